Background: an optimization exercise with open tools, aiming at small area and a short achievable clock period. Do not read the settings as production practice. In this exercise RTL edits were held to simulation tests only and were not proved equivalent to the original. Order is by start time. A run may have started before the one above it ended, and the first run may already hold edits. Not every run is shown, and edits may drop behaviour that the tests do not exercise. Power figures rest on the tool's default switching activity, not on a simulated workload.

===== flow/run.sh =====
#!/bin/bash
# synth_recipe.tcl (not shown) runs the flow's synth.tcl, then flattens the netlist and writes it again
# the make line also repeats each setting of config.mk as NAME=value (left out here)
make -C /OpenROAD-flow-scripts/flow DESIGN_CONFIG=/design/flow/config.mk WORK_HOME=/design/flow/orfs CLKGATE_MAP_FILE= SYNTH_SCRIPT=/design/flow/synth_recipe.tcl finish

===== flow/config.mk =====
export PLATFORM = sky130hd
export DESIGN_NAME = Mesh
export DESIGN_NICKNAME = Mesh
export VERILOG_FILES = /design/flow/design.v
export SDC_FILE = /design/flow/constraint.sdc
export NUM_CORES = 8
export LEC_CHECK = 0
export ABC_AREA = 1
export CAP_MARGIN = 20
export CORE_MARGIN = 2
export CORE_UTILIZATION = 45
export SETUP_SLACK_MARGIN = 0.2
export SLEW_MARGIN = 20

===== flow/constraint.sdc =====
create_clock -name core_clock -period 8.5 [get_ports {clock}]
set_input_delay 1.7000 -clock core_clock [delete_from_list [all_inputs] [get_ports {clock}]]
set_output_delay 1.7000 -clock core_clock [all_outputs]
set_load 0.01 [all_outputs]

===== flow/design.v =====
module MacUnit(
  input  [7:0]  io_in_a,
  input  [7:0]  io_in_b,
  input  [19:0] io_in_c,
  output [19:0] io_out_d
);
  wire pp_0_0 = io_in_a[0] & io_in_b[0];
  wire pp_0_1 = io_in_a[0] & io_in_b[1];
  wire pp_0_2 = io_in_a[0] & io_in_b[2];
  wire pp_0_3 = io_in_a[0] & io_in_b[3];
  wire pp_0_4 = io_in_a[0] & io_in_b[4];
  wire pp_0_5 = io_in_a[0] & io_in_b[5];
  wire pp_0_6 = io_in_a[0] & io_in_b[6];
  wire pp_0_7 = ~(io_in_a[0] & io_in_b[7]);
  wire pp_1_0 = io_in_a[1] & io_in_b[0];
  wire pp_1_1 = io_in_a[1] & io_in_b[1];
  wire pp_1_2 = io_in_a[1] & io_in_b[2];
  wire pp_1_3 = io_in_a[1] & io_in_b[3];
  wire pp_1_4 = io_in_a[1] & io_in_b[4];
  wire pp_1_5 = io_in_a[1] & io_in_b[5];
  wire pp_1_6 = io_in_a[1] & io_in_b[6];
  wire pp_1_7 = ~(io_in_a[1] & io_in_b[7]);
  wire pp_2_0 = io_in_a[2] & io_in_b[0];
  wire pp_2_1 = io_in_a[2] & io_in_b[1];
  wire pp_2_2 = io_in_a[2] & io_in_b[2];
  wire pp_2_3 = io_in_a[2] & io_in_b[3];
  wire pp_2_4 = io_in_a[2] & io_in_b[4];
  wire pp_2_5 = io_in_a[2] & io_in_b[5];
  wire pp_2_6 = io_in_a[2] & io_in_b[6];
  wire pp_2_7 = ~(io_in_a[2] & io_in_b[7]);
  wire pp_3_0 = io_in_a[3] & io_in_b[0];
  wire pp_3_1 = io_in_a[3] & io_in_b[1];
  wire pp_3_2 = io_in_a[3] & io_in_b[2];
  wire pp_3_3 = io_in_a[3] & io_in_b[3];
  wire pp_3_4 = io_in_a[3] & io_in_b[4];
  wire pp_3_5 = io_in_a[3] & io_in_b[5];
  wire pp_3_6 = io_in_a[3] & io_in_b[6];
  wire pp_3_7 = ~(io_in_a[3] & io_in_b[7]);
  wire pp_4_0 = io_in_a[4] & io_in_b[0];
  wire pp_4_1 = io_in_a[4] & io_in_b[1];
  wire pp_4_2 = io_in_a[4] & io_in_b[2];
  wire pp_4_3 = io_in_a[4] & io_in_b[3];
  wire pp_4_4 = io_in_a[4] & io_in_b[4];
  wire pp_4_5 = io_in_a[4] & io_in_b[5];
  wire pp_4_6 = io_in_a[4] & io_in_b[6];
  wire pp_4_7 = ~(io_in_a[4] & io_in_b[7]);
  wire pp_5_0 = io_in_a[5] & io_in_b[0];
  wire pp_5_1 = io_in_a[5] & io_in_b[1];
  wire pp_5_2 = io_in_a[5] & io_in_b[2];
  wire pp_5_3 = io_in_a[5] & io_in_b[3];
  wire pp_5_4 = io_in_a[5] & io_in_b[4];
  wire pp_5_5 = io_in_a[5] & io_in_b[5];
  wire pp_5_6 = io_in_a[5] & io_in_b[6];
  wire pp_5_7 = ~(io_in_a[5] & io_in_b[7]);
  wire pp_6_0 = io_in_a[6] & io_in_b[0];
  wire pp_6_1 = io_in_a[6] & io_in_b[1];
  wire pp_6_2 = io_in_a[6] & io_in_b[2];
  wire pp_6_3 = io_in_a[6] & io_in_b[3];
  wire pp_6_4 = io_in_a[6] & io_in_b[4];
  wire pp_6_5 = io_in_a[6] & io_in_b[5];
  wire pp_6_6 = io_in_a[6] & io_in_b[6];
  wire pp_6_7 = ~(io_in_a[6] & io_in_b[7]);
  wire pp_7_0 = ~(io_in_a[7] & io_in_b[0]);
  wire pp_7_1 = ~(io_in_a[7] & io_in_b[1]);
  wire pp_7_2 = ~(io_in_a[7] & io_in_b[2]);
  wire pp_7_3 = ~(io_in_a[7] & io_in_b[3]);
  wire pp_7_4 = ~(io_in_a[7] & io_in_b[4]);
  wire pp_7_5 = ~(io_in_a[7] & io_in_b[5]);
  wire pp_7_6 = ~(io_in_a[7] & io_in_b[6]);
  wire pp_7_7 = io_in_a[7] & io_in_b[7];
  wire s0 = pp_0_5 ^ pp_1_4;
  wire c0 = pp_0_5 & pp_1_4;
  wire s1 = pp_0_6 ^ pp_1_5 ^ pp_2_4;
  wire c1 = (pp_0_6 & pp_1_5) | (pp_0_6 & pp_2_4) | (pp_1_5 & pp_2_4);
  wire s2 = pp_3_3 ^ pp_4_2;
  wire c2 = pp_3_3 & pp_4_2;
  wire s3 = pp_0_7 ^ pp_1_6 ^ pp_2_5;
  wire c3 = (pp_0_7 & pp_1_6) | (pp_0_7 & pp_2_5) | (pp_1_6 & pp_2_5);
  wire s4 = pp_3_4 ^ pp_4_3 ^ pp_5_2;
  wire c4 = (pp_3_4 & pp_4_3) | (pp_3_4 & pp_5_2) | (pp_4_3 & pp_5_2);
  wire s5 = pp_6_1 ^ pp_7_0;
  wire c5 = pp_6_1 & pp_7_0;
  wire s6 = pp_1_7 ^ pp_2_6 ^ pp_3_5;
  wire c6 = (pp_1_7 & pp_2_6) | (pp_1_7 & pp_3_5) | (pp_2_6 & pp_3_5);
  wire s7 = pp_4_4 ^ pp_5_3 ^ pp_6_2;
  wire c7 = (pp_4_4 & pp_5_3) | (pp_4_4 & pp_6_2) | (pp_5_3 & pp_6_2);
  wire s8 = pp_7_1 ^ io_in_c[8] ^ 1'b1;
  wire c8 = (pp_7_1 & io_in_c[8]) | (pp_7_1 & 1'b1) | (io_in_c[8] & 1'b1);
  wire s9 = pp_2_7 ^ pp_3_6 ^ pp_4_5;
  wire c9 = (pp_2_7 & pp_3_6) | (pp_2_7 & pp_4_5) | (pp_3_6 & pp_4_5);
  wire s10 = pp_5_4 ^ pp_6_3 ^ pp_7_2;
  wire c10 = (pp_5_4 & pp_6_3) | (pp_5_4 & pp_7_2) | (pp_6_3 & pp_7_2);
  wire s11 = pp_3_7 ^ pp_4_6 ^ pp_5_5;
  wire c11 = (pp_3_7 & pp_4_6) | (pp_3_7 & pp_5_5) | (pp_4_6 & pp_5_5);
  wire s12 = pp_0_3 ^ pp_1_2;
  wire c12 = pp_0_3 & pp_1_2;
  wire s13 = pp_0_4 ^ pp_1_3 ^ pp_2_2;
  wire c13 = (pp_0_4 & pp_1_3) | (pp_0_4 & pp_2_2) | (pp_1_3 & pp_2_2);
  wire s14 = pp_3_1 ^ pp_4_0;
  wire c14 = pp_3_1 & pp_4_0;
  wire s15 = pp_2_3 ^ pp_3_2 ^ pp_4_1;
  wire c15 = (pp_2_3 & pp_3_2) | (pp_2_3 & pp_4_1) | (pp_3_2 & pp_4_1);
  wire s16 = pp_5_0 ^ io_in_c[5] ^ s0;
  wire c16 = (pp_5_0 & io_in_c[5]) | (pp_5_0 & s0) | (io_in_c[5] & s0);
  wire s17 = pp_5_1 ^ pp_6_0 ^ io_in_c[6];
  wire c17 = (pp_5_1 & pp_6_0) | (pp_5_1 & io_in_c[6]) | (pp_6_0 & io_in_c[6]);
  wire s18 = c0 ^ s1 ^ s2;
  wire c18 = (c0 & s1) | (c0 & s2) | (s1 & s2);
  wire s19 = io_in_c[7] ^ c1 ^ c2;
  wire c19 = (io_in_c[7] & c1) | (io_in_c[7] & c2) | (c1 & c2);
  wire s20 = s3 ^ s4 ^ s5;
  wire c20 = (s3 & s4) | (s3 & s5) | (s4 & s5);
  wire s21 = c3 ^ c4 ^ c5;
  wire c21 = (c3 & c4) | (c3 & c5) | (c4 & c5);
  wire s22 = s6 ^ s7 ^ s8;
  wire c22 = (s6 & s7) | (s6 & s8) | (s7 & s8);
  wire s23 = io_in_c[9] ^ c6 ^ c7;
  wire c23 = (io_in_c[9] & c6) | (io_in_c[9] & c7) | (c6 & c7);
  wire s24 = c8 ^ s9 ^ s10;
  wire c24 = (c8 & s9) | (c8 & s10) | (s9 & s10);
  wire s25 = pp_6_4 ^ pp_7_3 ^ io_in_c[10];
  wire c25 = (pp_6_4 & pp_7_3) | (pp_6_4 & io_in_c[10]) | (pp_7_3 & io_in_c[10]);
  wire s26 = c9 ^ c10 ^ s11;
  wire c26 = (c9 & c10) | (c9 & s11) | (c10 & s11);
  wire s27 = pp_4_7 ^ pp_5_6 ^ pp_6_5;
  wire c27 = (pp_4_7 & pp_5_6) | (pp_4_7 & pp_6_5) | (pp_5_6 & pp_6_5);
  wire s28 = pp_7_4 ^ io_in_c[11] ^ c11;
  wire c28 = (pp_7_4 & io_in_c[11]) | (pp_7_4 & c11) | (io_in_c[11] & c11);
  wire s29 = pp_5_7 ^ pp_6_6 ^ pp_7_5;
  wire c29 = (pp_5_7 & pp_6_6) | (pp_5_7 & pp_7_5) | (pp_6_6 & pp_7_5);
  wire s30 = pp_0_2 ^ pp_1_1;
  wire c30 = pp_0_2 & pp_1_1;
  wire s31 = pp_2_1 ^ pp_3_0 ^ io_in_c[3];
  wire c31 = (pp_2_1 & pp_3_0) | (pp_2_1 & io_in_c[3]) | (pp_3_0 & io_in_c[3]);
  wire s32 = io_in_c[4] ^ c12 ^ s13;
  wire c32 = (io_in_c[4] & c12) | (io_in_c[4] & s13) | (c12 & s13);
  wire s33 = c13 ^ c14 ^ s15;
  wire c33 = (c13 & c14) | (c13 & s15) | (c14 & s15);
  wire s34 = c15 ^ c16 ^ s17;
  wire c34 = (c15 & c16) | (c15 & s17) | (c16 & s17);
  wire s35 = c17 ^ c18 ^ s19;
  wire c35 = (c17 & c18) | (c17 & s19) | (c18 & s19);
  wire s36 = c19 ^ c20 ^ s21;
  wire c36 = (c19 & c20) | (c19 & s21) | (c20 & s21);
  wire s37 = c21 ^ c22 ^ s23;
  wire c37 = (c21 & c22) | (c21 & s23) | (c22 & s23);
  wire s38 = c23 ^ c24 ^ s25;
  wire c38 = (c23 & c24) | (c23 & s25) | (c24 & s25);
  wire s39 = c25 ^ c26 ^ s27;
  wire c39 = (c25 & c26) | (c25 & s27) | (c26 & s27);
  wire s40 = io_in_c[12] ^ c27 ^ c28;
  wire c40 = (io_in_c[12] & c27) | (io_in_c[12] & c28) | (c27 & c28);
  wire s41 = pp_6_7 ^ pp_7_6 ^ io_in_c[13];
  wire c41 = (pp_6_7 & pp_7_6) | (pp_6_7 & io_in_c[13]) | (pp_7_6 & io_in_c[13]);
  wire s42 = pp_0_1 ^ pp_1_0;
  wire c42 = pp_0_1 & pp_1_0;
  wire s43 = pp_2_0 ^ io_in_c[2] ^ s30;
  wire c43 = (pp_2_0 & io_in_c[2]) | (pp_2_0 & s30) | (io_in_c[2] & s30);
  wire s44 = s12 ^ c30 ^ s31;
  wire c44 = (s12 & c30) | (s12 & s31) | (c30 & s31);
  wire s45 = s14 ^ c31 ^ s32;
  wire c45 = (s14 & c31) | (s14 & s32) | (c31 & s32);
  wire s46 = s16 ^ c32 ^ s33;
  wire c46 = (s16 & c32) | (s16 & s33) | (c32 & s33);
  wire s47 = s18 ^ c33 ^ s34;
  wire c47 = (s18 & c33) | (s18 & s34) | (c33 & s34);
  wire s48 = s20 ^ c34 ^ s35;
  wire c48 = (s20 & c34) | (s20 & s35) | (c34 & s35);
  wire s49 = s22 ^ c35 ^ s36;
  wire c49 = (s22 & c35) | (s22 & s36) | (c35 & s36);
  wire s50 = s24 ^ c36 ^ s37;
  wire c50 = (s24 & c36) | (s24 & s37) | (c36 & s37);
  wire s51 = s26 ^ c37 ^ s38;
  wire c51 = (s26 & c37) | (s26 & s38) | (c37 & s38);
  wire s52 = s28 ^ c38 ^ s39;
  wire c52 = (s28 & c38) | (s28 & s39) | (c38 & s39);
  wire s53 = s29 ^ c39 ^ s40;
  wire c53 = (s29 & c39) | (s29 & s40) | (c39 & s40);
  wire s54 = c29 ^ c40 ^ s41;
  wire c54 = (c29 & c40) | (c29 & s41) | (c40 & s41);
  wire s55 = pp_7_7 ^ io_in_c[14] ^ c41;
  wire c55 = (pp_7_7 & io_in_c[14]) | (pp_7_7 & c41) | (io_in_c[14] & c41);
  wire s56 = io_in_c[15] ^ 1'b1;
  wire c56 = io_in_c[15] & 1'b1;
  wire s57 = io_in_c[16] ^ 1'b1;
  wire c57 = io_in_c[16] & 1'b1;
  wire s58 = io_in_c[17] ^ 1'b1;
  wire c58 = io_in_c[17] & 1'b1;
  wire s59 = io_in_c[18] ^ 1'b1;
  wire c59 = io_in_c[18] & 1'b1;
  wire s60 = io_in_c[19] ^ 1'b1;
  wire c60 = io_in_c[19] & 1'b1;
  wire [19:0] sum_x = {c59, c58, c57, c56, c55, c54, c53, c52, c51, c50, c49, c48, c47, c46, c45, c44, c43, c42, io_in_c[1], pp_0_0};
  wire [19:0] sum_y = {s60, s59, s58, s57, s56, s55, s54, s53, s52, s51, s50, s49, s48, s47, s46, s45, s44, s43, s42, io_in_c[0]};
  assign io_out_d = sum_x + sum_y;
endmodule
module PE_256(
  input         clock,
  input  [7:0]  io_in_a,
  input  [19:0] io_in_b,
  input  [19:0] io_in_d,
  input         io_in_control_dataflow,
  input         io_in_control_propagate,
  input  [4:0]  io_in_control_shift,
  input         io_in_valid,
  input         io_next_propagate,
  output [19:0] io_out_b,
  output [19:0] io_out_c
);
  reg  [19:0] sel;
  reg  [19:0] oth;
  reg         last_s;
  wire        df   = io_in_control_dataflow;
  wire        prop = io_in_control_propagate;
  wire [19:0] mac;
  MacUnit mac_unit (
    .io_in_a (io_in_a),
    .io_in_b (df ? oth[7:0] : io_in_b[7:0]),
    .io_in_c (df ? io_in_b : oth),
    .io_out_d(mac)
  );
  wire [4:0]  s = (~df & (last_s ^ prop)) ? io_in_control_shift : 5'd0;
  wire signed [20:0] z = $signed({sel, 1'b0}) >>> s;    
  wire [18:0] below;                                   
  genvar j;
  generate
    for (j = 0; j < 19; j = j + 1) begin : m
      assign below[j] = sel[j] & (s >= j + 2);
    end
  endgenerate
  wire        rnd = z[0] & ((|below) | z[1]);
  assign io_out_c = z[20:1] + {19'd0, rnd};
  assign io_out_b = df ? mac : io_in_b;
  wire [19:0] sel_new = io_in_valid ? io_in_d : sel;
  wire [19:0] oth_new = (io_in_valid & ~df) ? mac : oth;
  wire        swap    = io_next_propagate ^ prop;
  always @(posedge clock) begin
    sel <= swap ? oth_new : sel_new;
    oth <= swap ? sel_new : oth_new;
    if (io_in_valid) last_s <= prop;
  end
endmodule
module Tile(
  input         clock,
  input  [7:0]  io_in_a,
  input  [19:0] io_in_b,
  input  [19:0] io_in_d,
  input         io_in_dataflow,
  input         io_in_propagate,
  input  [4:0]  io_in_shift,
  input         io_in_valid,
  output [7:0]  io_out_a,
  output [19:0] io_out_b,
  output [19:0] io_out_c,
  output        io_out_dataflow,
  output        io_out_propagate,
  output [4:0]  io_out_shift,
  output        io_out_valid
);
  reg [7:0]  in_a;
  reg [19:0] in_b;
  reg [19:0] in_d;
  reg        in_dataflow;
  reg        in_propagate;
  reg [4:0]  in_shift;
  reg        in_valid;
  always @(posedge clock) begin
    in_a         <= io_in_a;
    in_b         <= io_in_b;
    in_d         <= io_in_d;
    in_dataflow  <= io_in_dataflow;
    in_propagate <= io_in_propagate;
    in_shift     <= io_in_shift;
    in_valid     <= io_in_valid;
  end
  PE_256 pe (
    .clock                  (clock),
    .io_in_a                (in_a),
    .io_in_b                (in_b),
    .io_in_d                (in_d),
    .io_in_control_dataflow (in_dataflow),
    .io_in_control_propagate(in_propagate),
    .io_in_control_shift    (in_shift),
    .io_in_valid            (in_valid),
    .io_next_propagate      (io_in_propagate),
    .io_out_b               (io_out_b),
    .io_out_c               (io_out_c)
  );
  assign io_out_a         = in_a;
  assign io_out_dataflow  = in_dataflow;
  assign io_out_propagate = in_propagate;
  assign io_out_shift     = in_shift;
  assign io_out_valid     = in_valid;
endmodule
module Mesh(
  input         clock,
  input  [7:0]  io_in_a_0_0,
  input  [7:0]  io_in_a_1_0,
  input  [7:0]  io_in_a_2_0,
  input  [7:0]  io_in_a_3_0,
  input  [7:0]  io_in_a_4_0,
  input  [7:0]  io_in_a_5_0,
  input  [7:0]  io_in_a_6_0,
  input  [7:0]  io_in_a_7_0,
  input  [19:0] io_in_b_0_0,
  input  [19:0] io_in_b_1_0,
  input  [19:0] io_in_b_2_0,
  input  [19:0] io_in_b_3_0,
  input  [19:0] io_in_b_4_0,
  input  [19:0] io_in_b_5_0,
  input  [19:0] io_in_b_6_0,
  input  [19:0] io_in_b_7_0,
  input  [19:0] io_in_d_0_0,
  input  [19:0] io_in_d_1_0,
  input  [19:0] io_in_d_2_0,
  input  [19:0] io_in_d_3_0,
  input  [19:0] io_in_d_4_0,
  input  [19:0] io_in_d_5_0,
  input  [19:0] io_in_d_6_0,
  input  [19:0] io_in_d_7_0,
  input         io_in_control_0_0_dataflow,
  input         io_in_control_0_0_propagate,
  input  [4:0]  io_in_control_0_0_shift,
  input         io_in_control_1_0_dataflow,
  input         io_in_control_1_0_propagate,
  input  [4:0]  io_in_control_1_0_shift,
  input         io_in_control_2_0_dataflow,
  input         io_in_control_2_0_propagate,
  input  [4:0]  io_in_control_2_0_shift,
  input         io_in_control_3_0_dataflow,
  input         io_in_control_3_0_propagate,
  input  [4:0]  io_in_control_3_0_shift,
  input         io_in_control_4_0_dataflow,
  input         io_in_control_4_0_propagate,
  input  [4:0]  io_in_control_4_0_shift,
  input         io_in_control_5_0_dataflow,
  input         io_in_control_5_0_propagate,
  input  [4:0]  io_in_control_5_0_shift,
  input         io_in_control_6_0_dataflow,
  input         io_in_control_6_0_propagate,
  input  [4:0]  io_in_control_6_0_shift,
  input         io_in_control_7_0_dataflow,
  input         io_in_control_7_0_propagate,
  input  [4:0]  io_in_control_7_0_shift,
  input  [2:0]  io_in_id_0_0,
  input  [2:0]  io_in_id_1_0,
  input  [2:0]  io_in_id_2_0,
  input  [2:0]  io_in_id_3_0,
  input  [2:0]  io_in_id_4_0,
  input  [2:0]  io_in_id_5_0,
  input  [2:0]  io_in_id_6_0,
  input  [2:0]  io_in_id_7_0,
  input         io_in_last_0_0,
  input         io_in_last_1_0,
  input         io_in_last_2_0,
  input         io_in_last_3_0,
  input         io_in_last_4_0,
  input         io_in_last_5_0,
  input         io_in_last_6_0,
  input         io_in_last_7_0,
  input         io_in_valid_0_0,
  input         io_in_valid_1_0,
  input         io_in_valid_2_0,
  input         io_in_valid_3_0,
  input         io_in_valid_4_0,
  input         io_in_valid_5_0,
  input         io_in_valid_6_0,
  input         io_in_valid_7_0,
  output [19:0] io_out_b_0_0,
  output [19:0] io_out_b_1_0,
  output [19:0] io_out_b_2_0,
  output [19:0] io_out_b_3_0,
  output [19:0] io_out_b_4_0,
  output [19:0] io_out_b_5_0,
  output [19:0] io_out_b_6_0,
  output [19:0] io_out_b_7_0,
  output [19:0] io_out_c_0_0,
  output [19:0] io_out_c_1_0,
  output [19:0] io_out_c_2_0,
  output [19:0] io_out_c_3_0,
  output [19:0] io_out_c_4_0,
  output [19:0] io_out_c_5_0,
  output [19:0] io_out_c_6_0,
  output [19:0] io_out_c_7_0,
  output        io_out_valid_0_0,
  output        io_out_control_0_0_dataflow,
  output [2:0]  io_out_id_0_0,
  output        io_out_last_0_0
);
  localparam N = 8;
  wire [8*N*(N+1)-1:0]  a_h;
  wire [20*N*(N+1)-1:0] b_v;
  wire [20*N*(N+1)-1:0] d_v;
  wire [N*(N+1)-1:0]    df_v;
  wire [N*(N+1)-1:0]    pr_v;
  wire [5*N*(N+1)-1:0]  sh_v;
  wire [N*(N+1)-1:0]    v_v;
  assign a_h[8*(0*(N+1))+:8] = io_in_a_0_0;
  assign a_h[8*(1*(N+1))+:8] = io_in_a_1_0;
  assign a_h[8*(2*(N+1))+:8] = io_in_a_2_0;
  assign a_h[8*(3*(N+1))+:8] = io_in_a_3_0;
  assign a_h[8*(4*(N+1))+:8] = io_in_a_4_0;
  assign a_h[8*(5*(N+1))+:8] = io_in_a_5_0;
  assign a_h[8*(6*(N+1))+:8] = io_in_a_6_0;
  assign a_h[8*(7*(N+1))+:8] = io_in_a_7_0;
  assign b_v[20*0+:20] = io_in_b_0_0;
  assign d_v[20*0+:20] = io_in_d_0_0;
  assign df_v[0] = io_in_control_0_0_dataflow;
  assign pr_v[0] = io_in_control_0_0_propagate;
  assign sh_v[5*0+:5] = io_in_control_0_0_shift;
  assign v_v[0] = io_in_valid_0_0;
  assign b_v[20*1+:20] = io_in_b_1_0;
  assign d_v[20*1+:20] = io_in_d_1_0;
  assign df_v[1] = io_in_control_1_0_dataflow;
  assign pr_v[1] = io_in_control_1_0_propagate;
  assign sh_v[5*1+:5] = io_in_control_1_0_shift;
  assign v_v[1] = io_in_valid_1_0;
  assign b_v[20*2+:20] = io_in_b_2_0;
  assign d_v[20*2+:20] = io_in_d_2_0;
  assign df_v[2] = io_in_control_2_0_dataflow;
  assign pr_v[2] = io_in_control_2_0_propagate;
  assign sh_v[5*2+:5] = io_in_control_2_0_shift;
  assign v_v[2] = io_in_valid_2_0;
  assign b_v[20*3+:20] = io_in_b_3_0;
  assign d_v[20*3+:20] = io_in_d_3_0;
  assign df_v[3] = io_in_control_3_0_dataflow;
  assign pr_v[3] = io_in_control_3_0_propagate;
  assign sh_v[5*3+:5] = io_in_control_3_0_shift;
  assign v_v[3] = io_in_valid_3_0;
  assign b_v[20*4+:20] = io_in_b_4_0;
  assign d_v[20*4+:20] = io_in_d_4_0;
  assign df_v[4] = io_in_control_4_0_dataflow;
  assign pr_v[4] = io_in_control_4_0_propagate;
  assign sh_v[5*4+:5] = io_in_control_4_0_shift;
  assign v_v[4] = io_in_valid_4_0;
  assign b_v[20*5+:20] = io_in_b_5_0;
  assign d_v[20*5+:20] = io_in_d_5_0;
  assign df_v[5] = io_in_control_5_0_dataflow;
  assign pr_v[5] = io_in_control_5_0_propagate;
  assign sh_v[5*5+:5] = io_in_control_5_0_shift;
  assign v_v[5] = io_in_valid_5_0;
  assign b_v[20*6+:20] = io_in_b_6_0;
  assign d_v[20*6+:20] = io_in_d_6_0;
  assign df_v[6] = io_in_control_6_0_dataflow;
  assign pr_v[6] = io_in_control_6_0_propagate;
  assign sh_v[5*6+:5] = io_in_control_6_0_shift;
  assign v_v[6] = io_in_valid_6_0;
  assign b_v[20*7+:20] = io_in_b_7_0;
  assign d_v[20*7+:20] = io_in_d_7_0;
  assign df_v[7] = io_in_control_7_0_dataflow;
  assign pr_v[7] = io_in_control_7_0_propagate;
  assign sh_v[5*7+:5] = io_in_control_7_0_shift;
  assign v_v[7] = io_in_valid_7_0;
  genvar r, c;
  generate
    for (r = 0; r < N; r = r + 1) begin : row
      for (c = 0; c < N; c = c + 1) begin : col
        Tile t (
          .clock         (clock),
          .io_in_a       (a_h[8*(r*(N+1)+c)+:8]),
          .io_in_b       (b_v[20*(r*N+c)+:20]),
          .io_in_d       (d_v[20*(r*N+c)+:20]),
          .io_in_dataflow(df_v[r*N+c]),
          .io_in_propagate(pr_v[r*N+c]),
          .io_in_shift   (sh_v[5*(r*N+c)+:5]),
          .io_in_valid   (v_v[r*N+c]),
          .io_out_a      (a_h[8*(r*(N+1)+c+1)+:8]),
          .io_out_b      (b_v[20*((r+1)*N+c)+:20]),
          .io_out_c      (d_v[20*((r+1)*N+c)+:20]),
          .io_out_dataflow(df_v[(r+1)*N+c]),
          .io_out_propagate(pr_v[(r+1)*N+c]),
          .io_out_shift  (sh_v[5*((r+1)*N+c)+:5]),
          .io_out_valid  (v_v[(r+1)*N+c])
        );
      end
    end
  endgenerate
  reg [3*(N+1)-1:0] id_pipe;
  reg [N:0]         last_pipe;
  always @(posedge clock) begin
    id_pipe   <= {id_pipe[3*N-1:0], io_in_id_0_0};
    last_pipe <= {last_pipe[N-1:0], io_in_last_0_0};
  end
  reg [20*N-1:0] out_b;
  reg [20*N-1:0] out_c;
  reg            out_valid;
  reg            out_dataflow;
  always @(posedge clock) begin
    out_b        <= b_v[20*N*N+:20*N];
    out_c        <= d_v[20*N*N+:20*N];
    out_valid    <= v_v[N*N];
    out_dataflow <= df_v[N*N];
  end
  assign io_out_b_0_0 = out_b[20*0+:20];
  assign io_out_c_0_0 = out_c[20*0+:20];
  assign io_out_b_1_0 = out_b[20*1+:20];
  assign io_out_c_1_0 = out_c[20*1+:20];
  assign io_out_b_2_0 = out_b[20*2+:20];
  assign io_out_c_2_0 = out_c[20*2+:20];
  assign io_out_b_3_0 = out_b[20*3+:20];
  assign io_out_c_3_0 = out_c[20*3+:20];
  assign io_out_b_4_0 = out_b[20*4+:20];
  assign io_out_c_4_0 = out_c[20*4+:20];
  assign io_out_b_5_0 = out_b[20*5+:20];
  assign io_out_c_5_0 = out_c[20*5+:20];
  assign io_out_b_6_0 = out_b[20*6+:20];
  assign io_out_c_6_0 = out_c[20*6+:20];
  assign io_out_b_7_0 = out_b[20*7+:20];
  assign io_out_c_7_0 = out_c[20*7+:20];
  assign io_out_valid_0_0 = out_valid;
  assign io_out_control_0_0_dataflow = out_dataflow;
  assign io_out_id_0_0 = id_pipe[3*N+:3];
  assign io_out_last_0_0 = last_pipe[N];
endmodule

==> results of run 1 <==
[cells in the final DEF (no fill, tap or decap), drive strengths merged, types with 18 or more instances in the layout]
| cell type | synthesis | final |
|---|---|---|
| a31oi | 238 | 238 |
| clkinv | 63 | 240 |
| o22ai | 38 | 38 |
| or2 | 280 | 280 |
| nand4 | 587 | 587 |
| xnor2 | 940 | 940 |
| nand3 | 8077 | 8077 |
| fa | 3136 | 3136 |
| nand3b | 157 | 157 |
| ha | 1792 | 1792 |
| mux2i | 660 | 660 |
| o211ai | 378 | 378 |
| a311oi | 24 | 24 |
| clkbuf | 1638 | 1001 |
| a21o | 259 | 259 |
| bufinv | 0 | 77 |
| clkinvlp | 0 | 56 |
| o2111ai | 26 | 26 |
| dfxtp | 6502 | 6502 |
| nor3 | 399 | 399 |
| a21oi | 1497 | 1497 |
| diode | 0 | 36 |
| xor2 | 646 | 646 |
| clkdlybuf4s50 | 0 | 778 |
| o21ai | 7316 | 7316 |
| o221ai | 18 | 18 |
| nor2 | 5308 | 5308 |
| inv | 8142 | 8218 |
| nand2 | 23080 | 23080 |
| buf | 872 | 357 |
| a211oi | 55 | 55 |
| o31ai | 96 | 96 |
| o21bai | 262 | 262 |
| edfxtp | 64 | 64 |
| nor4 | 109 | 109 |
[registers in the layout, indices dropped and copies added, names as in the netlist]
name / cells
row.col.t.in_valid: 64
id_pipe: 27
out_dataflow: 1
row.col.t.in_b: 1280
row.col.t.pe.last_s: 64
row.col.t.in_propagate: 64
out_b: 160
row.col.t.in_a: 512
last_pipe: 9
row.col.t.pe.oth: 1280
row.col.t.in_shift: 320
out_valid: 1
row.col.t.in_dataflow: 64
row.col.t.in_d: 1280
row.col.t.pe.sel: 1280
out_c: 160
[critical path: stages, from the launching register on]
cell and delay (ns):
sky130_fd_sc_hd__dfxtp_1 0.30, sky130_fd_sc_hd__buf_4 0.25, sky130_fd_sc_hd__inv_2 0.60, sky130_fd_sc_hd__nand2_1 0.14
sky130_fd_sc_hd__nand2_1 0.32, sky130_fd_sc_hd__inv_1 0.16, sky130_fd_sc_hd__nor2_1 0.15, sky130_fd_sc_hd__fa_1 0.45
sky130_fd_sc_hd__fa_1 0.45, sky130_fd_sc_hd__fa_1 0.54, sky130_fd_sc_hd__fa_1 0.43, sky130_fd_sc_hd__ha_1 0.36
sky130_fd_sc_hd__nand2_1 0.08, sky130_fd_sc_hd__nor2_1 0.11, sky130_fd_sc_hd__inv_1 0.04, sky130_fd_sc_hd__o21ai_0 0.32
sky130_fd_sc_hd__a21oi_1 0.18, sky130_fd_sc_hd__o21ai_0 0.45, sky130_fd_sc_hd__xnor2_1 0.15, sky130_fd_sc_hd__o21ai_0 0.56
[worst max-delay path by stage]
stage,start,end,slack [ns],cells after the start
CTS,row[7].col[3].t.in_dataflow,out_b[75],2.22,19
floorplan,row[1].col[6].t.in_dataflow,row[1].col[6].t.pe.oth[17],3.52,24
global route,row[7].col[3].t.in_dataflow,out_b[75],1.72,19
finish,row[5].col[4].t.in_dataflow,row[6].col[4].t.in_b[15],2.22,19
detailed placement,row[7].col[3].t.in_dataflow,out_b[75],2.22,19
global placement,row[7].col[3].t.in_dataflow,out_b[75],2.25,19
[layer usage]
layer,global-route usage (%),wire length [um],vias to the layer above
li1,-,-,232500
met1,43.59,788500,220300
met2,41.16,657800,15440
met3,3.144,114600,1759
met4,5.349,31440,22
met5,0,149,-
[area by class of cell]
class,instances,area (sq um),share of cell area [%]
Inverter,8205,30820,5.718
Tap cell,14510,18160,3.369
Clock inverter,386,4841,0.8981
Timing Repair Buffer,1136,10720,1.988
Sequential cell,6566,132100,24.51
Clock buffer,1000,21520,3.993
Multi-Input combinational cell,55480,320800,59.51
Antenna cell,36,90.09,0.01671
[metrics by stage]
stage	instances	area [sq um]	hold WS (ns)	setup slack, ns	utilization, %
finish	87320	539000	0.3161	2.221	49.12
global route	87290	538900	0.3263	1.719	49.11
CTS	87270	538600	0.3241	2.218	49.08
detailed placement	85880	512200	0.3121	2.224	46.68
global placement	85880	512200	0.3103	2.251	46.67
floorplan	72760	494600	0.3096	3.523	-
[kinds of logic after synthesis]
kind of cell | share of synthesized area [%]
AND/OR/NAND/NOR | 32.27
buffers and inverters | 8.563
AO/OA/AOI/OAI | 11.09
flip-flops | 26.71
adder cells (fa/ha/maj) | 17.23
XOR/XNOR | 2.809
multiplexers | 1.336
==> results by group, run 1 <==
Floorplan
  • Ports placed on the boundary: a little over 800
  • Std cell rows: around 390
  • Core area: around 1100000 sq um
  • Starting Density: between 40% and 50%
  • Total Die Area: about 1100000 sq um
  • Die X: about 1100 um
  • Die boundary height: 1052 um

Clocking
  • CTS Buf Count: between 700 and 800
  • Clock sinks: ~6600
  • Clock-pin slew of the registers on the worst-case setup and hold paths: around 0.070 ns
  • Post-CTS Resized: 0
  • Clock root buffer: sky130_fd_sc_hd__clkbuf_16
  • Count of hold-fix buffers inserted at cts: 0
  • Insertion delay of the later-clocked pin in the worst-skew pair: about 1.2 ns
  • Buffer count from post-CTS setup fixing: 0
  • Max Root-Sink Buffers: 5
  • Clock H-tree levels: 6
  • Clock tree from TritonCTS: yes

Global routing
  • Global-route usage over all layers: ~28%
  • Global-route wire length before repair: approximately 2500000 um
  • Initial antenna violation count: 91
  • Pin count of the biggest net entering global routing: 51
  • Global route total overflow: 0
  • Number of global-route vias before repair: ~440k

Detailed routing
  • Antenna Nets Post-Route: 1
  • Total routed wirelength: around 1600000 um
  • Via total after detailed routing: between 400k and 500k
  • Pre-antenna DRT Iters: 7
  • Iteration-0 DRC count of the detailed router: 44680
  • Avg WL per Cell: 18.24 um
  • Drt via density: between 5 and 6
  • DRC viols: 0

Timing
  • Shortest period the worst path allows: between 6 and 7 ns
  • Highest clock frequency the design can meet: 159.3 MHz
  • Slew at the pin with the worst max-slew slack: 1.122 ns
  • Number of hold violations in the final report: 0
  • Summed negative setup slack over all endpoints: 0 ns
  • Portion of the clock cycle consumed by the worst path in the final layout: 73.87%
  • Slew HR: about a quarter
  • Maximum clock skew at final layout: 0.06278 ns
  • Number of max-slew violations in the final report: 0
  • Setup repair after global routing missed its margin: false
  • Final setup violation count: 0

Critical path
  • Reg-to-reg endpoint: row[6].col[4].t.in_b[15]
  • Critical Path Sink Type: flip-flop
  • Worst flop-to-flop path startpoint: row[5].col[4].t.in_dataflow
  • Critical Path Fanout Max: 48
  • Sort of element at the start of the critical path: flip-flop
  • Number of cells traversed by the worst register-to-register path: 19
  • Register-to-register setup slack: approximately 2.2 ns
  • Crit path DAT: about 7.2 ns
  • Setup CP Type: flip-flop to flip-flop
  • Data required time of the critical path: ~9.5 ns

Worst hold path
  • Worst min-delay path startpoint: id_pipe[22]
  • Hold Crit Depth: 0
  • Classification of the worst-slack hold path: flip-flop to flip-flop
  • Endpoint of the worst hold-timing path: id_pipe[25]

Synthesis
  • Top post-synthesis cells by area: sky130_fd_sc_hd__dfxtp_1 (26%), sky130_fd_sc_hd__nand2_1 (17%), sky130_fd_sc_hd__fa_1 (13%)
  • Cell Area, Synth: slightly below 500000 sq um
  • Asr flop ratio synth: 0%
  • Number of flops mapped to enable cells by yosys: 64
  • Most instantiated library cell after synthesis: sky130_fd_sc_hd__nand2_1
  • Proportion of netlist area held by the largest area contributor: about a quarter
  • Synthesis warning total: 3
  • Per-instance average area after synthesis: ~6.8 sq um
  • Register area share after synthesis: a little over a quarter
  • Ys flop type: sky130_fd_sc_hd__dfxtp_1
  • Post-synthesis cell type with the largest combined area: sky130_fd_sc_hd__dfxtp_1
  • Synthesized flop and latch total: about 6600
  • Number of nets produced by synthesis: approximately 80000
  • Most instantiated cells after synthesis: sky130_fd_sc_hd__nand2_1 (22860), sky130_fd_sc_hd__nand3_1 (8053), sky130_fd_sc_hd__inv_1 (7869), sky130_fd_sc_hd__o21ai_0 (7252), sky130_fd_sc_hd__dfxtp_1 (6502)
  • Yosys cell types: between 70 and 80
  • Number of instances in the synthesized netlist: between 70000 and 80000

Status
  • SO Faults: antenna rules
  • Outcome: failed layout checks

Place
  • Estimated wirelength of the detail-placed design: between 1000000 and 1500000 um
  • Count of input and output buffers: between 700 and 800
  • Placer's final routability congestion estimate: between 0.9 and 1

Finish
  • # fillers: ~110k
  • Share of cells above drive strength 1: 4.228%
  • Net count reported at finish: just under 80000
  • Relative area change from synthesis to final layout: 8.987%

Flow run
  • Max-cap check violation count: 0
Power of run 1 is left out: the tool's default activity adds up to more than one toggle a clock period on the data nets, which glitch-free logic cannot reach.
==> inputs of run 2 (changes only) <==
==> flow/design.v (replaced) <==
module MacUnit(
  input  [11:0] io_in_a,    
  input  [7:0]  io_in_b,
  input  [19:0] io_in_c,
  output [19:0] io_out_d
);
  wire [9:0] x = {{2{io_in_b[7]}}, io_in_b};
  wire one0 = io_in_a[0];
  wire two0 = io_in_a[1];
  wire neg0 = io_in_a[2];
  wire sel0_0 = (one0 & x[0]) | (two0 & 1'b0);
  wire sel0_1 = (one0 & x[1]) | (two0 & x[0]);
  wire sel0_2 = (one0 & x[2]) | (two0 & x[1]);
  wire sel0_3 = (one0 & x[3]) | (two0 & x[2]);
  wire sel0_4 = (one0 & x[4]) | (two0 & x[3]);
  wire sel0_5 = (one0 & x[5]) | (two0 & x[4]);
  wire sel0_6 = (one0 & x[6]) | (two0 & x[5]);
  wire sel0_7 = (one0 & x[7]) | (two0 & x[6]);
  wire sel0_8 = (one0 & x[8]) | (two0 & x[7]);
  wire sel0_9 = (one0 & x[9]) | (two0 & x[8]);
  wire one1 = io_in_a[3];
  wire two1 = io_in_a[4];
  wire neg1 = io_in_a[5];
  wire sel1_0 = (one1 & x[0]) | (two1 & 1'b0);
  wire sel1_1 = (one1 & x[1]) | (two1 & x[0]);
  wire sel1_2 = (one1 & x[2]) | (two1 & x[1]);
  wire sel1_3 = (one1 & x[3]) | (two1 & x[2]);
  wire sel1_4 = (one1 & x[4]) | (two1 & x[3]);
  wire sel1_5 = (one1 & x[5]) | (two1 & x[4]);
  wire sel1_6 = (one1 & x[6]) | (two1 & x[5]);
  wire sel1_7 = (one1 & x[7]) | (two1 & x[6]);
  wire sel1_8 = (one1 & x[8]) | (two1 & x[7]);
  wire sel1_9 = (one1 & x[9]) | (two1 & x[8]);
  wire one2 = io_in_a[6];
  wire two2 = io_in_a[7];
  wire neg2 = io_in_a[8];
  wire sel2_0 = (one2 & x[0]) | (two2 & 1'b0);
  wire sel2_1 = (one2 & x[1]) | (two2 & x[0]);
  wire sel2_2 = (one2 & x[2]) | (two2 & x[1]);
  wire sel2_3 = (one2 & x[3]) | (two2 & x[2]);
  wire sel2_4 = (one2 & x[4]) | (two2 & x[3]);
  wire sel2_5 = (one2 & x[5]) | (two2 & x[4]);
  wire sel2_6 = (one2 & x[6]) | (two2 & x[5]);
  wire sel2_7 = (one2 & x[7]) | (two2 & x[6]);
  wire sel2_8 = (one2 & x[8]) | (two2 & x[7]);
  wire sel2_9 = (one2 & x[9]) | (two2 & x[8]);
  wire one3 = io_in_a[9];
  wire two3 = io_in_a[10];
  wire neg3 = io_in_a[11];
  wire sel3_0 = (one3 & x[0]) | (two3 & 1'b0);
  wire sel3_1 = (one3 & x[1]) | (two3 & x[0]);
  wire sel3_2 = (one3 & x[2]) | (two3 & x[1]);
  wire sel3_3 = (one3 & x[3]) | (two3 & x[2]);
  wire sel3_4 = (one3 & x[4]) | (two3 & x[3]);
  wire sel3_5 = (one3 & x[5]) | (two3 & x[4]);
  wire sel3_6 = (one3 & x[6]) | (two3 & x[5]);
  wire sel3_7 = (one3 & x[7]) | (two3 & x[6]);
  wire sel3_8 = (one3 & x[8]) | (two3 & x[7]);
  wire sel3_9 = (one3 & x[9]) | (two3 & x[8]);
  wire s0 = (sel0_4 ^ neg0) ^ (sel1_2 ^ neg1);
  wire c0 = (sel0_4 ^ neg0) & (sel1_2 ^ neg1);
  wire s1 = (sel0_5 ^ neg0) ^ (sel1_3 ^ neg1);
  wire c1 = (sel0_5 ^ neg0) & (sel1_3 ^ neg1);
  wire s2 = (sel0_6 ^ neg0) ^ (sel1_4 ^ neg1) ^ (sel2_2 ^ neg2);
  wire c2 = ((sel0_6 ^ neg0) & (sel1_4 ^ neg1)) | ((sel0_6 ^ neg0) & (sel2_2 ^ neg2)) | ((sel1_4 ^ neg1) & (sel2_2 ^ neg2));
  wire s3 = (sel3_0 ^ neg3) ^ neg3;
  wire c3 = (sel3_0 ^ neg3) & neg3;
  wire s4 = (sel0_7 ^ neg0) ^ (sel1_5 ^ neg1) ^ (sel2_3 ^ neg2);
  wire c4 = ((sel0_7 ^ neg0) & (sel1_5 ^ neg1)) | ((sel0_7 ^ neg0) & (sel2_3 ^ neg2)) | ((sel1_5 ^ neg1) & (sel2_3 ^ neg2));
  wire s5 = (sel3_1 ^ neg3) ^ io_in_c[7];
  wire c5 = (sel3_1 ^ neg3) & io_in_c[7];
  wire s6 = (sel0_8 ^ neg0) ^ (sel1_6 ^ neg1) ^ (sel2_4 ^ neg2);
  wire c6 = ((sel0_8 ^ neg0) & (sel1_6 ^ neg1)) | ((sel0_8 ^ neg0) & (sel2_4 ^ neg2)) | ((sel1_6 ^ neg1) & (sel2_4 ^ neg2));
  wire s7 = (sel3_2 ^ neg3) ^ io_in_c[8];
  wire c7 = (sel3_2 ^ neg3) & io_in_c[8];
  wire s8 = ~(sel0_9 ^ neg0) ^ (sel1_7 ^ neg1) ^ (sel2_5 ^ neg2);
  wire c8 = (~(sel0_9 ^ neg0) & (sel1_7 ^ neg1)) | (~(sel0_9 ^ neg0) & (sel2_5 ^ neg2)) | ((sel1_7 ^ neg1) & (sel2_5 ^ neg2));
  wire s9 = (sel3_3 ^ neg3) ^ io_in_c[9] ^ 1'b1;
  wire c9 = ((sel3_3 ^ neg3) & io_in_c[9]) | ((sel3_3 ^ neg3) & 1'b1) | (io_in_c[9] & 1'b1);
  wire s10 = (sel1_8 ^ neg1) ^ (sel2_6 ^ neg2) ^ (sel3_4 ^ neg3);
  wire c10 = ((sel1_8 ^ neg1) & (sel2_6 ^ neg2)) | ((sel1_8 ^ neg1) & (sel3_4 ^ neg3)) | ((sel2_6 ^ neg2) & (sel3_4 ^ neg3));
  wire s11 = io_in_c[10] ^ 1'b1;
  wire c11 = io_in_c[10] & 1'b1;
  wire s12 = ~(sel1_9 ^ neg1) ^ (sel2_7 ^ neg2) ^ (sel3_5 ^ neg3);
  wire c12 = (~(sel1_9 ^ neg1) & (sel2_7 ^ neg2)) | (~(sel1_9 ^ neg1) & (sel3_5 ^ neg3)) | ((sel2_7 ^ neg2) & (sel3_5 ^ neg3));
  wire s13 = (sel2_8 ^ neg2) ^ (sel3_6 ^ neg3);
  wire c13 = (sel2_8 ^ neg2) & (sel3_6 ^ neg3);
  wire s14 = (sel0_2 ^ neg0) ^ (sel1_0 ^ neg1);
  wire c14 = (sel0_2 ^ neg0) & (sel1_0 ^ neg1);
  wire s15 = (sel0_3 ^ neg0) ^ (sel1_1 ^ neg1);
  wire c15 = (sel0_3 ^ neg0) & (sel1_1 ^ neg1);
  wire s16 = s0 ^ (sel2_0 ^ neg2) ^ neg2;
  wire c16 = (s0 & (sel2_0 ^ neg2)) | (s0 & neg2) | ((sel2_0 ^ neg2) & neg2);
  wire s17 = c0 ^ s1 ^ (sel2_1 ^ neg2);
  wire c17 = (c0 & s1) | (c0 & (sel2_1 ^ neg2)) | (s1 & (sel2_1 ^ neg2));
  wire s18 = c1 ^ s2 ^ s3;
  wire c18 = (c1 & s2) | (c1 & s3) | (s2 & s3);
  wire s19 = c2 ^ c3 ^ s4;
  wire c19 = (c2 & c3) | (c2 & s4) | (c3 & s4);
  wire s20 = c4 ^ c5 ^ s6;
  wire c20 = (c4 & c5) | (c4 & s6) | (c5 & s6);
  wire s21 = c6 ^ c7 ^ s8;
  wire c21 = (c6 & c7) | (c6 & s8) | (c7 & s8);
  wire s22 = c8 ^ c9 ^ s10;
  wire c22 = (c8 & c9) | (c8 & s10) | (c9 & s10);
  wire s23 = c10 ^ c11 ^ s12;
  wire c23 = (c10 & c11) | (c10 & s12) | (c11 & s12);
  wire s24 = c12 ^ s13 ^ io_in_c[12];
  wire c24 = (c12 & s13) | (c12 & io_in_c[12]) | (s13 & io_in_c[12]);
  wire s25 = c13 ^ ~(sel2_9 ^ neg2) ^ (sel3_7 ^ neg3);
  wire c25 = (c13 & ~(sel2_9 ^ neg2)) | (c13 & (sel3_7 ^ neg3)) | (~(sel2_9 ^ neg2) & (sel3_7 ^ neg3));
  wire s26 = (sel3_8 ^ neg3) ^ io_in_c[14];
  wire c26 = (sel3_8 ^ neg3) & io_in_c[14];
  wire s27 = (sel0_0 ^ neg0) ^ neg0;
  wire c27 = (sel0_0 ^ neg0) & neg0;
  wire s28 = (sel0_1 ^ neg0) ^ io_in_c[1];
  wire c28 = (sel0_1 ^ neg0) & io_in_c[1];
  wire s29 = s14 ^ neg1 ^ io_in_c[2];
  wire c29 = (s14 & neg1) | (s14 & io_in_c[2]) | (neg1 & io_in_c[2]);
  wire s30 = c14 ^ s15 ^ io_in_c[3];
  wire c30 = (c14 & s15) | (c14 & io_in_c[3]) | (s15 & io_in_c[3]);
  wire s31 = c15 ^ s16 ^ io_in_c[4];
  wire c31 = (c15 & s16) | (c15 & io_in_c[4]) | (s16 & io_in_c[4]);
  wire s32 = c16 ^ s17 ^ io_in_c[5];
  wire c32 = (c16 & s17) | (c16 & io_in_c[5]) | (s17 & io_in_c[5]);
  wire s33 = c17 ^ s18 ^ io_in_c[6];
  wire c33 = (c17 & s18) | (c17 & io_in_c[6]) | (s18 & io_in_c[6]);
  wire s34 = s5 ^ c18 ^ s19;
  wire c34 = (s5 & c18) | (s5 & s19) | (c18 & s19);
  wire s35 = s7 ^ c19 ^ s20;
  wire c35 = (s7 & c19) | (s7 & s20) | (c19 & s20);
  wire s36 = s9 ^ c20 ^ s21;
  wire c36 = (s9 & c20) | (s9 & s21) | (c20 & s21);
  wire s37 = s11 ^ c21 ^ s22;
  wire c37 = (s11 & c21) | (s11 & s22) | (c21 & s22);
  wire s38 = c22 ^ s23 ^ io_in_c[11];
  wire c38 = (c22 & s23) | (c22 & io_in_c[11]) | (s23 & io_in_c[11]);
  wire s39 = c23 ^ s24 ^ 1'b1;
  wire c39 = (c23 & s24) | (c23 & 1'b1) | (s24 & 1'b1);
  wire s40 = c24 ^ s25 ^ io_in_c[13];
  wire c40 = (c24 & s25) | (c24 & io_in_c[13]) | (s25 & io_in_c[13]);
  wire s41 = c25 ^ s26 ^ 1'b1;
  wire c41 = (c25 & s26) | (c25 & 1'b1) | (s26 & 1'b1);
  wire s42 = c26 ^ ~(sel3_9 ^ neg3) ^ io_in_c[15];
  wire c42 = (c26 & ~(sel3_9 ^ neg3)) | (c26 & io_in_c[15]) | (~(sel3_9 ^ neg3) & io_in_c[15]);
  wire s43 = io_in_c[16] ^ 1'b1;
  wire c43 = io_in_c[16] & 1'b1;
  wire s44 = io_in_c[17] ^ 1'b1;
  wire c44 = io_in_c[17] & 1'b1;
  wire s45 = io_in_c[18] ^ 1'b1;
  wire c45 = io_in_c[18] & 1'b1;
  wire s46 = io_in_c[19] ^ 1'b1;
  wire c46 = io_in_c[19] & 1'b1;
  wire [19:0] sum_x = {c45, c44, c43, c42, c41, c40, c39, c38, c37, c36, c35, c34, c33, c32, c31, c30, c29, c28, c27, io_in_c[0]};
  wire [19:0] sum_y = {s46, s45, s44, s43, s42, s41, s40, s39, s38, s37, s36, s35, s34, s33, s32, s31, s30, s29, s28, s27};
  assign io_out_d = sum_x + sum_y;
endmodule
module BoothEncode(
  input  [7:0]  a,
  output [11:0] digits
);
  wire [8:0] y = {a, 1'b0};
  assign digits[0] = y[1] ^ y[0];
  assign digits[1] = (y[2] & ~y[1] & ~y[0]) | (~y[2] & y[1] & y[0]);
  assign digits[2] = y[2];
  assign digits[3] = y[3] ^ y[2];
  assign digits[4] = (y[4] & ~y[3] & ~y[2]) | (~y[4] & y[3] & y[2]);
  assign digits[5] = y[4];
  assign digits[6] = y[5] ^ y[4];
  assign digits[7] = (y[6] & ~y[5] & ~y[4]) | (~y[6] & y[5] & y[4]);
  assign digits[8] = y[6];
  assign digits[9] = y[7] ^ y[6];
  assign digits[10] = (y[8] & ~y[7] & ~y[6]) | (~y[8] & y[7] & y[6]);
  assign digits[11] = y[8];
endmodule
module PE_256(
  input         clock,
  input  [11:0] io_in_a,    
  input  [19:0] io_in_b,
  input  [19:0] io_in_d,
  input         io_in_control_dataflow,
  input         io_in_control_propagate,
  input  [4:0]  io_in_control_shift,
  input         io_in_valid,
  input         io_next_dataflow,
  input         io_next_propagate,
  input  [7:0]  io_next_b,
  output [19:0] io_out_b,
  output [19:0] io_out_c
);
  reg  [19:0] sel;
  reg  [19:0] oth;
  reg  [7:0]  mb;
  reg         last_s;
  wire        df   = io_in_control_dataflow;
  wire        prop = io_in_control_propagate;
  wire [19:0] mac;
  MacUnit mac_unit (
    .io_in_a (io_in_a),
    .io_in_b (mb),
    .io_in_c (df ? io_in_b : oth),
    .io_out_d(mac)
  );
  wire [4:0]  s = (~df & (last_s ^ prop)) ? io_in_control_shift : 5'd0;
  wire signed [20:0] z = $signed({sel, 1'b0}) >>> s;    
  wire [18:0] below;                                   
  genvar j;
  generate
    for (j = 0; j < 19; j = j + 1) begin : m
      assign below[j] = sel[j] & (s >= j + 2);
    end
  endgenerate
  wire        rnd = z[0] & ((|below) | z[1]);
  assign io_out_c = z[20:1] + {19'd0, rnd};
  assign io_out_b = df ? mac : io_in_b;
  wire        swap     = io_next_propagate ^ prop;
  wire        acc      = io_in_valid & ~df;
  wire [19:0] sel_new  = io_in_valid ? io_in_d : sel;
  wire [19:0] sel_nm   = swap ? oth : sel_new;    
  wire [19:0] oth_nm   = swap ? sel_new : oth;    
  wire [19:0] oth_next = (~swap & acc) ? mac : oth_nm;
  always @(posedge clock) begin
    sel    <= (swap & acc) ? mac : sel_nm;
    oth    <= oth_next;
    mb     <= io_next_dataflow ? oth_next[7:0] : io_next_b;
    if (io_in_valid) last_s <= prop;
  end
endmodule
module Tile(
  input         clock,
  input  [11:0] io_in_a,    
  input  [19:0] io_in_b,
  input  [7:0]  io_in_b_reg,
  input  [19:0] io_in_d,
  input         io_in_dataflow,
  input         io_in_propagate,
  input  [4:0]  io_in_shift,
  input         io_in_valid,
  output [11:0] io_out_a,
  output [19:0] io_out_b,
  output [7:0]  io_out_b_reg,
  output [19:0] io_out_c,
  output        io_out_dataflow,
  output        io_out_propagate,
  output [4:0]  io_out_shift,
  output        io_out_valid
);
  reg [11:0] in_a;
  reg [19:0] in_b;
  reg [19:0] in_d;
  reg        in_dataflow;
  reg        in_propagate;
  reg [4:0]  in_shift;
  reg        in_valid;
  always @(posedge clock) begin
    in_a         <= io_in_a;
    in_b         <= io_in_b;
    in_d         <= io_in_d;
    in_dataflow  <= io_in_dataflow;
    in_propagate <= io_in_propagate;
    in_shift     <= io_in_shift;
    in_valid     <= io_in_valid;
  end
  PE_256 pe (
    .clock                  (clock),
    .io_in_a                (in_a),
    .io_in_b                (in_b),
    .io_in_d                (in_d),
    .io_in_control_dataflow (in_dataflow),
    .io_in_control_propagate(in_propagate),
    .io_in_control_shift    (in_shift),
    .io_in_valid            (in_valid),
    .io_next_dataflow       (io_in_dataflow),
    .io_next_propagate      (io_in_propagate),
    .io_next_b              (io_in_b_reg),
    .io_out_b               (io_out_b),
    .io_out_c               (io_out_c)
  );
  assign io_out_a         = in_a;
  assign io_out_b_reg     = in_b[7:0];
  assign io_out_dataflow  = in_dataflow;
  assign io_out_propagate = in_propagate;
  assign io_out_shift     = in_shift;
  assign io_out_valid     = in_valid;
endmodule
module Mesh(
  input         clock,
  input  [7:0]  io_in_a_0_0,
  input  [7:0]  io_in_a_1_0,
  input  [7:0]  io_in_a_2_0,
  input  [7:0]  io_in_a_3_0,
  input  [7:0]  io_in_a_4_0,
  input  [7:0]  io_in_a_5_0,
  input  [7:0]  io_in_a_6_0,
  input  [7:0]  io_in_a_7_0,
  input  [19:0] io_in_b_0_0,
  input  [19:0] io_in_b_1_0,
  input  [19:0] io_in_b_2_0,
  input  [19:0] io_in_b_3_0,
  input  [19:0] io_in_b_4_0,
  input  [19:0] io_in_b_5_0,
  input  [19:0] io_in_b_6_0,
  input  [19:0] io_in_b_7_0,
  input  [19:0] io_in_d_0_0,
  input  [19:0] io_in_d_1_0,
  input  [19:0] io_in_d_2_0,
  input  [19:0] io_in_d_3_0,
  input  [19:0] io_in_d_4_0,
  input  [19:0] io_in_d_5_0,
  input  [19:0] io_in_d_6_0,
  input  [19:0] io_in_d_7_0,
  input         io_in_control_0_0_dataflow,
  input         io_in_control_0_0_propagate,
  input  [4:0]  io_in_control_0_0_shift,
  input         io_in_control_1_0_dataflow,
  input         io_in_control_1_0_propagate,
  input  [4:0]  io_in_control_1_0_shift,
  input         io_in_control_2_0_dataflow,
  input         io_in_control_2_0_propagate,
  input  [4:0]  io_in_control_2_0_shift,
  input         io_in_control_3_0_dataflow,
  input         io_in_control_3_0_propagate,
  input  [4:0]  io_in_control_3_0_shift,
  input         io_in_control_4_0_dataflow,
  input         io_in_control_4_0_propagate,
  input  [4:0]  io_in_control_4_0_shift,
  input         io_in_control_5_0_dataflow,
  input         io_in_control_5_0_propagate,
  input  [4:0]  io_in_control_5_0_shift,
  input         io_in_control_6_0_dataflow,
  input         io_in_control_6_0_propagate,
  input  [4:0]  io_in_control_6_0_shift,
  input         io_in_control_7_0_dataflow,
  input         io_in_control_7_0_propagate,
  input  [4:0]  io_in_control_7_0_shift,
  input  [2:0]  io_in_id_0_0,
  input  [2:0]  io_in_id_1_0,
  input  [2:0]  io_in_id_2_0,
  input  [2:0]  io_in_id_3_0,
  input  [2:0]  io_in_id_4_0,
  input  [2:0]  io_in_id_5_0,
  input  [2:0]  io_in_id_6_0,
  input  [2:0]  io_in_id_7_0,
  input         io_in_last_0_0,
  input         io_in_last_1_0,
  input         io_in_last_2_0,
  input         io_in_last_3_0,
  input         io_in_last_4_0,
  input         io_in_last_5_0,
  input         io_in_last_6_0,
  input         io_in_last_7_0,
  input         io_in_valid_0_0,
  input         io_in_valid_1_0,
  input         io_in_valid_2_0,
  input         io_in_valid_3_0,
  input         io_in_valid_4_0,
  input         io_in_valid_5_0,
  input         io_in_valid_6_0,
  input         io_in_valid_7_0,
  output [19:0] io_out_b_0_0,
  output [19:0] io_out_b_1_0,
  output [19:0] io_out_b_2_0,
  output [19:0] io_out_b_3_0,
  output [19:0] io_out_b_4_0,
  output [19:0] io_out_b_5_0,
  output [19:0] io_out_b_6_0,
  output [19:0] io_out_b_7_0,
  output [19:0] io_out_c_0_0,
  output [19:0] io_out_c_1_0,
  output [19:0] io_out_c_2_0,
  output [19:0] io_out_c_3_0,
  output [19:0] io_out_c_4_0,
  output [19:0] io_out_c_5_0,
  output [19:0] io_out_c_6_0,
  output [19:0] io_out_c_7_0,
  output        io_out_valid_0_0,
  output        io_out_control_0_0_dataflow,
  output [2:0]  io_out_id_0_0,
  output        io_out_last_0_0
);
  localparam N = 8;
  wire [12*N*(N+1)-1:0] a_h;     
  wire [20*N*(N+1)-1:0] b_v;
  wire [8*N*(N+1)-1:0]  bp_v;    
  wire [20*N*(N+1)-1:0] d_v;
  wire [N*(N+1)-1:0]    df_v;
  wire [N*(N+1)-1:0]    pr_v;
  wire [5*N*(N+1)-1:0]  sh_v;
  wire [N*(N+1)-1:0]    v_v;
  BoothEncode enc_0 (.a(io_in_a_0_0), .digits(a_h[12*(0*(N+1))+:12]));
  BoothEncode enc_1 (.a(io_in_a_1_0), .digits(a_h[12*(1*(N+1))+:12]));
  BoothEncode enc_2 (.a(io_in_a_2_0), .digits(a_h[12*(2*(N+1))+:12]));
  BoothEncode enc_3 (.a(io_in_a_3_0), .digits(a_h[12*(3*(N+1))+:12]));
  BoothEncode enc_4 (.a(io_in_a_4_0), .digits(a_h[12*(4*(N+1))+:12]));
  BoothEncode enc_5 (.a(io_in_a_5_0), .digits(a_h[12*(5*(N+1))+:12]));
  BoothEncode enc_6 (.a(io_in_a_6_0), .digits(a_h[12*(6*(N+1))+:12]));
  BoothEncode enc_7 (.a(io_in_a_7_0), .digits(a_h[12*(7*(N+1))+:12]));
  assign b_v[20*0+:20] = io_in_b_0_0;
  assign bp_v[8*0+:8] = io_in_b_0_0[7:0];
  assign d_v[20*0+:20] = io_in_d_0_0;
  assign df_v[0] = io_in_control_0_0_dataflow;
  assign pr_v[0] = io_in_control_0_0_propagate;
  assign sh_v[5*0+:5] = io_in_control_0_0_shift;
  assign v_v[0] = io_in_valid_0_0;
  assign b_v[20*1+:20] = io_in_b_1_0;
  assign bp_v[8*1+:8] = io_in_b_1_0[7:0];
  assign d_v[20*1+:20] = io_in_d_1_0;
  assign df_v[1] = io_in_control_1_0_dataflow;
  assign pr_v[1] = io_in_control_1_0_propagate;
  assign sh_v[5*1+:5] = io_in_control_1_0_shift;
  assign v_v[1] = io_in_valid_1_0;
  assign b_v[20*2+:20] = io_in_b_2_0;
  assign bp_v[8*2+:8] = io_in_b_2_0[7:0];
  assign d_v[20*2+:20] = io_in_d_2_0;
  assign df_v[2] = io_in_control_2_0_dataflow;
  assign pr_v[2] = io_in_control_2_0_propagate;
  assign sh_v[5*2+:5] = io_in_control_2_0_shift;
  assign v_v[2] = io_in_valid_2_0;
  assign b_v[20*3+:20] = io_in_b_3_0;
  assign bp_v[8*3+:8] = io_in_b_3_0[7:0];
  assign d_v[20*3+:20] = io_in_d_3_0;
  assign df_v[3] = io_in_control_3_0_dataflow;
  assign pr_v[3] = io_in_control_3_0_propagate;
  assign sh_v[5*3+:5] = io_in_control_3_0_shift;
  assign v_v[3] = io_in_valid_3_0;
  assign b_v[20*4+:20] = io_in_b_4_0;
  assign bp_v[8*4+:8] = io_in_b_4_0[7:0];
  assign d_v[20*4+:20] = io_in_d_4_0;
  assign df_v[4] = io_in_control_4_0_dataflow;
  assign pr_v[4] = io_in_control_4_0_propagate;
  assign sh_v[5*4+:5] = io_in_control_4_0_shift;
  assign v_v[4] = io_in_valid_4_0;
  assign b_v[20*5+:20] = io_in_b_5_0;
  assign bp_v[8*5+:8] = io_in_b_5_0[7:0];
  assign d_v[20*5+:20] = io_in_d_5_0;
  assign df_v[5] = io_in_control_5_0_dataflow;
  assign pr_v[5] = io_in_control_5_0_propagate;
  assign sh_v[5*5+:5] = io_in_control_5_0_shift;
  assign v_v[5] = io_in_valid_5_0;
  assign b_v[20*6+:20] = io_in_b_6_0;
  assign bp_v[8*6+:8] = io_in_b_6_0[7:0];
  assign d_v[20*6+:20] = io_in_d_6_0;
  assign df_v[6] = io_in_control_6_0_dataflow;
  assign pr_v[6] = io_in_control_6_0_propagate;
  assign sh_v[5*6+:5] = io_in_control_6_0_shift;
  assign v_v[6] = io_in_valid_6_0;
  assign b_v[20*7+:20] = io_in_b_7_0;
  assign bp_v[8*7+:8] = io_in_b_7_0[7:0];
  assign d_v[20*7+:20] = io_in_d_7_0;
  assign df_v[7] = io_in_control_7_0_dataflow;
  assign pr_v[7] = io_in_control_7_0_propagate;
  assign sh_v[5*7+:5] = io_in_control_7_0_shift;
  assign v_v[7] = io_in_valid_7_0;
  genvar r, c;
  generate
    for (r = 0; r < N; r = r + 1) begin : row
      for (c = 0; c < N; c = c + 1) begin : col
        Tile t (
          .clock         (clock),
          .io_in_a       (a_h[12*(r*(N+1)+c)+:12]),
          .io_in_b       (b_v[20*(r*N+c)+:20]),
          .io_in_b_reg   (bp_v[8*(r*N+c)+:8]),
          .io_in_d       (d_v[20*(r*N+c)+:20]),
          .io_in_dataflow(df_v[r*N+c]),
          .io_in_propagate(pr_v[r*N+c]),
          .io_in_shift   (sh_v[5*(r*N+c)+:5]),
          .io_in_valid   (v_v[r*N+c]),
          .io_out_a      (a_h[12*(r*(N+1)+c+1)+:12]),
          .io_out_b      (b_v[20*((r+1)*N+c)+:20]),
          .io_out_b_reg  (bp_v[8*((r+1)*N+c)+:8]),
          .io_out_c      (d_v[20*((r+1)*N+c)+:20]),
          .io_out_dataflow(df_v[(r+1)*N+c]),
          .io_out_propagate(pr_v[(r+1)*N+c]),
          .io_out_shift  (sh_v[5*((r+1)*N+c)+:5]),
          .io_out_valid  (v_v[(r+1)*N+c])
        );
      end
    end
  endgenerate
  reg [3*(N+1)-1:0] id_pipe;
  reg [N:0]         last_pipe;
  always @(posedge clock) begin
    id_pipe   <= {id_pipe[3*N-1:0], io_in_id_0_0};
    last_pipe <= {last_pipe[N-1:0], io_in_last_0_0};
  end
  reg [20*N-1:0] out_b;
  reg [20*N-1:0] out_c;
  reg            out_valid;
  reg            out_dataflow;
  always @(posedge clock) begin
    out_b        <= b_v[20*N*N+:20*N];
    out_c        <= d_v[20*N*N+:20*N];
    out_valid    <= v_v[N*N];
    out_dataflow <= df_v[N*N];
  end
  assign io_out_b_0_0 = out_b[20*0+:20];
  assign io_out_c_0_0 = out_c[20*0+:20];
  assign io_out_b_1_0 = out_b[20*1+:20];
  assign io_out_c_1_0 = out_c[20*1+:20];
  assign io_out_b_2_0 = out_b[20*2+:20];
  assign io_out_c_2_0 = out_c[20*2+:20];
  assign io_out_b_3_0 = out_b[20*3+:20];
  assign io_out_c_3_0 = out_c[20*3+:20];
  assign io_out_b_4_0 = out_b[20*4+:20];
  assign io_out_c_4_0 = out_c[20*4+:20];
  assign io_out_b_5_0 = out_b[20*5+:20];
  assign io_out_c_5_0 = out_c[20*5+:20];
  assign io_out_b_6_0 = out_b[20*6+:20];
  assign io_out_c_6_0 = out_c[20*6+:20];
  assign io_out_b_7_0 = out_b[20*7+:20];
  assign io_out_c_7_0 = out_c[20*7+:20];
  assign io_out_valid_0_0 = out_valid;
  assign io_out_control_0_0_dataflow = out_dataflow;
  assign io_out_id_0_0 = id_pipe[3*N+:3];
  assign io_out_last_0_0 = last_pipe[N];
endmodule
--- a/flow/config.mk
+++ b/flow/config.mk
@@ -11,3 +11,3 @@
 export CORE_UTILIZATION = 45
-export SETUP_SLACK_MARGIN = 0.2
+export SETUP_SLACK_MARGIN = 4.5
 export SLEW_MARGIN = 20
==> run 2 against run 1 <==
The run now finishes clean. Die area is 5.4% higher. First-iteration DRC count grew 30%. Core utilization up 8.2 points. Count of clock-buffer cells in the layout grew 147. Register-to-register slack better by 1.8 ns. Non-clock buffer count increased by 3850. Design area grew 23%. Worst setup slack gained 1.8 ns. Flip-flop and latch count is 768 higher. Wire length is 21% higher.
==> results by group, run 2 <==
Finish
  • Filler-free cell count of the finished design: 93440 (+7.0%)
  • Net count reported at finish: 81600 (+5.2%)
  • Commonest cells after routing, fill and taps aside: sky130_fd_sc_hd__nand2_1 (18020), sky130_fd_sc_hd__nand3_1 (8536), sky130_fd_sc_hd__inv_1 (7584)
  • Relative area change from synthesis to final layout: 26.97%
  • Most common cell after layout, fill and taps aside: sky130_fd_sc_hd__nand2_1
  • Core occupancy in the finished layout: 57.28% (+8.2 points)
  • Share of cells above drive strength 1: 21.34% (+17 points)

Detailed routing
  • DRC viols: 0 (unchanged)
  • Iteration-0 DRC count of the detailed router: 57960 (+30%)
  • Total routed wirelength: 1925000 um (+21%)
  • Antenna Nets Post-Route: 0 (-1)
  • Pre-antenna DRT Iters: 7 (unchanged)
  • Drt via density: 5.649 (+4.9%)
  • Via total after detailed routing: 527900 (+12%)
  • Avg WL per Cell: 20.60 um (+13%)

Timing
  • Final setup violation count: 0 (unchanged)
  • Slew at the pin with the worst max-slew slack: 0.9988 ns (-0.1237 ns)
  • Number of max-slew violations in the final report: 0 (unchanged)
  • Portion of the clock cycle consumed by the worst path in the final layout: 52.79% (-21 points)
  • Maximum clock skew at final layout: 0.06310 ns (+0.0003192 ns)
  • Number of hold violations in the final report: 0 (unchanged)
  • Shortest period the worst path allows: 4.487 ns (-1.792 ns)
  • Highest clock frequency the design can meet: 222.8 MHz (+40%)
  • Slew HR: 33.33% (+8.4 points)
  • Worst slack on hold paths: 0.3171 ns (+0.001031 ns)
  • Summed negative setup slack over all endpoints: 0 ns (unchanged)
  • Setup repair after global routing missed its margin: true

Synthesis
  • Register area share after synthesis: 29.75% (+3.0 points)
  • Ys flop type: sky130_fd_sc_hd__dfxtp_1
  • Number of flops mapped to enable cells by yosys: 832 (+1200%)
  • Yosys cell types: 77 (+1.3%)
  • Synthesized flop and latch total: 7334 (+12%)
  • Cell Area, Synth: 521500 sq um (+5.5%)
  • Number of nets produced by synthesis: 78300 (+0.16%)
  • Post-synthesis cell type with the largest combined area: sky130_fd_sc_hd__dfxtp_1
  • Number of instances in the synthesized netlist: 74100 (+1.8%)
  • Proportion of netlist area held by the largest area contributor: 24.96% (-1.4 points)
  • Most instantiated cells after synthesis: sky130_fd_sc_hd__nand2_1 (19190), sky130_fd_sc_hd__inv_1 (9095), sky130_fd_sc_hd__nand3_1 (8985), sky130_fd_sc_hd__dfxtp_1 (6502), sky130_fd_sc_hd__nor2_1 (4070)
  • Asr flop ratio synth: 0% (unchanged)
  • Synthesis warning total: 3 (unchanged)
  • Top post-synthesis cells by area: sky130_fd_sc_hd__dfxtp_1 (25%), sky130_fd_sc_hd__nand2_1 (14%), sky130_fd_sc_hd__nand3_1 (8.6%)
  • Per-instance average area after synthesis: 7.038 sq um (+3.5%)
  • Most instantiated library cell after synthesis: sky130_fd_sc_hd__nand2_1

Global routing
  • Met1 demand-to-capacity share in global routing: 44.95% (+1.4 points)
  • Pin count of the biggest net entering global routing: 58 (+14%)
  • Met3 track utilization from global routing: 3.927% (+0.78 points)
  • Met2 track demand over resource: 45.36% (+4.2 points)
  • Global routing's busiest layer: met2
  • Initial antenna violation count: 81 (-11%)
  • Global-route usage over all layers: 29.99% (+2.1 points)
  • Global-route wire length before repair: 2816000 um (+13%)
  • Number of global-route vias before repair: 478800 (+9.1%)
  • Global route total overflow: 0 (unchanged)

Critical path
  • Crit path DAT: 5.40 ns (-1.84 ns)
  • Most frequent cell on the critical path: sky130_fd_sc_hd__nand2_2
  • Highest-delay cell along the critical path: sky130_fd_sc_hd__fa_1
  • Worst path max stage delay: 0.55 ns (-0.05 ns)
  • Critical Path Sink Type: flip-flop
  • Series of cell instances along the critical path: inv_6 > a21oi_4 > xor2_2 > buf_4 > inv_2 > fa_1 > fa_1 > fa_1 > inv_2 > ha_4 > a21oi_2 > o21ai_2 > inv_1 > nand2_2 > nand2_2 > nand2_2 > nand2_2 > nand2_4 > buf_6 > buf_6 > xnor2_4 > o22ai_1
  • Setup CP Type: flip-flop to flip-flop
  • Sort of element at the start of the critical path: flip-flop
  • Register-to-register setup slack: 4.01 ns (+1.79 ns)
  • Critical Path Fanout Max: 5 (-90%)
  • Data required time of the critical path: 9.41 ns (-0.05 ns)

Floorplan
  • Core area: 1156000 sq um (+5.3%)
  • Die X: 1081 um (+2.7%)
  • Std cell rows: 395 (+2.6%)
  • Ports placed on the boundary: 807 (unchanged)
  • Total Die Area: 1168000 sq um (+5.4%)
  • Die boundary height: 1081 um (+2.7%)
  • Starting Density: 45.12% (+0.047 points)

Clocking
  • Clock H-tree levels: 6 (unchanged)
  • Clock sinks: 7334 (+12%)
  • CTS Buf Count: 833 (+11%)
  • Insertion delay of the later-clocked pin in the worst-skew pair: 1.21 ns (+0.04 ns)
  • Clock tree from TritonCTS: yes
  • Clock root buffer: sky130_fd_sc_hd__clkbuf_16
  • Clock-pin slew of the registers on the worst-case setup and hold paths: 0.06 ns (about the same)
  • Max Root-Sink Buffers: 5 (unchanged)
  • Count of hold-fix buffers inserted at cts: 0 (unchanged)

Worst hold path
  • Classification of the worst-slack hold path: flip-flop to flip-flop

Place
  • Post-Place Cells: 87990 (+2.5%)
  • Estimated wirelength of the detail-placed design: 1408000 um (+10%)
  • Count of input and output buffers: 778 (unchanged)
  • Placer's final routability congestion estimate: 0.9495 (-0.50%)

Status
  • Outcome: complete, no violations

Flow run
  • Max-cap check violation count: 0 (unchanged)
==> run 2: cell families after synthesis <==
group	after synthesis	synth area share, %
flip-flops	7334	29.75
multiplexers	563	1.122
buffers and inverters	12250	9.215
adder cells (fa/ha/maj)	3827	11.24
AND/OR/NAND/NOR	34730	28.55
XOR/XNOR	4116	6.912
AO/OA/AOI/OAI	11280	13.21
==> run 2: path summary, 6_finish.rpt <==
check | end | start | cells after the start
setup / recovery | row[6].col[5].t.pe.oth[15] | row[6].col[5].t.in_a[3] | 22
hold / removal | id_pipe[16] | id_pipe[13] | 0
setup reg to reg | row[6].col[5].t.pe.oth[15] | row[6].col[5].t.in_a[3] | 22
hold reg to reg | id_pipe[16] | id_pipe[13] | 0
==> run 2: layout make-up <==
type	instances	area (sq um)
Antenna cell	23	57.56
Sequential cell	7334	157800
Multi-Input combinational cell	54550	372100
Fill cell	105500	493800
Inverter	9700	39850
Tap cell	15280	19120
Clock buffer	1147	24490
Timing Repair inverter	2	10.01
Timing Repair Buffer	4986	44380
Clock inverter	418	4384
==> run 2: metrics by stage <==
| step | worst slack [ns] | area, sq um |
|---|---|---|
| final | 4.013 | 662200 |
| after global routing | 3.869 | 662200 |
| after CTS | 4.149 | 612300 |
| after detailed placement | 3.530 | 542200 |
| after global placement | 3.552 | 542200 |
| after floorplan | 4.436 | 525000 |
==> run 2: layer usage <==
| layer | routed length (um) | vias up |
|---|---|---|
| met4 | 58220 | 46 |
| met3 | 162300 | 3379 |
| met5 | 291 | - |
| met1 | 870600 | 248900 |
| li1 | - | 252400 |
| met2 | 833900 | 23230 |
==> run 2: critical path: cells and delay by family (launching register included) <==
family / cells / cell delay (ns)
compound gates: 4 / 0.54
fa+ha+maj: 4 / 1.81
simple gates: 5 / 0.43
xor+xnor: 2 / 0.42
flops: 1 / 0.37
buf+inv: 7 / 0.63
==> run 2: timing repair <==
item	4_1_cts	5_1_grt
pin swaps	2012	3221
setup endpoints to repair	3222	3149
gates resized for setup	7015	7919
buffers inserted	2113	1706
cloned	22	22
Power of run 2 is left out for the same reason.
==> inputs of run 3 (changes only) <==
==> flow/flow/run.sh (new file) <==
#!/bin/bash
# Layout flow: the standard flow (standard.sh, all steps) with these make settings:
#  - SYNTH_ARGS=-noabc: no generic ABC pass before Yosys extracts full adders, so the
#    carry-save trees keep their structure (registers and their names are unchanged)
#  - port buffers are buf_4 cells (BUFFER_PORTS_ARGS)
#  - sizing may change a cell's footprint (MATCH_CELL_FOOTPRINT=0)
#  - up to 10 antenna repair rounds after detailed routing (MAX_REPAIR_ANTENNAS_ITER_DRT)
# standard.sh's full output goes to standard.log here; ORFS's own logs are under orfs/logs.
set -euo pipefail
bash standard.sh \
  SYNTH_ARGS=-noabc \
  MATCH_CELL_FOOTPRINT=0 \
  "BUFFER_PORTS_ARGS=-buffer_cell sky130_fd_sc_hd__buf_4" \
  MAX_REPAIR_ANTENNAS_ITER_DRT=10 \
  finish > standard.log 2>&1
==> flow/standard.sh (new file) <==
#!/bin/bash
# synth_recipe.tcl (not shown) runs the flow's synth.tcl, then flattens the netlist and writes it again
# the make line also repeats each setting of config.mk as NAME=value (left out here)
make -C /OpenROAD-flow-scripts/flow DESIGN_CONFIG=/design/flow/config.mk WORK_HOME=/design/flow/orfs CLKGATE_MAP_FILE= SYNTH_SCRIPT=/design/flow/synth_recipe.tcl "${@:-finish}"
removed: flow/run.sh
==> run 3 against run 2 <==
Sequential share of layout area grew 0.41 points. Area after synthesis decreased by 1.2%. Largest cell class unchanged. Maximum frequency decreased by 0.28%. Critical endpoint is now row[5].col[2].t.pe.oth[15]. Worst setup slack worse by 0.013 ns. Flip-flop and latch count stayed put. Design area down 1.5%.
==> results by group, run 3 <==
Floorplan
  • Total Die Area: 1153000 sq um (-1.2%)
  • Die X: 1074 um (-0.62%)
  • Core area: 1143000 sq um (-1.1%)
  • Ports placed on the boundary: 807 (unchanged)
  • Die boundary height: 1074 um (-0.62%)
  • Starting Density: 45.06% (-0.061 points)
  • Std cell rows: 393 (-0.51%)

Clocking
  • Clock sinks: 7334 (unchanged)
  • Count of hold-fix buffers inserted at cts: 0 (unchanged)
  • Clock root buffer: sky130_fd_sc_hd__clkbuf_16
  • Clock-pin slew of the registers on the worst-case setup and hold paths: 0.07 ns (about the same)
  • Clock H-tree levels: 6 (unchanged)
  • Max Root-Sink Buffers: 5 (unchanged)
  • Clock tree from TritonCTS: yes
  • CTS Buf Count: 837 (+0.48%)
  • Insertion delay of the later-clocked pin in the worst-skew pair: 1.20 ns (about the same)

Worst hold path
  • Classification of the worst-slack hold path: flip-flop to flip-flop

Synthesis
  • Per-instance average area after synthesis: 7.279 sq um (+3.4%)
  • Post-synthesis cell type with the largest combined area: sky130_fd_sc_hd__dfxtp_1
  • Yosys cell types: 85 (+10%)
  • Top post-synthesis cells by area: sky130_fd_sc_hd__dfxtp_1 (25%), sky130_fd_sc_hd__nand2_1 (13%), sky130_fd_sc_hd__nand3_1 (8.5%)
  • Ys flop type: sky130_fd_sc_hd__dfxtp_1
  • Number of instances in the synthesized netlist: 70760 (-4.5%)
  • Cell Area, Synth: 515100 sq um (-1.2%)
  • Synthesized flop and latch total: 7334 (unchanged)
  • Register area share after synthesis: 30.12% (+0.37 points)
  • Number of nets produced by synthesis: 75660 (-3.4%)
  • Asr flop ratio synth: 0% (unchanged)
  • Most instantiated cells after synthesis: sky130_fd_sc_hd__nand2_1 (17840), sky130_fd_sc_hd__nand3_1 (8726), sky130_fd_sc_hd__inv_1 (7617), sky130_fd_sc_hd__dfxtp_1 (6502), sky130_fd_sc_hd__nor2_1 (3381)
  • Proportion of netlist area held by the largest area contributor: 25.27% (+0.31 points)
  • Synthesis warning total: 3 (unchanged)
  • Number of flops mapped to enable cells by yosys: 832 (unchanged)
  • Most instantiated library cell after synthesis: sky130_fd_sc_hd__nand2_1

Detailed routing
  • Drt via density: 5.713 (+1.1%)
  • Antenna Nets Post-Route: 0 (unchanged)
  • DRC viols: 0 (unchanged)
  • Pre-antenna DRT Iters: 10 (+3)
  • Avg WL per Cell: 20.95 um (+1.7%)
  • Total routed wirelength: 1876000 um (-2.6%)
  • Via total after detailed routing: 511600 (-3.1%)
  • Iteration-0 DRC count of the detailed router: 56730 (-2.1%)

Global routing
  • Global route total overflow: 0 (unchanged)
  • Initial antenna violation count: 108 (+33%)
  • Global-route wire length before repair: 2749000 um (-2.4%)
  • Number of global-route vias before repair: 465600 (-2.8%)
  • Global-route usage over all layers: 29.62% (-0.37 points)
  • Pin count of the biggest net entering global routing: 73 (+26%)

Critical path
  • Crit path DAT: 5.41 ns (about the same)
  • Setup CP Type: flip-flop to flip-flop
  • Critical Path Fanout Max: 3 (-2)
  • Sort of element at the start of the critical path: flip-flop
  • Critical Path Sink Type: flip-flop
  • Data required time of the critical path: 9.41 ns (about the same)
  • Register-to-register setup slack: 4.00 ns (about the same)

Timing
  • Number of max-slew violations in the final report: 0 (unchanged)
  • Shortest period the worst path allows: 4.500 ns (+0.01264 ns)
  • Setup repair after global routing missed its margin: true
  • Slew at the pin with the worst max-slew slack: 1.175 ns (+0.1759 ns)
  • Final setup violation count: 0 (unchanged)
  • Portion of the clock cycle consumed by the worst path in the final layout: 52.94% (+0.15 points)
  • Summed negative setup slack over all endpoints: 0 ns (unchanged)
  • Number of hold violations in the final report: 0 (unchanged)
  • Highest clock frequency the design can meet: 222.2 MHz (-0.28%)
  • Slew HR: 21.58% (-12 points)
  • Maximum clock skew at final layout: 0.05752 ns (-0.005583 ns)

Finish
  • Commonest cells after routing, fill and taps aside: sky130_fd_sc_hd__nand2_1 (16740), sky130_fd_sc_hd__nand3_1 (8200), sky130_fd_sc_hd__inv_1 (6402)
  • Most common cell after layout, fill and taps aside: sky130_fd_sc_hd__nand2_1
  • Core occupancy in the finished layout: 57.08% (-0.20 points)
  • Relative area change from synthesis to final layout: 26.69%
  • Share of cells above drive strength 1: 22.89% (+1.6 points)
  • # fillers: 104000 (-1.4%)
  • Net count reported at finish: 78490 (-3.8%)

Place
  • Count of input and output buffers: 778 (unchanged)
  • Estimated wirelength of the detail-placed design: 1369000 um (-2.7%)
  • Placer's final routability congestion estimate: 0.9472 (-0.24%)

Flow run
  • Max-cap check violation count: 0 (unchanged)

Status
  • Outcome: complete, no violations
## run 3: per-stage QoR
stage                     setup WS [ns]  std cells  hold WS [ns]  area (sq um)
after global placement            3.287      84500        0.3098        533500
after global routing              3.863      89530        0.3131        652500
after detailed placement          3.248      84500        0.3121        533500
final                             4.000      89560        0.3152        652600
after floorplan                   4.459      70760        0.3096        518300
after CTS                         4.187      87810        0.3131        602100
## run 3: worst max-delay path: stages (launching register included)
cell and delay, ns:
sky130_fd_sc_hd__dfxtp_4 0.39, sky130_fd_sc_hd__clkinvlp_4 0.11, sky130_fd_sc_hd__buf_4 0.16, sky130_fd_sc_hd__o22ai_4 0.19, sky130_fd_sc_hd__xor2_2 0.19, sky130_fd_sc_hd__fa_1 0.46, sky130_fd_sc_hd__fa_1 0.52, sky130_fd_sc_hd__fa_1 0.59
sky130_fd_sc_hd__ha_4 0.23, sky130_fd_sc_hd__buf_6 0.15, sky130_fd_sc_hd__a21oi_4 0.13, sky130_fd_sc_hd__o211ai_1 0.14, sky130_fd_sc_hd__nand2_1 0.12, sky130_fd_sc_hd__nand2_2 0.10, sky130_fd_sc_hd__nand2_2 0.08, sky130_fd_sc_hd__nand2_2 0.06
sky130_fd_sc_hd__nand2_2 0.07, sky130_fd_sc_hd__nand2_2 0.06, sky130_fd_sc_hd__buf_6 0.14, sky130_fd_sc_hd__xnor2_4 0.20, sky130_fd_sc_hd__o22ai_1 0.10
## run 3: area by class of cell
class | count | area, sq um | area share [%]
Clock buffer | 1108 | 23960 | 3.672
Timing Repair inverter | 4 | 20.02 | 0.003068
Sequential cell | 7334 | 158200 | 24.24
Antenna cell | 41 | 102.6 | 0.01572
Clock inverter | 456 | 4802 | 0.7359
Timing Repair Buffer | 4531 | 39600 | 6.068
Tap cell | 15210 | 19030 | 2.916
Multi-Input combinational cell | 52710 | 373500 | 57.23
Inverter | 8173 | 33420 | 5.121
## run 3: per-layer routing
metal,global-route usage [%],routed length [um],share of wire [%]
met3,3.641,157800,8.4
met5,0,274,0.015
met1,44.90,851300,45
met2,44.54,809500,43
met4,7.099,57240,3.1
## run 3: cell families after synthesis
family | count (synthesis) | synth area share, %
simple gates | 32760 | 27.70
xor+xnor | 3756 | 6.386
mux | 351 | 0.7039
fa+ha+maj | 4416 | 13.43
compound gates | 11380 | 13.42
buf+inv | 10770 | 8.237
flops | 7334 | 30.12
## run 3: what timing repair did
action,in CTS,in global routing
resized for setup,7580,7737
buffers inserted,1716,1661
cloned,39,48
setup endpoints to repair,3625,3368
pin swaps,2640,3368
## run 3: worst paths after layout
check                                    end  cells past startpoint                     from
hold reg to reg                  id_pipe[21]                      0              id_pipe[18]
setup reg to reg  row[5].col[2].t.pe.oth[15]                     20  row[5].col[2].t.in_a[0]
setup / recovery  row[5].col[2].t.pe.oth[15]                     20  row[5].col[2].t.in_a[0]
hold / removal                   id_pipe[21]                      0              id_pipe[18]
Power of run 3 is left out for the same reason.
==> inputs of run 4 (changes only) <==
==> flow/flow/run.sh (replaced) <==
#!/bin/bash
# Layout flow: the standard flow (standard.sh) with these make settings:
#  - SYNTH_ARGS=-noabc: no generic ABC pass before Yosys extracts full adders, so the
#    carry-save trees keep their structure (registers and their names are unchanged)
#  - port buffers are buf_4 cells (BUFFER_PORTS_ARGS)
#  - sizing may change a cell's footprint (MATCH_CELL_FOOTPRINT=0)
#  - up to 10 antenna repair rounds after detailed routing (MAX_REPAIR_ANTENNAS_ITER_DRT)
set -euo pipefail
GRT_SETUP_MARGIN=0.2
common=(
  SYNTH_ARGS=-noabc
  MATCH_CELL_FOOTPRINT=0
  "BUFFER_PORTS_ARGS=-buffer_cell sky130_fd_sc_hd__buf_4"
  MAX_REPAIR_ANTENNAS_ITER_DRT=10
)
bash standard.sh "${common[@]}" cts > standard_cts.log 2>&1
bash standard.sh "${common[@]}" SETUP_SLACK_MARGIN=$GRT_SETUP_MARGIN finish > standard_finish.log 2>&1
==> run 4 against run 3 <==
Hold slack worse by 0.0020 ns. Register-to-register slack better by 0.04 ns. Global-route usage stayed put. Flip-flop and latch count stayed put. Final cell count is 1.9% lower.
==> results by group, run 4 <==
Synthesis
  • Synthesis warning total: 3 (unchanged)
  • Proportion of netlist area held by the largest area contributor: 25.27% (unchanged)
  • Cell Area, Synth: 515100 sq um (unchanged)
  • Most instantiated cells after synthesis: sky130_fd_sc_hd__nand2_1 (17840), sky130_fd_sc_hd__nand3_1 (8726), sky130_fd_sc_hd__inv_1 (7617), sky130_fd_sc_hd__dfxtp_1 (6502), sky130_fd_sc_hd__nor2_1 (3381)
  • Per-instance average area after synthesis: 7.279 sq um (unchanged)
  • Number of nets produced by synthesis: 75660 (unchanged)
  • Number of instances in the synthesized netlist: 70760 (unchanged)
  • Most instantiated library cell after synthesis: sky130_fd_sc_hd__nand2_1
  • Yosys cell types: 85 (unchanged)
  • Post-synthesis cell type with the largest combined area: sky130_fd_sc_hd__dfxtp_1
  • Asr flop ratio synth: 0% (unchanged)
  • Number of flops mapped to enable cells by yosys: 832 (unchanged)
  • Register area share after synthesis: 30.12% (unchanged)
  • Ys flop type: sky130_fd_sc_hd__dfxtp_1
  • Synthesized flop and latch total: 7334 (unchanged)
  • Top post-synthesis cells by area: sky130_fd_sc_hd__dfxtp_1 (25%), sky130_fd_sc_hd__nand2_1 (13%), sky130_fd_sc_hd__nand3_1 (8.5%)

Floorplan
  • Ports placed on the boundary: 807 (unchanged)
  • Starting Density: 45.06% (unchanged)
  • Die X: 1074 um (unchanged)
  • Core area: 1143000 sq um (unchanged)
  • Total Die Area: 1153000 sq um (unchanged)
  • Std cell rows: 393 (unchanged)
  • Die boundary height: 1074 um (unchanged)

Timing
  • Maximum clock skew at final layout: 0.06467 ns (+0.007154 ns)
  • Summed negative setup slack over all endpoints: 0 ns (unchanged)
  • Final setup violation count: 0 (unchanged)
  • Portion of the clock cycle consumed by the worst path in the final layout: 52.42% (-0.52 points)
  • Setup repair after global routing missed its margin: false
  • Number of hold violations in the final report: 0 (unchanged)
  • Slew at the pin with the worst max-slew slack: 1.095 ns (-0.08000 ns)
  • Highest clock frequency the design can meet: 224.4 MHz (+0.99%)
  • Number of max-slew violations in the final report: 0 (unchanged)
  • Shortest period the worst path allows: 4.456 ns (-0.04401 ns)
  • Slew HR: 26.92% (+5.3 points)

Finish
  • Multi-input gate area in the final layout: 341400 sq um (-8.6%)
  • Net count reported at finish: 76780 (-2.2%)
  • Share of cells above drive strength 1: 15.60% (-7.3 points)
  • Most common cell after layout, fill and taps aside: sky130_fd_sc_hd__nand2_1
  • Relative area change from synthesis to final layout: 16.90%
  • Storage element area: 157900 sq um (-0.16%)
  • # fillers: 111400 (+7.1%)
  • Commonest cells after routing, fill and taps aside: sky130_fd_sc_hd__nand2_1 (17390), sky130_fd_sc_hd__nand3_1 (8551), sky130_fd_sc_hd__inv_1 (6633)

Detailed routing
  • Drt via density: 5.632 (-1.4%)
  • Total routed wirelength: 1785000 um (-4.8%)
  • Antenna Nets Post-Route: 0 (unchanged)
  • DRC viols: 0 (unchanged)
  • Via total after detailed routing: 494800 (-3.3%)
  • Pre-antenna DRT Iters: 10 (unchanged)
  • Iteration-0 DRC count of the detailed router: 53810 (-5.1%)
  • Avg WL per Cell: 20.32 um (-3.0%)

Worst hold path
  • Classification of the worst-slack hold path: flip-flop to flip-flop

Clocking
  • Count of hold-fix buffers inserted at cts: 0 (unchanged)
  • Max Root-Sink Buffers: 5 (unchanged)
  • Clock H-tree levels: 6 (unchanged)
  • Clock-pin slew of the registers on the worst-case setup and hold paths: 0.06 ns (about the same)
  • Clock tree from TritonCTS: yes
  • Clock sinks: 7334 (unchanged)
  • Clock root buffer: sky130_fd_sc_hd__clkbuf_16
  • CTS Buf Count: 837 (unchanged)
  • Insertion delay of the later-clocked pin in the worst-skew pair: 1.19 ns (about the same)

Status
  • Outcome: complete, no violations

Global routing
  • Global-route wire length before repair: 2749000 um (unchanged)
  • Global route total overflow: 0 (unchanged)
  • Number of global-route vias before repair: 465600 (unchanged)
  • Pin count of the biggest net entering global routing: 73 (unchanged)
  • Initial antenna violation count: 108 (unchanged)
  • Global-route usage over all layers: 29.62% (unchanged)

Critical path
  • Sort of element at the start of the critical path: flip-flop
  • Critical Path Sink Type: flip-flop
  • Crit path DAT: 5.35 ns (-0.06 ns)
  • Data required time of the critical path: 9.39 ns (-0.02 ns)
  • Critical Path Fanout Max: 4 (+1)
  • Setup CP Type: flip-flop to flip-flop

Flow run
  • Max-cap check violation count: 0 (unchanged)

Place
  • Estimated wirelength of the detail-placed design: 1369000 um (unchanged)
  • Placer's final routability congestion estimate: 0.9472 (unchanged)
  • Count of input and output buffers: 778 (unchanged)
-- run 4: critical path, stage by stage (launching register included) --
cell	delay, ns
sky130_fd_sc_hd__dfxtp_4	0.38
sky130_fd_sc_hd__clkinvlp_4	0.14
sky130_fd_sc_hd__buf_6	0.15
sky130_fd_sc_hd__o22ai_2	0.18
sky130_fd_sc_hd__xor2_1	0.19
sky130_fd_sc_hd__fa_1	0.45
sky130_fd_sc_hd__fa_2	0.55
sky130_fd_sc_hd__fa_1	0.45
sky130_fd_sc_hd__ha_4	0.32
sky130_fd_sc_hd__nand2_4	0.07
sky130_fd_sc_hd__nor2_4	0.11
sky130_fd_sc_hd__nand2_1	0.07
sky130_fd_sc_hd__o211ai_1	0.19
sky130_fd_sc_hd__nand2_1	0.12
sky130_fd_sc_hd__nand2_2	0.10
sky130_fd_sc_hd__nand2_2	0.06
sky130_fd_sc_hd__nand2_2	0.07
sky130_fd_sc_hd__nand2_1	0.07
sky130_fd_sc_hd__nand2_2	0.11
sky130_fd_sc_hd__nand2_2	0.07
sky130_fd_sc_hd__nand2_2	0.08
sky130_fd_sc_hd__xor2_2	0.17
sky130_fd_sc_hd__o22ai_1	0.09
-- run 4: layer usage --
layer | wire (um) | part of all wire [%] | global-route usage [%] | vias to the layer above
met4 | 46770 | 2.6 | 7.099 | 28
met2 | 753500 | 42 | 44.54 | 20080
met3 | 143200 | 8.0 | 3.641 | 2588
li1 | - | - | - | 239300
met1 | 841500 | 47 | 44.90 | 232800
met5 | 195 | 0.011 | 0 | -
-- run 4: worst paths after layout --
check / from / end / slack, ns / cells past startpoint
hold / removal: id_pipe[17] / id_pipe[20] / 0.31 / 0
hold reg to reg: id_pipe[17] / id_pipe[20] / 0.31 / 0
setup reg to reg: row[1].col[4].t.in_a[7] / row[1].col[4].t.pe.oth[17] / 4.04 / 22
setup / recovery: row[1].col[4].t.in_a[7] / row[1].col[4].t.pe.oth[17] / 4.04 / 22
-- run 4: metrics by stage --
| step | instance area [sq um] | setup slack, ns | hold slack (ns) | util (%) | std cells |
|---|---|---|---|---|---|
| finish | 602200 | 4.044 | 0.3132 | 52.67 | 87840 |
| global route | 602100 | 3.739 | 0.3133 | 52.67 | 87820 |
| CTS | 602100 | 4.187 | 0.3131 | 52.66 | 87810 |
| detailed placement | 533500 | 3.248 | 0.3121 | 46.66 | 84500 |
| global placement | 533500 | 3.287 | 0.3098 | 46.66 | 84500 |
| floorplan | 518300 | 4.459 | 0.3096 | - | 70760 |
-- run 4: repair_timing --
| action | CTS | global route |
|---|---|---|
| setup endpoints to repair | 3625 | 0 |
| setup buffers | 1716 | 0 |
| resized for setup | 7580 | 0 |
-- run 4: layout make-up --
class / instances / share of cell area [%]
Antenna cell: 30 / 0.01247
Clock inverter: 456 / 0.7975
Timing Repair Buffer: 2843 / 3.791
Sequential cell: 7334 / 26.22
Inverter: 8173 / 5.336
Tap cell: 15210 / 3.160
Clock buffer: 1108 / 3.979
Timing Repair inverter: 3 / 0.002493
Multi-Input combinational cell: 52690 / 56.70
-- run 4: cell families after synthesis --
family	count (synthesis)	synth area share (%)
AND/OR/NAND/NOR	32760	27.70
multiplexers	351	0.7039
flip-flops	7334	30.12
buffers and inverters	10770	8.237
adder cells (fa/ha/maj)	4416	13.43
XOR/XNOR	3756	6.386
AO/OA/AOI/OAI	11380	13.42
Power of run 4 is left out for the same reason.
==> inputs of run 5 (changes only) <==
==> flow/flow/run.sh (replaced) <==
#!/bin/bash
# Layout flow: the standard flow (standard.sh, all steps) with these make settings:
#  - SYNTH_ARGS=-noabc: no generic ABC pass before the final technology mapping
#  - ADDER_MAP_FILE empty: Yosys does not extract full/half adders into the library's
#    adder cells (which are slow); ABC maps the adder trees from plain gates
#    (registers and their names are unchanged)
#  - port buffers are buf_4 cells (BUFFER_PORTS_ARGS)
#  - sizing may change a cell's footprint (MATCH_CELL_FOOTPRINT=0)
#  - up to 10 antenna repair rounds after detailed routing (MAX_REPAIR_ANTENNAS_ITER_DRT)
# standard.sh's full output goes to standard.log here; ORFS's own logs are under orfs/logs.
set -euo pipefail
bash standard.sh \
  SYNTH_ARGS=-noabc \
  ADDER_MAP_FILE= \
  MATCH_CELL_FOOTPRINT=0 \
  "BUFFER_PORTS_ARGS=-buffer_cell sky130_fd_sc_hd__buf_4" \
  MAX_REPAIR_ANTENNAS_ITER_DRT=10 \
  finish > standard.log 2>&1
==> run 5 against run 4 <==
Via count increased by 24%. Count of clock-buffer cells in the layout increased by 29. Wire length increased by 12%. Non-clock buffer count decreased by 1443. Design area increased by 2.4%. Global-route usage about the same. Synthesized cell count increased by 40%. Hold slack improved by 0.0015 ns. Die area increased by 10%. First-iteration DRC count increased by 7.8%. Area after synthesis increased by 10%. Critical path type unchanged. Critical path depth decreased by 12.
==> results by group, run 5 <==
Status
  • Outcome: complete, no violations

Global routing
  • Global-route usage over all layers: 29.58% (-0.044 points)
  • Global-route wire length before repair: 3070000 um (+12%)
  • Pin count of the biggest net entering global routing: 54 (-26%)
  • Initial antenna violation count: 106 (-1.9%)
  • Number of global-route vias before repair: 544300 (+17%)
  • Global route total overflow: 0 (unchanged)

Floorplan
  • Core area: 1258000 sq um (+10%)
  • Die boundary height: 1127 um (+4.9%)
  • Std cell rows: 412 (+4.8%)
  • Total Die Area: 1270000 sq um (+10%)
  • Die X: 1127 um (+4.9%)
  • Ports placed on the boundary: 807 (unchanged)
  • Starting Density: 45.12% (+0.063 points)

Detailed routing
  • Pre-antenna DRT Iters: 8 (-2)
  • DRC viols: 0 (unchanged)
  • Iteration-0 DRC count of the detailed router: 58010 (+7.8%)
  • Avg WL per Cell: 17.31 um (-15%)
  • Total routed wirelength: 1991000 um (+12%)
  • Drt via density: 5.351 (-5.0%)
  • Via total after detailed routing: 615300 (+24%)
  • Antenna Nets Post-Route: 0 (unchanged)

Timing
  • Slew at the pin with the worst max-slew slack: 1.170 ns (+0.07547 ns)
  • Shortest period the worst path allows: 3.822 ns (-0.6337 ns)
  • Highest clock frequency the design can meet: 261.6 MHz (+17%)
  • Slew HR: 21.70% (-5.2 points)
  • Maximum clock skew at final layout: 0.1000 ns (+0.03535 ns)
  • Number of max-slew violations in the final report: 0 (unchanged)
  • Number of hold violations in the final report: 0 (unchanged)
  • Portion of the clock cycle consumed by the worst path in the final layout: 44.97% (-7.5 points)
  • Summed negative setup slack over all endpoints: 0 ns (unchanged)
  • Setup repair after global routing missed its margin: true
  • Final setup violation count: 0 (unchanged)

Synthesis
  • Synthesized flop and latch total: 7334 (unchanged)
  • Yosys cell types: 104 (+22%)
  • Top post-synthesis cells by area: sky130_fd_sc_hd__nand2_1 (27%), sky130_fd_sc_hd__dfxtp_1 (23%), sky130_fd_sc_hd__nand3_1 (9.8%)
  • Synthesis warning total: 3 (unchanged)
  • Most instantiated library cell after synthesis: sky130_fd_sc_hd__nand2_1
  • Most instantiated cells after synthesis: sky130_fd_sc_hd__nand2_1 (40760), sky130_fd_sc_hd__nand3_1 (11160), sky130_fd_sc_hd__inv_1 (9305), sky130_fd_sc_hd__dfxtp_1 (6502), sky130_fd_sc_hd__nor2_1 (6298)
  • Proportion of netlist area held by the largest area contributor: 26.96% (+1.7 points)
  • Number of nets produced by synthesis: 99200 (+31%)
  • Ys flop type: sky130_fd_sc_hd__dfxtp_1
  • Number of flops mapped to enable cells by yosys: 832 (unchanged)
  • Register area share after synthesis: 27.34% (-2.8 points)
  • Post-synthesis cell type with the largest combined area: sky130_fd_sc_hd__nand2_1
  • Per-instance average area after synthesis: 5.749 sq um (-21%)
  • Asr flop ratio synth: 0% (unchanged)
  • Number of instances in the synthesized netlist: 98720 (+40%)
  • Cell Area, Synth: 567500 sq um (+10%)

Clocking
  • Clock-pin slew of the registers on the worst-case setup and hold paths: 0.07 ns (about the same)
  • Clock H-tree levels: 6 (unchanged)
  • Clock tree from TritonCTS: yes
  • Clock root buffer: sky130_fd_sc_hd__clkbuf_16
  • CTS Buf Count: 844 (+0.84%)
  • Clock sinks: 7334 (unchanged)
  • Insertion delay of the later-clocked pin in the worst-skew pair: 1.26 ns (+0.07 ns)
  • Max Root-Sink Buffers: 5 (unchanged)

Critical path
  • Register-to-register setup slack: 4.68 ns (+0.63 ns)
  • Data required time of the critical path: 9.71 ns (+0.32 ns)
  • Setup CP Type: flip-flop to flip-flop
  • Reg-to-reg endpoint: row[1].col[4].t.pe.mb[1]
  • Critical Path Sink Type: flip-flop
  • Sort of element at the start of the critical path: flip-flop
  • Crit path DAT: 5.03 ns (-0.32 ns)
  • Worst flop-to-flop path startpoint: row[1].col[4].t.in_dataflow
  • Critical Path Fanout Max: 48 (+44)
  • Number of cells traversed by the worst register-to-register path: 10 (-55%)

Finish
  • Net count reported at finish: 97940 (+28%)
  • Most common cell after layout, fill and taps aside: sky130_fd_sc_hd__nand2_1
  • Relative area change from synthesis to final layout: 8.631%
  • Share of cells above drive strength 1: 5.981% (-9.6 points)
  • Commonest cells after routing, fill and taps aside: sky130_fd_sc_hd__nand2_1 (40680), sky130_fd_sc_hd__nand3_1 (11150), sky130_fd_sc_hd__inv_1 (9258)

Worst hold path
  • Hold Crit Depth: 0 (unchanged)
  • Classification of the worst-slack hold path: flip-flop to flip-flop
  • Endpoint of the worst hold-timing path: last_pipe[4]
  • Worst min-delay path startpoint: last_pipe[3]

Place
  • Count of input and output buffers: 778 (unchanged)
  • Estimated wirelength of the detail-placed design: 1586000 um (+16%)
  • Placer's final routability congestion estimate: 0.9399 (-0.77%)

Flow run
  • Max-cap check violation count: 0 (unchanged)
==> run 5: changes by cell type after synthesis, sizes merged, moves of 432 or more <==
cell and change:
nand2 +22770, o21ai +3381, nor2 +2678, ha -2560, nand3 +2380, o22ai -2021, fa -1856, inv +1760
xor2 -1423, or2 +1078, buf +928, a31oi +500, o221ai -432
==> run 5: kinds of logic (layout without fill, tap and decap cells) <==
group,Yosys count,count (layout),synth area share [%]
AOI/OAI and AO/OA,13000,13000,13.18
muxes,735,735,1.310
buffers and inverters,13500,12950,9.417
and+or+nand+nor,61910,61940,45.30
DFF,7334,7334,27.34
adders and majority gates,1,1,0.001764
other,0,30,0
xor gates and xnor gates,2236,2236,3.457
==> run 5: worst max path at each step <==
stage / from / end / slack [ns]
2_1_floorplan: io_in_control_3_0_propagate / row[0].col[3].t.pe.sel[1] / 5.25
3_3_place_gp: row[5].col[0].t.in_dataflow / row[6].col[0].t.in_d[12] / 3.80
3_5_place_dp: row[3].col[7].t.in_dataflow / row[4].col[7].t.in_d[19] / 3.83
4_1_cts: row[1].col[5].t.in_dataflow / row[2].col[5].t.in_d[16] / 4.46
5_1_grt: row[7].col[5].t.in_dataflow / out_c[112] / 4.47
6_report: row[1].col[4].t.in_dataflow / row[1].col[4].t.pe.mb[1] / 4.68
==> run 5: per-stage QoR <==
stage | instances | hold slack [ns] | instance area, sq um | utilization [%] | setup WS, ns
2_1_floorplan | 98720 | 0.3096 | 567500 | - | 5.249
3_3_place_gp | 113200 | 0.3095 | 582200 | 46.29 | 3.800
3_5_place_dp | 113200 | 0.3121 | 582200 | 46.29 | 3.825
4_1_cts | 114700 | 0.3144 | 612200 | 48.67 | 4.456
5_1_grt | 115000 | 0.3285 | 616400 | 49.01 | 4.466
6_report | 115000 | 0.3147 | 616500 | 49.01 | 4.678
==> run 5: cell type report <==
class	count	area (sq um)
Multi-Input combinational cell	77910	361300
Tap cell	16770	20980
Timing Repair inverter	4	22.52
Antenna cell	30	75.07
Clock inverter	445	5036
Inverter	9967	37980
Sequential cell	7334	155400
Fill cell	134500	641300
Clock buffer	1137	24390
Timing Repair Buffer	1400	11290
==> run 5: what timing repair did <==
action	4_1_cts	5_1_grt
cloned	4	28
hold endpoints to repair	0	0
gates resized for setup	179	840
pin swaps	4	57
buffers inserted	5	189
setup endpoints to repair	779	2562
hold buffers	0	0
==> run 5: critical path: stages (launching register included) <==
cell,delay [ns]
sky130_fd_sc_hd__dfxtp_2,0.33
sky130_fd_sc_hd__buf_12,0.17
sky130_fd_sc_hd__inv_1,0.10
sky130_fd_sc_hd__buf_4,0.37
sky130_fd_sc_hd__nand2_1,0.09
sky130_fd_sc_hd__buf_4,0.25
sky130_fd_sc_hd__nor2_1,0.92
sky130_fd_sc_hd__clkinv_1,0.64
sky130_fd_sc_hd__o221ai_1,0.68
sky130_fd_sc_hd__nand2_1,0.10
sky130_fd_sc_hd__nand2_1,0.08
==> run 5: layer usage <==
layer	vias up	GRT usage, %	share of wire, %
met5	-	0	0.0047
met4	14	5.652	1.9
met3	2164	3.081	7.2
met2	19010	44.65	41
met1	277600	45.34	50
li1	316500	-	-
Power of run 5 is not shown: the default activity estimate is doubtful for this run.
==> inputs of run 6 (changes only) <==
--- a/flow/design.v
+++ b/flow/design.v
@@ -182,3 +182,2 @@
   input         io_in_control_propagate,
-  input  [4:0]  io_in_control_shift,
   input         io_in_valid,
@@ -186,2 +185,3 @@
   input         io_next_propagate,
+  input  [4:0]  io_next_shift,
   input  [7:0]  io_next_b,
@@ -193,2 +193,3 @@
   reg  [7:0]  mb;
+  reg  [4:0]  s;
   reg         last_s;
@@ -203,3 +204,2 @@
   );
-  wire [4:0]  s = (~df & (last_s ^ prop)) ? io_in_control_shift : 5'd0;
   wire signed [20:0] z = $signed({sel, 1'b0}) >>> s;    
@@ -216,2 +216,3 @@
   wire        swap     = io_next_propagate ^ prop;
+  wire        last_s_next = io_in_valid ? prop : last_s;
   wire        acc      = io_in_valid & ~df;
@@ -225,3 +226,4 @@
     mb     <= io_next_dataflow ? oth_next[7:0] : io_next_b;
-    if (io_in_valid) last_s <= prop;
+    s            <= (~io_next_dataflow & (last_s_next ^ io_next_propagate)) ? io_next_shift : 5'd0;
+    last_s       <= last_s_next;
   end
@@ -270,3 +272,2 @@
     .io_in_control_propagate(in_propagate),
-    .io_in_control_shift    (in_shift),
     .io_in_valid            (in_valid),
@@ -274,2 +275,3 @@
     .io_next_propagate      (io_in_propagate),
+    .io_next_shift          (io_in_shift),
     .io_next_b              (io_in_b_reg),
==> flow/flow/run.sh (replaced) <==
#!/bin/bash
# Layout flow: the standard flow (standard.sh) with these make settings:
#  - SYNTH_ARGS=-noabc: no generic ABC pass before the final technology mapping
#  - ADDER_MAP_FILE empty: Yosys does not extract full/half adders into the library's
#    adder cells (which are slow); ABC maps the adder trees from plain gates
#    (registers and their names are unchanged)
#  - port buffers are buf_4 cells (BUFFER_PORTS_ARGS)
#  - sizing may change a cell's footprint (MATCH_CELL_FOOTPRINT=0)
#  - up to 10 antenna repair rounds after detailed routing (MAX_REPAIR_ANTENNAS_ITER_DRT)
set -euo pipefail
GRT_SETUP_MARGIN=0.2
common=(
  SYNTH_ARGS=-noabc
  ADDER_MAP_FILE=
  MATCH_CELL_FOOTPRINT=0
  "BUFFER_PORTS_ARGS=-buffer_cell sky130_fd_sc_hd__buf_4"
  MAX_REPAIR_ANTENNAS_ITER_DRT=10
)
bash standard.sh "${common[@]}" cts > standard_cts.log 2>&1
bash standard.sh "${common[@]}" SETUP_SLACK_MARGIN=$GRT_SETUP_MARGIN finish > standard_finish.log 2>&1
--- a/flow/config.mk
+++ b/flow/config.mk
@@ -11,3 +11,3 @@
 export CORE_UTILIZATION = 45
-export SETUP_SLACK_MARGIN = 4.5
+export SETUP_SLACK_MARGIN = 5.0
 export SLEW_MARGIN = 20
==> run 6 against run 5 <==
Wire length shrank 1.6%. Via count shrank 1.3%. Area after synthesis is essentially flat. Non-clock buffer count shrank 93. Count of clock-buffer cells in the layout grew 39. Critical path type unchanged.
==> results by group, run 6 <==
Floorplan
  • Die X: 1127 um (about the same)
  • Std cell rows: 412 (unchanged)
  • Die boundary height: 1127 um (about the same)
  • Core area: 1258000 sq um (about the same)
  • Ports placed on the boundary: 807 (unchanged)
  • Starting Density: 45.13% (about the same)
  • Total Die Area: 1271000 sq um (about the same)

Critical path
  • Data required time of the critical path: 9.64 ns (-0.07 ns)
  • Register-to-register setup slack: 4.80 ns (+0.12 ns)
  • Critical Path Fanout Max: 25 (-48%)
  • Sort of element at the start of the critical path: flip-flop
  • Crit path DAT: 4.84 ns (-0.19 ns)
  • Critical Path Sink Type: flip-flop
  • Setup CP Type: flip-flop to flip-flop

Finish
  • # fillers: 133200 (-0.96%)
  • Relative area change from synthesis to final layout: 8.585% (about the same)
  • Most common cell after layout, fill and taps aside: sky130_fd_sc_hd__nand2_1
  • Commonest cells after routing, fill and taps aside: sky130_fd_sc_hd__nand2_1 (40970), sky130_fd_sc_hd__nand3_1 (11150), sky130_fd_sc_hd__inv_1 (9378)
  • Share of cells above drive strength 1: 5.628% (-0.35 points)
  • Net count reported at finish: 96760 (-1.2%)

Timing
  • Setup repair after global routing missed its margin: false
  • Number of hold violations in the final report: 0 (unchanged)
  • Worst slack on hold paths: 0.3213 ns (+0.006577 ns)
  • Final setup violation count: 0 (unchanged)
  • Summed negative setup slack over all endpoints: 0 ns (unchanged)
  • Shortest period the worst path allows: 3.700 ns (-0.1225 ns)
  • Crit path setup slack, layout: 4.800 ns (+0.1225 ns)
  • Highest clock frequency the design can meet: 270.3 MHz (+3.3%)
  • Slew at the pin with the worst max-slew slack: 1.129 ns (-0.04123 ns)
  • Portion of the clock cycle consumed by the worst path in the final layout: 43.53% (-1.4 points)
  • Slew HR: 23.95% (+2.2 points)
  • Number of max-slew violations in the final report: 0 (unchanged)
  • Maximum clock skew at final layout: 0.07915 ns (-0.02088 ns)

Place
  • Placer's final routability congestion estimate: 0.9374 (-0.27%)
  • Estimated wirelength of the detail-placed design: 1559000 um (-1.7%)
  • Count of input and output buffers: 778 (unchanged)
  • Placement Setup Slack: 3.385 ns (-0.4400 ns)

Clocking
  • Max Root-Sink Buffers: 5 (unchanged)
  • Insertion delay of the later-clocked pin in the worst-skew pair: 1.22 ns (-0.04 ns)
  • CTS Buf Count: 881 (+4.4%)
  • Clock H-tree levels: 6 (unchanged)
  • Clock sinks: 7614 (+3.8%)
  • Clock tree from TritonCTS: yes
  • Clock-pin slew of the registers on the worst-case setup and hold paths: 0.06 ns (about the same)
  • Clock root buffer: sky130_fd_sc_hd__clkbuf_16

Synthesis
  • Number of nets produced by synthesis: 98250 (-0.96%)
  • Synthesized flop and latch total: 7614 (+3.8%)
  • Proportion of netlist area held by the largest area contributor: 27.09% (+0.13 points)
  • Simple-Gate Fraction of Synth Area: 44.07% (-1.2 points)
  • Most instantiated library cell after synthesis: sky130_fd_sc_hd__nand2_1
  • Synthesized-area fraction occupied by ao, oa, aoi and oai cells: 13.01% (-0.16 points)
  • Number of instances in the synthesized netlist: 97770 (-0.97%)
  • Post-synthesis cell type with the largest combined area: sky130_fd_sc_hd__nand2_1
  • Register area share after synthesis: 28.19% (+0.86 points)
  • Synthesis warning total: 3 (unchanged)
  • Number of flops mapped to enable cells by yosys: 768 (-7.7%)
  • Adder-cell share of the synthesized area: 0.005288% (+0.0035 points)
  • Cell Area, Synth: 567900 sq um (about the same)
  • Most instantiated cells after synthesis: sky130_fd_sc_hd__nand2_1 (40980), sky130_fd_sc_hd__nand3_1 (11160), sky130_fd_sc_hd__inv_1 (9420), sky130_fd_sc_hd__dfxtp_1 (6846), sky130_fd_sc_hd__o21ai_0 (6570)
  • Asr flop ratio synth: 0% (unchanged)
  • Top post-synthesis cells by area: sky130_fd_sc_hd__nand2_1 (27%), sky130_fd_sc_hd__dfxtp_1 (24%), sky130_fd_sc_hd__nand3_1 (9.8%)
  • Share of synthesized area spent on multiplexers: 1.576% (+0.27 points)
  • Ys flop type: sky130_fd_sc_hd__dfxtp_1
  • Area share of xor/xnor cells in the synthesized design: 3.613% (+0.16 points)
  • Per-instance average area after synthesis: 5.809 sq um (+1.0%)
  • Dominant combinational cell family by area after synthesis: simple AND/OR/NAND/NOR gates
  • Yosys cell types: 98 (-5.8%)

Detailed routing
  • Antenna Nets Post-Route: 0 (unchanged)
  • Iteration-0 DRC count of the detailed router: 56780 (-2.1%)
  • Pre-antenna DRT Iters: 7 (-1)
  • Via total after detailed routing: 607000 (-1.3%)
  • Drt via density: 5.331 (-0.36%)
  • Total routed wirelength: 1960000 um (-1.6%)
  • Avg WL per Cell: 17.21 um (-0.57%)
  • DRC viols: 0 (unchanged)

Global routing
  • Global-route wire length before repair: 3037000 um (-1.1%)
  • Global-route usage over all layers: 29.25% (-0.33 points)
  • Pin count of the biggest net entering global routing: 58 (+7.4%)
  • Initial antenna violation count: 91 (-14%)
  • Number of global-route vias before repair: 539300 (-0.93%)
  • Global route total overflow: 0 (unchanged)

Status
  • Outcome: complete, no violations

Worst hold path
  • Classification of the worst-slack hold path: flip-flop to flip-flop

Flow run
  • Max-cap check violation count: 0 (unchanged)
-- run 6: worst max-delay path, cell delays in order (launching register included) --
cell and delay (ns):
sky130_fd_sc_hd__dfxtp_1 0.32, sky130_fd_sc_hd__buf_4 0.30, sky130_fd_sc_hd__inv_1 0.09, sky130_fd_sc_hd__nor2_1 0.11, sky130_fd_sc_hd__clkinv_1 0.73, sky130_fd_sc_hd__nor2_2 0.79, sky130_fd_sc_hd__inv_1 0.40, sky130_fd_sc_hd__o221ai_1 0.68
sky130_fd_sc_hd__nand2_1 0.10, sky130_fd_sc_hd__nand2_1 0.08
-- run 6: path summary, 6_finish.rpt --
check | startpoint | to | cells past startpoint
hold reg to reg | id_pipe[21] | id_pipe[24] | 0
setup reg to reg | row[2].col[4].t.in_valid | row[2].col[4].t.pe.mb[2] | 9
setup / recovery | row[2].col[4].t.in_valid | row[2].col[4].t.pe.mb[2] | 9
hold / removal | id_pipe[21] | id_pipe[24] | 0
-- run 6: cell families after synthesis --
kind of cell / Yosys count
compound gates: 12750
xor+xnor: 2339
fa+ha+maj: 3
buf+inv: 13600
flops: 7614
mux: 891
simple gates: 60570
-- run 6: layout make-up --
type	instances	area (sq um)	share of cell area, %
Inverter	9912	37740	6.120
Sequential cell	7614	160700	26.05
Clock inverter	473	5345	0.8668
Antenna cell	38	95.09	0.01542
Timing Repair Buffer	1307	11070	1.795
Multi-Input combinational cell	76560	355100	57.58
Tap cell	16770	20980	3.402
Timing Repair inverter	9	45.04	0.007305
Clock buffer	1176	25650	4.160
-- run 6: repair_timing --
action | CTS | global route
hold buffers | 0 | 0
buffers inserted | 91 | 0
resized for setup | 1055 | 0
setup endpoints to repair | 3432 | 0
endpoints found under the hold margin | 0 | 0
-- run 6: through the flow --
stage,instance area (sq um),instances,utilization (%)
floorplan,567900,97770,-
global placement,581600,112000,46.22
detailed placement,581600,112000,46.22
CTS,616500,113800,49.00
global route,616600,113800,49.00
finish,616600,113900,49.00
-- run 6: routing by layer --
layer  up-vias  share of wire (%)  GRT usage, %
li1     312600                  -             -
met1    273300                 50         44.81
met2     18900                 41         43.85
met3      2178                7.5         3.432
met4         8                2.0         5.718
met5         -             0.0028             0
Power of run 6 is not shown: the default activity estimate is doubtful for this run.
==> inputs of run 7 (changes only) <==
==> flow/flow/run.sh (replaced) <==
#!/bin/bash
# Layout flow: the standard flow (standard.sh, all steps) with these make settings:
#  - SYNTH_ARGS=-noabc: no generic ABC pass before the final technology mapping
#  - ADDER_MAP_FILE empty: Yosys does not extract full/half adders into the library's
#    adder cells (which are slow); ABC maps the adder trees from plain gates
#    (registers and their names are unchanged)
#  - port buffers are buf_4 cells (BUFFER_PORTS_ARGS)
#  - sizing may change a cell's footprint (MATCH_CELL_FOOTPRINT=0)
#  - up to 10 antenna repair rounds after detailed routing (MAX_REPAIR_ANTENNAS_ITER_DRT)
# standard.sh's full output goes to standard.log here; ORFS's own logs are under orfs/logs.
set -euo pipefail
bash standard.sh \
  SYNTH_ARGS=-noabc \
  ADDER_MAP_FILE= \
  MATCH_CELL_FOOTPRINT=0 \
  "BUFFER_PORTS_ARGS=-buffer_cell sky130_fd_sc_hd__buf_4" \
  MAX_REPAIR_ANTENNAS_ITER_DRT=10 \
  finish > standard.log 2>&1
==> run 7 against run 6 <==
Non-clock buffer count rose by 874. Clock skew up 0.0017 ns. Area after synthesis stayed put. Register-to-register slack improved by 0.24 ns. Sequential share of layout area down 0.39 points. Synthesized cell count unchanged. Wire length grew 1.7%. First-iteration DRC count up 1.9%. Design area rose by 2.9%. Critical endpoint is now row[2].col[3].t.pe.mb[0].
==> results by group, run 7 <==
Synthesis
  • Number of instances in the synthesized netlist: 97770 (unchanged)
  • Synthesized flop and latch total: 7614 (unchanged)
  • Register area share after synthesis: 28.19% (unchanged)
  • Cell Area, Synth: 567900 sq um (unchanged)
  • Number of nets produced by synthesis: 98250 (unchanged)
  • Synthesis warning total: 3 (unchanged)
  • Asr flop ratio synth: 0% (unchanged)
  • Most instantiated cells after synthesis: sky130_fd_sc_hd__nand2_1 (40980), sky130_fd_sc_hd__nand3_1 (11160), sky130_fd_sc_hd__inv_1 (9420), sky130_fd_sc_hd__dfxtp_1 (6846), sky130_fd_sc_hd__o21ai_0 (6570)
  • Top post-synthesis cells by area: sky130_fd_sc_hd__nand2_1 (27%), sky130_fd_sc_hd__dfxtp_1 (24%), sky130_fd_sc_hd__nand3_1 (9.8%)
  • Yosys cell types: 98 (unchanged)
  • Most instantiated library cell after synthesis: sky130_fd_sc_hd__nand2_1
  • Number of flops mapped to enable cells by yosys: 768 (unchanged)
  • Per-instance average area after synthesis: 5.809 sq um (unchanged)
  • Proportion of netlist area held by the largest area contributor: 27.09% (unchanged)
  • Ys flop type: sky130_fd_sc_hd__dfxtp_1
  • Post-synthesis cell type with the largest combined area: sky130_fd_sc_hd__nand2_1

Critical path
  • Cell family with the largest share of critical-path delay: buffers and inverters
  • Data required time of the critical path: 9.62 ns (-0.02 ns)
  • Crit path DAT: 4.59 ns (-0.25 ns)
  • Highest-delay cell along the critical path: sky130_fd_sc_hd__o221ai_1
  • Worst path max stage delay: 0.66 ns (-0.13 ns)
  • Sort of element at the start of the critical path: flip-flop
  • Critical Path Fanout Max: 24 (-4.0%)
  • Critical Path Sink Type: flip-flop
  • Critical path buffer and inverter count: 5 (+1)
  • Series of cell instances along the critical path: buf_4 > inv_1 > nor2_1 > inv_1 > nor2_1 > buf_4 > clkinv_1 > o221ai_1 > nand2_1 > nand2_1
  • Register-to-register setup slack: 5.04 ns (+0.24 ns)
  • Setup CP Type: flip-flop to flip-flop

Global routing
  • Global route total overflow: 0 (unchanged)
  • Pin count of the biggest net entering global routing: 58 (unchanged)
  • Initial antenna violation count: 97 (+6.6%)
  • Global-route usage over all layers: 29.25% (unchanged)
  • Global-route wire length before repair: 3037000 um (unchanged)
  • Number of global-route vias before repair: 539300 (unchanged)

Worst hold path
  • Classification of the worst-slack hold path: flip-flop to flip-flop

Timing
  • Final setup violation count: 0 (unchanged)
  • Setup repair after global routing missed its margin: true
  • Number of hold violations in the final report: 0 (unchanged)
  • Maximum clock skew at final layout: 0.08083 ns (+0.001687 ns)
  • Summed negative setup slack over all endpoints: 0 ns (unchanged)
  • Portion of the clock cycle consumed by the worst path in the final layout: 40.75% (-2.8 points)
  • Slew HR: 22.81% (-1.1 points)
  • Shortest period the worst path allows: 3.464 ns (-0.2362 ns)
  • Highest clock frequency the design can meet: 288.7 MHz (+6.8%)
  • Slew at the pin with the worst max-slew slack: 1.146 ns (+0.01682 ns)
  • Number of max-slew violations in the final report: 0 (unchanged)

Clocking
  • Clock sinks: 7614 (unchanged)
  • Clock H-tree levels: 6 (unchanged)
  • Insertion delay of the later-clocked pin in the worst-skew pair: 1.21 ns (about the same)
  • Clock tree from TritonCTS: yes
  • Clock root buffer: sky130_fd_sc_hd__clkbuf_16
  • Max Root-Sink Buffers: 5 (unchanged)
  • CTS Buf Count: 881 (unchanged)
  • Clock-pin slew of the registers on the worst-case setup and hold paths: 0.06 ns (about the same)

Flow run
  • Max-cap check violation count: 0 (unchanged)

Finish
  • Commonest cells after routing, fill and taps aside: sky130_fd_sc_hd__nand2_1 (40600), sky130_fd_sc_hd__nand3_1 (10990), sky130_fd_sc_hd__inv_1 (9221)
  • Relative area change from synthesis to final layout: 11.73%
  • Share of cells above drive strength 1: 8.991% (+3.4 points)
  • # fillers: 131900 (-0.96%)
  • Net count reported at finish: 97700 (+0.97%)
  • Most common cell after layout, fill and taps aside: sky130_fd_sc_hd__nand2_1

Detailed routing
  • Drt via density: 5.351 (+0.36%)
  • DRC viols: 0 (unchanged)
  • Iteration-0 DRC count of the detailed router: 57890 (+1.9%)
  • Antenna Nets Post-Route: 0 (unchanged)
  • Via total after detailed routing: 614200 (+1.2%)
  • Total routed wirelength: 1993000 um (+1.7%)
  • Avg WL per Cell: 17.36 um (+0.86%)
  • Pre-antenna DRT Iters: 9 (+2)

Floorplan
  • Std cell rows: 412 (unchanged)
  • Die boundary height: 1127 um (unchanged)
  • Total Die Area: 1271000 sq um (unchanged)
  • Ports placed on the boundary: 807 (unchanged)
  • Die X: 1127 um (unchanged)
  • Core area: 1258000 sq um (unchanged)
  • Starting Density: 45.13% (unchanged)

Place
  • Estimated wirelength of the detail-placed design: 1559000 um (unchanged)
  • Count of input and output buffers: 778 (unchanged)
  • Placer's final routability congestion estimate: 0.9374 (unchanged)

Status
  • Outcome: complete, no violations
[run 7: cell count changes in the layout (fill, tap and decap cells not counted), moves of 305 or more]
cell | previous run | this run
sky130_fd_sc_hd__o21ai_0 | 6473 | 6158
sky130_fd_sc_hd__dfxtp_2 | 322 | 847
sky130_fd_sc_hd__nand2_2 | 89 | 448
sky130_fd_sc_hd__buf_4 | 1187 | 1859
sky130_fd_sc_hd__dfxtp_4 | 38 | 451
sky130_fd_sc_hd__nand2_1 | 40973 | 40597
sky130_fd_sc_hd__nor2_1 | 5172 | 4867
sky130_fd_sc_hd__dfxtp_1 | 6486 | 5548
[run 7: cell families after synthesis]
kind of cell	Yosys count	synth area share [%]
and+or+nand+nor	60570	44.07
buffers and inverters	13600	9.527
AOI/OAI and AO/OA	12750	13.01
DFF	7614	28.19
xor gates and xnor gates	2339	3.613
muxes	891	1.576
adders and majority gates	3	0.005288
[run 7: what timing repair did]
item                                     CTS  global route
cloned                                    38           133
endpoints found under the setup margin  3432          3411
buffers inserted                          91           804
pin swaps                                 11           218
gates resized for setup                 1055          3685
endpoints found under the hold margin      0             0
hold buffers                               0             0
[run 7: worst reg2reg max path: cells and delay by family, from the launching register on]
family,cells,cell delay (ns)
AOI/OAI and AO/OA,1,0.66
buffers and inverters,5,1.70
DFF,1,0.31
and+or+nand+nor,4,0.69
[run 7: worst paths after layout]
kind	end	start	cells after the start
setup / recovery	row[2].col[3].t.pe.mb[0]	row[2].col[3].t.in_valid	10
hold / removal	id_pipe[24]	id_pipe[21]	0
setup reg to reg	row[2].col[3].t.pe.mb[0]	row[2].col[3].t.in_valid	10
hold reg to reg	id_pipe[24]	id_pipe[21]	0
[run 7: layout make-up]
| cell class | count | area, sq um | share of cell area (%) |
|---|---|---|---|
| antenna | 36 | 90.09 | 0.01420 |
| clock buffer | 1176 | 25650 | 4.043 |
| clock inverter | 473 | 5345 | 0.8424 |
| inverter | 9912 | 38650 | 6.092 |
| multi-input combinational | 76560 | 360600 | 56.83 |
| sequential | 7614 | 162900 | 25.67 |
| tap | 16770 | 20980 | 3.306 |
| timing repair buffer | 2181 | 19930 | 3.141 |
| timing repair inverter | 72 | 422.9 | 0.06665 |
[run 7: metrics by stage]
stage | setup slack, ns | utilization (%) | cell area, sq um | std cells | hold WS [ns]
floorplan | 5.192 | - | 567900 | 97770 | 0.3096
global placement | 3.466 | 46.22 | 581600 | 112000 | 0.3097
detailed placement | 3.385 | 46.22 | 581600 | 112000 | 0.3121
CTS | 4.938 | 49.00 | 616500 | 113800 | 0.3238
global route | 4.853 | 50.42 | 634500 | 114800 | 0.3300
finish | 5.036 | 50.43 | 634500 | 114800 | 0.3206
[run 7: routing by layer]
| metal | global-route usage, % | routed length, um |
|---|---|---|
| met4 | 5.718 | 40140 |
| met1 | 44.81 | 980100 |
| met2 | 43.85 | 821800 |
| met3 | 3.432 | 150400 |
| met5 | 0 | 130 |
Power of run 7 is not shown: the default activity estimate is doubtful for this run.
==> inputs of run 8 (changes only) <==
--- a/flow/config.mk
+++ b/flow/config.mk
@@ -10,3 +10,3 @@
 export CORE_MARGIN = 2
-export CORE_UTILIZATION = 45
+export CORE_UTILIZATION = 55
 export SETUP_SLACK_MARGIN = 5.0
==> run 8 against run 7 <==
Hold slack got worse by 0.013 ns. Sequential share of layout area is 0.25 points higher. Via count is 1.2% higher. Global-route usage increased by 5.0 points. Register-to-register slack got worse by 0.05 ns. Largest cell class unchanged. Still clean on timing, DRC and antenna. Core utilization up 11 points. Critical path type unchanged. Worst setup slack got worse by 0.049 ns. First-iteration DRC count up 14%. Wire length fell by 3.6%.
==> results by group, run 8 <==
Timing
  • Final setup violation count: 0 (unchanged)
  • Number of max-slew violations in the final report: 0 (unchanged)
  • Portion of the clock cycle consumed by the worst path in the final layout: 41.32% (+0.57 points)
  • Summed negative setup slack over all endpoints: 0 ns (unchanged)
  • Slew HR: 26.95% (+4.1 points)
  • Maximum clock skew at final layout: 0.07852 ns (-0.002313 ns)
  • Worst slack on hold paths: 0.3073 ns (-0.01330 ns)
  • Setup repair after global routing missed its margin: true
  • Highest clock frequency the design can meet: 284.7 MHz (-1.4%)
  • Slew at the pin with the worst max-slew slack: 1.089 ns (-0.05652 ns)
  • Shortest period the worst path allows: 3.512 ns (+0.04870 ns)
  • Number of hold violations in the final report: 0 (unchanged)
  • Crit path setup slack, layout: 4.988 ns (-0.04870 ns)

Finish
  • Commonest cells after routing, fill and taps aside: sky130_fd_sc_hd__nand2_1 (40680), sky130_fd_sc_hd__nand3_1 (11030), sky130_fd_sc_hd__inv_1 (9219)
  • Filler-free cell count of the finished design: 111600 (-2.8%)
  • # fillers: 102400 (-22%)
  • Most common cell after layout, fill and taps aside: sky130_fd_sc_hd__nand2_1
  • Relative area change from synthesis to final layout: 10.61%
  • Share of cells above drive strength 1: 8.653% (-0.34 points)
  • Net count reported at finish: 97600 (-0.10%)

Clocking
  • Max Root-Sink Buffers: 5 (unchanged)
  • Insertion delay of the later-clocked pin in the worst-skew pair: 1.21 ns (about the same)
  • Clock sinks: 7614 (unchanged)
  • Clock H-tree levels: 6 (unchanged)
  • Clock-pin slew of the registers on the worst-case setup and hold paths: 0.07 ns (about the same)
  • Clock root buffer: sky130_fd_sc_hd__clkbuf_16
  • Clock tree from TritonCTS: yes
  • CTS Buf Count: 850 (-3.5%)

Detailed routing
  • DRC viols: 0 (unchanged)
  • Avg WL per Cell: 17.21 um (-0.85%)
  • Via total after detailed routing: 621700 (+1.2%)
  • Pre-antenna DRT Iters: 9 (unchanged)
  • Met3 layer wire length in the routed design: 183200 um (+22%)
  • Routed metal-1 wirelength: 894900 um (-8.7%)
  • Total routed wirelength: 1920000 um (-3.6%)
  • Antenna Nets Post-Route: 0 (unchanged)
  • Highest layer used for signal routing: met5
  • Total met2 wirelength after detailed routing: 792400 um (-3.6%)
  • Iteration-0 DRC count of the detailed router: 65870 (+14%)
  • Drt via density: 5.573 (+4.1%)

Place
  • Placer's final routability congestion estimate: 0.9673 (+3.2%)
  • Estimated wirelength of the detail-placed design: 1487000 um (-4.6%)
  • Placement Setup Slack: 3.576 ns (+0.1909 ns)
  • Count of input and output buffers: 778 (unchanged)
  • Post-Place Cells: 108900 (-2.8%)

Synthesis
  • Ys flop type: sky130_fd_sc_hd__dfxtp_1
  • Synthesized flop and latch total: 7614 (unchanged)
  • Number of instances in the synthesized netlist: 97770 (unchanged)
  • Number of flops mapped to enable cells by yosys: 768 (unchanged)
  • Register area share after synthesis: 28.19% (unchanged)
  • Cell Area, Synth: 567900 sq um (unchanged)
  • Top post-synthesis cells by area: sky130_fd_sc_hd__nand2_1 (27%), sky130_fd_sc_hd__dfxtp_1 (24%), sky130_fd_sc_hd__nand3_1 (9.8%)
  • Most instantiated cells after synthesis: sky130_fd_sc_hd__nand2_1 (40980), sky130_fd_sc_hd__nand3_1 (11160), sky130_fd_sc_hd__inv_1 (9420), sky130_fd_sc_hd__dfxtp_1 (6846), sky130_fd_sc_hd__o21ai_0 (6570)
  • Most instantiated library cell after synthesis: sky130_fd_sc_hd__nand2_1
  • Post-synthesis cell type with the largest combined area: sky130_fd_sc_hd__nand2_1
  • Yosys cell types: 98 (unchanged)
  • Asr flop ratio synth: 0% (unchanged)
  • Number of nets produced by synthesis: 98250 (unchanged)
  • Synthesis warning total: 3 (unchanged)
  • Proportion of netlist area held by the largest area contributor: 27.09% (unchanged)
  • Per-instance average area after synthesis: 5.809 sq um (unchanged)

Floorplan
  • Ports placed on the boundary: 807 (unchanged)
  • Std cell rows: 373 (-9.5%)
  • Starting Density: 55.11% (+10 points)
  • Die boundary height: 1020 um (-9.5%)
  • Core area: 1030000 sq um (-18%)
  • Total Die Area: 1041000 sq um (-18%)
  • Die X: 1020 um (-9.5%)

Worst hold path
  • Classification of the worst-slack hold path: flip-flop to flip-flop

Global routing
  • Pin count of the biggest net entering global routing: 58 (unchanged)
  • Number of global-route vias before repair: 536200 (-0.58%)
  • Global-route wire length before repair: 2935000 um (-3.4%)
  • Global-route usage over all layers: 34.28% (+5.0 points)
  • Initial antenna violation count: 102 (+5.2%)
  • Global route total overflow: 0 (unchanged)

Critical path
  • Critical Path Fanout Max: 25 (+4.2%)
  • Setup CP Type: flip-flop to flip-flop
  • Sort of element at the start of the critical path: flip-flop
  • Crit path DAT: 4.59 ns (about the same)
  • Critical Path Sink Type: flip-flop
  • Data required time of the critical path: 9.58 ns (-0.04 ns)

Status
  • Outcome: complete, no violations

Flow run
  • Max-cap check violation count: 0 (unchanged)
[run 8: cell count changes in the layout (fill, tap and decap cells not counted), moves of 17 or more]
| cell | change |
|---|---|
| sky130_fd_sc_hd__nand3_2 | -39 |
| sky130_fd_sc_hd__dfxtp_1 | +28 |
| sky130_fd_sc_hd__clkbuf_8 | -33 |
| sky130_fd_sc_hd__o21ai_2 | -18 |
| sky130_fd_sc_hd__dfxtp_2 | -21 |
| sky130_fd_sc_hd__clkinvlp_2 | +17 |
| sky130_fd_sc_hd__nand2_2 | -77 |
| sky130_fd_sc_hd__buf_6 | -20 |
| sky130_fd_sc_hd__nand2_1 | +84 |
| sky130_fd_sc_hd__clkbuf_16 | -18 |
| sky130_fd_sc_hd__buf_4 | -92 |
| sky130_fd_sc_hd__nand3_1 | +38 |
[run 8: cells by family (layout without fill, tap and decap cells)]
logic type | after synthesis | count (layout) | share of synthesized area (%)
AO/OA/AOI/OAI | 12750 | 12750 | 13.01
XOR/XNOR | 2339 | 2339 | 3.613
adder cells (fa/ha/maj) | 3 | 3 | 0.005288
buffers and inverters | 13600 | 13680 | 9.527
flip-flops | 7614 | 7614 | 28.19
multiplexers | 891 | 891 | 1.576
other | 0 | 27 | 0
AND/OR/NAND/NOR | 60570 | 60570 | 44.07
[run 8: final timing paths]
kind / start / end / slack, ns / depth (start not counted)
worst max-delay path: row[1].col[0].t.in_valid / row[1].col[0].t.pe.sel[5] / 4.99 / 6
worst min-delay path: id_pipe[4] / id_pipe[7] / 0.31 / 0
worst max register to register: row[1].col[0].t.in_valid / row[1].col[0].t.pe.sel[5] / 4.99 / 6
worst min register to register: id_pipe[4] / id_pipe[7] / 0.31 / 0
[run 8: timing repair]
item | in CTS | in global routing
setup buffers | 64 | 754
setup endpoints to repair | 3329 | 3542
hold buffers | 0 | 0
gates resized for setup | 940 | 3528
cloned | 42 | 172
pin swaps | 12 | 193
[run 8: area by class of cell]
class	count	area, sq um	share of cell area [%]
multi-input combinational	76560	359700	57.26
tap	13690	17130	2.726
timing repair inverter	91	523.0	0.08326
inverter	9912	38600	6.145
clock inverter	471	5502	0.8758
antenna	27	67.56	0.01076
sequential	7614	162800	25.92
timing repair buffer	2092	19620	3.123
clock buffer	1115	24200	3.853
[run 8: worst max-delay path, cell delays in order, from the launching register on]
cell                         delay [ns]
sky130_fd_sc_hd__dfxtp_2           0.63
sky130_fd_sc_hd__clkinvlp_4        0.42
sky130_fd_sc_hd__nor2_1            0.17
sky130_fd_sc_hd__inv_1             0.39
sky130_fd_sc_hd__nor2_1            0.87
sky130_fd_sc_hd__clkinv_1          0.51
sky130_fd_sc_hd__o221ai_1          0.38
[run 8: routing by layer]
metal / vias to the layer above / global-route usage, %
li1: 314400 / -
met1: 279600 / 51.80
met4: 26 / 8.345
met3: 2946 / 4.768
met2: 24740 / 51.08
met5: - / 0
[run 8: per-stage QoR]
stage               instance area, sq um  util [%]
floorplan                         567900         -
global placement                  577400     56.03
detailed placement                577400     56.03
CTS                               610600     59.25
global route                      628100     60.96
finish                            628200     60.96
Power of run 8 is not shown: the default activity estimate is doubtful for this run.
==> inputs of run 9 (changes only) <==
--- a/flow/design.v
+++ b/flow/design.v
@@ -183,2 +183,3 @@
   input         io_in_valid,
+  input         io_next_valid,
   input         io_next_dataflow,
@@ -194,2 +195,3 @@
   reg  [4:0]  s;
+  reg         acc;
   reg         last_s;
@@ -217,3 +219,2 @@
   wire        last_s_next = io_in_valid ? prop : last_s;
-  wire        acc      = io_in_valid & ~df;
   wire [19:0] sel_new  = io_in_valid ? io_in_d : sel;
@@ -221,9 +222,12 @@
   wire [19:0] oth_nm   = swap ? sel_new : oth;    
-  wire [19:0] oth_next = (~swap & acc) ? mac : oth_nm;
+  wire        oth_mac  = ~swap & acc;
+  wire        mb_mac   = io_next_dataflow & ~swap & acc;
+  wire [7:0]  mb_nm    = io_next_dataflow ? oth_nm[7:0] : io_next_b;
   always @(posedge clock) begin
     sel    <= (swap & acc) ? mac : sel_nm;
-    oth    <= oth_next;
-    mb     <= io_next_dataflow ? oth_next[7:0] : io_next_b;
-    s            <= (~io_next_dataflow & (last_s_next ^ io_next_propagate)) ? io_next_shift : 5'd0;
-    last_s       <= last_s_next;
+    oth    <= oth_mac ? mac : oth_nm;
+    mb     <= mb_mac ? mac[7:0] : mb_nm;
+    s      <= (~io_next_dataflow & (last_s_next ^ io_next_propagate)) ? io_next_shift : 5'd0;
+    acc    <= io_next_valid & ~io_next_dataflow;
+    last_s <= last_s_next;
   end
@@ -273,2 +277,3 @@
     .io_in_valid            (in_valid),
+    .io_next_valid          (io_in_valid),
     .io_next_dataflow       (io_in_dataflow),
--- a/flow/config.mk
+++ b/flow/config.mk
@@ -10,3 +10,3 @@
 export CORE_MARGIN = 2
-export CORE_UTILIZATION = 55
+export CORE_UTILIZATION = 45
 export SETUP_SLACK_MARGIN = 5.0
==> run 9 against run 8 <==
Worst setup slack improved by 0.038 ns. First-iteration DRC count fell by 5.6%. Still clean on timing, DRC and antenna. Synthesized cell count rose by 3.2%. Final cell count rose by 5.7%. Critical path depth fell by 5. Die area rose by 24%. Maximum frequency rose by 1.1%. Highest routed layer unchanged. Area after synthesis rose by 1.4%. Clock skew rose by 0.026 ns. Via count rose by 1.3%.
==> results by group, run 9 <==
Detailed routing
  • Iteration-0 DRC count of the detailed router: 62160 (-5.6%)
  • Avg WL per Cell: 17.37 um (+0.93%)
  • Pre-antenna DRT Iters: 9 (unchanged)
  • DRC viols: 0 (unchanged)
  • Antenna Nets Post-Route: 0 (unchanged)
  • Via total after detailed routing: 629900 (+1.3%)
  • Total routed wirelength: 2048000 um (+6.7%)
  • Drt via density: 5.343 (-4.1%)

Synthesis
  • Top post-synthesis cells by area: sky130_fd_sc_hd__nand2_1 (28%), sky130_fd_sc_hd__dfxtp_1 (24%), sky130_fd_sc_hd__nand3_1 (10%)
  • Yosys cell types: 91 (-7.1%)
  • Register area share after synthesis: 28.02% (-0.17 points)
  • Post-synthesis cell type with the largest combined area: sky130_fd_sc_hd__nand2_1
  • Most instantiated cells after synthesis: sky130_fd_sc_hd__nand2_1 (43700), sky130_fd_sc_hd__nand3_1 (11910), sky130_fd_sc_hd__inv_1 (10180), sky130_fd_sc_hd__o21ai_0 (6931), sky130_fd_sc_hd__dfxtp_1 (6910)
  • Synthesis warning total: 3 (unchanged)
  • Ys flop type: sky130_fd_sc_hd__dfxtp_1
  • Proportion of netlist area held by the largest area contributor: 28.48% (+1.4 points)
  • Synthesized flop and latch total: 7678 (+0.84%)
  • Per-instance average area after synthesis: 5.710 sq um (-1.7%)
  • Most instantiated library cell after synthesis: sky130_fd_sc_hd__nand2_1
  • Cell Area, Synth: 576000 sq um (+1.4%)
  • Asr flop ratio synth: 0% (unchanged)
  • Number of instances in the synthesized netlist: 100900 (+3.2%)
  • Number of nets produced by synthesis: 101400 (+3.2%)
  • Number of flops mapped to enable cells by yosys: 768 (unchanged)

Finish
  • Most common cell after layout, fill and taps aside: sky130_fd_sc_hd__nand2_1
  • Commonest cells after routing, fill and taps aside: sky130_fd_sc_hd__nand2_1 (43350), sky130_fd_sc_hd__nand3_1 (11790), sky130_fd_sc_hd__inv_1 (10020)
  • Filler-free cell count of the finished design: 117900 (+5.7%)
  • Relative area change from synthesis to final layout: 11.17%
  • Share of cells above drive strength 1: 8.044% (-0.61 points)
  • Design Area, Final: 640300 sq um (+1.9%)
  • Net count reported at finish: 100700 (+3.2%)
  • # fillers: 135300 (+32%)
  • Core occupancy in the finished layout: 50.17% (-11 points)

Floorplan
  • Total Die Area: 1289000 sq um (+24%)
  • Die X: 1135 um (+11%)
  • Starting Density: 45.13% (-10 points)
  • Die boundary height: 1135 um (+11%)
  • Core area: 1276000 sq um (+24%)
  • Ports placed on the boundary: 807 (unchanged)
  • Std cell rows: 415 (+11%)

Critical path
  • Highest-delay cell along the critical path: sky130_fd_sc_hd__dfxtp_4
  • Crit path DAT: 1.77 ns (-2.82 ns)
  • Data required time of the critical path: 6.80 ns (-2.78 ns)
  • Worst path max stage delay: 0.36 ns (-0.51 ns)
  • Series of cell instances along the critical path: buf_6
  • Critical path buffer and inverter count: 1 (-2)
  • Setup CP Type: flip-flop to primary output
  • Sort of element at the start of the critical path: flip-flop
  • Critical Path Fanout Max: 1 (-96%)
  • Critical Path Sink Type: primary output
  • Cell family with the largest share of critical-path delay: flip-flops

Clocking
  • Clock tree from TritonCTS: yes
  • Insertion delay of the later-clocked pin in the worst-skew pair: 1.29 ns (+0.08 ns)
  • Clock H-tree levels: 6 (unchanged)
  • Clock-pin slew of the registers on the worst-case setup and hold paths: 0.06 ns (about the same)
  • CTS Buf Count: 890 (+4.7%)
  • Clock sinks: 7678 (+0.84%)
  • Clock root buffer: sky130_fd_sc_hd__clkbuf_16
  • Max Root-Sink Buffers: 5 (unchanged)

Global routing
  • Number of global-route vias before repair: 552100 (+3.0%)
  • Global-route usage over all layers: 29.71% (-4.6 points)
  • Pin count of the biggest net entering global routing: 56 (-3.4%)
  • Global-route wire length before repair: 3118000 um (+6.2%)
  • Initial antenna violation count: 116 (+14%)
  • Global route total overflow: 0 (unchanged)

Timing
  • Number of max-slew violations in the final report: 0 (unchanged)
  • Maximum clock skew at final layout: 0.1050 ns (+0.02648 ns)
  • Portion of the clock cycle consumed by the worst path in the final layout: 40.87% (-0.45 points)
  • Highest clock frequency the design can meet: 287.8 MHz (+1.1%)
  • Slew HR: 23.85% (-3.1 points)
  • Final setup violation count: 0 (unchanged)
  • Setup repair after global routing missed its margin: true
  • Crit path setup slack, layout: 5.026 ns (+0.03804 ns)
  • Slew at the pin with the worst max-slew slack: 1.138 ns (+0.04889 ns)
  • Worst slack on hold paths: 0.2948 ns (-0.01243 ns)
  • Number of hold violations in the final report: 0 (unchanged)
  • Summed negative setup slack over all endpoints: 0 ns (unchanged)
  • Shortest period the worst path allows: 3.474 ns (-0.03804 ns)

Power and ir drop
  • Maximum vdd ir drop: about 0.00023 V
  • Static leakage: about 340 nW
  • Power Total: 263.4 mW
  • Power Dens Cells: a little over 400 nW/um^2

Place
  • Estimated wirelength of the detail-placed design: 1609000 um (+8.2%)
  • Placed cell areas: 589100 sq um (+2.0%)
  • Placer's final routability congestion estimate: 0.9364 (-3.2%)
  • Placement Setup Slack: 3.730 ns (+0.1537 ns)
  • Count of input and output buffers: 778 (unchanged)
  • Post-Place Cells: 115300 (+5.8%)

Status
  • Outcome: complete, no violations

Flow run
  • Max-cap check violation count: 0 (unchanged)

Worst hold path
  • Classification of the worst-slack hold path: flip-flop to flip-flop
run 9: path summary, 6_finish.rpt:
kind              cells after the start  slack, ns                         start                           to
hold reg to reg                       0       0.29   row[2].col[1].t.in_shift[1]  row[3].col[1].t.in_shift[1]
setup / recovery                      1       5.03                     out_b[22]              io_out_b_1_0[2]
hold / removal                        0       0.29   row[2].col[1].t.in_shift[1]  row[3].col[1].t.in_shift[1]
setup reg to reg                      9       5.11  row[2].col[1].t.in_propagate     row[3].col[1].t.pe.mb[0]
run 9: cells by family (layout without fill, tap and decap cells):
group | count (synthesis) | after routing | share of synthesized area (%)
AND/OR/NAND/NOR | 63280 | 63280 | 45.21
XOR/XNOR | 2177 | 2177 | 3.326
multiplexers | 474 | 474 | 0.8290
AO/OA/AOI/OAI | 12810 | 12810 | 12.63
buffers and inverters | 14450 | 14560 | 9.990
flip-flops | 7678 | 7678 | 28.02
other | 0 | 30 | 0
run 9: per-layer routing:
layer	global-route usage, %	part of all wire (%)
met4	5.734	2.0
met1	45.69	49
met5	0	0.0066
met3	3.232	7.7
met2	44.56	41
run 9: final cells by class:
cell class / instances / area (sq um) / area share [%]
multi-input cells: 78740 / 362000 / 56.54
inverters: 10720 / 41330 / 6.454
well taps: 16890 / 21130 / 3.300
diodes: 30 / 75.07 / 0.01172
flip-flops and latches: 7678 / 164200 / 25.64
clock inverters: 488 / 5679 / 0.8869
repair buffers: 2111 / 19880 / 3.104
clock buffers: 1186 / 25680 / 4.011
repair inverters: 56 / 335.3 / 0.05237
run 9: repair_timing:
action,in CTS,in global routing
setup endpoints to repair,2596,3016
resized for setup,881,3364
hold buffers,0,0
buffers inserted,52,716
cloned,22,147
pin swaps,13,177
hold endpoints to repair,0,0
run 9: power breakdown:
group          internal (mW)  switching, mW  total, mW
clock                   23.7           17.2       41.0
combinational           49.3            110        160
sequential              49.8           13.0       62.8
total                    123            141        263
==> inputs of run 10 (changes only) <==
--- a/flow/design.v
+++ b/flow/design.v
@@ -183,3 +183,2 @@
   input         io_in_valid,
-  input         io_next_valid,
   input         io_next_dataflow,
@@ -195,3 +194,2 @@
   reg  [4:0]  s;
-  reg         acc;
   reg         last_s;
@@ -219,2 +217,3 @@
   wire        last_s_next = io_in_valid ? prop : last_s;
+  wire        acc      = io_in_valid & ~df;
   wire [19:0] sel_new  = io_in_valid ? io_in_d : sel;
@@ -222,12 +221,9 @@
   wire [19:0] oth_nm   = swap ? sel_new : oth;    
-  wire        oth_mac  = ~swap & acc;
-  wire        mb_mac   = io_next_dataflow & ~swap & acc;
-  wire [7:0]  mb_nm    = io_next_dataflow ? oth_nm[7:0] : io_next_b;
+  wire [19:0] oth_next = (~swap & acc) ? mac : oth_nm;
   always @(posedge clock) begin
     sel    <= (swap & acc) ? mac : sel_nm;
-    oth    <= oth_mac ? mac : oth_nm;
-    mb     <= mb_mac ? mac[7:0] : mb_nm;
-    s      <= (~io_next_dataflow & (last_s_next ^ io_next_propagate)) ? io_next_shift : 5'd0;
-    acc    <= io_next_valid & ~io_next_dataflow;
-    last_s <= last_s_next;
+    oth    <= oth_next;
+    mb     <= io_next_dataflow ? oth_next[7:0] : io_next_b;
+    s            <= (~io_next_dataflow & (last_s_next ^ io_next_propagate)) ? io_next_shift : 5'd0;
+    last_s       <= last_s_next;
   end
@@ -277,3 +273,2 @@
     .io_in_valid            (in_valid),
-    .io_next_valid          (io_in_valid),
     .io_next_dataflow       (io_in_dataflow),
--- a/flow/config.mk
+++ b/flow/config.mk
@@ -11,2 +11,4 @@
 export CORE_UTILIZATION = 45
+export CTS_CLUSTER_DIAMETER = 80
+export CTS_CLUSTER_SIZE = 24
 export SETUP_SLACK_MARGIN = 5.0
==> run 10 against run 9 <==
First-iteration DRC count fell by 6.7%. Global-route usage fell by 0.60 points. Non-clock buffer count rose by 70. Critical path type is now flip-flop to flip-flop.
==> results by group, run 10 <==
Synthesis
  • Ys flop type: sky130_fd_sc_hd__dfxtp_1
  • Synthesis warning total: 3 (unchanged)
  • Cell Area, Synth: 567900 sq um (-1.4%)
  • Synthesized flop and latch total: 7614 (-0.83%)
  • Number of flops mapped to enable cells by yosys: 768 (unchanged)
  • Number of nets produced by synthesis: 98250 (-3.1%)
  • Post-synthesis cell type with the largest combined area: sky130_fd_sc_hd__nand2_1
  • Proportion of netlist area held by the largest area contributor: 27.09% (-1.4 points)
  • Most instantiated cells after synthesis: sky130_fd_sc_hd__nand2_1 (40980), sky130_fd_sc_hd__nand3_1 (11160), sky130_fd_sc_hd__inv_1 (9420), sky130_fd_sc_hd__dfxtp_1 (6846), sky130_fd_sc_hd__o21ai_0 (6570)
  • Yosys cell types: 98 (+7.7%)
  • Top post-synthesis cells by area: sky130_fd_sc_hd__nand2_1 (27%), sky130_fd_sc_hd__dfxtp_1 (24%), sky130_fd_sc_hd__nand3_1 (9.8%)
  • Number of instances in the synthesized netlist: 97770 (-3.1%)
  • Asr flop ratio synth: 0% (unchanged)
  • Register area share after synthesis: 28.19% (+0.17 points)
  • Most instantiated library cell after synthesis: sky130_fd_sc_hd__nand2_1
  • Per-instance average area after synthesis: 5.809 sq um (+1.7%)

Global routing
  • Number of global-route vias before repair: 535400 (-3.0%)
  • Global route total overflow: 0 (unchanged)
  • Global-route usage over all layers: 29.11% (-0.60 points)
  • Initial antenna violation count: 94 (-19%)
  • Global-route wire length before repair: 3023000 um (-3.0%)
  • Pin count of the biggest net entering global routing: 58 (+3.6%)

Clocking
  • Insertion delay of the later-clocked pin in the worst-skew pair: 1.20 ns (-0.09 ns)
  • Clock-pin slew of the registers on the worst-case setup and hold paths: 0.09 ns (+0.03 ns)
  • Clock sinks: 7614 (-0.83%)
  • Clock root buffer: sky130_fd_sc_hd__clkbuf_16
  • Clock H-tree levels: 6 (unchanged)
  • Clock tree from TritonCTS: yes
  • Max Root-Sink Buffers: 5 (unchanged)
  • Count of hold-fix buffers inserted at cts: 0 (unchanged)
  • CTS Buf Count: 575 (-35%)

Place
  • Estimated wirelength of the detail-placed design: 1559000 um (-3.1%)
  • Placed cell areas: 581600 sq um (-1.3%)
  • Placer's final routability congestion estimate: 0.9374 (+0.11%)
  • Placement Setup Slack: 3.385 ns (-0.3446 ns)
  • Count of input and output buffers: 778 (unchanged)

Detailed routing
  • Total routed wirelength: 1984000 um (-3.1%)
  • Antenna Nets Post-Route: 0 (unchanged)
  • Avg WL per Cell: 17.37 um (about the same)
  • Met3 layer wire length in the routed design: 148500 um (-6.4%)
  • Pre-antenna DRT Iters: 8 (-1)
  • DRC viols: 0 (unchanged)
  • Total met2 wirelength after detailed routing: 819700 um (-2.7%)
  • Drt via density: 5.355 (+0.23%)
  • Highest layer used for signal routing: met5
  • Iteration-0 DRC count of the detailed router: 57970 (-6.7%)
  • Via total after detailed routing: 611500 (-2.9%)
  • Routed metal-1 wirelength: 977600 um (-2.8%)

Floorplan
  • Std cell rows: 412 (-0.72%)
  • Die boundary height: 1127 um (-0.70%)
  • Die X: 1127 um (-0.70%)
  • Core area: 1258000 sq um (-1.4%)
  • Ports placed on the boundary: 807 (unchanged)
  • Total Die Area: 1271000 sq um (-1.4%)
  • Starting Density: 45.13% (about the same)

Timing
  • Number of hold violations in the final report: 0 (unchanged)
  • Crit path setup slack, layout: 5.022 ns (-0.003490 ns)
  • Summed negative setup slack over all endpoints: 0 ns (unchanged)
  • Highest clock frequency the design can meet: 287.5 MHz (-0.10%)
  • Maximum clock skew at final layout: 0.06398 ns (-0.04101 ns)
  • Setup repair after global routing missed its margin: true
  • Final setup violation count: 0 (unchanged)
  • Slew at the pin with the worst max-slew slack: 1.139 ns (+0.0004907 ns)
  • Number of max-slew violations in the final report: 0 (unchanged)
  • Portion of the clock cycle consumed by the worst path in the final layout: 40.92% (+0.041 points)
  • Slew HR: 23.29% (-0.55 points)
  • Shortest period the worst path allows: 3.478 ns (+0.003490 ns)

Critical path
  • Sort of element at the start of the critical path: flip-flop
  • Worst setup path startpoint: row[2].col[3].t.in_valid
  • Crit path DAT: 4.61 ns (+2.84 ns)
  • Worst flop-to-flop path startpoint: row[2].col[3].t.in_valid
  • Critical Path Fanout Max: 24 (+23)
  • Critical Path Sink Type: flip-flop
  • Setup CP Type: flip-flop to flip-flop
  • Data required time of the critical path: 9.63 ns (+2.83 ns)

Finish
  • Most common cell after layout, fill and taps aside: sky130_fd_sc_hd__nand2_1
  • Commonest cells after routing, fill and taps aside: sky130_fd_sc_hd__nand2_1 (40590), sky130_fd_sc_hd__nand3_1 (10990), sky130_fd_sc_hd__inv_1 (9228)
  • Core occupancy in the finished layout: 49.64% (-0.53 points)
  • Relative area change from synthesis to final layout: 10.00%
  • Share of cells above drive strength 1: 8.511% (+0.47 points)
  • Design Area, Final: 624700 sq um (-2.4%)
  • Net count reported at finish: 97390 (-3.3%)

Status
  • Outcome: complete, no violations

Worst hold path
  • Worst min-delay path startpoint: last_pipe[6]
  • Classification of the worst-slack hold path: flip-flop to flip-flop

Flow run
  • Max-cap check violation count: 0 (unchanged)
==> run 10: changes by cell type in the layout (fill, tap and decap cells not counted), sizes merged, moves of 163 or more <==
cell / delta
a21oi: -263
nand2: -2724
mux2i: +417
clkbuf: -516
inv: -752
a31oi: +576
nor2: +297
o221ai: +399
o31ai: -163
nand3: -770
or2: +386
o21ai: -436
==> run 10: repair_timing <==
action / 4_1_cts / 5_1_grt
endpoints found under the setup margin: 3464 / 3424
gates cloned: 37 / 131
resized for setup: 1027 / 3738
pin swaps: 12 / 230
setup buffers: 80 / 814
==> run 10: per-layer routing <==
metal,global-route usage (%),up-vias
met3,3.189,2001
met4,5.526,14
li1,-,313700
met5,0,-
met1,44.80,276500
met2,43.64,19270
==> run 10: stage by stage <==
stage	hold WS, ns	std cells
2_1_floorplan	0.3096	97770
3_3_place_gp	0.3097	112000
3_5_place_dp	0.3121	112000
4_1_cts	0.3217	113200
5_1_grt	0.3194	114200
6_report	0.3187	114200
==> run 10: worst max-delay path, cell delays in order (launching register included) <==
cell,delay (ns)
sky130_fd_sc_hd__dfxtp_1,0.32
sky130_fd_sc_hd__buf_4,0.28
sky130_fd_sc_hd__inv_1,0.41
sky130_fd_sc_hd__nor2_1,0.25
sky130_fd_sc_hd__inv_1,0.44
sky130_fd_sc_hd__nor2_1,0.22
sky130_fd_sc_hd__buf_4,0.24
sky130_fd_sc_hd__clkinv_1,0.35
sky130_fd_sc_hd__o221ai_1,0.69
sky130_fd_sc_hd__nand2_1,0.12
sky130_fd_sc_hd__nand2_1,0.08
==> run 10: path summary, 6_finish.rpt <==
| path | endpoint | slack, ns | depth (start not counted) |
|---|---|---|---|
| worst max-delay path | row[2].col[3].t.pe.mb[0] | 5.02 | 10 |
| worst min-delay path | last_pipe[7] | 0.32 | 0 |
| worst max register to register | row[2].col[3].t.pe.mb[0] | 5.02 | 10 |
| worst min register to register | last_pipe[7] | 0.32 | 0 |
==> run 10: area by class of cell <==
cell class	count	area, sq um
clock inverters	389	5700
inverters	9912	38630
flip-flops and latches	7614	163000
repair buffers	2181	19870
clock buffers	665	15500
multi-input cells	76560	360500
repair inverters	68	390.4
diodes	38	95.09
fillers	132900	633700
well taps	16770	20980
==> run 10: cell families after synthesis <==
family                   after synthesis  share of synthesized area [%]
XOR/XNOR                            2339                          3.613
buffers and inverters              13600                          9.527
AO/OA/AOI/OAI                      12750                          13.01
adder cells (fa/ha/maj)                3                       0.005288
AND/OR/NAND/NOR                    60570                          44.07
multiplexers                         891                          1.576
flip-flops                          7614                          28.19
Power of run 10 is not shown: the default activity estimate is doubtful for this run.
==> inputs of run 11 (changes only) <==
--- a/flow/design.v
+++ b/flow/design.v
@@ -183,2 +183,3 @@
   input         io_in_valid,
+  input         io_next_valid,
   input         io_next_dataflow,
@@ -194,2 +195,3 @@
   reg  [4:0]  s;
+  reg         acc;
   reg         last_s;
@@ -217,3 +219,2 @@
   wire        last_s_next = io_in_valid ? prop : last_s;
-  wire        acc      = io_in_valid & ~df;
   wire [19:0] sel_new  = io_in_valid ? io_in_d : sel;
@@ -221,9 +222,12 @@
   wire [19:0] oth_nm   = swap ? sel_new : oth;    
-  wire [19:0] oth_next = (~swap & acc) ? mac : oth_nm;
+  wire        oth_mac  = ~swap & acc;
+  wire        mb_mac   = io_next_dataflow & ~swap & acc;
+  wire [7:0]  mb_nm    = io_next_dataflow ? oth_nm[7:0] : io_next_b;
   always @(posedge clock) begin
     sel    <= (swap & acc) ? mac : sel_nm;
-    oth    <= oth_next;
-    mb     <= io_next_dataflow ? oth_next[7:0] : io_next_b;
-    s            <= (~io_next_dataflow & (last_s_next ^ io_next_propagate)) ? io_next_shift : 5'd0;
-    last_s       <= last_s_next;
+    oth    <= oth_mac ? mac : oth_nm;
+    mb     <= mb_mac ? mac[7:0] : mb_nm;
+    s      <= (~io_next_dataflow & (last_s_next ^ io_next_propagate)) ? io_next_shift : 5'd0;
+    acc    <= io_next_valid & ~io_next_dataflow;
+    last_s <= last_s_next;
   end
@@ -273,2 +277,3 @@
     .io_in_valid            (in_valid),
+    .io_next_valid          (io_in_valid),
     .io_next_dataflow       (io_in_dataflow),
==> run 11 against run 10 <==
Wire length is 2.7% higher. Flip-flop and latch count is 64 higher. Non-clock buffer count is 89 lower. Clock skew is 0.0074 ns higher. Highest routed layer unchanged. Maximum frequency is 2.3% higher. Register-to-register slack better by 0.08 ns. Hold slack better by 0.0096 ns. Critical endpoint is now row[5].col[4].t.pe.sel[4]. Critical path depth is 2 lower. Final cell count is 2.7% higher. Design area is 0.77% higher. Critical path type unchanged. Area after synthesis is 1.4% higher. Sequential share of layout area hardly changed.
==> results by group, run 11 <==
Floorplan
  • Die X: 1135 um (+0.71%)
  • Core area: 1276000 sq um (+1.4%)
  • Die boundary height: 1135 um (+0.71%)
  • Ports placed on the boundary: 807 (unchanged)
  • Std cell rows: 415 (+0.73%)
  • Starting Density: 45.13% (about the same)
  • Total Die Area: 1289000 sq um (+1.4%)

Global routing
  • Global-route usage over all layers: 29.56% (+0.45 points)
  • Global-route wire length before repair: 3102000 um (+2.6%)
  • Number of global-route vias before repair: 548300 (+2.4%)
  • Global route total overflow: 0 (unchanged)
  • Pin count of the biggest net entering global routing: 56 (-3.4%)
  • Initial antenna violation count: 107 (+14%)

Clocking
  • Clock-pin slew of the registers on the worst-case setup and hold paths: 0.09 ns (about the same)
  • CTS Buf Count: 578 (+0.52%)
  • Clock sinks: 7678 (+0.84%)
  • Clock H-tree levels: 6 (unchanged)
  • Clock root buffer: sky130_fd_sc_hd__clkbuf_16
  • Insertion delay of the later-clocked pin in the worst-skew pair: 1.20 ns (about the same)
  • Clock tree from TritonCTS: yes
  • Max Root-Sink Buffers: 5 (unchanged)

Timing
  • Number of max-slew violations in the final report: 0 (unchanged)
  • Number of hold violations in the final report: 0 (unchanged)
  • Slew at the pin with the worst max-slew slack: 1.110 ns (-0.02826 ns)
  • Slew HR: 25.71% (+2.4 points)
  • Maximum clock skew at final layout: 0.07133 ns (+0.007351 ns)
  • Portion of the clock cycle consumed by the worst path in the final layout: 39.99% (-0.93 points)
  • Summed negative setup slack over all endpoints: 0 ns (unchanged)
  • Crit path setup slack, layout: 5.101 ns (+0.07889 ns)
  • Setup repair after global routing missed its margin: true
  • Highest clock frequency the design can meet: 294.2 MHz (+2.3%)
  • Shortest period the worst path allows: 3.399 ns (-0.07889 ns)
  • Final setup violation count: 0 (unchanged)

Critical path
  • Series of cell instances along the critical path: inv_1 > nand2_1 > nand2_1 > buf_4 > inv_2 > nor2_1 > inv_1 > o221ai_1
  • Number of cells traversed by the worst register-to-register path: 8 (-2)
  • Crit path DAT: 4.47 ns (-0.14 ns)
  • Cell family with the largest share of critical-path delay: buffers and inverters
  • Sort of element at the start of the critical path: flip-flop
  • Data required time of the critical path: 9.57 ns (-0.06 ns)
  • Register-to-register setup slack: 5.10 ns (+0.08 ns)
  • Worst path max stage delay: 0.89 ns (+0.20 ns)
  • Critical Path Fanout Max: 37 (+54%)
  • Critical Path Sink Type: flip-flop
  • Reg-to-reg endpoint: row[5].col[4].t.pe.sel[4]
  • Setup CP Type: flip-flop to flip-flop
  • Critical path buffer and inverter count: 4 (-1)
  • Highest-delay cell along the critical path: sky130_fd_sc_hd__nor2_1
  • Worst flop-to-flop path startpoint: row[4].col[4].t.in_propagate

Finish
  • Share of cells above drive strength 1: 7.455% (-1.1 points)
  • Core occupancy in the finished layout: 49.32% (-0.32 points)
  • Most common cell after layout, fill and taps aside: sky130_fd_sc_hd__nand2_1
  • Design Area, Final: 629500 sq um (+0.77%)
  • Relative area change from synthesis to final layout: 9.291%
  • Commonest cells after routing, fill and taps aside: sky130_fd_sc_hd__nand2_1 (43390), sky130_fd_sc_hd__nand3_1 (11800), sky130_fd_sc_hd__inv_1 (10020)
  • Net count reported at finish: 100300 (+3.0%)

Synthesis
  • Top post-synthesis cells by area: sky130_fd_sc_hd__nand2_1 (28%), sky130_fd_sc_hd__dfxtp_1 (24%), sky130_fd_sc_hd__nand3_1 (10%)
  • Synthesis warning total: 3 (unchanged)
  • Post-synthesis cell type with the largest combined area: sky130_fd_sc_hd__nand2_1
  • Synthesized flop and latch total: 7678 (+0.84%)
  • Number of instances in the synthesized netlist: 100900 (+3.2%)
  • Register area share after synthesis: 28.02% (-0.17 points)
  • Yosys cell types: 91 (-7.1%)
  • Ys flop type: sky130_fd_sc_hd__dfxtp_1
  • Proportion of netlist area held by the largest area contributor: 28.48% (+1.4 points)
  • Number of nets produced by synthesis: 101400 (+3.2%)
  • Per-instance average area after synthesis: 5.710 sq um (-1.7%)
  • Most instantiated cells after synthesis: sky130_fd_sc_hd__nand2_1 (43700), sky130_fd_sc_hd__nand3_1 (11910), sky130_fd_sc_hd__inv_1 (10180), sky130_fd_sc_hd__o21ai_0 (6931), sky130_fd_sc_hd__dfxtp_1 (6910)
  • Most instantiated library cell after synthesis: sky130_fd_sc_hd__nand2_1
  • Number of flops mapped to enable cells by yosys: 768 (unchanged)
  • Asr flop ratio synth: 0% (unchanged)
  • Cell Area, Synth: 576000 sq um (+1.4%)

Power and ir drop
  • Power Total: ~250 mW
  • Power Dens Cells: between 400 and 500 nW/um^2
  • Static leakage: 331.5 nW
  • Maximum vdd ir drop: about 0.00025 V

Status
  • Outcome: complete, no violations

Worst hold path
  • Classification of the worst-slack hold path: flip-flop to flip-flop
  • Endpoint of the worst hold-timing path: row[3].col[1].t.in_shift[1]
  • Hold Crit Depth: 0 (unchanged)
  • Worst min-delay path startpoint: row[2].col[1].t.in_shift[1]

Place
  • Placer's final routability congestion estimate: 0.9364 (-0.11%)
  • Count of input and output buffers: 778 (unchanged)
  • Estimated wirelength of the detail-placed design: 1609000 um (+3.2%)
  • Placed cell areas: 589100 sq um (+1.3%)
  • Placement Setup Slack: 3.730 ns (+0.3446 ns)

Detailed routing
  • Total met2 wirelength after detailed routing: 839000 um (+2.4%)
  • Highest layer used for signal routing: met5
  • Antenna Nets Post-Route: 0 (unchanged)
  • Iteration-0 DRC count of the detailed router: 61870 (+6.7%)
  • DRC viols: 0 (unchanged)
  • Routed metal-1 wirelength: 1002000 um (+2.5%)
  • Via total after detailed routing: 627200 (+2.6%)
  • Drt via density: 5.349 (-0.12%)
  • Met3 layer wire length in the routed design: 156600 um (+5.4%)
  • Pre-antenna DRT Iters: 10 (+2)
  • Avg WL per Cell: 17.37 um (about the same)
  • Total routed wirelength: 2037000 um (+2.7%)

Flow run
  • Max-cap check violation count: 0 (unchanged)
-- run 11: changes by cell type after synthesis, sizes merged, moves of 163 or more --
cell	change
o221ai	-399
nand3	+770
inv	+844
nor2	-297
a21oi	+263
or2	-386
a31oi	-576
nand2	+2724
o31ai	+163
mux2i	-417
o21ai	+436
-- run 11: cells by family after synthesis --
kind of cell	synth area share [%]
AO/OA/AOI/OAI	12.63
XOR/XNOR	3.326
buffers and inverters	9.990
flip-flops	28.02
multiplexers	0.8290
AND/OR/NAND/NOR	45.21
-- run 11: layout make-up --
| cell class | instances | area [sq um] |
|---|---|---|
| diodes | 33 | 82.58 |
| multi-input cells | 78740 | 361800 |
| fillers | 136300 | 646800 |
| clock buffers | 655 | 15270 |
| inverters | 10720 | 41320 |
| repair buffers | 2092 | 19530 |
| clock inverters | 397 | 5862 |
| well taps | 16890 | 21130 |
| repair inverters | 54 | 322.8 |
| flip-flops and latches | 7678 | 164200 |
-- run 11: how the worst max path moves through the flow --
stage                                       endpoint  slack, ns  cells past startpoint                         start
final                      row[5].col[4].t.pe.sel[4]       5.10                      8  row[4].col[4].t.in_propagate
after floorplan           row[0].col[0].t.pe.oth[10]       5.33                      7   io_in_control_0_0_propagate
after CTS                   row[1].col[4].t.in_b[15]       4.89                     25       row[0].col[4].t.in_a[0]
after global routing       row[7].col[1].t.pe.sel[0]       4.93                      8  row[6].col[1].t.in_propagate
after detailed placement   row[0].col[1].t.pe.sel[1]       3.73                      8   io_in_control_1_0_propagate
after global placement     row[0].col[1].t.pe.sel[3]       3.76                      8   io_in_control_1_0_propagate
-- run 11: timing repair --
action                                  4_1_cts  5_1_grt
endpoints found under the setup margin     2548     3002
gates resized for setup                     808     3311
setup buffers                                41      710
pin swaps                                    11      167
hold buffers                                  0        0
cloned                                       21      144
-- run 11: routing by layer --
metal	vias up	global-route usage, %
met5	-	0
met4	20	5.385
met3	2137	3.156
met2	20020	44.34
met1	284200	45.60
li1	320800	-
-- run 11: through the flow --
stage	hold WS, ns	std cells
global placement	0.3116	115300
floorplan	0.3096	100900
detailed placement	0.3128	115300
finish	0.3283	117300
CTS	0.3300	116400
global route	0.3387	117200
-- run 11: where the power goes --
part | leakage, nW | internal [mW] | total, mW | switching [mW]
Clock | 10.2 | 14.5 | 31.2 | 16.6
Combinational | 255 | 49.0 | 159 | 110
Sequential | 66.3 | 49.7 | 62.6 | 12.9
Total | 332 | 113 | 253 | 140
==> inputs of run 12 (changes only) <==
--- a/flow/design.v
+++ b/flow/design.v
@@ -186,2 +186,3 @@
   input         io_next_propagate,
+  input         io_swap,       
   input  [4:0]  io_next_shift,
@@ -217,3 +218,3 @@
   assign io_out_b = df ? mac : io_in_b;
-  wire        swap     = io_next_propagate ^ prop;
+  wire        swap     = io_swap;
   wire        last_s_next = io_in_valid ? prop : last_s;
@@ -234,3 +235,3 @@
 endmodule
-module Tile(
+module Tile #(parameter FIRST = 0) (
   input         clock,
@@ -242,2 +243,3 @@
   input         io_in_propagate,
+  input         io_in_propagate_above,
   input  [4:0]  io_in_shift,
@@ -269,2 +271,12 @@
   end
+  wire swap;
+  generate
+    if (FIRST) begin : swap_now
+      assign swap = io_in_propagate ^ in_propagate;
+    end else begin : swap_early
+      reg swap_r;
+      always @(posedge clock) swap_r <= io_in_propagate_above ^ io_in_propagate;
+      assign swap = swap_r;
+    end
+  endgenerate
   PE_256 pe (
@@ -280,2 +292,3 @@
     .io_next_propagate      (io_in_propagate),
+    .io_swap                (swap),
     .io_next_shift          (io_in_shift),
@@ -464,3 +477,3 @@
       for (c = 0; c < N; c = c + 1) begin : col
-        Tile t (
+        Tile #(.FIRST(r == 0)) t (
           .clock         (clock),
@@ -472,2 +485,3 @@
           .io_in_propagate(pr_v[r*N+c]),
+          .io_in_propagate_above(r == 0 ? 1'b0 : pr_v[((r == 0 ? 1 : r)-1)*N+c]),
           .io_in_shift   (sh_v[5*(r*N+c)+:5]),
--- a/flow/config.mk
+++ b/flow/config.mk
@@ -11,4 +11,2 @@
 export CORE_UTILIZATION = 45
-export CTS_CLUSTER_DIAMETER = 80
-export CTS_CLUSTER_SIZE = 24
 export SETUP_SLACK_MARGIN = 5.0
==> run 12 against run 11 <==
Still clean. Clock skew is 0.0060 ns lower. Maximum frequency is 0.40% higher. Non-clock buffer count is 176 lower. Via count is 0.81% lower. Wire length is 0.38% lower. Critical path depth is 7 lower. Die area is 0.22% lower. Count of clock-buffer cells in the layout is 525 higher. Sequential share of layout area is 0.073 points lower. Core utilization is 0.56 points higher. Final cell count is 0.84% lower.
==> results by group, run 12 <==
Detailed routing
  • Drt via density: 5.350 (about the same)
  • Total routed wirelength: 2029000 um (-0.38%)
  • DRC viols: 0 (unchanged)
  • Pre-antenna DRT Iters: 8 (-2)
  • Avg WL per Cell: 17.45 um (+0.46%)
  • Via total after detailed routing: 622100 (-0.81%)
  • Iteration-0 DRC count of the detailed router: 61330 (-0.87%)
  • Antenna Nets Post-Route: 0 (unchanged)

Finish
  • Most common cell after layout, fill and taps aside: sky130_fd_sc_hd__nand2_1
  • Share of cells above drive strength 1: 8.155% (+0.70 points)
  • Net count reported at finish: 99060 (-1.3%)
  • Commonest cells after routing, fill and taps aside: sky130_fd_sc_hd__nand2_1 (41580), sky130_fd_sc_hd__nand3_1 (11170), sky130_fd_sc_hd__inv_1 (9426)
  • Relative area change from synthesis to final layout: 10.65%
  • # fillers: 134500 (-1.3%)
  • Core occupancy in the finished layout: 49.88% (+0.56 points)

Clocking
  • Max Root-Sink Buffers: 5 (unchanged)
  • Clock root buffer: sky130_fd_sc_hd__clkbuf_16
  • Clock sinks: 7734 (+0.73%)
  • Clock tree from TritonCTS: yes
  • Insertion delay of the later-clocked pin in the worst-skew pair: 1.24 ns (+0.04 ns)
  • Clock H-tree levels: 6 (unchanged)
  • CTS Buf Count: 890 (+54%)
  • Clock-pin slew of the registers on the worst-case setup and hold paths: 0.06 ns (-0.03 ns)
  • Count of hold-fix buffers inserted at cts: 0 (unchanged)

Synthesis
  • Yosys cell types: 99 (+8.8%)
  • Synthesis warning total: 4 (+1)
  • Most instantiated cells after synthesis: sky130_fd_sc_hd__nand2_1 (41830), sky130_fd_sc_hd__nand3_1 (11280), sky130_fd_sc_hd__inv_1 (9562), sky130_fd_sc_hd__dfxtp_1 (6966), sky130_fd_sc_hd__o21ai_0 (6729)
  • Number of flops mapped to enable cells by yosys: 768 (unchanged)
  • Number of nets produced by synthesis: 99870 (-1.5%)
  • Cell Area, Synth: 574700 sq um (-0.23%)
  • Synthesized flop and latch total: 7734 (+0.73%)
  • Top post-synthesis cells by area: sky130_fd_sc_hd__nand2_1 (27%), sky130_fd_sc_hd__dfxtp_1 (24%), sky130_fd_sc_hd__nand3_1 (9.8%)
  • Number of instances in the synthesized netlist: 99390 (-1.5%)
  • Post-synthesis cell type with the largest combined area: sky130_fd_sc_hd__nand2_1
  • Register area share after synthesis: 28.28% (+0.26 points)
  • Per-instance average area after synthesis: 5.782 sq um (+1.3%)
  • Most instantiated library cell after synthesis: sky130_fd_sc_hd__nand2_1
  • Ys flop type: sky130_fd_sc_hd__dfxtp_1
  • Asr flop ratio synth: 0% (unchanged)
  • Proportion of netlist area held by the largest area contributor: 27.33% (-1.2 points)

Timing
  • Slew at the pin with the worst max-slew slack: 1.150 ns (+0.03939 ns)
  • Summed negative setup slack over all endpoints: 0 ns (unchanged)
  • Setup repair after global routing missed its margin: true
  • Final setup violation count: 0 (unchanged)
  • Shortest period the worst path allows: 3.385 ns (-0.01363 ns)
  • Portion of the clock cycle consumed by the worst path in the final layout: 39.83% (-0.16 points)
  • Slew HR: 23.07% (-2.6 points)
  • Number of hold violations in the final report: 0 (unchanged)
  • Maximum clock skew at final layout: 0.06531 ns (-0.006019 ns)
  • Highest clock frequency the design can meet: 295.4 MHz (+0.40%)
  • Number of max-slew violations in the final report: 0 (unchanged)

Global routing
  • Global route total overflow: 0 (unchanged)
  • Pin count of the biggest net entering global routing: 56 (unchanged)
  • Global-route wire length before repair: 3090000 um (-0.39%)
  • Global-route usage over all layers: 29.48% (-0.074 points)
  • Number of global-route vias before repair: 546200 (-0.37%)
  • Initial antenna violation count: 100 (-6.5%)

Critical path
  • Worst path max stage delay: 0.33 ns (-0.56 ns)
  • Sort of element at the start of the critical path: flip-flop
  • Highest-delay cell along the critical path: sky130_fd_sc_hd__dfxtp_2
  • Critical path buffer and inverter count: 1 (-3)
  • Data required time of the critical path: 6.80 ns (-2.77 ns)
  • Crit path DAT: 1.69 ns (-2.78 ns)
  • Cell family with the largest share of critical-path delay: flip-flops
  • Series of cell instances along the critical path: buf_6
  • Worst flop-to-flop path startpoint: row[2].col[3].t.in_a[5]
  • Worst setup path startpoint: out_c[80]
  • Setup CP Type: flip-flop to primary output
  • Critical Path Fanout Max: 1 (-97%)
  • Critical Path Sink Type: primary output
  • Register-to-register setup slack: 5.15 ns (+0.05 ns)

Worst hold path
  • Classification of the worst-slack hold path: flip-flop to flip-flop
  • Worst min-delay path startpoint: id_pipe[10]

Place
  • Estimated wirelength of the detail-placed design: 1593000 um (-0.94%)
  • Count of input and output buffers: 778 (unchanged)
  • Placer's final routability congestion estimate: 0.9416 (+0.56%)

Floorplan
  • Die boundary height: 1134 um (-0.11%)
  • Core area: 1275000 sq um (-0.12%)
  • Die X: 1134 um (-0.11%)
  • Std cell rows: 415 (unchanged)
  • Starting Density: 45.08% (-0.047 points)
  • Ports placed on the boundary: 807 (unchanged)
  • Total Die Area: 1286000 sq um (-0.22%)

Status
  • Outcome: complete, no violations

Flow run
  • Max-cap check violation count: 0 (unchanged)
==> run 12: changes by cell type after synthesis, sizes merged, moves of 129 or more <==
cell and delta:
nand2 -1754, nand3 -617, inv -540, a21oi +432, nor2 +403, or2 +222
mux2i +211, clkbuf -194, o31ai -140, buf +129
==> run 12: kinds of logic after synthesis <==
| logic type | after synthesis | synth area share (%) |
|---|---|---|
| mux | 685 | 1.198 |
| compound gates | 13370 | 13.17 |
| flops | 7734 | 28.28 |
| xor+xnor | 2268 | 3.467 |
| buf+inv | 13820 | 9.697 |
| simple gates | 61510 | 44.18 |
==> run 12: metal layers <==
layer | GRT usage, % | share of wire (%)
met5 | 0 | 0.0071
met3 | 3.393 | 7.9
met1 | 45.37 | 49
met2 | 44.03 | 41
met4 | 5.696 | 2.0
==> run 12: final timing paths <==
check | to | cells past startpoint
worst max-delay path | io_out_c_4_0[0] | 1
worst min-delay path | id_pipe[13] | 0
worst max register to register | row[3].col[3].t.in_b[11] | 25
worst min register to register | id_pipe[13] | 0
==> run 12: final cells by class <==
cell class	count	area (sq um)	area share, %
multi-input combinational	77840	360500	56.70
sequential	7734	165400	26.01
inverter	10160	39270	6.176
clock buffer	1180	25520	4.014
tap	16890	21130	3.323
timing repair buffer	1916	18010	2.832
clock inverter	489	5698	0.8961
timing repair inverter	39	241.5	0.03798
antenna	34	85.08	0.01338
==> run 12: what timing repair did <==
item,4_1_cts,5_1_grt
pin swaps,10,123
setup endpoints to repair,2597,2902
cloned,11,135
resized for setup,825,3138
buffers inserted,27,630
==> run 12: through the flow <==
stage	std cells	setup slack (ns)	hold slack, ns	area (sq um)
2_1_floorplan	99390	5.455	0.3096	574700
3_3_place_gp	113800	3.570	0.3096	586900
3_5_place_dp	113800	3.554	0.3121	586900
4_1_cts	115500	4.977	0.3148	620600
5_1_grt	116200	4.929	0.3299	635800
6_report	116300	5.115	0.3246	635900
Power of run 12 is not shown: the default activity estimate is doubtful for this run.
==> inputs of run 13 (changes only) <==
--- a/flow/config.mk
+++ b/flow/config.mk
@@ -11,2 +11,4 @@
 export CORE_UTILIZATION = 45
+export CTS_CLUSTER_DIAMETER = 80
+export CTS_CLUSTER_SIZE = 24
 export SETUP_SLACK_MARGIN = 5.0
==> run 13 against run 12 <==
Still clean on timing, DRC and antenna. Final cell count is 0.51% lower. Core utilization is 0.80 points lower. Wire length is 0.52% lower. Count of clock-buffer cells in the layout is 503 lower. Global-route usage is 0.14 points lower. Highest routed layer unchanged.
==> results by group, run 13 <==
Status
  • Outcome: complete, no violations

Detailed routing
  • Antenna Nets Post-Route: 0 (unchanged)
  • Total routed wirelength: 2019000 um (-0.52%)
  • Drt via density: 5.358 (+0.15%)
  • Iteration-0 DRC count of the detailed router: 61060 (-0.45%)
  • Pre-antenna DRT Iters: 9 (+1)
  • Via total after detailed routing: 619900 (-0.36%)
  • Avg WL per Cell: 17.45 um (about the same)
  • DRC viols: 0 (unchanged)

Global routing
  • Global-route usage over all layers: 29.35% (-0.14 points)
  • Global-route wire length before repair: 3075000 um (-0.49%)
  • Number of global-route vias before repair: 541800 (-0.81%)
  • Pin count of the biggest net entering global routing: 58 (+3.6%)
  • Global route total overflow: 0 (unchanged)
  • Initial antenna violation count: 99 (-1.0%)

Critical path
  • Worst setup endpoint: io_out_b_1_0[3]
  • Series of cell instances along the critical path: buf_4
  • Number of cells traversed by the worst register-to-register path: 15 (-40%)
  • Reg-to-reg endpoint: row[5].col[3].t.in_d[18]
  • Crit path DAT: 1.65 ns (-0.04 ns)
  • Setup CP Type: flip-flop to primary output
  • Cell family with the largest share of critical-path delay: flip-flops
  • Register-to-register setup slack: 5.15 ns (about the same)
  • Data required time of the critical path: 6.80 ns (about the same)
  • Critical Path Sink Type: primary output
  • Worst path max stage delay: 0.32 ns (about the same)
  • Highest-delay cell along the critical path: sky130_fd_sc_hd__dfxtp_1
  • Sort of element at the start of the critical path: flip-flop
  • Critical Path Fanout Max: 1 (unchanged)
  • Worst flop-to-flop path startpoint: row[4].col[3].t.pe.s[0]
  • Critical path buffer and inverter count: 1 (unchanged)
  • Number of logic stages on the critical path including buffering: 1 (unchanged)
  • Worst setup path startpoint: out_b[23]

Clocking
  • Clock-pin slew of the registers on the worst-case setup and hold paths: 0.10 ns (+0.04 ns)
  • Clock tree from TritonCTS: yes
  • Insertion delay of the later-clocked pin in the worst-skew pair: 1.18 ns (-0.06 ns)
  • Clock root buffer: sky130_fd_sc_hd__clkbuf_16
  • Max Root-Sink Buffers: 5 (unchanged)
  • Clock H-tree levels: 6 (unchanged)
  • Clock sinks: 7734 (unchanged)
  • CTS Buf Count: 582 (-35%)
  • Count of hold-fix buffers inserted at cts: 0 (unchanged)

Place
  • Placer's final routability congestion estimate: 0.9416 (unchanged)
  • Estimated wirelength of the detail-placed design: 1593000 um (unchanged)
  • Placed cell areas: 586900 sq um (unchanged)
  • Post-Place Cells: 113800 (unchanged)
  • Count of input and output buffers: 778 (unchanged)

Synthesis
  • Yosys cell types: 99 (unchanged)
  • Most instantiated cells after synthesis: sky130_fd_sc_hd__nand2_1 (41830), sky130_fd_sc_hd__nand3_1 (11280), sky130_fd_sc_hd__inv_1 (9562), sky130_fd_sc_hd__dfxtp_1 (6966), sky130_fd_sc_hd__o21ai_0 (6729)
  • Register area share after synthesis: 28.28% (unchanged)
  • Synthesis warning total: 4 (unchanged)
  • Cell Area, Synth: 574700 sq um (unchanged)
  • Number of flops mapped to enable cells by yosys: 768 (unchanged)
  • Ys flop type: sky130_fd_sc_hd__dfxtp_1
  • Asr flop ratio synth: 0% (unchanged)
  • Proportion of netlist area held by the largest area contributor: 27.33% (unchanged)
  • Synthesized flop and latch total: 7734 (unchanged)
  • Number of nets produced by synthesis: 99870 (unchanged)
  • Number of instances in the synthesized netlist: 99390 (unchanged)
  • Top post-synthesis cells by area: sky130_fd_sc_hd__nand2_1 (27%), sky130_fd_sc_hd__dfxtp_1 (24%), sky130_fd_sc_hd__nand3_1 (9.8%)
  • Per-instance average area after synthesis: 5.782 sq um (unchanged)
  • Most instantiated library cell after synthesis: sky130_fd_sc_hd__nand2_1
  • Post-synthesis cell type with the largest combined area: sky130_fd_sc_hd__nand2_1

Finish
  • # fillers: 135300 (+0.61%)
  • Relative area change from synthesis to final layout: 8.890%
  • Most common cell after layout, fill and taps aside: sky130_fd_sc_hd__nand2_1
  • Filler-free cell count of the finished design: 115700 (-0.51%)
  • Design Area, Final: 625700 sq um (-1.6%)
  • Share of cells above drive strength 1: 7.623% (-0.53 points)
  • Commonest cells after routing, fill and taps aside: sky130_fd_sc_hd__nand2_1 (41580), sky130_fd_sc_hd__nand3_1 (11200), sky130_fd_sc_hd__inv_1 (9424)
  • Net count reported at finish: 98760 (-0.30%)

Floorplan
  • Std cell rows: 415 (unchanged)
  • Starting Density: 45.08% (unchanged)
  • Core area: 1275000 sq um (unchanged)
  • Die X: 1134 um (unchanged)
  • Die boundary height: 1134 um (unchanged)
  • Total Die Area: 1286000 sq um (unchanged)
  • Ports placed on the boundary: 807 (unchanged)

Flow run
  • Max-cap check violation count: 0 (unchanged)

Timing
  • Slew HR: 23.90% (+0.83 points)
  • Slew at the pin with the worst max-slew slack: 1.137 ns (-0.01239 ns)
  • Number of hold violations in the final report: 0 (unchanged)
  • Shortest period the worst path allows: 3.351 ns (-0.03424 ns)
  • Final setup violation count: 0 (unchanged)
  • Number of max-slew violations in the final report: 0 (unchanged)
  • Maximum clock skew at final layout: 0.05981 ns (-0.005499 ns)
  • Setup repair after global routing missed its margin: true
  • Summed negative setup slack over all endpoints: 0 ns (unchanged)
  • Portion of the clock cycle consumed by the worst path in the final layout: 39.42% (-0.40 points)
  • Highest clock frequency the design can meet: 298.4 MHz (+1.0%)

Worst hold path
  • Classification of the worst-slack hold path: flip-flop to flip-flop
  • Hold Crit Depth: 0 (unchanged)
==> run 13: cell families after synthesis <==
family | count (synthesis) | share of synthesized area [%]
compound gates | 13370 | 13.17
xor+xnor | 2268 | 3.467
buf+inv | 13820 | 9.697
flops | 7734 | 28.28
mux | 685 | 1.198
simple gates | 61510 | 44.18
==> run 13: layout make-up <==
cell class	count	area, sq um	share of cell area, %
antenna	32	80.08	0.01280
clock buffer	677	15680	2.505
clock inverter	389	5629	0.8996
inverter	10160	39260	6.274
multi-input combinational	77840	360400	57.60
sequential	7734	165400	26.43
tap	16890	21130	3.377
timing repair buffer	1933	17960	2.871
timing repair inverter	35	214.0	0.03419
==> run 13: how the worst min path moves through the flow <==
| stage | from | to | slack [ns] |
|---|---|---|---|
| 6_report | id_pipe[16] | id_pipe[19] | 0.32 |
| 5_1_grt | id_pipe[11] | id_pipe[14] | 0.34 |
| 4_1_cts | id_pipe[16] | id_pipe[19] | 0.33 |
| 3_5_place_dp | id_pipe[16] | id_pipe[19] | 0.31 |
| 3_3_place_gp | id_pipe[0] | id_pipe[3] | 0.31 |
| 2_1_floorplan | id_pipe[7] | id_pipe[10] | 0.31 |
==> run 13: metal layers <==
metal  part of all wire (%)  vias up  track usage (%)
met2                     41    19920            43.87
li1                       -   317300                -
met4                    2.0       18            5.506
met5                 0.0060        -                0
met3                    7.7     2045            3.005
met1                     49   280500            45.42
==> run 13: what timing repair did <==
item | in CTS | in global routing
gates cloned | 10 | 128
resized for setup | 720 | 3133
endpoints found under the setup margin | 2567 | 2943
pin swaps | 8 | 113
buffers inserted | 27 | 651
==> run 13: through the flow <==
stage | utilization, % | hold slack (ns) | setup WS (ns)
2_1_floorplan | - | 0.3096 | 5.455
3_3_place_gp | 46.04 | 0.3096 | 3.570
3_5_place_dp | 46.04 | 0.3121 | 3.554
4_1_cts | 47.88 | 0.3306 | 4.955
5_1_grt | 49.08 | 0.3364 | 4.828
6_report | 49.09 | 0.3232 | 5.149
Power of run 13 is not shown: the default activity estimate is doubtful for this run.
==> inputs of run 14 (changes only) <==
==> flow/flow/run.sh (replaced) <==
#!/bin/bash
# Layout flow: the standard flow (standard.sh, standard synthesis) with these make
# settings:
#  - port buffers are buf_4 cells (BUFFER_PORTS_ARGS)
#  - sizing may change a cell's footprint (MATCH_CELL_FOOTPRINT=0)
#  - up to 10 antenna repair rounds after detailed routing (MAX_REPAIR_ANTENNAS_ITER_DRT)
set -euo pipefail
GRT_SETUP_MARGIN=0.2
common=(
  MATCH_CELL_FOOTPRINT=0
  "BUFFER_PORTS_ARGS=-buffer_cell sky130_fd_sc_hd__buf_4"
  MAX_REPAIR_ANTENNAS_ITER_DRT=10
)
bash standard.sh "${common[@]}" cts > standard_cts.log 2>&1
bash standard.sh "${common[@]}" SETUP_SLACK_MARGIN=$GRT_SETUP_MARGIN finish > standard_finish.log 2>&1
--- a/flow/config.mk
+++ b/flow/config.mk
@@ -13,3 +13,3 @@
 export CTS_CLUSTER_SIZE = 24
-export SETUP_SLACK_MARGIN = 5.0
+export SETUP_SLACK_MARGIN = 4.5
 export SLEW_MARGIN = 20
==> run 14 against run 13 <==
Sequential share of layout area grew 1.3 points. Register-to-register slack lost 0.90 ns. First-iteration DRC count fell by 14%. Area after synthesis is 7.6% lower. Count of clock-buffer cells in the layout shrank 17. Flip-flop and latch count unchanged. Final cell count decreased by 20%.
==> results by group, run 14 <==
Synthesis
  • Asr flop ratio synth: 0% (unchanged)
  • Top post-synthesis cells by area: sky130_fd_sc_hd__dfxtp_1 (26%), sky130_fd_sc_hd__nand2_1 (16%), sky130_fd_sc_hd__inv_1 (6.7%)
  • Number of flops mapped to enable cells by yosys: 768 (unchanged)
  • Most instantiated cells after synthesis: sky130_fd_sc_hd__nand2_1 (22400), sky130_fd_sc_hd__inv_1 (9481), sky130_fd_sc_hd__nand3_1 (7036), sky130_fd_sc_hd__dfxtp_1 (6966), sky130_fd_sc_hd__o21ai_0 (4667)
  • Number of nets produced by synthesis: 80450 (-19%)
  • Simple-Gate Fraction of Synth Area: 28.82% (-15 points)
  • Synthesized-area fraction occupied by ao, oa, aoi and oai cells: 12.48% (-0.69 points)
  • Number of instances in the synthesized netlist: 76260 (-23%)
  • Register area share after synthesis: 30.61% (+2.3 points)
  • Proportion of netlist area held by the largest area contributor: 26.27% (-1.1 points)
  • Cell Area, Synth: 530900 sq um (-7.6%)
  • Most instantiated library cell after synthesis: sky130_fd_sc_hd__nand2_1
  • Adder-cell share of the synthesized area: 11.05% (+11 points)
  • Post-synthesis cell type with the largest combined area: sky130_fd_sc_hd__dfxtp_1
  • Per-instance average area after synthesis: 6.961 sq um (+20%)
  • Area share of xor/xnor cells in the synthesized design: 5.969% (+2.5 points)
  • Yosys cell types: 78 (-21%)
  • Ys flop type: sky130_fd_sc_hd__dfxtp_1
  • Synthesized flop and latch total: 7734 (unchanged)
  • Dominant combinational cell family by area after synthesis: simple AND/OR/NAND/NOR gates
  • Synthesis warning total: 4 (unchanged)
  • Share of synthesized area spent on multiplexers: 1.740% (+0.54 points)

Timing
  • Number of max-slew violations in the final report: 0 (unchanged)
  • Shortest period the worst path allows: 4.250 ns (+0.8992 ns)
  • Maximum clock skew at final layout: 0.06391 ns (+0.004097 ns)
  • Slew HR: 22.25% (-1.7 points)
  • Summed negative setup slack over all endpoints: 0 ns (unchanged)
  • Slew at the pin with the worst max-slew slack: 1.162 ns (+0.02469 ns)
  • Portion of the clock cycle consumed by the worst path in the final layout: 50.00% (+11 points)
  • Final setup violation count: 0 (unchanged)
  • Highest clock frequency the design can meet: 235.3 MHz (-21%)
  • Number of hold violations in the final report: 0 (unchanged)
  • Crit path setup slack, layout: 4.250 ns (-0.8992 ns)
  • Setup repair after global routing missed its margin: false

Flow run
  • Max-cap check violation count: 0 (unchanged)

Detailed routing
  • Via total after detailed routing: 505900 (-18%)
  • Antenna Nets Post-Route: 0 (unchanged)
  • Pre-antenna DRT Iters: 19 (+10)
  • Iteration-0 DRC count of the detailed router: 52600 (-14%)
  • Avg WL per Cell: 19.36 um (+11%)
  • Drt via density: 5.461 (+1.9%)
  • Total routed wirelength: 1794000 um (-11%)
  • DRC viols: 0 (unchanged)

Clocking
  • CTS Buf Count: 575 (-1.2%)
  • Max Root-Sink Buffers: 5 (unchanged)
  • Clock tree from TritonCTS: yes
  • Clock root buffer: sky130_fd_sc_hd__clkbuf_16
  • Clock sinks: 7734 (unchanged)
  • Insertion delay of the later-clocked pin in the worst-skew pair: 1.19 ns (about the same)
  • Clock H-tree levels: 6 (unchanged)
  • Clock-pin slew of the registers on the worst-case setup and hold paths: 0.10 ns (about the same)

Floorplan
  • Core area: 1178000 sq um (-7.6%)
  • Die boundary height: 1090 um (-3.9%)
  • Ports placed on the boundary: 807 (unchanged)
  • Starting Density: 45.06% (about the same)
  • Std cell rows: 399 (-3.9%)
  • Die X: 1090 um (-3.9%)
  • Total Die Area: 1188000 sq um (-7.6%)

Critical path
  • Setup CP Type: flip-flop to flip-flop
  • Critical Path Sink Type: flip-flop
  • Sort of element at the start of the critical path: flip-flop
  • Data required time of the critical path: 9.37 ns (+2.57 ns)
  • Critical Path Fanout Max: 8 (+7)
  • Crit path DAT: 5.12 ns (+3.47 ns)

Finish
  • Most common cell after layout, fill and taps aside: sky130_fd_sc_hd__nand2_1
  • Core occupancy in the finished layout: 50.39% (+1.3 points)
  • Commonest cells after routing, fill and taps aside: sky130_fd_sc_hd__nand2_1 (22200), sky130_fd_sc_hd__inv_1 (8553), sky130_fd_sc_hd__nand3_1 (6959)
  • Relative area change from synthesis to final layout: 11.84%
  • Net count reported at finish: 80700 (-18%)
  • Design Area, Final: 593700 sq um (-5.1%)
  • Share of cells above drive strength 1: 10.91% (+3.3 points)

Global routing
  • Number of global-route vias before repair: 465400 (-14%)
  • Global-route usage over all layers: 28.89% (-0.46 points)
  • Global route total overflow: 0 (unchanged)
  • Initial antenna violation count: 88 (-11%)
  • Global-route wire length before repair: 2751000 um (-11%)
  • Pin count of the biggest net entering global routing: 57 (-1.7%)

Place
  • Estimated wirelength of the detail-placed design: 1419000 um (-11%)
  • Placer's final routability congestion estimate: 0.9530 (+1.2%)
  • Count of input and output buffers: 778 (unchanged)
  • Placed cell areas: 547400 sq um (-6.7%)
  • Placement Setup Slack: 3.073 ns (-0.4813 ns)

Worst hold path
  • Classification of the worst-slack hold path: flip-flop to flip-flop

Status
  • Outcome: complete, no violations
run 14: area by class of cell:
class | count | area, sq um
Inverter | 9993 | 38600
Fill cell | 118900 | 584500
Multi-Input combinational cell | 56010 | 331800
Timing Repair inverter | 5 | 25.02
Timing Repair Buffer | 2183 | 17770
Clock inverter | 383 | 5761
Antenna cell | 34 | 85.08
Tap cell | 15640 | 19570
Clock buffer | 660 | 15330
Sequential cell | 7734 | 164800
run 14: worst max-delay path, stage by stage (launching register included):
cell and delay (ns):
sky130_fd_sc_hd__dfxtp_1 0.30, sky130_fd_sc_hd__inv_1 0.20, sky130_fd_sc_hd__o22ai_1 0.15, sky130_fd_sc_hd__xor2_1 0.17
sky130_fd_sc_hd__fa_1 0.55, sky130_fd_sc_hd__inv_1 0.05, sky130_fd_sc_hd__fa_1 0.49, sky130_fd_sc_hd__inv_1 0.05
sky130_fd_sc_hd__fa_1 0.50, sky130_fd_sc_hd__inv_1 0.06, sky130_fd_sc_hd__ha_4 0.24, sky130_fd_sc_hd__a21oi_4 0.16
sky130_fd_sc_hd__nor2_1 0.05, sky130_fd_sc_hd__nor2_1 0.15, sky130_fd_sc_hd__a21boi_2 0.24, sky130_fd_sc_hd__o21ai_1 0.09
sky130_fd_sc_hd__xor2_1 0.17, sky130_fd_sc_hd__buf_4 0.15, sky130_fd_sc_hd__nand2_1 0.04, sky130_fd_sc_hd__o21ai_0 0.10
run 14: cells by family (layout without fill, tap and decap cells):
logic type               count (synthesis)  in the layout
AND/OR/NAND/NOR                      36250          36250
buffers and inverters                12510          13220
AO/OA/AOI/OAI                        11400          11400
flip-flops                            7734           7734
adder cells (fa/ha/maj)               3827           3827
XOR/XNOR                              3617           3617
multiplexers                           920            920
other                                    0             34
run 14: timing repair:
action	CTS	global route
gates resized for setup	5356	0
setup buffers	1055	0
hold buffers	0	0
setup endpoints to repair	2661	0
run 14: path summary, 6_finish.rpt:
kind / start / endpoint / slack [ns] / depth (start not counted)
setup / recovery: row[6].col[1].t.pe.mb[2] / row[6].col[1].t.pe.oth[13] / 4.25 / 19
hold / removal: row[3].col[6].t.in_a[10] / row[3].col[7].t.in_a[10] / 0.32 / 0
setup reg to reg: row[6].col[1].t.pe.mb[2] / row[6].col[1].t.pe.oth[13] / 4.25 / 19
hold reg to reg: row[3].col[6].t.in_a[10] / row[3].col[7].t.in_a[10] / 0.32 / 0
run 14: stage by stage:
step                      hold WS [ns]  cells
after detailed placement        0.3121  90480
after CTS                       0.3177  92610
final                           0.3209  92640
after global placement          0.3095  90480
after global routing            0.3195  92610
after floorplan                 0.3096  76260
run 14: layer usage:
metal / track usage, % / part of all wire (%)
met1: 44.32 / 48
met2: 42.81 / 41
met3: 3.504 / 8.1
met4: 6.797 / 2.6
met5: 0 / 0.0085
Power of run 14 is left out: the tool's default activity adds up to more than one toggle a clock period on the data nets, which glitch-free logic cannot reach.
==> inputs of run 15 (changes only) <==
==> flow/flow/run.sh (replaced) <==
#!/bin/bash
# Layout flow: the standard flow (standard.sh, all steps) with these make settings:
#  - SYNTH_ARGS=-noabc: no generic ABC pass before the final technology mapping
#  - ADDER_MAP_FILE empty: Yosys does not extract full/half adders into the library's
#    adder cells (which are slow); ABC maps the adder trees from plain gates
#    (registers and their names are unchanged)
#  - port buffers are buf_4 cells (BUFFER_PORTS_ARGS)
#  - sizing may change a cell's footprint (MATCH_CELL_FOOTPRINT=0)
#  - up to 10 antenna repair rounds after detailed routing (MAX_REPAIR_ANTENNAS_ITER_DRT)
#  - timing repair aims at 5.1 ns of setup slack (SETUP_SLACK_MARGIN; config.mk's settings
#    stop at 5)
# standard.sh's full output goes to standard.log here; ORFS's own logs are under orfs/logs.
set -euo pipefail
bash standard.sh \
  SYNTH_ARGS=-noabc \
  ADDER_MAP_FILE= \
  MATCH_CELL_FOOTPRINT=0 \
  "BUFFER_PORTS_ARGS=-buffer_cell sky130_fd_sc_hd__buf_4" \
  MAX_REPAIR_ANTENNAS_ITER_DRT=10 \
  SETUP_SLACK_MARGIN=5.1 \
  finish > standard.log 2>&1
--- a/flow/config.mk
+++ b/flow/config.mk
@@ -13,3 +13,3 @@
 export CTS_CLUSTER_SIZE = 24
-export SETUP_SLACK_MARGIN = 4.5
+export SETUP_SLACK_MARGIN = 5.0
 export SLEW_MARGIN = 20
==> run 15 against run 14 <==
Count of clock-buffer cells in the layout is 17 higher. Via count is 23% higher. Clock skew is 0.0034 ns lower. Synthesized cell count is 30% higher. Non-clock buffer count is 203 higher. Largest cell class unchanged. Highest routed layer unchanged.
==> results by group, run 15 <==
Timing
  • Shortest period the worst path allows: 3.338 ns (-0.9125 ns)
  • Portion of the clock cycle consumed by the worst path in the final layout: 39.27% (-11 points)
  • Summed negative setup slack over all endpoints: 0 ns (unchanged)
  • Number of hold violations in the final report: 0 (unchanged)
  • Slew HR: 22.89% (+0.65 points)
  • Maximum clock skew at final layout: 0.06056 ns (-0.003351 ns)
  • Highest clock frequency the design can meet: 299.6 MHz (+27%)
  • Number of max-slew violations in the final report: 0 (unchanged)
  • Slew at the pin with the worst max-slew slack: 1.152 ns (-0.009666 ns)
  • Final setup violation count: 0 (unchanged)
  • Setup repair after global routing missed its margin: true

Critical path
  • Critical Path Sink Type: primary output
  • Critical path buffer and inverter count: 1 (-4)
  • Series of cell instances along the critical path: buf_6
  • Critical Path Fanout Max: 1 (-7)
  • Sort of element at the start of the critical path: flip-flop
  • Highest-delay cell along the critical path: sky130_fd_sc_hd__dfxtp_2
  • Setup CP Type: flip-flop to primary output
  • Crit path DAT: 1.64 ns (-3.48 ns)
  • Data required time of the critical path: 6.80 ns (-2.57 ns)
  • Cell family with the largest share of critical-path delay: flip-flops
  • Worst path max stage delay: 0.36 ns (-0.19 ns)

Floorplan
  • Ports placed on the boundary: 807 (unchanged)
  • Starting Density: 45.08% (about the same)
  • Die boundary height: 1134 um (+4.0%)
  • Total Die Area: 1286000 sq um (+8.2%)
  • Die X: 1134 um (+4.0%)
  • Core area: 1275000 sq um (+8.2%)
  • Std cell rows: 415 (+4.0%)

Worst hold path
  • Classification of the worst-slack hold path: flip-flop to flip-flop

Place
  • Placer's final routability congestion estimate: 0.9416 (-1.2%)
  • Count of input and output buffers: 778 (unchanged)
  • Estimated wirelength of the detail-placed design: 1593000 um (+12%)
  • Placed cell areas: 586900 sq um (+7.2%)

Detailed routing
  • Antenna Nets Post-Route: 0 (unchanged)
  • Pre-antenna DRT Iters: 10 (-9)
  • Iteration-0 DRC count of the detailed router: 61890 (+18%)
  • Drt via density: 5.369 (-1.7%)
  • Total routed wirelength: 2035000 um (+13%)
  • Via total after detailed routing: 623500 (+23%)
  • DRC viols: 0 (unchanged)
  • Avg WL per Cell: 17.52 um (-9.5%)

Clocking
  • Clock H-tree levels: 6 (unchanged)
  • Max Root-Sink Buffers: 5 (unchanged)
  • Clock tree from TritonCTS: yes
  • Clock-pin slew of the registers on the worst-case setup and hold paths: 0.09 ns (about the same)
  • CTS Buf Count: 582 (+1.2%)
  • Clock sinks: 7734 (unchanged)
  • Clock root buffer: sky130_fd_sc_hd__clkbuf_16
  • Count of hold-fix buffers inserted at cts: 0 (unchanged)
  • Insertion delay of the later-clocked pin in the worst-skew pair: 1.17 ns (-0.02 ns)

Synthesis
  • Top post-synthesis cells by area: sky130_fd_sc_hd__nand2_1 (27%), sky130_fd_sc_hd__dfxtp_1 (24%), sky130_fd_sc_hd__nand3_1 (9.8%)
  • Register area share after synthesis: 28.28% (-2.3 points)
  • Ys flop type: sky130_fd_sc_hd__dfxtp_1
  • Number of nets produced by synthesis: 99870 (+24%)
  • Cell Area, Synth: 574700 sq um (+8.3%)
  • Yosys cell types: 99 (+27%)
  • Most instantiated library cell after synthesis: sky130_fd_sc_hd__nand2_1
  • Synthesized flop and latch total: 7734 (unchanged)
  • Asr flop ratio synth: 0% (unchanged)
  • Number of flops mapped to enable cells by yosys: 768 (unchanged)
  • Proportion of netlist area held by the largest area contributor: 27.33% (+1.1 points)
  • Per-instance average area after synthesis: 5.782 sq um (-17%)
  • Post-synthesis cell type with the largest combined area: sky130_fd_sc_hd__nand2_1
  • Most instantiated cells after synthesis: sky130_fd_sc_hd__nand2_1 (41830), sky130_fd_sc_hd__nand3_1 (11280), sky130_fd_sc_hd__inv_1 (9562), sky130_fd_sc_hd__dfxtp_1 (6966), sky130_fd_sc_hd__o21ai_0 (6729)
  • Synthesis warning total: 4 (unchanged)
  • Number of instances in the synthesized netlist: 99390 (+30%)

Finish
  • # fillers: 134600 (+13%)
  • Storage element area: 166500 sq um (+1.1%)
  • Most common cell after layout, fill and taps aside: sky130_fd_sc_hd__nand2_1
  • Design Area, Final: 636200 sq um (+7.2%)
  • Commonest cells after routing, fill and taps aside: sky130_fd_sc_hd__nand2_1 (41230), sky130_fd_sc_hd__nand3_1 (11030), sky130_fd_sc_hd__inv_1 (9390)
  • Multi-input gate area in the final layout: 363900 sq um (+9.7%)
  • Share of cells above drive strength 1: 9.336% (-1.6 points)
  • Relative area change from synthesis to final layout: 10.71%
  • Net count reported at finish: 99220 (+23%)

Global routing
  • Global-route usage over all layers: 29.45% (+0.56 points)
  • Met3 track utilization from global routing: 3.044% (-0.46 points)
  • Initial antenna violation count: 100 (+14%)
  • Met1 demand-to-capacity share in global routing: 45.53% (+1.2 points)
  • Number of global-route vias before repair: 543000 (+17%)
  • Global route total overflow: 0 (unchanged)
  • Global routing's busiest layer: met1
  • Global-route wire length before repair: 3084000 um (+12%)
  • Met2 track demand over resource: 44.05% (+1.2 points)
  • Pin count of the biggest net entering global routing: 56 (-1.8%)

Status
  • Outcome: complete, no violations

Flow run
  • Max-cap check violation count: 0 (unchanged)
[run 15: cell count changes in the layout (fill, tap and decap cells not counted), sizes merged, moves of 350 or more]
cell,previous run,this run
o21ai,4991,7756
nand4,979,629
nor2,4186,5591
xor2,3111,1700
a21oi,2021,2638
fa,1472,0
nand2,22477,42035
or2,657,1062
o22ai,2027,437
nand3,7080,11336
ha,2240,0
[run 15: cells by family after synthesis]
group	after synthesis	synth area share, %
multiplexers	685	1.198
XOR/XNOR	2268	3.467
buffers and inverters	13820	9.697
flip-flops	7734	28.28
AO/OA/AOI/OAI	13370	13.17
AND/OR/NAND/NOR	61510	44.18
[run 15: worst paths after layout]
kind	from	endpoint	slack (ns)	depth (start not counted)
hold reg to reg	id_pipe[16]	id_pipe[19]	0.33	0
setup reg to reg	row[6].col[5].t.in_dataflow	row[7].col[5].t.in_b[9]	5.24	19
setup / recovery	out_c[140]	io_out_c_7_0[0]	5.16	1
hold / removal	id_pipe[16]	id_pipe[19]	0.33	0
[run 15: per-stage QoR]
step	setup slack (ns)	std cells	hold WS [ns]	util [%]
2_1_floorplan	5.455	99390	0.3096	-
5_1_grt	5.015	116100	0.3364	49.90
3_5_place_dp	3.554	113800	0.3121	46.04
3_3_place_gp	3.570	113800	0.3096	46.04
6_report	5.162	116100	0.3252	49.91
4_1_cts	5.024	114900	0.3306	48.14
[run 15: layout make-up]
| type | instances | share of cell area, % |
|---|---|---|
| Tap cell | 16890 | 3.321 |
| Sequential cell | 7734 | 26.18 |
| Clock inverter | 389 | 0.8848 |
| Inverter | 10160 | 6.209 |
| Timing Repair Buffer | 2386 | 3.695 |
| Timing Repair inverter | 45 | 0.04386 |
| Antenna cell | 26 | 0.01023 |
| Clock buffer | 677 | 2.464 |
| Multi-Input combinational cell | 77840 | 57.20 |
[run 15: repair_timing]
action | CTS | global route
endpoints found under the setup margin | 3380 | 3135
pin swaps | 22 | 285
gates resized for setup | 1629 | 4430
setup buffers | 79 | 1025
gates cloned | 34 | 140
[run 15: layer usage]
metal,up-vias,share of wire (%),routed length [um]
li1,318300,-,-
met1,283000,49,1000000
met2,20110,41,836800
met3,2093,7.7,156000
met4,20,2.0,41590
met5,-,0.0063,128
Power of run 15 is not shown: the default activity estimate is doubtful for this run.

==> re-timing with driven ports <==
In the flow no input, the clock included, has a driving cell. The finished layouts below were timed again as built, in two steps. Step 1, drivers: a clkbuf_16 drives clock and a buf_2 each remaining input, both assumed. Step 2 also shifts input and output timing later by t, the mid clock arrival at the registers, as if the neighbouring blocks saw the same clock. Slacks: ideal ports / drivers / drivers and shift; pairs: ideal ports / drivers.
run	shift t [ns]	setup slack, ns	clock arrival spread, ns	cell pins on the clock port's net
run 1	1.304	2.221 / 2.221 / 2.221	0.084 / 0.084	1
run 2	1.359	4.013 / 4.013 / 3.348	0.072 / 0.073	1
run 3	1.350	4.000 / 4.000 / 3.774	0.079 / 0.079	1
run 4	1.343	4.044 / 4.044 / 3.962	0.090 / 0.089	1
run 5	1.399	4.678 / 4.678 / 3.867	0.113 / 0.113	1
run 6	1.366	4.800 / 4.800 / 3.976	0.091 / 0.091	1
run 7	1.361	5.036 / 4.924 / 4.098	0.097 / 0.097	1
run 8	1.344	4.988 / 4.934 / 4.099	0.083 / 0.083	1
run 9	1.392	5.026 / 4.865 / 4.010	0.125 / 0.126	1
run 10	1.342	5.022 / 4.935 / 4.090	0.095 / 0.095	1
run 11	1.333	5.101 / 4.943 / 3.945	0.095 / 0.095	1
run 12	1.388	5.115 / 4.936 / 4.023	0.092 / 0.091	1
run 13	1.347	5.149 / 4.967 / 4.037	0.114 / 0.113	1
run 14	1.328	4.250 / 4.250 / 3.787	0.085 / 0.085	1
run 15	1.355	5.162 / 4.982 / 4.153	0.122 / 0.122	1
The setup slack of run 11, which loses most, moves by -0.158 ns with the drivers and by -1.156 ns with both steps.
